Context: an optimization exercise on an open-source flow, tuned for small area. The choices shown serve that exercise and are no tape-out recipe.
Only simulation tests tie the RTL to the original design; equivalence was not proved.
The runs stand in the order in which they began. Some may have run side by side, so a run need not build on the results above it, and the first need not be the original design.
The series may have gaps, and a smaller design here may also do less where the tests do not look.
The flow treats the clock pin as an ideal source, which a real chip does not have.
Power is estimated from default activity; no workload was simulated.

==> design.v <==
module register
#(
  parameter int WORD_WIDTH = 1,
  parameter logic [WORD_WIDTH-1:0] RESET_VALUE = 0
)
(
  input  logic                  clk,
  input  logic                  rstn,
  input  logic                  ce,    
  input  logic [WORD_WIDTH-1:0] in,
  output logic [WORD_WIDTH-1:0] out
);
  always_ff @(posedge clk) begin
    if (~rstn)
      out <= RESET_VALUE;
    else if (ce)
      out <= in;
  end
endmodule
module counter #(
    parameter int WORD_WIDTH = 32,
    parameter logic [WORD_WIDTH-1:0] RESET_VALUE = 0
)(
    input  logic clk,
    input  logic rstn,
    input  logic ce,
    output logic [WORD_WIDTH-1:0] count
);
    logic [WORD_WIDTH-1:0] plus_one;
    register #(
        .WORD_WIDTH (WORD_WIDTH),
        .RESET_VALUE(RESET_VALUE)
    ) rvfi_order_reg (
        .clk (clk),
        .rstn(rstn),
        .ce  (ce),
        .in  (plus_one),
        .out (count)
    );
    assign plus_one = count + 1'b1;
endmodule
module shift_register
#(
  parameter int WORD_WIDTH = 1,
  parameter logic [WORD_WIDTH-1:0] RESET_VALUE = 0
)
(
  input  logic                  clk,
  input  logic                  rstn,
  input  logic                  ce,
  input  logic                  in,
  output logic [WORD_WIDTH-1:0] out
);
  register #(.WORD_WIDTH(WORD_WIDTH), .RESET_VALUE(RESET_VALUE))
  shift_register_inst(
    .clk  (clk),
    .rstn (rstn),
    .ce   (ce),
    .in   ({out[WORD_WIDTH-2:0], in}),
    .out  (out)
  );
endmodule
module obi_spi #(
  parameter int unsigned BASE_ADDR                = 0,
  parameter int unsigned ADDR_WIDTH               = 32,
  parameter int unsigned DATA_WIDTH               = 32,
  parameter int unsigned NUM_SLAVES               = 4,
  parameter int unsigned SCLK_COUNTER_RESET_VALUE = 0,
  parameter int unsigned SPI_DATA_LENGTH          = 8,
  parameter int unsigned SPI_DIV_WIDTH            = 16
) (
  input logic clk_i,
  input logic rstn_i,
  input   logic                     obi_areq_i,
  output  logic                     obi_agnt_o,
  input   logic [ADDR_WIDTH-1:0]    obi_aaddr_i,
  input   logic [DATA_WIDTH-1:0]    obi_awdata_i,
  input   logic                     obi_awe_i,
  input   logic [DATA_WIDTH/8-1:0]  obi_abe_i,
  output  logic                     obi_rvalid_o,
  input   logic                     obi_rready_i,
  output  logic [DATA_WIDTH-1:0]    obi_rdata_o,
  output  logic                     obi_rerr_o,    
  output  logic [NUM_SLAVES-1 : 0]  spi_ss_o,
  output  logic                     spi_sclk_o,
  output  logic                     spi_mosi_o,
  input   logic                     spi_miso_i,
  output  logic                     complete_o
);
  localparam int TxDataRegAddrOffset        = BASE_ADDR + 0;
  localparam int RxDataRegAddrOffset        = BASE_ADDR + 4;
  localparam int SpiDivClkRegAddrOffset     = BASE_ADDR + 8;
  localparam int SsRegAddrOffset            = BASE_ADDR + 12;
  localparam int CtrlRegAddrOffset          = BASE_ADDR + 16;
  localparam int CtrlStartWritingBit         = 0;
  localparam int CtrlStartReadingBit         = 1;
  localparam int CtrlBusyBit                 = 2;
  localparam int CtrlTxBufferEmptyBit        = 3;
  localparam int CtrlRxBufferNonEmptyBit     = 4;
  localparam int CtrlCompleteBit             = 5;
  localparam int CtrlStartWritingBitMask     = 1 << CtrlStartWritingBit;
  localparam int CtrlStartReadingBitMask     = 1 << CtrlStartReadingBit;
  localparam int CtrlBusyBitMask             = 1 << CtrlBusyBit;
  localparam int CtrlTxBufferEmptyBitMask    = 1 << CtrlTxBufferEmptyBit;
  localparam int CtrlRxBufferNonEmptyBitMask = 1 << CtrlRxBufferNonEmptyBit;
  localparam int CtrlCompleteBitMask         = 1 << CtrlCompleteBit;
  localparam int SclkMaxValue = SCLK_COUNTER_RESET_VALUE << 1;
  typedef enum reg [1:0] {
    eSPI_IDLE,       
    eSPI_WRITING,    
    eSPI_READING,    
    eSPI_DONE        
    } spi_state_t;
  typedef enum reg [1:0] {
    eOBI_IDLE,        
    eOBI_READING,     
    eOBI_WRITING      
  } obi_state_t;
  logic [SPI_DATA_LENGTH-1:0] tx_data_reg;
  logic [SPI_DATA_LENGTH-1:0] rx_data_reg;
  logic [SPI_DIV_WIDTH-1 : 0] spi_div_clk_reg;
  logic [NUM_SLAVES-1 : 0] ss_reg;
  logic ctrl_start_writing_bit;
  logic ctrl_start_reading_bit; 
  logic ctrl_busy_bit;
  logic ctrl_tx_buffer_empty_bit;
  logic ctrl_rx_buffer_non_empty_bit;
  logic ctrl_complete_bit;
  logic ctrl_complete_bit_next, ctrl_complete_bit_write;
  logic [5:0] ctrl_reg_value;
  logic obi_a_fire;
  logic obi_a_write, obi_a_read;
  logic obi_a_write_valid;
  logic obi_started_reading, obi_started_writing, obi_done;
  obi_state_t obi_state, obi_state_next;
  logic [DATA_WIDTH-1 : 0] obi_read_value;
  logic [3:0] spi_data_index;
  logic [SPI_DIV_WIDTH-1:0] spi_sclk_counter;
  logic spi_sclk_prev;
  logic spi_sclk_counter_en;
  logic spi_started_writing, spi_stopped_writing, spi_started_reading, spi_stopped_reading, spi_completed;
  spi_state_t spi_state, spi_state_next;
  register ctrl_complete_bit_inst (.clk(clk_i), .rstn(rstn_i), .ce(ctrl_complete_bit_write), .in(ctrl_complete_bit_next), .out(ctrl_complete_bit));
  assign ctrl_complete_bit_write = (obi_a_write && obi_aaddr_i == CtrlRegAddrOffset && obi_abe_i[0]) || spi_state == eSPI_DONE;
  always_comb begin
    ctrl_complete_bit_next = ctrl_complete_bit;
    if(obi_a_write && obi_aaddr_i == CtrlRegAddrOffset && obi_abe_i[0])
      ctrl_complete_bit_next = obi_awdata_i[CtrlCompleteBit];
    else if(spi_state == eSPI_DONE)
      ctrl_complete_bit_next = '1;
  end
  register ctrl_start_reading_bit_inst (.clk (clk_i), .rstn (rstn_i && ~spi_completed), .ce(spi_started_reading), .in(1'b1), .out(ctrl_start_reading_bit));
  register ctrl_start_writing_bit_inst (.clk (clk_i), .rstn (rstn_i && ~spi_completed), .ce(spi_started_writing), .in(1'b1), .out(ctrl_start_writing_bit));
  assign ctrl_reg_value = (
      ({5'b0, ctrl_start_writing_bit} << CtrlStartWritingBit)
    | ({5'b0, ctrl_start_reading_bit} << CtrlStartReadingBit)
    | ({5'b0, ctrl_busy_bit} << CtrlBusyBit)
    | ({5'b0, ctrl_tx_buffer_empty_bit} << CtrlTxBufferEmptyBit)
    | ({5'b0, ctrl_rx_buffer_non_empty_bit} << CtrlRxBufferNonEmptyBit)
    | ({5'b0, ctrl_complete_bit} << CtrlCompleteBit)
    | 6'b0
  );
  shift_register #(
    .WORD_WIDTH(SPI_DATA_LENGTH)
  ) rx_data_reg_inst (
    .clk  (clk_i),
    .rstn (rstn_i),
    .ce   (~spi_sclk_prev && spi_sclk_o && ctrl_start_reading_bit),
    .in   (spi_miso_i),
    .out  (rx_data_reg)
  );
  counter #(
    .WORD_WIDTH(4)
  ) spi_data_index_inst (
      .clk (clk_i),
      .rstn(rstn_i && ~({28'b0, spi_data_index} == SPI_DATA_LENGTH)),
      .ce  (spi_sclk_counter == 0 && ~spi_sclk_o && spi_sclk_prev),
      .count (spi_data_index)
  );
  counter #(
    .WORD_WIDTH(SPI_DIV_WIDTH)
  ) spi_sclk_counter_inst (
      .clk (clk_i),
      .rstn(rstn_i && ~(spi_sclk_counter == spi_div_clk_reg) && spi_sclk_counter_en),
      .ce  ((spi_sclk_counter < spi_div_clk_reg) && spi_sclk_counter_en),
      .count (spi_sclk_counter)
  );
  register spi_sclk_prev_inst (.clk(clk_i), .rstn(rstn_i), .ce(1'b1), .in(spi_sclk_o), .out(spi_sclk_prev));
  register spi_sclk_o_inst (.clk(clk_i), .rstn(rstn_i && spi_ss_o < '1), .ce(spi_sclk_counter == spi_div_clk_reg), .in(~spi_sclk_o), .out(spi_sclk_o));
  assign spi_sclk_counter_en = (spi_state == eSPI_WRITING || spi_state == eSPI_READING);
  assign spi_ss_o = ~(ss_reg);
  assign spi_mosi_o = (spi_state == eSPI_IDLE || spi_data_index == SPI_DATA_LENGTH || spi_state == eSPI_DONE || spi_state == eSPI_READING) ? 1'b0 : tx_data_reg[SPI_DATA_LENGTH - 1 - {28'b0, spi_data_index}];
  assign complete_o = ctrl_complete_bit;
  assign spi_started_reading = obi_a_write_valid && obi_aaddr_i == CtrlRegAddrOffset && obi_abe_i[0] && ((obi_awdata_i & CtrlStartReadingBitMask) > '0);
  assign spi_started_writing = obi_a_write_valid && obi_aaddr_i == CtrlRegAddrOffset && obi_abe_i[0] && ((obi_awdata_i & CtrlStartWritingBitMask) > '0);
  assign ctrl_busy_bit = (spi_state == eSPI_READING || spi_state == eSPI_WRITING);
  assign ctrl_tx_buffer_empty_bit     = 1'b0;
  assign ctrl_rx_buffer_non_empty_bit = 1'b0;
  always_comb begin
    spi_stopped_writing =   spi_state == eSPI_WRITING  && {28'b0, spi_data_index} == SPI_DATA_LENGTH;
    spi_stopped_reading = spi_state == eSPI_READING && {28'b0, spi_data_index} == SPI_DATA_LENGTH;
    spi_completed = spi_state == eSPI_DONE && ~ctrl_complete_bit;
  end
  always_comb begin
    spi_state_next = spi_started_writing                          ? eSPI_WRITING : spi_state;
    spi_state_next = spi_started_reading                          ? eSPI_READING : spi_state_next;
    spi_state_next = (spi_stopped_writing || spi_stopped_reading) ? eSPI_DONE :    spi_state_next;
    spi_state_next = spi_completed                                ? eSPI_IDLE :    spi_state_next;
  end
  register #(.WORD_WIDTH(2), .RESET_VALUE(eSPI_IDLE)) spi_state_inst (.clk(clk_i), .rstn(rstn_i), .ce(1'b1), .in(spi_state_next), .out(spi_state));
  assign obi_rerr_o = 1'b0;
  assign obi_a_fire = obi_areq_i && obi_agnt_o;
  assign obi_a_write = obi_a_fire && obi_awe_i;
  assign obi_a_read = obi_a_fire && ~obi_awe_i;
  assign obi_a_write_valid = obi_a_write && spi_state == eSPI_IDLE && obi_state == eOBI_IDLE;
  register #(
    .WORD_WIDTH(SPI_DATA_LENGTH)
  ) tx_data_reg_inst (
    .clk  (clk_i),
    .rstn (rstn_i),
    .ce   (obi_a_write_valid && obi_aaddr_i == TxDataRegAddrOffset && obi_abe_i[0]),
    .in   (obi_awdata_i[SPI_DATA_LENGTH - 1:0]),
    .out  (tx_data_reg)
  );
  register #(
    .WORD_WIDTH(SPI_DIV_WIDTH),
    .RESET_VALUE(SCLK_COUNTER_RESET_VALUE)
  ) spi_div_clk_reg_inst (
    .clk  (clk_i),
    .rstn (rstn_i),
    .ce   (obi_a_write_valid && obi_aaddr_i == SpiDivClkRegAddrOffset && obi_abe_i[0]),
    .in   (obi_awdata_i[SPI_DIV_WIDTH-1:0]),
    .out  (spi_div_clk_reg)
  );
  register #(
    .WORD_WIDTH(NUM_SLAVES)
  ) ss_reg_inst (
    .clk  (clk_i),
    .rstn (rstn_i),
    .ce   (obi_a_write_valid && obi_aaddr_i == SsRegAddrOffset && obi_abe_i[0]),
    .in   (obi_awdata_i[NUM_SLAVES-1:0]),
    .out  (ss_reg)
  );
  register #(.WORD_WIDTH(DATA_WIDTH)) obi_rdata_o_inst (.clk(clk_i), .rstn(rstn_i && (obi_a_read || ~obi_done)), .ce(obi_a_read), .in(obi_read_value), .out(obi_rdata_o));
  always_comb begin
    unique case (obi_aaddr_i)
      TxDataRegAddrOffset: obi_read_value = {24'b0, tx_data_reg};
      RxDataRegAddrOffset: obi_read_value = {24'b0, rx_data_reg};
      SpiDivClkRegAddrOffset: obi_read_value = {{(DATA_WIDTH-SPI_DIV_WIDTH){1'b0}}, spi_div_clk_reg};
      SsRegAddrOffset: obi_read_value = {28'b0, ss_reg};
      CtrlRegAddrOffset: obi_read_value = {26'b0, ctrl_reg_value};
      default: obi_read_value = '0;
    endcase
  end
  assign obi_agnt_o = (obi_state == eOBI_IDLE);
  assign obi_rvalid_o = (obi_state == eOBI_READING || obi_state == eOBI_WRITING);
  always_comb begin
    obi_started_reading = obi_state == eOBI_IDLE && obi_a_read;
    obi_started_writing = obi_state == eOBI_IDLE && obi_a_write;
    obi_done            = obi_rvalid_o && obi_rready_i;
  end
  always_comb begin
    obi_state_next = obi_started_reading  ? eOBI_READING : obi_state;
    obi_state_next = obi_started_writing  ? eOBI_WRITING : obi_state_next;
    obi_state_next = obi_done             ? eOBI_IDLE    : obi_state_next;
  end
  register #(.WORD_WIDTH(2), .RESET_VALUE(eOBI_IDLE)) obi_state_inst (.clk(clk_i), .rstn(rstn_i), .ce(1'b1), .in(obi_state_next), .out(obi_state));
endmodule
==> run.sh <==
#!/bin/bash
# synth_recipe.tcl (not shown) runs the flow's synth.tcl, then flattens the netlist and writes it again
# the make line also repeats each setting of config.mk as NAME=value (left out here)
make -C /OpenROAD-flow-scripts/flow DESIGN_CONFIG=/design/flow/config.mk WORK_HOME=/design/flow/orfs CLKGATE_MAP_FILE= SYNTH_SCRIPT=/design/flow/synth_recipe.tcl finish
==> config.mk <==
export PLATFORM = sky130hd
export DESIGN_NAME = obi_spi
export DESIGN_NICKNAME = obi_spi
export VERILOG_FILES = /design/flow/design.v
export SDC_FILE = /design/flow/constraint.sdc
export NUM_CORES = 4
export LEC_CHECK = 0
export CAP_MARGIN = 20
export CORE_MARGIN = 2
export CORE_UTILIZATION = 40
export SLEW_MARGIN = 20
==> constraint.sdc <==
create_clock -name core_clock -period 10.0 [get_ports {clk_i}]
set_input_delay 2.0000 -clock core_clock [delete_from_list [all_inputs] [get_ports {clk_i}]]
set_output_delay 2.0000 -clock core_clock [all_outputs]
set_load 0.01 [all_outputs]
==> results of run 1 <==
[cell usage in the layout, fill, tap and decap left out, types with 2 or more instances in the layout]
master	Yosys	final
inv_8	0	2
a32o_1	2	2
nor3_2	2	2
a21boi_1	16	16
xor2_1	2	2
mux2_2	2	2
a222oi_1	3	3
nand4_1	14	14
a31oi_1	4	4
nor4b_1	3	3
nand3b_1	2	2
inv_6	0	2
nor3b_1	2	2
nor4_1	11	11
nand2_1	72	72
o21ai_0	8	8
and4_1	2	2
mux4_2	3	3
nor3_1	4	4
conb_1	1	17
inv_1	34	34
clkbuf_8	0	9
and2_1	6	6
or3_1	6	6
buf_4	19	2
xnor2_1	10	10
nor2b_1	24	24
ha_1	25	25
nor4_2	2	2
nor2_1	27	27
clkdlybuf4s50_1	0	79
or4_1	2	2
o21a_1	2	2
dfxtp_1	81	81
nand3_1	6	6
and3_1	4	4
mux2i_1	29	29
a21oi_1	36	36
[tightest hold or removal path, cell delays in order, from the launching register on]
cell and delay (ns):
dfxtp_1 0.32, inv_1 0.05, a21oi_1 0.05
[layer usage]
metal / up-vias / track usage [%]
met1: 1750 / 25.9
li1: 1869 / -
met2: 106 / 33.6
met4: 0 / 7.60
met3: 30 / 3.95
met5: - / 0
[power breakdown]
group / total, W / switching (W) / internal, W
Sequential: 0.000329 / 0.00000229 / 0.000327
Clock: 0.000243 / 0.000145 / 0.0000981
Combinational: 0.0000645 / 0.0000286 / 0.0000359
Total: 0.000637 / 0.000176 / 0.000461
[path summary, 6_finish.rpt]
path | slack (ns) | to | cells past startpoint | startpoint
worst max-delay path | 5.48 | spi_div_clk_reg_inst.out[2] | 6 | obi_aaddr_i[3]
worst min-delay path | 0.45 | ctrl_start_writing_bit_inst.out | 2 | ctrl_start_writing_bit_inst.out
worst max register to register | 7.52 | spi_sclk_counter_inst.rvfi_order_reg.out[9] | 8 | spi_div_clk_reg_inst.out[15]
worst min register to register | 0.45 | ctrl_start_writing_bit_inst.out | 2 | ctrl_start_writing_bit_inst.out
[sequential cells by signal, indices dropped and copies added (netlist names)]
signal                                    flops
ctrl_complete_bit_inst.out                    1
ctrl_start_reading_bit_inst.out               1
ctrl_start_writing_bit_inst.out               1
obi_rdata_o_inst.out                         16
obi_state_inst.out                            2
rx_data_reg_inst.shift_register_inst.out      8
spi_data_index_inst.rvfi_order_reg.out        4
spi_div_clk_reg_inst.out                     16
spi_sclk_counter_inst.rvfi_order_reg.out     16
spi_sclk_o_inst.out                           1
spi_sclk_prev_inst.out                        1
spi_state_inst.out                            2
ss_reg_inst.out                               4
tx_data_reg_inst.out                          8
[final cells by class]
cell class	count	area share (%)
inverters	34	2.36
clock inverters	7	1.34
repair buffers	81	14.9
clock buffers	9	2.29
well taps	140	3.24
flip-flops and latches	81	30.0
multi-input cells	368	45.8
[through the flow]
stage	hold slack (ns)	instances	cell area, um2	setup slack (ns)	total power [W]
2_1_floorplan	0.422	521	4440	6.50	0.000367
3_3_place_gp	0.433	704	5200	5.10	0.000400
3_5_place_dp	0.438	704	5200	5.12	0.000401
4_1_cts	0.452	720	5400	5.49	0.000643
5_1_grt	0.486	720	5400	5.15	0.000662
6_report	0.450	720	5400	5.48	0.000637
[cell families after synthesis]
logic type	count (synthesis)	share of synthesized area, %
fa+ha+maj	25	7.14
buf+inv	72	7.89
other cells	1	0.0856
flops	81	37.0
simple gates	198	24.2
compound gates	82	12.5
mux	34	8.69
xor+xnor	12	2.40
==> run_results.csv, run 1 <==
group,metric,value,unit
power_and_ir_drop,p_leak,1.96,nW
detailed_routing,routedWlPerCell,15.5,um
placed_design,gp_congestion,0.837,
yosys,synth_top_area_share,37.0,%
flow_run,drv_cap,0,
critical_path,crit_path_end_kind,"flop",
status,status,"finished clean",
grt,grt_usage,20.2,%
sta,tightest_slew,0.789,ns
sta,rsz0062_at_grt,"false",
detailed_routing,routed.top_layer,"met4",
die,die_w,109,um
worst_hold_path,hp-class,"flop to flop",
clocking,htree_levels,3,
yosys,synth-seq-cells,81,
yosys,synth_top_area_cell,"dfxtp_1",
clocking,cts.sinks,81,
critical_path,critPathKind,"primary input to flop",
clocking,hold_buffers,0,
die,rows,38,
die,pin_count,116,
detailed_routing,firstDrtPassIters,4,
layout,final-seq-area,1620,um2
power_and_ir_drop,powerDensity,118,nW/um2
die,dieArea,11800,um2
sta,setup_viol,0,
critical_path,crit_fanout,16,
power_and_ir_drop,peakVddDrop,0.0587,mV
critical_path,worstPathCellList,"clkdlybuf4s50_1 -> nor3b_1 -> nor3b_2 -> and2_1 -> nand2_1 -> a21boi_1",
clocking,clk_latency,0.37,ns
grt,antenna_found_initial,0,
detailed_routing,antenna_left,0,
grt,grt_pass1_wl,18.5,mm
clocking,numCtsBuffers,9,
sta,period_share,45.2,%
layout,antenna_cells,0,
layout,multi_input_area,2470,um2
grt,grt_max_degree,47,
sta,skew,0.0180,ns
layout,final_util,50.2,%
detailed_routing,num_vias,3755,
yosys,synth-edff-count,0,
sta,fin_setup_tns,0,ns
clocking,clk_pin_slew,0.09,ns
detailed_routing,wl_met1,5.08,mm
grt,grt_pass1_vias,3712,
sta,slew_viol_final,0,
sta,fin_crit,4.52,ns
yosys,seq_area_frac_synth,37.0,%
yosys,synth-async-reset-ratio,0,%
critical_path,cpLargestDelayFamily,"simple AND/OR/NAND/NOR gates",
yosys,ys_warn_count,10,
die,die-height,109,um
yosys,yosys-top-cells-count,"dfxtp_1, nand2_1, a21oi_1",
placed_design,portBuffers,79,
detailed_routing,drt_iter0_drc,155,
critical_path,cp_slowest_stage_delay,0.84,ns
clocking,post_cts_buffers,0,
detailed_routing,routed_wl,11.2,mm
detailed_routing,vias_per_cell,5.22,
critical_path,startpoint_type,"primary input",
grt,grt.overflow.total,0,
clocking,clk_path_buf_depth,2,
yosys,synth_top_flop_cell,"dfxtp_1",
yosys,synth_area_leaders,"dfxtp_1, ha_1, mux2i_1",
layout,num-fill-cells,1078,
sta,hold_violations,0,
detailed_routing,routed-wl-met2,5.24,mm
detailed_routing,met3_length,541,um
detailed_routing,drc_errors,0,
sta,max_freq,221,MHz
layout,syn_to_final_growth,23.3,%
sta,relSlewSlack,47.2,%
critical_path,critPathBufInv,1,
critical_path,slowest_stage,"clkdlybuf4s50_1",
clocking,clockRootBuffer,"clkbuf_8",
critical_path,critical_path_required,10.29,ns
yosys,yosysUniqueCellTypes,56,
clocking,tritoncts,"built",
critical_path,cp.arrival,4.81,ns
yosys,yosys.cell_count.top_type,"dfxtp_1",
yosys,synth_area,4380,um2
layout,drive_gt1_share,6.72,%
clocking,cts.repair.resized,0,
yosys,synthCells,505,
die,start_util,40.8,%
placed_design,post-dp-hpwl,8.51,mm
yosys,postSynthAreaPerCell,8.67,um2
layout,nets,674,
die,core_area,10700,um2
==> inputs of run 2 (changes only) <==
==> design.v (replaced) <==
module register
#(
  parameter int WORD_WIDTH = 1,
  parameter logic [WORD_WIDTH-1:0] RESET_VALUE = 0
)
(
  input  logic                  clk,
  input  logic                  rstn,
  input  logic                  ce,    
  input  logic [WORD_WIDTH-1:0] in,
  output logic [WORD_WIDTH-1:0] out
);
  always_ff @(posedge clk) begin
    if (~rstn)
      out <= RESET_VALUE;
    else if (ce)
      out <= in;
  end
endmodule
module counter #(
    parameter int WORD_WIDTH = 32,
    parameter logic [WORD_WIDTH-1:0] RESET_VALUE = 0
)(
    input  logic clk,
    input  logic rstn,
    input  logic ce,
    output logic [WORD_WIDTH-1:0] count
);
    logic [WORD_WIDTH-1:0] plus_one;
    register #(
        .WORD_WIDTH (WORD_WIDTH),
        .RESET_VALUE(RESET_VALUE)
    ) rvfi_order_reg (
        .clk (clk),
        .rstn(rstn),
        .ce  (ce),
        .in  (plus_one),
        .out (count)
    );
    assign plus_one = count + 1'b1;
endmodule
module shift_register
#(
  parameter int WORD_WIDTH = 1,
  parameter logic [WORD_WIDTH-1:0] RESET_VALUE = 0
)
(
  input  logic                  clk,
  input  logic                  rstn,
  input  logic                  ce,
  input  logic                  in,
  output logic [WORD_WIDTH-1:0] out
);
  register #(.WORD_WIDTH(WORD_WIDTH), .RESET_VALUE(RESET_VALUE))
  shift_register_inst(
    .clk  (clk),
    .rstn (rstn),
    .ce   (ce),
    .in   ({out[WORD_WIDTH-2:0], in}),
    .out  (out)
  );
endmodule
module obi_spi #(
  parameter int unsigned ADDR_WIDTH = 32,
  parameter int unsigned DATA_WIDTH = 32,
  parameter int unsigned NUM_SLAVES = 4
) (
  input logic clk_i,
  input logic rstn_i,
  input   logic                     obi_areq_i,
  output  logic                     obi_agnt_o,
  input   logic [ADDR_WIDTH-1:0]    obi_aaddr_i,
  input   logic [DATA_WIDTH-1:0]    obi_awdata_i,
  input   logic                     obi_awe_i,
  input   logic [DATA_WIDTH/8-1:0]  obi_abe_i,
  output  logic                     obi_rvalid_o,
  input   logic                     obi_rready_i,
  output  logic [DATA_WIDTH-1:0]    obi_rdata_o,
  output  logic                     obi_rerr_o,
  output  logic [NUM_SLAVES-1 : 0]  spi_ss_o,
  output  logic                     spi_sclk_o,
  output  logic                     spi_mosi_o,
  input   logic                     spi_miso_i,
  output  logic                     complete_o
);
  logic [7:0]  tx_q, rx_q;
  logic [15:0] div_q;
  logic [3:0]  ss_q;
  logic        complete_q;
  logic        w_q, r_q, done_q;
  logic [2:0]  idx_q;         
  logic        idx8_q;        
  logic [15:0] cnt_q;         
  logic        sclk_q, sclk_prev_q;
  logic        rvalid_q;
  logic [7:0]  rdata_lo_q;
  logic        rdata_div_q;
  logic addr_ok, a_tx, a_rx, a_div, a_ss, a_ctrl;
  assign addr_ok = ~|obi_aaddr_i[31:5] & ~|obi_aaddr_i[1:0];
  assign a_tx   = addr_ok & (obi_aaddr_i[4:2] == 3'd0);
  assign a_rx   = addr_ok & (obi_aaddr_i[4:2] == 3'd1);
  assign a_div  = addr_ok & (obi_aaddr_i[4:2] == 3'd2);
  assign a_ss   = addr_ok & (obi_aaddr_i[4:2] == 3'd3);
  assign a_ctrl = addr_ok & (obi_aaddr_i[4:2] == 3'd4);
  logic spi_idle, busy, wr, wr_idle;
  assign spi_idle = ~w_q & ~r_q;
  assign busy     = (w_q | r_q) & ~done_q;
  assign wr       = obi_areq_i & ~rvalid_q & obi_awe_i & obi_abe_i[0];
  assign wr_idle  = wr & spi_idle;
  assign obi_agnt_o   = ~rvalid_q;
  assign obi_rvalid_o = rvalid_q;
  assign obi_rerr_o   = 1'b0;
  always_ff @(posedge clk_i) begin
    if (~rstn_i) rvalid_q <= 1'b0;
    else rvalid_q <= rvalid_q ? ~obi_rready_i : obi_areq_i;
  end
  logic [15:0] div_d;
  assign div_d = (wr_idle & a_div) ? obi_awdata_i[15:0] : div_q;
  always_ff @(posedge clk_i) begin
    if (~rstn_i) begin
      tx_q  <= '0;
      div_q <= '0;
      ss_q  <= '0;
    end else begin
      if (wr_idle & a_tx) tx_q <= obi_awdata_i[7:0];
      div_q <= div_d;
      if (wr_idle & a_ss) ss_q <= obi_awdata_i[3:0];
    end
  end
  always_ff @(posedge clk_i) begin
    if (~rstn_i) complete_q <= 1'b0;
    else if (wr & a_ctrl) complete_q <= obi_awdata_i[5];
    else if (done_q) complete_q <= 1'b1;
  end
  logic completed, start;
  assign completed = done_q & ~complete_q;
  assign start     = wr_idle & a_ctrl;
  always_ff @(posedge clk_i) begin
    if (~rstn_i | completed) begin
      w_q <= 1'b0;
      r_q <= 1'b0;
    end else begin
      if (start & obi_awdata_i[0]) w_q <= 1'b1;
      if (start & obi_awdata_i[1]) r_q <= 1'b1;
    end
  end
  always_ff @(posedge clk_i) begin
    if (~rstn_i) done_q <= 1'b0;
    else done_q <= (busy & idx8_q) | (done_q & complete_q);
  end
  logic cnt_zero, sclk_fall, sclk_rise;
  assign cnt_zero  = ~|cnt_q;
  assign sclk_fall = sclk_prev_q & ~sclk_q;
  assign sclk_rise = ~sclk_prev_q & sclk_q;
  always_ff @(posedge clk_i) begin
    if (~busy | cnt_zero) cnt_q <= div_d;
    else cnt_q <= cnt_q - 16'd1;
  end
  always_ff @(posedge clk_i) begin
    if (~rstn_i | ~|ss_q) sclk_q <= 1'b0;
    else if (cnt_zero) sclk_q <= ~sclk_q;
  end
  always_ff @(posedge clk_i) begin
    if (~rstn_i) sclk_prev_q <= 1'b0;
    else sclk_prev_q <= sclk_q;
  end
  always_ff @(posedge clk_i) begin
    if (~rstn_i) begin
      idx_q  <= '0;
      idx8_q <= 1'b0;
    end else begin
      idx8_q <= sclk_fall & (&idx_q);
      if (sclk_fall) idx_q <= idx_q + 3'd1;
    end
  end
  always_ff @(posedge clk_i) begin
    if (~rstn_i) rx_q <= '0;
    else if (sclk_rise & r_q) rx_q <= {rx_q[6:0], spi_miso_i};
  end
  assign spi_ss_o   = ~ss_q;
  assign spi_sclk_o = sclk_q;
  assign spi_mosi_o = w_q & ~r_q & ~done_q & ~idx8_q & tx_q[~idx_q];
  assign complete_o = complete_q;
  logic [7:0] rd_lo;
  assign rd_lo = ({8{a_tx}}  & tx_q)
               | ({8{a_rx}}  & rx_q)
               | ({8{a_div}} & div_q[7:0])
               | ({8{a_ss}}  & {4'b0, ss_q})
               | ({8{a_ctrl}} & {2'b0, complete_q, 2'b0, busy, r_q, w_q});
  always_ff @(posedge clk_i) begin
    if (~rvalid_q) begin
      rdata_lo_q  <= rd_lo;
      rdata_div_q <= a_div;
    end
  end
  assign obi_rdata_o = {16'b0, {8{rdata_div_q}} & div_q[15:8], rdata_lo_q};
endmodule
==> run_results.csv, run 2 <==
group,metric,value,unit
detailed_routing,num_vias,2913,
grt,grt_usage,18.3,%
power_and_ir_drop,powerDensity,126,nW/um2
die,pin_count,116,
yosys,synth-edff-count,9,
critical_path,reg2reg_depth,5,
yosys,synth_area,3570,um2
clocking,cts.sinks,72,
grt,grt_max_degree,58,
power_and_ir_drop,p_leak,1.73,nW
layout,final_cell_area,4550,um2
critical_path,critPathKind,"primary input to flop",
yosys,synth-seq-cells,72,
yosys,ys_warn_count,1,
power_and_ir_drop,p_clk_share,40.1,%
placed_design,dpl-instance-area,4360,um2
placed_design,placedCellCount,550,
die,die-height,98.5,um
die,start_util,41.1,%
critical_path,crit_path_end_kind,"flop",
sta,fin_crit,5.04,ns
detailed_routing,vias_per_cell,5.15,
power_and_ir_drop,pwr-share-seq,51.8,%
status,status,"finished clean",
yosys,synth_top_area_share,35.3,%
layout,layout_commonest_cell,"clkdlybuf4s50_1",
die,dieArea,9690,um2
critical_path,cpLargestDelayFamily,"simple AND/OR/NAND/NOR gates",
placed_design,portBuffers,79,
detailed_routing,drt_iter0_drc,154,
placed_design,gp_congestion,0.848,
critical_path,critical_path_required,10.19,ns
critical_path,cp_slowest_stage_delay,0.94,ns
layout,syn_to_final_growth,27.6,%
clocking,clockRootBuffer,"clkbuf_8",
critical_path,startpoint_type,"primary input",
power_and_ir_drop,netSwitchingPower,0.000128,W
critical_path,cp.arrival,5.22,ns
yosys,yosys-top-cells-count,"dfxtp_1, mux2i_1, nand2_1",
sta,fin_setup_tns,0,ns
detailed_routing,drc_errors,0,
clocking,cts.repair.resized,0,
clocking,hold_buffers,0,
clocking,clk_pin_slew,0.07,ns
power_and_ir_drop,power.total,0.000572,W
die,die_w,98.5,um
detailed_routing,firstDrtPassIters,5,
yosys,seq_area_frac_synth,42.9,%
yosys,synthCells,382,
layout,nets,531,
sta,tightest_slew,1.01,ns
sta,rsz0062_at_grt,"false",
power_and_ir_drop,pwr-share-comb,8.1,%
detailed_routing,routed_wl,8.50,mm
worst_hold_path,hp-class,"flop to flop",
clocking,post_cts_buffers,0,
critical_path,slowest_stage,"clkdlybuf4s50_1",
sta,max_freq,199,MHz
clocking,numCtsBuffers,9,
clocking,htree_levels,3,
yosys,synth_top_flop_cell,"dfxtp_1",
critical_path,worstPathCellList,"clkdlybuf4s50_1 -> nor2b_1 -> nand4b_1 -> nor3_4 -> mux2i_1 -> a21oi_1",
yosys,yosysUniqueCellTypes,48,
worst_hold_path,hold_path_depth,2,
critical_path,worst-path-stages,6,
critical_path,crit_fanout,16,
power_and_ir_drop,internal-power,0.000444,W
grt,grt_pass1_vias,2799,
critical_path,r2r_slack,7.18,ns
yosys,synth-async-reset-ratio,0,%
critical_path,critPathBufInv,1,
sta,setup_viol,0,
layout,antenna_cells,0,
grt,grt_pass1_wl,14.0,mm
clocking,clk_path_buf_depth,2,
sta,hold_violations,0,
yosys,yosys.cell_count.top_type,"dfxtp_1",
layout,reg_top3,"cnt_q x16, div_q x16",
detailed_routing,antenna_left,0,
die,core_area,8680,um2
yosys,synth_area_leaders,"dfxtp_1, mux2i_1, edfxtp_1",
clocking,tritoncts,"built",
placed_design,post-dp-hpwl,6.23,mm
detailed_routing,routedWlPerCell,15.0,um
layout,drive_gt1_share,5.24,%
sta,whs,0.481,ns
layout,fin_cells,566,
grt,grt.overflow.total,0,
sta,period_share,50.4,%
power_and_ir_drop,peakVddDrop,0.0699,mV
sta,slew_viol_final,0,
die,rows,34,
layout,layout_common_cells,"clkdlybuf4s50_1, dfxtp_1, mux2i_1, nand2_1, nor2_1",
flow_run,drv_cap,0,
clocking,clk_latency,0.35,ns
sta,skew,0.0117,ns
power_and_ir_drop,switching_share,22.4,%
yosys,synth_top_area_cell,"dfxtp_1",
sta,relSlewSlack,32.7,%
yosys,postSynthAreaPerCell,9.34,um2
grt,antenna_found_initial,0,
[run 2: cell types whose count changed after synthesis, moves of 6 or more]
cell,before,now
a21boi_1,16,10
a21oi_1,36,9
a31oi_1,4,10
dfxtp_1,81,63
edfxtp_1,0,9
ha_1,25,4
inv_1,34,9
nand2_1,72,33
nand3_1,6,13
nand4_1,14,3
o21ai_1,0,12
[run 2: final timing paths]
kind             startpoint         to
max          obi_aaddr_i[3]  cnt_q[13]
min                 tx_q[5]    tx_q[5]
max reg2reg        rvalid_q  cnt_q[13]
min reg2reg         tx_q[5]    tx_q[5]
[run 2: kinds of logic after synthesis]
kind of cell | count (synthesis) | synth area share [%]
other cells | 1 | 0.105
fa+ha+maj | 4 | 1.40
flops | 72 | 42.9
xor+xnor | 14 | 3.44
mux | 37 | 11.8
buf+inv | 45 | 6.94
simple gates | 149 | 22.8
compound gates | 60 | 10.6
[run 2: final cells by class]
| cell class | count | area, um2 |
|---|---|---|
| fill | 830 | 4120 |
| multi-input combinational | 281 | 1860 |
| sequential | 72 | 1530 |
| timing repair buffer | 80 | 798 |
| clock buffer | 11 | 141 |
| tap | 108 | 135 |
| clock inverter | 5 | 56.3 |
| inverter | 9 | 33.8 |
[run 2: routing by layer]
layer	share of wire, %	track usage [%]	vias to the layer above
li1	-	-	1457
met1	46	24.4	1370
met2	46	29.1	73
met3	5.5	4.18	13
met4	1.7	6.53	0
met5	0	0	-
[run 2: worst reg2reg max path, stage by stage (launching register included)]
cell and delay, ns:
dfxtp_1 0.36, and4b_1 0.37, nand4b_1 0.58, nor3_4 0.93, mux2i_1 0.33, a21oi_1 0.10
[run 2: through the flow]
stage | worst slack (ns) | utilization (%)
after floorplan | 6.47 | -
after global placement | 4.66 | 50.1
after detailed placement | 4.62 | 50.2
after CTS | 4.98 | 52.5
after global routing | 4.68 | 52.5
final | 4.96 | 52.5
[run 2: power by group through the flow]
stage               Sequential [W]  Clock [W]  Combinational [W]
finish                    0.000296   0.000229          0.0000466
global route              0.000297   0.000245          0.0000500
CTS                       0.000296   0.000236          0.0000469
detailed placement        0.000303          0          0.0000466
global placement          0.000303          0          0.0000462
floorplan                 0.000304          0          0.0000195
==> inputs of run 3 (changes only) <==
--- a/config.mk
+++ b/config.mk
@@ -6,4 +6,5 @@
 export NUM_CORES = 4
 export LEC_CHECK = 0
+export ABC_AREA = 1
 export CAP_MARGIN = 20
 export CORE_MARGIN = 2
==> run_results.csv, run 3 <==
group,metric,value,unit
power_and_ir_drop,powerDensity,119,nW/um2
yosys,yosys.cell_count.top_type,"nand2_1",
sta,rsz0062_at_grt,"false",
yosys,yosysUniqueCellTypes,34,
grt,grt_usage,19.8,%
clocking,htree_levels,3,
layout,antenna_cells,0,
critical_path,crit_path_end_kind,"primary output",
layout,nets,714,
critical_path,reg2reg_depth,7,
clocking,clk_latency,0.34,ns
clocking,clockRootBuffer,"clkbuf_8",
detailed_routing,firstDrtPassIters,4,
grt,antenna_found_initial,0,
critical_path,crit_end,"spi_mosi_o",
yosys,yosys-top-cells-count,"nand2_1, nor2_1, inv_1",
sta,hold_violations,0,
die,rows,35,
yosys,synth_area_leaders,"dfxtp_1, nand2_1, nor2_1",
layout,syn_to_final_growth,26.0,%
flow_run,drv_cap,0,
layout,multi_input_area,1850,um2
placed_design,post-dp-hpwl,7.36,mm
clocking,post_cts_buffers,0,
die,die-height,102,um
worst_hold_path,hp-class,"flop to flop",
clocking,numCtsBuffers,9,
sta,tightest_slew,0.871,ns
critical_path,crit_start,"idx_q[0]",
die,dieArea,10400,um2
yosys,synth_area,3850,um2
layout,num-fill-cells,957,
sta,relSlewSlack,41.5,%
layout,layout_common_cells,"nand2_1, nor2_1, clkdlybuf4s50_1",
die,start_util,41.5,%
critical_path,startpoint_type,"flop",
grt,grt_pass1_vias,3487,
critical_path,cp.arrival,2.05,ns
sta,skew,0.00741,ns
critical_path,reg2reg_to,"tx_q[5]",
yosys,postSynthAreaPerCell,6.83,um2
die,die_w,102,um
sta,fin_crit,4.05,ns
detailed_routing,drt_iter0_drc,188,
power_and_ir_drop,peakVddDrop,0.0565,mV
layout,final-seq-area,1530,um2
clocking,cts.repair.resized,0,
sta,period_share,40.5,%
yosys,ys_warn_count,1,
sta,whs,0.472,ns
sta,max_freq,247,MHz
critical_path,r2r_start,"rvalid_q",
detailed_routing,num_vias,3658,
yosys,synth_top_area_cell,"dfxtp_1",
sta,slew_viol_final,0,
layout,reg_top3,"cnt_q x16, div_q x16",
yosys,synth-edff-count,9,
clocking,cts.sinks,72,
critical_path,critical_path_required,8.00,ns
detailed_routing,antenna_left,0,
critical_path,crit_fanout,7,
detailed_routing,vias_per_cell,4.75,
power_and_ir_drop,p_leak,2.25,nW
yosys,synth-async-reset-ratio,0,%
critical_path,critPathKind,"flop to primary output",
layout,drive_gt1_share,4.68,%
sta,setup_viol,0,
detailed_routing,routed_wl,9.70,mm
yosys,synth_top_area_share,32.7,%
clocking,hold_buffers,0,
yosys,seq_area_frac_synth,39.8,%
status,status,"finished clean",
clocking,clk_pin_slew,0.07,ns
clocking,tritoncts,"built",
grt,grt_pass1_wl,16.2,mm
layout,layout_commonest_cell,"nand2_1",
die,core_area,9280,um2
grt,grt.overflow.total,0,
placed_design,gp_congestion,0.853,
die,pin_count,116,
critical_path,r2r_slack,7.86,ns
clocking,clk_path_buf_depth,2,
yosys,synth_top_flop_cell,"dfxtp_1",
detailed_routing,routedWlPerCell,12.6,um
grt,grt_max_degree,54,
placed_design,portBuffers,79,
detailed_routing,drc_errors,0,
sta,fin_setup_tns,0,ns
yosys,synth-seq-cells,72,
yosys,synthCells,564,
-- run 3: changes by cell type after synthesis, sizes merged, moves of 11 or more --
| cell | change |
|---|---|
| nor2b | -20 |
| a21boi | -11 |
| mux2i | -33 |
| nand3 | +21 |
| nand4 | +38 |
| nor2 | +63 |
| inv | +71 |
| and2 | -11 |
| nor4 | -12 |
| nand2 | +103 |
-- run 3: power breakdown --
group,internal (W),switching [W]
sequential,0.000295,0.00000121
clock,0.000128,0.000105
combinational,0.0000255,0.0000222
-- run 3: critical path, cell delays in order (launching register included) --
cell and delay [ns]:
dfxtp_1 0.42, inv_1 0.14, a21oi_1 0.16, o21ai_0 0.10, o211ai_1 0.09, nand2_1 0.07, a21oi_1 0.17, clkdlybuf4s50_1 0.56
-- run 3: final cells by class --
| cell class | instances | share of cell area [%] |
|---|---|---|
| Inverter | 80 | 6.19 |
| Clock inverter | 3 | 0.825 |
| Timing Repair Buffer | 82 | 16.8 |
| Sequential cell | 72 | 31.6 |
| Clock buffer | 13 | 3.28 |
| Multi-Input combinational cell | 391 | 38.0 |
| Tap cell | 129 | 3.33 |
-- run 3: through the flow --
stage	instance area, um2	util (%)	total power [W]	setup slack, ns	cells
6_report	4850	52.3	0.000577	5.95	770
5_1_grt	4850	52.3	0.000601	5.80	770
4_1_cts	4850	52.3	0.000584	5.92	770
3_5_place_dp	4650	50.1	0.000350	5.79	754
3_3_place_gp	4650	50.1	0.000350	5.81	754
2_1_floorplan	3910	-	0.000323	6.84	580
-- run 3: layer usage --
metal | vias up | track usage, % | routed length, um
li1 | 1900 | - | -
met1 | 1634 | 25.9 | 4550
met2 | 108 | 32.3 | 4410
met3 | 16 | 4.79 | 543
met4 | 0 | 6.36 | 194
met5 | - | 0 | 0
-- run 3: worst min-delay path by stage --
| stage | start | cells past startpoint | slack [ns] | end |
|---|---|---|---|---|
| floorplan | idx8_q | 2 | 0.44 | done_q |
| global placement | idx8_q | 2 | 0.46 | done_q |
| global route | sclk_q | 2 | 0.50 | sclk_prev_q |
| CTS | idx8_q | 2 | 0.48 | done_q |
| finish | idx8_q | 2 | 0.47 | done_q |
| detailed placement | idx8_q | 2 | 0.47 | done_q |
-- run 3: logic make-up after synthesis --
group,count (synthesis),synth area share (%)
compound gates,43,5.98
fa+ha+maj,4,1.30
flops,72,39.8
xor+xnor,10,2.27
buf+inv,117,13.9
simple gates,317,36.7
other cells,1,0.0974
==> inputs of run 4 (changes only) <==
==> flow/run.sh (new file) <==
#!/bin/bash
# Standard ORFS layout, with single-drive-strength port buffers, no CTS dummy loads and a
# shared tie cell for the constant outputs. Each step's full log stays in orfs/logs/.
set -euo pipefail
export BUFFER_PORTS_ARGS="-buffer_cell sky130_fd_sc_hd__buf_1"
export SKIP_REPAIR_TIE_FANOUT=1
export CTS_ARGS="-sink_clustering_enable -repair_clock_nets -dont_use_dummy_load"
bash standard.sh > standard.log 2>&1
==> standard.sh (new file) <==
#!/bin/bash
# synth_recipe.tcl (not shown) runs the flow's synth.tcl, then flattens the netlist and writes it again
# the make line also repeats each setting of config.mk as NAME=value (left out here)
make -C /OpenROAD-flow-scripts/flow DESIGN_CONFIG=/design/flow/config.mk WORK_HOME=/design/flow/orfs CLKGATE_MAP_FILE= SYNTH_SCRIPT=/design/flow/synth_recipe.tcl "${@:-finish}"
removed: run.sh
==> run_results.csv, run 4 <==
group,metric,value,unit
critical_path,cp_slowest_stage_delay,0.42,ns
critical_path,worstPathCellList,"inv_1 -> a21oi_1 -> o21ai_0 -> o211ai_1 -> nand2_1 -> a21oi_1 -> buf_1",
power_and_ir_drop,powerDensity,119,nW/um2
grt,grt_pass1_vias,3239,
power_and_ir_drop,internal-power,0.000384,W
yosys,synth-edff-count,9,
yosys,synth_top_area_share,32.7,%
placed_design,place_ws,6.08,ns
die,pin_count,116,
yosys,yosys-top-cells-count,"nand2_1, nor2_1, inv_1",
critical_path,cp.arrival,1.62,ns
yosys,synthCells,564,
clocking,post_cts_buffers,0,
layout,final-seq-area,1530,um2
layout,drive_gt1_share,4.05,%
die,core_area,9280,um2
layout,syn_to_final_growth,9.62,%
detailed_routing,vias_per_cell,4.85,
critical_path,critPathKind,"flop to primary output",
flow_run,drv_cap,0,
critical_path,cpLargestDelayFamily,"compound AO/OA/AOI/OAI gates",
grt,grt.overflow.total,0,
yosys,synth_top_flop_cell,"dfxtp_1",
critical_path,slowest_stage,"dfxtp_1",
placed_design,portBuffers,79,
grt,antenna_found_initial,0,
clocking,hold_buffers,0,
sta,tightest_slew,0.849,ns
clocking,tritoncts,"built",
power_and_ir_drop,p_clk_share,35.0,%
layout,layout_common_cells,"nand2_1, nor2_1, buf_1",
sta,finalWorstSetupSlack,6.38,ns
clocking,htree_levels,3,
die,dieArea,10400,um2
yosys,synth-seq-cells,72,
yosys,synth_area_leaders,"dfxtp_1, nand2_1, nor2_1",
clocking,clockRootBuffer,"clkbuf_8",
critical_path,crit_path_end_kind,"primary output",
power_and_ir_drop,switching_share,23.8,%
sta,relSlewSlack,43.3,%
clocking,cts.sinks,72,
detailed_routing,drc_errors,0,
sta,setup_viol,0,
placed_design,post-dp-hpwl,6.91,mm
yosys,yosys.cell_count.top_type,"nand2_1",
layout,antenna_cells,0,
sta,period_share,36.2,%
sta,slew_viol_final,0,
sta,skew,0.0276,ns
critical_path,critical_path_required,8.00,ns
sta,fin_setup_tns,0,ns
yosys,synth_top_area_cell,"dfxtp_1",
yosys,ys_warn_count,1,
die,die-height,102,um
clocking,cts.repair.resized,0,
layout,num-fill-cells,1018,
yosys,seq_area_frac_synth,39.8,%
clocking,numCtsBuffers,9,
sta,max_freq,277,MHz
sta,rsz0062_at_grt,"false",
placed_design,gp_congestion,0.829,
detailed_routing,routedWlPerCell,12.9,um
clocking,clk_path_buf_depth,2,
layout,multi_input_area,1790,um2
clocking,clk_latency,0.35,ns
sta,hold_violations,0,
clocking,clk_pin_slew,0.08,ns
layout,reg_top3,"cnt_q x16, div_q x16",
power_and_ir_drop,pwr-share-comb,6.3,%
power_and_ir_drop,p_leak,1.95,nW
power_and_ir_drop,pwr-share-seq,58.7,%
grt,grt_max_degree,54,
yosys,synth-async-reset-ratio,0,%
critical_path,path_common_cell,"a21oi_1",
detailed_routing,drt_iter0_drc,226,
critical_path,crit_fanout,7,
layout,layout_commonest_cell,"nand2_1",
detailed_routing,num_vias,3626,
power_and_ir_drop,peakVddDrop,0.0606,mV
yosys,postSynthAreaPerCell,6.83,um2
layout,nets,698,
detailed_routing,antenna_left,0,
worst_hold_path,hp-class,"flop to flop",
yosys,yosysUniqueCellTypes,34,
detailed_routing,routed_wl,9.61,mm
yosys,synth_area,3850,um2
sta,fin_crit,3.62,ns
critical_path,critPathBufInv,2,
die,start_util,41.5,%
power_and_ir_drop,netSwitchingPower,0.000120,W
die,die_w,102,um
critical_path,startpoint_type,"flop",
status,status,"finished clean",
die,rows,35,
detailed_routing,firstDrtPassIters,4,
grt,grt_pass1_wl,15.8,mm
grt,grt_usage,19.4,%
## run 4: worst reg2reg max path, delay by kind of cell (launching register included)
family,cells,cell delay (ns)
buffers and inverters,2,0.68
flip-flops,1,0.31
AND/OR/NAND/NOR,6,1.09
## run 4: worst paths after layout
kind / startpoint / endpoint / slack [ns] / depth (start not counted)
hold / removal: sclk_q / sclk_prev_q / 0.48 / 2
setup reg to reg: rvalid_q / cnt_q[7] / 7.85 / 8
hold reg to reg: sclk_q / sclk_prev_q / 0.48 / 2
setup / recovery: idx_q[0] / spi_mosi_o / 6.38 / 7
## run 4: metrics by stage
step	utilization, %	total power, W	cells	cell area [um2]	hold WS, ns
3_3_place_gp	44.1	0.000334	738	4100	0.466
5_1_grt	45.5	0.000521	747	4220	0.499
6_report	45.5	0.000504	747	4220	0.480
4_1_cts	45.5	0.000509	747	4220	0.476
2_1_floorplan	-	0.000323	564	3850	0.439
3_5_place_dp	44.1	0.000334	738	4100	0.472
## run 4: logic make-up after synthesis
group                    synth area share (%)
AO/OA/AOI/OAI                            5.98
XOR/XNOR                                 2.27
adder cells (fa/ha/maj)                  1.30
buffers and inverters                    13.9
flip-flops                               39.8
other                                  0.0974
AND/OR/NAND/NOR                          36.7
## run 4: metal layers
layer / wire length (um) / global-route usage, % / part of all wire [%] / vias to the layer above
li1: - / - / - / 1888
met1: 4670 / 27.2 / 49 / 1610
met2: 4160 / 30.5 / 43 / 121
met3: 694 / 2.74 / 7.2 / 7
met4: 87 / 6.77 / 0.91 / 0
met5: 0 / 0 / 0 / -
## run 4: final cells by class
class / count / share of cell area, %
clock buffers: 9 / 2.93
inverters: 80 / 7.11
multi-input cells: 375 / 42.3
flip-flops and latches: 72 / 36.3
well taps: 129 / 3.82
repair buffers: 82 / 7.56
## run 4: power groups by stage
stage,registers (W),logic [W],clock network (W)
5_1_grt,0.000296,0.0000354,0.000190
2_1_floorplan,0.000303,0.0000202,0
4_1_cts,0.000296,0.0000316,0.000182
3_5_place_dp,0.000303,0.0000315,0
3_3_place_gp,0.000302,0.0000311,0
6_report,0.000296,0.0000316,0.000176
==> inputs of run 5 (changes only) <==
==> flow/run.sh (replaced) <==
#!/bin/bash
# Standard ORFS layout, with single-drive-strength port buffers, small clock buffers and no CTS
# dummy loads, and a shared tie cell for the constant outputs. Each step's full log stays in
# orfs/logs/; make's own output goes to standard.log.
set -euo pipefail
export BUFFER_PORTS_ARGS="-buffer_cell sky130_fd_sc_hd__buf_1"
export SKIP_REPAIR_TIE_FANOUT=1
export CTS_ARGS="-sink_clustering_enable -repair_clock_nets -dont_use_dummy_load -buf_list sky130_fd_sc_hd__clkbuf_4"
bash standard.sh > standard.log 2>&1
--- a/config.mk
+++ b/config.mk
@@ -6,7 +6,7 @@
 export NUM_CORES = 4
 export LEC_CHECK = 0
-export ABC_AREA = 1
 export CAP_MARGIN = 20
 export CORE_MARGIN = 2
-export CORE_UTILIZATION = 40
+export CORE_UTILIZATION = 65
+export PLACE_DENSITY = 0.85
 export SLEW_MARGIN = 20
==> run_results.csv, run 5 <==
group,metric,value,unit
layout,reg_top3,"cnt_q x16, div_q x16",
clocking,clk_path_buf_depth,2,
clocking,cts.sinks,72,
sta,relSlewSlack,33.7,%
die,core_area,5200,um2
power_and_ir_drop,p_leak,1.41,nW
yosys,synth-seq-cells,72,
critical_path,r2r_start,"w_q",
yosys,synth-edff-count,9,
power_and_ir_drop,powerDensity,118,nW/um2
yosys,synth_top_area_cell,"dfxtp_1",
critical_path,crit_path_end_kind,"flop",
sta,tightest_slew,0.992,ns
status,status,"finished clean",
grt,grt_pass1_vias,2779,
worst_hold_path,hold_start,"tx_q[6]",
critical_path,slowest_stage,"nor3_4",
die,die-height,78.1,um
sta,fin_setup_tns,0,ns
critical_path,cp_slowest_stage_delay,0.86,ns
yosys,synthCells,382,
clocking,htree_levels,3,
yosys,yosys.area_share.adder,1.40,%
clocking,numCtsBuffers,9,
clocking,cts.repair.resized,0,
grt,grt.overflow.total,0,
critical_path,critPathBufInv,1,
detailed_routing,routedWlPerCell,15.3,um
sta,hold_violations,0,
yosys,synth-async-reset-ratio,0,%
detailed_routing,num_vias,2930,
grt,grt_pass1_wl,12.8,mm
sta,setup_viol,0,
die,pin_count,116,
detailed_routing,vias_per_cell,5.81,
detailed_routing,routed_wl,7.69,mm
clocking,post_cts_buffers,0,
detailed_routing,firstDrtPassIters,5,
yosys,synth_area_leaders,"dfxtp_1, mux2i_1, edfxtp_1",
critical_path,startpoint_type,"primary input",
layout,layout_commonest_cell,"buf_1",
yosys,synth_area,3570,um2
yosys,postSynthAreaPerCell,9.34,um2
placed_design,post-dp-hpwl,5.58,mm
flow_run,drv_cap,0,
die,dieArea,6100,um2
sta,skew,0.0310,ns
critical_path,cpLargestDelayFamily,"simple AND/OR/NAND/NOR gates",
placed_design,portBuffers,79,
detailed_routing,drt_iter0_drc,215,
critical_path,critical_path_required,10.24,ns
clocking,tritoncts,"built",
layout,layout_common_cells,"buf_1, dfxtp_1, mux2i_1, nand2_1, nor2_1",
yosys,yosys-top-cells-count,"dfxtp_1, mux2i_1, nand2_1",
worst_hold_path,hp-class,"flop to flop",
clocking,hold_buffers,0,
critical_path,crit_start,"obi_aaddr_i[3]",
die,rows,26,
yosys,synth-xor-area-share,3.44,%
yosys,synth_mux_area_share,11.8,%
clocking,clk_pin_slew,0.10,ns
grt,antenna_found_initial,0,
critical_path,crit_fanout,16,
layout,drive_gt1_share,4.15,%
critical_path,critPathKind,"primary input to flop",
detailed_routing,antenna_left,0,
yosys,synth_top_family_by_area,"simple AND/OR/NAND/NOR gates",
clocking,clockRootBuffer,"clkbuf_4",
yosys,yosys.area_share.simple,22.8,%
yosys,yosysUniqueCellTypes,48,
die,die_w,78.1,um
yosys,synth-compound-area-share,10.6,%
die,start_util,68.6,%
critical_path,cp.arrival,4.75,ns
layout,antenna_cells,0,
sta,max_freq,222,MHz
critical_path,worstPathCellList,"buf_1 -> nor2b_1 -> nand4b_1 -> nor3_4 -> mux2i_1 -> a21oi_1",
sta,period_share,45.1,%
yosys,yosys.cell_count.top_type,"dfxtp_1",
layout,num-fill-cells,417,
detailed_routing,drc_errors,0,
sta,fin_crit,4.51,ns
sta,slew_viol_final,0,
layout,nets,514,
yosys,synth_top_flop_cell,"dfxtp_1",
yosys,synth_top_area_share,35.3,%
grt,grt_max_degree,58,
placed_design,gp_congestion,0.844,
layout,final_util,73.3,%
layout,syn_to_final_growth,6.94,%
yosys,ys_warn_count,1,
sta,rsz0062_at_grt,"false",
grt,grt_usage,26.6,%
clocking,clk_latency,0.40,ns
power_and_ir_drop,peakVddDrop,0.0889,mV
yosys,seq_area_frac_synth,42.9,%
## run 5: worst paths after layout
kind / end / slack (ns) / cells past startpoint
worst min register to register: tx_q[6] / 0.49 / 2
worst max register to register: cnt_q[0] / 7.36 / 5
worst max-delay path: cnt_q[0] / 5.49 / 6
worst min-delay path: tx_q[6] / 0.49 / 2
## run 5: metal layers
layer,share of wire (%),track usage (%),vias to the layer above
met4,1.6,12.1,0
met2,48,42.6,115
met5,0,0,-
met1,46,34.9,1369
met3,5.2,5.52,12
li1,-,-,1434
## run 5: cell type report
type | count | area (um2) | share of cell area, %
Multi-Input combinational cell | 265 | 1800 | 47.1
Inverter | 9 | 33.8 | 0.885
Sequential cell | 72 | 1530 | 40.1
Clock buffer | 9 | 67.6 | 1.77
Timing Repair Buffer | 79 | 298 | 7.80
Tap cell | 70 | 87.6 | 2.30
## run 5: worst min-delay path: stages, from the launching register on
cell and delay, ns:
dfxtp_1 0.34, nand2_1 0.06, o21ai_1 0.05
## run 5: logic make-up after synthesis
kind of cell             Yosys count
buffers and inverters             45
other                              1
AO/OA/AOI/OAI                     60
AND/OR/NAND/NOR                  149
XOR/XNOR                          14
adder cells (fa/ha/maj)            4
flip-flops                        72
multiplexers                      37
## run 5: where the power goes
part	internal, W	switching [W]
Combinational	0.0000103	0.0000183
Sequential	0.000295	0.00000149
Clock	0.0000419	0.0000850
## run 5: stage by stage
| stage | hold WS (ns) | instances | instance area [um2] | worst slack (ns) | total power (W) |
|---|---|---|---|---|---|
| 3_3_place_gp | 0.462 | 495 | 3740 | 5.07 | 0.000331 |
| 2_1_floorplan | 0.438 | 382 | 3570 | 6.47 | 0.000323 |
| 4_1_cts | 0.488 | 504 | 3810 | 5.50 | 0.000454 |
| 5_1_grt | 0.503 | 504 | 3820 | 5.31 | 0.000469 |
| 6_report | 0.490 | 504 | 3820 | 5.49 | 0.000452 |
| 3_5_place_dp | 0.476 | 495 | 3740 | 5.10 | 0.000331 |
==> inputs of run 6 (changes only) <==
--- a/flow/run.sh
+++ b/flow/run.sh
@@ -6,4 +6,4 @@
 export BUFFER_PORTS_ARGS="-buffer_cell sky130_fd_sc_hd__buf_1"
 export SKIP_REPAIR_TIE_FANOUT=1
-export CTS_ARGS="-sink_clustering_enable -repair_clock_nets -dont_use_dummy_load -buf_list sky130_fd_sc_hd__clkbuf_4"
+export CTS_ARGS="-sink_clustering_enable -repair_clock_nets -dont_use_dummy_load -buf_list sky130_fd_sc_hd__clkbuf_4 -sink_clustering_size 24 -sink_clustering_max_diameter 60"
 bash standard.sh > standard.log 2>&1
==> run_results.csv, run 6 <==
group,metric,value,unit
critical_path,r2r_start,"w_q",
sta,rsz0062_at_grt,"false",
clocking,numCtsBuffers,9,
critical_path,startpoint_type,"primary input",
grt,grt_max_degree,58,
yosys,synth_area,3570,um2
power_and_ir_drop,power.total,0.000452,W
clocking,clk_pin_slew,0.10,ns
status,status,"finished clean",
yosys,synth-async-reset-ratio,0,%
clocking,hold_buffers,0,
grt,grt_pass1_vias,2779,
layout,nets,514,
layout,layout_commonest_cell,"buf_1",
power_and_ir_drop,pwr-share-seq,65.6,%
die,core_area,5200,um2
sta,max_freq,222,MHz
die,die_w,78.1,um
layout,reg_top3,"cnt_q x16, div_q x16",
die,die-height,78.1,um
power_and_ir_drop,internal-power,0.000347,W
grt,grt.overflow.total,0,
clocking,post_cts_buffers,0,
yosys,synth_top_area_share,35.3,%
clocking,clk_latency,0.40,ns
power_and_ir_drop,peakVddDrop,0.0889,mV
sta,setup_viol,0,
sta,fin_setup_tns,0,ns
die,start_util,68.6,%
sta,period_share,45.1,%
yosys,yosys-top-cells-count,"dfxtp_1, mux2i_1, nand2_1",
yosys,synth_top_flop_cell,"dfxtp_1",
power_and_ir_drop,p_leak,1.41,nW
power_and_ir_drop,powerDensity,118,nW/um2
power_and_ir_drop,netSwitchingPower,0.000105,W
placed_design,gp_congestion,0.844,
yosys,ys_warn_count,1,
die,pin_count,116,
detailed_routing,routed_wl,7.69,mm
sta,fin_crit,4.51,ns
worst_hold_path,hold_start,"tx_q[6]",
sta,skew,0.0310,ns
detailed_routing,antenna_left,0,
yosys,yosysUniqueCellTypes,48,
power_and_ir_drop,p_clk_share,28.1,%
clocking,clk_path_buf_depth,2,
placed_design,post-dp-hpwl,5.58,mm
yosys,postSynthAreaPerCell,9.34,um2
grt,grt_usage,26.6,%
sta,tightest_slew,0.992,ns
die,dieArea,6100,um2
yosys,yosys.cell_count.top_type,"dfxtp_1",
layout,drive_gt1_share,4.15,%
clocking,htree_levels,3,
yosys,synth-edff-count,9,
layout,fin_cells,504,
clocking,cts.sinks,72,
critical_path,critPathKind,"primary input to flop",
worst_hold_path,hp-class,"flop to flop",
critical_path,crit_fanout,16,
critical_path,cp.arrival,4.75,ns
layout,antenna_cells,0,
detailed_routing,vias_per_cell,5.81,
detailed_routing,num_vias,2930,
yosys,synth_area_leaders,"dfxtp_1, mux2i_1, edfxtp_1",
power_and_ir_drop,switching_share,23.2,%
critical_path,critical_path_required,10.24,ns
power_and_ir_drop,pwr-share-comb,6.3,%
clocking,cts.repair.resized,0,
detailed_routing,routedWlPerCell,15.3,um
yosys,synth-seq-cells,72,
sta,relSlewSlack,33.7,%
flow_run,drv_cap,0,
detailed_routing,drc_errors,0,
clocking,tritoncts,"built",
critical_path,crit_start,"obi_aaddr_i[3]",
yosys,seq_area_frac_synth,42.9,%
sta,slew_viol_final,0,
die,rows,26,
yosys,synthCells,382,
yosys,synth_top_area_cell,"dfxtp_1",
placed_design,portBuffers,79,
clocking,clockRootBuffer,"clkbuf_4",
sta,hold_violations,0,
detailed_routing,drt_iter0_drc,215,
grt,grt_pass1_wl,12.8,mm
critical_path,crit_path_end_kind,"flop",
grt,antenna_found_initial,0,
layout,syn_to_final_growth,6.94,%
layout,layout_common_cells,"buf_1, dfxtp_1, mux2i_1, nand2_1, nor2_1",
layout,num-fill-cells,417,
placed_design,placedCellCount,495,
detailed_routing,firstDrtPassIters,5,
-- run 6: per-stage QoR --
step / util [%] / hold WS (ns) / worst slack (ns) / instance area (um2)
6_report: 73.3 / 0.490 / 5.49 / 3820
5_1_grt: 73.3 / 0.503 / 5.31 / 3820
3_5_place_dp: 71.9 / 0.476 / 5.10 / 3740
2_1_floorplan: - / 0.438 / 6.47 / 3570
4_1_cts: 73.1 / 0.488 / 5.50 / 3810
3_3_place_gp: 71.9 / 0.462 / 5.07 / 3740
-- run 6: layout make-up --
type                            instances  area (um2)  area share [%]
Multi-Input combinational cell        265        1800            47.1
Sequential cell                        72        1530            40.1
Timing Repair Buffer                   79         298            7.80
Tap cell                               70        87.6            2.30
Clock buffer                            9        67.6            1.77
Inverter                                9        33.8           0.885
-- run 6: cell families after synthesis --
logic type | after synthesis | share of synthesized area, %
muxes | 37 | 11.8
xor gates and xnor gates | 14 | 3.44
buffers and inverters | 45 | 6.94
AOI/OAI and AO/OA | 60 | 10.6
other | 1 | 0.105
and+or+nand+nor | 149 | 22.8
adders and majority gates | 4 | 1.40
DFF | 72 | 42.9
-- run 6: layer usage --
layer	vias to the layer above	wire length, um	global-route usage (%)
li1	1434	-	-
met1	1369	3500	34.9
met2	115	3660	42.6
met3	12	403	5.52
met4	0	126	12.1
met5	-	0	0
-- run 6: final timing paths --
path | to | slack (ns) | cells after the start
max | cnt_q[0] | 5.49 | 6
min | tx_q[6] | 0.49 | 2
max reg2reg | cnt_q[0] | 7.36 | 5
min reg2reg | tx_q[6] | 0.49 | 2
-- run 6: critical path: stages --
cell and delay (ns):
buf_1 0.62, nor2b_1 0.29, nand4b_1 0.53, nor3_4 0.86, mux2i_1 0.34, a21oi_1 0.09
-- run 6: power groups by stage --
stage                     sequential (W)  clock (W)  combinational [W]
after floorplan                 0.000304          0          0.0000195
after global placement          0.000303          0          0.0000277
after CTS                       0.000296   0.000129          0.0000282
after detailed placement        0.000303          0          0.0000281
final                           0.000296   0.000127          0.0000286
after global routing            0.000297   0.000141          0.0000314
==> inputs of run 7 (changes only) <==
--- a/flow/run.sh
+++ b/flow/run.sh
@@ -6,4 +6,4 @@
 export BUFFER_PORTS_ARGS="-buffer_cell sky130_fd_sc_hd__buf_1"
 export SKIP_REPAIR_TIE_FANOUT=1
-export CTS_ARGS="-sink_clustering_enable -repair_clock_nets -dont_use_dummy_load -buf_list sky130_fd_sc_hd__clkbuf_4 -sink_clustering_size 24 -sink_clustering_max_diameter 60"
+export CTS_ARGS="-sink_clustering_enable -repair_clock_nets -dont_use_dummy_load -buf_list sky130_fd_sc_hd__clkbuf_4"
 bash standard.sh > standard.log 2>&1
--- a/config.mk
+++ b/config.mk
@@ -8,5 +8,4 @@
 export CAP_MARGIN = 20
 export CORE_MARGIN = 2
-export CORE_UTILIZATION = 65
-export PLACE_DENSITY = 0.85
+export CORE_UTILIZATION = 40
 export SLEW_MARGIN = 20
==> run_results.csv, run 7 <==
group,metric,value,unit
critical_path,critPathKind,"primary input to flop",
power_and_ir_drop,internal-power,0.000347,W
yosys,postSynthAreaPerCell,9.34,um2
grt,grt_usage,17.4,%
layout,reg_top3,"cnt_q x16, div_q x16",
placed_design,gp_congestion,0.802,
layout,num-fill-cells,910,
yosys,synthCells,382,
yosys,synth-async-reset-ratio,0,%
yosys,yosys.cell_count.top_type,"dfxtp_1",
grt,grt_max_degree,58,
detailed_routing,num_vias,2817,
clocking,cts.sinks,72,
placed_design,dpl-instance-area,3790,um2
critical_path,startpoint_type,"primary input",
clocking,clk_latency,0.40,ns
power_and_ir_drop,p_leak,1.41,nW
die,start_util,41.1,%
sta,slew_viol_final,0,
worst_hold_path,hp-class,"flop to flop",
power_and_ir_drop,peakVddDrop,0.0367,mV
yosys,synth_area_leaders,"dfxtp_1, mux2i_1, edfxtp_1",
sta,fin_crit,4.54,ns
clocking,hold_buffers,0,
sta,hold_violations,0,
detailed_routing,drt_iter0_drc,131,
placed_design,post-dp-hpwl,6.00,mm
layout,syn_to_final_growth,8.28,%
detailed_routing,routedWlPerCell,15.1,um
grt,grt.overflow.total,0,
die,pin_count,116,
sta,skew,0.0265,ns
detailed_routing,vias_per_cell,5.20,
layout,final_util,44.5,%
yosys,synth_top_area_share,35.3,%
power_and_ir_drop,powerDensity,118,nW/um2
layout,antenna_cells,0,
critical_path,crit_path_end_kind,"flop",
clocking,post_cts_buffers,0,
grt,grt_pass1_wl,13.5,mm
clocking,clockRootBuffer,"clkbuf_4",
detailed_routing,routed_wl,8.16,mm
clocking,htree_levels,3,
flow_run,drv_cap,0,
sta,fin_setup_tns,0,ns
layout,drive_gt1_share,4.15,%
die,core_area,8680,um2
yosys,synth-seq-cells,72,
yosys,yosysUniqueCellTypes,48,
critical_path,cp.arrival,4.79,ns
layout,layout_common_cells,"buf_1, dfxtp_1, mux2i_1, nand2_1, nor2_1",
layout,layout_commonest_cell,"buf_1",
detailed_routing,drc_errors,0,
status,status,"finished clean",
grt,grt_pass1_vias,2746,
power_and_ir_drop,netSwitchingPower,0.000108,W
critical_path,crit_fanout,16,
yosys,synth_area,3570,um2
yosys,synth-edff-count,9,
clocking,clk_pin_slew,0.11,ns
detailed_routing,antenna_left,0,
die,rows,34,
clocking,clk_path_buf_depth,2,
yosys,synth_top_flop_cell,"dfxtp_1",
power_and_ir_drop,switching_share,23.8,%
yosys,synth_top_area_cell,"dfxtp_1",
die,dieArea,9690,um2
yosys,seq_area_frac_synth,42.9,%
sta,max_freq,220,MHz
critical_path,critical_path_required,10.25,ns
layout,nets,514,
sta,setup_viol,0,
layout,final_cell_area,3860,um2
sta,whs,0.478,ns
sta,rsz0062_at_grt,"false",
clocking,numCtsBuffers,9,
sta,period_share,45.4,%
power_and_ir_drop,pwr-share-comb,6.5,%
detailed_routing,firstDrtPassIters,4,
clocking,cts.repair.resized,0,
power_and_ir_drop,pwr-share-seq,65.1,%
yosys,ys_warn_count,1,
die,die-height,98.5,um
placed_design,portBuffers,79,
yosys,yosys-top-cells-count,"dfxtp_1, mux2i_1, nand2_1",
grt,antenna_found_initial,0,
sta,tightest_slew,1.03,ns
die,die_w,98.5,um
sta,relSlewSlack,31.3,%
power_and_ir_drop,p_clk_share,28.5,%
clocking,tritoncts,"built",
## run 7: cell counts after synthesis
Identical to the previous run, type by type.
## run 7: metal layers
metal	routed length [um]	share of wire (%)	GRT usage [%]	up-vias
li1	-	-	-	1430
met4	116	1.4	6.32	0
met2	3760	46	27.0	72
met5	0	0	0	-
met3	427	5.2	3.19	15
met1	3860	47	24.3	1300
## run 7: power groups by stage
stage          Sequential, W  Clock (W)  Combinational (W)
6_report            0.000296   0.000130          0.0000294
5_1_grt             0.000297   0.000146          0.0000324
4_1_cts             0.000296   0.000134          0.0000295
3_5_place_dp        0.000303          0          0.0000293
3_3_place_gp        0.000303          0          0.0000291
2_1_floorplan       0.000304          0          0.0000195
## run 7: worst max-delay path, stage by stage
cell and delay (ns):
buf_1 0.65, nor2b_1 0.31, nand4b_1 0.53, nor3_4 0.88
mux2i_1 0.31, mux2i_1 0.10
## run 7: area by class of cell
cell class                      count  area, um2  area share (%)
Timing Repair Buffer               79        298            7.71
Clock buffer                        9       67.6            1.75
Multi-Input combinational cell    265       1800            46.5
Sequential cell                    72       1530            39.6
Inverter                            9       33.8           0.874
Tap cell                          108        135            3.50
## run 7: logic make-up (layout without fill, tap and decap cells)
| family | count (synthesis) | after routing | share of synthesized area, % |
|---|---|---|---|
| AO/OA/AOI/OAI | 60 | 60 | 10.6 |
| flip-flops | 72 | 72 | 42.9 |
| multiplexers | 37 | 37 | 11.8 |
| buffers and inverters | 45 | 97 | 6.94 |
| adder cells (fa/ha/maj) | 4 | 4 | 1.40 |
| AND/OR/NAND/NOR | 149 | 149 | 22.8 |
| XOR/XNOR | 14 | 14 | 3.44 |
| other | 1 | 1 | 0.105 |
## run 7: path summary, 6_finish.rpt
kind                        from   endpoint  slack (ns)  depth (start not counted)
setup / recovery  obi_aaddr_i[3]  cnt_q[15]        5.46                          6
hold / removal           tx_q[6]    tx_q[6]        0.48                          2
hold reg to reg          tx_q[6]    tx_q[6]        0.48                          2
setup reg to reg        rvalid_q  cnt_q[15]        7.32                          5
## run 7: metrics by stage
step	instances	power (W)	worst slack (ns)
after global routing	542	0.000475	5.22
final	542	0.000455	5.46
after CTS	542	0.000460	5.43
after detailed placement	533	0.000332	5.02
after global placement	533	0.000332	5.03
after floorplan	382	0.000323	6.47
==> inputs of run 8 (changes only) <==
==> flow/run.sh (replaced) <==
#!/bin/bash
# Standard ORFS layout (standard.sh), with these changes:
#  - port buffers are buf_1 instead of the default clkdlybuf4s50_1,
#  - one tie cell drives all constant outputs,
#  - CTS uses clkbuf_4 only and inserts no dummy loads,
#  - before repair_design, combinational cells go to their smallest drive strength.
# Each ORFS step's full log stays in orfs/logs/; make's own output goes to standard.log.
set -euo pipefail
export BUFFER_PORTS_ARGS="-buffer_cell sky130_fd_sc_hd__buf_1"
export SKIP_REPAIR_TIE_FANOUT=1
export CTS_ARGS="-sink_clustering_enable -repair_clock_nets -dont_use_dummy_load -buf_list sky130_fd_sc_hd__clkbuf_4"
export PRE_RESIZE_TCL="$PWD/flow/downsize.tcl"
bash standard.sh > standard.log 2>&1
==> flow/downsize.tcl (new file) <==
# Before repair_design: put every combinational cell at the smallest drive strength of its
# family (synthesis sizes for a far tighter clock than the design has); repair_design then
# upsizes wherever slew, capacitance or fanout need it.
set db [ord::get_db]
set block [[$db getChip] getBlock]
set smallest [dict create]
foreach lib [$db getLibs] {
  foreach m [$lib getMasters] {
    set n [$m getName]
    if {[regexp {^(sky130_fd_sc_hd__[a-z0-9]+)_([0-9]+)$} $n -> fam drv]} {
      set a [expr {[$m getWidth] * [$m getHeight]}]
      if {![dict exists $smallest $fam] || $a < [lindex [dict get $smallest $fam] 1]} {
        dict set smallest $fam [list $m $a]
      }
    }
  }
}
set n_swapped 0
foreach inst [$block getInsts] {
  set m [$inst getMaster]
  set n [$m getName]
  if {![regexp {^(sky130_fd_sc_hd__[a-z0-9]+)_([0-9]+)$} $n -> fam drv]} { continue }
  if {[regexp {__(df|edf|sdf|dl|clk|conb|tap|fill|decap|diode)} $n]} { continue }
  if {![dict exists $smallest $fam]} { continue }
  set best [lindex [dict get $smallest $fam] 0]
  if {[$best getName] ne $n} {
    $inst swapMaster $best
    incr n_swapped
  }
}
puts "downsize: swapped $n_swapped instances to their family's smallest cell"
--- a/config.mk
+++ b/config.mk
@@ -8,4 +8,5 @@
 export CAP_MARGIN = 20
 export CORE_MARGIN = 2
-export CORE_UTILIZATION = 40
+export CORE_UTILIZATION = 65
+export PLACE_DENSITY = 0.85
 export SLEW_MARGIN = 20
==> run_results.csv, run 8 <==
group,metric,value,unit
sta,fin_setup_tns,0,ns
grt,grt_pass1_wl,12.7,mm
worst_hold_path,hold_path_depth,2,
layout,final_util,73.0,%
sta,tightest_slew,0.982,ns
sta,setup_viol,0,
clocking,clk_path_buf_depth,2,
detailed_routing,routed_wl,7.65,mm
yosys,synth_area,3570,um2
yosys,yosys-top-cells-count,"dfxtp_1, mux2i_1, nand2_1",
die,rows,26,
sta,skew,0.0280,ns
die,core_area,5200,um2
critical_path,crit_path_end_kind,"flop",
flow_run,drv_cap,0,
clocking,numCtsBuffers,9,
sta,fin_crit,4.53,ns
critical_path,reg2reg_depth,5,
sta,rsz0062_at_grt,"false",
critical_path,critical_path_required,10.28,ns
clocking,cts.sinks,72,
layout,nets,517,
detailed_routing,vias_per_cell,5.74,
critical_path,r2r_start,"cnt_q[6]",
critical_path,reg2reg_to,"cnt_q[4]",
sta,hold_violations,0,
sta,relSlewSlack,34.0,%
clocking,htree_levels,3,
critical_path,crit_fanout,15,
clocking,cts.repair.resized,0,
die,die_w,78.1,um
grt,grt.overflow.total,0,
detailed_routing,drt_iter0_drc,148,
detailed_routing,num_vias,2908,
die,start_util,68.6,%
layout,layout_common_cells,"buf_1, dfxtp_1, mux2i_1, nand2_1, nor2_1",
layout,drive_gt1_share,4.35,%
yosys,synth-edff-count,9,
clocking,clk_latency,0.42,ns
worst_hold_path,min_to,"tx_q[4]",
layout,layout_commonest_cell,"buf_1",
grt,antenna_found_initial,0,
worst_hold_path,hp-class,"flop to flop",
layout,reg_top3,"cnt_q x16, div_q x16",
yosys,postSynthAreaPerCell,9.34,um2
sta,period_share,45.3,%
grt,grt_usage,26.6,%
yosys,synth_top_flop_cell,"dfxtp_1",
placed_design,gp_congestion,0.844,
power_and_ir_drop,powerDensity,119,nW/um2
grt,grt_pass1_vias,2783,
placed_design,post-dp-hpwl,5.66,mm
placed_design,portBuffers,79,
layout,num-fill-cells,430,
yosys,yosysUniqueCellTypes,48,
yosys,synthCells,382,
clocking,hold_buffers,0,
detailed_routing,routedWlPerCell,15.1,um
critical_path,startpoint_type,"primary input",
clocking,clk_pin_slew,0.12,ns
yosys,yosys.cell_count.top_type,"dfxtp_1",
yosys,seq_area_frac_synth,42.9,%
clocking,clockRootBuffer,"clkbuf_4",
yosys,synth_top_area_cell,"dfxtp_1",
die,pin_count,116,
yosys,synth_area_leaders,"dfxtp_1, mux2i_1, edfxtp_1",
layout,syn_to_final_growth,6.52,%
critical_path,cp.arrival,4.81,ns
detailed_routing,firstDrtPassIters,4,
critical_path,critPathKind,"primary input to flop",
yosys,synth-seq-cells,72,
worst_hold_path,hold_start,"tx_q[4]",
power_and_ir_drop,p_leak,1.37,nW
clocking,post_cts_buffers,0,
detailed_routing,antenna_left,0,
sta,whs,0.491,ns
detailed_routing,drc_errors,0,
clocking,tritoncts,"built",
layout,antenna_cells,0,
yosys,synth-async-reset-ratio,0,%
die,dieArea,6100,um2
sta,max_freq,221,MHz
critical_path,r2r_slack,7.22,ns
yosys,ys_warn_count,1,
power_and_ir_drop,peakVddDrop,0.0762,mV
grt,grt_max_degree,58,
die,die-height,78.1,um
sta,slew_viol_final,0,
yosys,synth_top_area_share,35.3,%
status,status,"finished clean",
run 8: worst max path at each step:
stage / start / to / depth (start not counted)
3_5_place_dp: obi_aaddr_i[3] / cnt_q[9] / 7
6_report: obi_aaddr_i[3] / cnt_q[9] / 7
5_1_grt: obi_aaddr_i[3] / cnt_q[9] / 7
3_3_place_gp: obi_aaddr_i[3] / cnt_q[9] / 6
2_1_floorplan: obi_aaddr_i[12] / ss_q[0] / 6
4_1_cts: obi_aaddr_i[3] / cnt_q[9] / 7
run 8: cells by family after synthesis:
kind of cell | Yosys count | synth area share [%]
AND/OR/NAND/NOR | 149 | 22.8
flip-flops | 72 | 42.9
AO/OA/AOI/OAI | 60 | 10.6
buffers and inverters | 45 | 6.94
multiplexers | 37 | 11.8
XOR/XNOR | 14 | 3.44
adder cells (fa/ha/maj) | 4 | 1.40
other | 1 | 0.105
run 8: layout make-up:
class	count	area (um2)	share of cell area, %
sequential	72	1530	40.3
timing repair buffer	82	319	8.39
tap	70	87.6	2.30
clock buffer	9	67.6	1.78
inverter	9	33.8	0.889
multi-input combinational	265	1760	46.3
run 8: power breakdown:
part           leakage, nW  internal [W]  switching (W)
clock               0.0414     0.0000419      0.0000879
sequential           0.607      0.000295     0.00000148
combinational        0.724     0.0000102      0.0000177
run 8: worst max-delay path, stage by stage:
cell and delay [ns]:
buf_1 0.62, nor2b_1 0.31, nand4b_1 0.47, nor3_2 0.77, buf_6 0.24, mux2i_1 0.27, mux2i_1 0.11
run 8: through the flow:
stage          power (W)  cell area (um2)  setup slack [ns]  instances
2_1_floorplan   0.000323             3570              6.47        382
3_3_place_gp    0.000331             3740              5.07        495
3_5_place_dp    0.000331             3730              5.07        497
4_1_cts         0.000455             3800              5.53        506
5_1_grt         0.000467             3800              5.18        507
6_report        0.000454             3800              5.47        507
run 8: routing by layer:
metal | part of all wire [%] | GRT usage, %
met5 | 0 | 0
met4 | 2.0 | 11.9
met3 | 4.5 | 4.25
met2 | 48 | 43.7
met1 | 46 | 34.7
==> inputs of run 9 (changes only) <==
--- a/flow/run.sh
+++ b/flow/run.sh
@@ -9,5 +9,5 @@
 export BUFFER_PORTS_ARGS="-buffer_cell sky130_fd_sc_hd__buf_1"
 export SKIP_REPAIR_TIE_FANOUT=1
-export CTS_ARGS="-sink_clustering_enable -repair_clock_nets -dont_use_dummy_load -buf_list sky130_fd_sc_hd__clkbuf_4"
+export CTS_ARGS="-sink_clustering_enable -repair_clock_nets -dont_use_dummy_load -buf_list sky130_fd_sc_hd__clkbuf_4 -root_buf sky130_fd_sc_hd__clkbuf_8"
 export PRE_RESIZE_TCL="$PWD/flow/downsize.tcl"
 bash standard.sh > standard.log 2>&1
==> run_results.csv, run 9 <==
group,metric,value,unit
status,status,"finished clean",
clocking,hold_buffers,0,
placed_design,post-dp-hpwl,5.66,mm
critical_path,critical_path_required,10.19,ns
layout,layout_common_cells,"buf_1, dfxtp_1, mux2i_1, nand2_1, nor2_1",
yosys,synth-seq-cells,72,
yosys,synth_top_area_share,35.3,%
clocking,cts.repair.resized,0,
clocking,htree_levels,3,
placed_design,portBuffers,79,
layout,nets,516,
clocking,clk_pin_slew,0.08,ns
sta,slew_viol_final,0,
clocking,tritoncts,"built",
worst_hold_path,hold_start,"tx_q[4]",
clocking,cts.sinks,72,
sta,whs,0.482,ns
yosys,seq_area_frac_synth,42.9,%
detailed_routing,drc_errors,0,
die,rows,26,
die,core_area,5200,um2
detailed_routing,routed_wl,7.82,mm
critical_path,worstPathCellList,"buf_1 -> nor2b_1 -> nand4b_1 -> nor3_2 -> buf_6 -> mux2i_1 -> mux2i_1",
grt,grt_max_degree,58,
yosys,postSynthAreaPerCell,9.34,um2
critical_path,crit_fanout,15,
critical_path,reg2reg_to,"cnt_q[12]",
yosys,synth_area_leaders,"dfxtp_1, mux2i_1, edfxtp_1",
clocking,post_cts_buffers,0,
worst_hold_path,hold_path_depth,2,
detailed_routing,routedWlPerCell,15.4,um
sta,hold_violations,0,
die,pin_count,116,
yosys,yosysUniqueCellTypes,48,
placed_design,gp_congestion,0.844,
layout,final_cell_area,3860,um2
yosys,synth_top_area_cell,"dfxtp_1",
grt,grt_pass1_vias,2854,
power_and_ir_drop,peakVddDrop,0.109,mV
power_and_ir_drop,powerDensity,129,nW/um2
die,die_w,78.1,um
grt,grt_usage,26.7,%
sta,period_share,46.4,%
worst_hold_path,min_to,"tx_q[4]",
layout,syn_to_final_growth,8.13,%
worst_hold_path,hp-class,"flop to flop",
sta,fin_setup_tns,0,ns
critical_path,startpoint_type,"primary input",
yosys,yosys-top-cells-count,"dfxtp_1, mux2i_1, nand2_1",
clocking,clk_latency,0.34,ns
detailed_routing,firstDrtPassIters,5,
critical_path,cp.arrival,4.83,ns
detailed_routing,vias_per_cell,5.81,
sta,tightest_slew,0.979,ns
sta,rsz0062_at_grt,"false",
critical_path,r2r_slack,7.23,ns
critical_path,cpLargestDelayFamily,"simple AND/OR/NAND/NOR gates",
flow_run,drv_cap,0,
critical_path,critPathKind,"primary input to flop",
layout,drive_gt1_share,4.36,%
clocking,clk_path_buf_depth,2,
critical_path,reg2reg_depth,5,
layout,antenna_cells,0,
yosys,synth-edff-count,9,
die,start_util,68.6,%
power_and_ir_drop,p_leak,1.39,nW
yosys,synth-async-reset-ratio,0,%
sta,max_freq,216,MHz
yosys,synth_top_flop_cell,"dfxtp_1",
grt,grt_pass1_wl,12.8,mm
yosys,synth_area,3570,um2
sta,setup_viol,0,
critical_path,path_common_cell,"mux2i_1",
layout,layout_commonest_cell,"buf_1",
sta,fin_crit,4.64,ns
layout,reg_top3,"cnt_q x16, div_q x16",
clocking,numCtsBuffers,9,
critical_path,cp_slowest_stage_delay,0.77,ns
critical_path,crit_path_end_kind,"flop",
critical_path,r2r_start,"cnt_q[6]",
detailed_routing,drt_iter0_drc,177,
sta,relSlewSlack,34.1,%
yosys,ys_warn_count,1,
yosys,synthCells,382,
detailed_routing,num_vias,2941,
grt,antenna_found_initial,0,
critical_path,critPathBufInv,2,
sta,skew,0.0164,ns
critical_path,worst-path-stages,7,
clocking,clockRootBuffer,"clkbuf_8",
grt,grt.overflow.total,0,
detailed_routing,antenna_left,0,
critical_path,slowest_stage,"nor3_2",
placed_design,dpl-instance-area,3730,um2
die,die-height,78.1,um
yosys,yosys.cell_count.top_type,"dfxtp_1",
die,dieArea,6100,um2
run 9: worst max path at each step:
stage	from	slack [ns]	end
global placement	obi_aaddr_i[3]	5.07	cnt_q[9]
finish	obi_aaddr_i[3]	5.36	cnt_q[14]
floorplan	obi_aaddr_i[12]	6.47	ss_q[0]
detailed placement	obi_aaddr_i[3]	5.07	cnt_q[9]
CTS	obi_aaddr_i[3]	5.41	cnt_q[14]
global route	obi_aaddr_i[3]	5.09	cnt_q[9]
run 9: layout make-up:
| class | count | area (um2) |
|---|---|---|
| well taps | 70 | 87.6 |
| inverters | 9 | 33.8 |
| flip-flops and latches | 72 | 1530 |
| multi-input cells | 265 | 1770 |
| clock buffers | 9 | 124 |
| fillers | 410 | 1350 |
| repair buffers | 81 | 314 |
run 9: kinds of logic (layout without fill, tap and decap cells):
| kind of cell | count (synthesis) | after routing | synth area share [%] |
|---|---|---|---|
| AOI/OAI and AO/OA | 60 | 60 | 10.6 |
| xor gates and xnor gates | 14 | 14 | 3.44 |
| adders and majority gates | 4 | 4 | 1.40 |
| buffers and inverters | 45 | 99 | 6.94 |
| DFF | 72 | 72 | 42.9 |
| muxes | 37 | 37 | 11.8 |
| other | 1 | 1 | 0.105 |
| and+or+nand+nor | 149 | 149 | 22.8 |
run 9: where the power goes:
part | total [W] | leakage (nW) | internal (W) | switching [W]
sequential | 0.000297 | 0.607 | 0.000295 | 0.00000151
combinational | 0.0000281 | 0.719 | 0.0000103 | 0.0000178
clock | 0.000172 | 0.0647 | 0.0000802 | 0.0000914
total | 0.000496 | 1.39 | 0.000386 | 0.000111
run 9: worst reg2reg max path, cell delays in order, from the launching register on:
cell	delay, ns
dfxtp_1	0.33
nor4_1	0.85
nand4_1	0.35
nand2_1	0.84
nor2_1	0.15
a31oi_1	0.19
run 9: per-layer routing:
| layer | up-vias | part of all wire (%) | track usage, % |
|---|---|---|---|
| li1 | 1431 | - | - |
| met2 | 99 | 48 | 44.5 |
| met5 | - | 0 | 0 |
| met1 | 1393 | 45 | 34.2 |
| met3 | 18 | 5.1 | 4.48 |
| met4 | 0 | 2.2 | 11.9 |
run 9: metrics by stage:
stage | worst slack [ns] | cells | power [W] | util, %
2_1_floorplan | 6.47 | 382 | 0.000323 | -
3_3_place_gp | 5.07 | 495 | 0.000331 | 71.9
3_5_place_dp | 5.07 | 497 | 0.000331 | 71.6
4_1_cts | 5.41 | 506 | 0.000498 | 74.0
5_1_grt | 5.09 | 506 | 0.000511 | 74.1
6_report | 5.36 | 506 | 0.000496 | 74.1
==> inputs of run 10 (changes only) <==
--- a/flow/run.sh
+++ b/flow/run.sh
@@ -9,5 +9,5 @@
 export BUFFER_PORTS_ARGS="-buffer_cell sky130_fd_sc_hd__buf_1"
 export SKIP_REPAIR_TIE_FANOUT=1
-export CTS_ARGS="-sink_clustering_enable -repair_clock_nets -dont_use_dummy_load -buf_list sky130_fd_sc_hd__clkbuf_4 -root_buf sky130_fd_sc_hd__clkbuf_8"
+export CTS_ARGS="-sink_clustering_enable -repair_clock_nets -dont_use_dummy_load -buf_list sky130_fd_sc_hd__clkbuf_4"
 export PRE_RESIZE_TCL="$PWD/flow/downsize.tcl"
 bash standard.sh > standard.log 2>&1
--- a/config.mk
+++ b/config.mk
@@ -8,5 +8,5 @@
 export CAP_MARGIN = 20
 export CORE_MARGIN = 2
-export CORE_UTILIZATION = 65
-export PLACE_DENSITY = 0.85
+export CORE_UTILIZATION = 75
+export PLACE_DENSITY = 0.9
 export SLEW_MARGIN = 20
==> run_results.csv, run 10 <==
group,metric,value,unit
sta,rsz0062_at_grt,"false",
critical_path,path_common_cell,"mux2i_1",
die,core_area,4660,um2
clocking,clockRootBuffer,"clkbuf_4",
yosys,synth_mux_area_share,11.8,%
clocking,clk_pin_slew,0.10,ns
detailed_routing,num_vias,3013,
yosys,yosys.area_share.adder,1.40,%
yosys,synth-compound-area-share,10.6,%
sta,whs,0.486,ns
critical_path,cpLargestDelayFamily,"simple AND/OR/NAND/NOR gates",
die,die_w,73.0,um
detailed_routing,routed_wl,8.13,mm
clocking,tritoncts,"built",
detailed_routing,routedWlPerCell,16.6,um
critical_path,worstPathCellList,"buf_1 -> nor2b_1 -> nand4b_1 -> nor3_2 -> buf_6 -> mux2i_1 -> mux2i_1",
die,rows,25,
sta,fin_crit,4.46,ns
layout,num-fill-cells,315,
yosys,synth_top_family_by_area,"simple AND/OR/NAND/NOR gates",
status,status,"finished clean",
detailed_routing,drc_errors,0,
sta,tightest_slew,1.07,ns
critical_path,critPathBufInv,2,
flow_run,drv_cap,0,
placed_design,placedCellCount,481,
sta,skew,0.0287,ns
sta,slew_viol_final,0,
yosys,synth-seq-cells,72,
placed_design,portBuffers,79,
layout,nets,516,
critical_path,slowest_stage,"nor3_2",
yosys,synth_top_area_cell,"dfxtp_1",
grt,grt.overflow.total,0,
critical_path,critical_path_required,10.24,ns
critical_path,critPathKind,"primary input to flop",
sta,max_freq,224,MHz
yosys,ys_warn_count,1,
layout,layout_common_cells,"buf_1, dfxtp_1, mux2i_1, nand2_1, nor2_1",
detailed_routing,vias_per_cell,6.15,
layout,layout_commonest_cell,"buf_1",
yosys,synth_area,3570,um2
layout,drive_gt1_share,4.13,%
sta,setup_viol,0,
detailed_routing,antenna_left,0,
sta,hold_violations,0,
clocking,cts.sinks,72,
power_and_ir_drop,peakVddDrop,0.0894,mV
grt,grt_max_degree,58,
grt,grt_pass1_wl,13.2,mm
yosys,synth_top_flop_cell,"dfxtp_1",
grt,grt_usage,32.5,%
placed_design,gp_congestion,0.856,
power_and_ir_drop,powerDensity,119,nW/um2
grt,antenna_found_initial,0,
yosys,yosys.area_share.simple,22.8,%
yosys,yosysUniqueCellTypes,48,
yosys,synth-edff-count,9,
layout,antenna_cells,0,
yosys,yosys-top-cells-count,"dfxtp_1, mux2i_1, nand2_1",
yosys,synth_top_area_share,35.3,%
detailed_routing,drt_iter0_drc,227,
sta,relSlewSlack,28.1,%
clocking,cts.repair.resized,0,
die,die-height,73.0,um
clocking,htree_levels,3,
die,pin_count,116,
clocking,post_cts_buffers,0,
yosys,synth-xor-area-share,3.44,%
yosys,seq_area_frac_synth,42.9,%
clocking,numCtsBuffers,9,
power_and_ir_drop,p_leak,1.37,nW
yosys,synth-async-reset-ratio,0,%
layout,reg_top3,"cnt_q x16, div_q x16",
yosys,postSynthAreaPerCell,9.34,um2
sta,fin_setup_tns,0,ns
detailed_routing,firstDrtPassIters,5,
layout,syn_to_final_growth,5.82,%
critical_path,crit_path_end_kind,"flop",
worst_hold_path,hp-class,"flop to flop",
clocking,clk_path_buf_depth,2,
sta,period_share,44.6,%
clocking,clk_latency,0.41,ns
placed_design,post-dp-hpwl,5.94,mm
critical_path,startpoint_type,"primary input",
die,start_util,76.6,%
yosys,synth_area_leaders,"dfxtp_1, mux2i_1, edfxtp_1",
critical_path,crit_fanout,15,
clocking,hold_buffers,0,
critical_path,cp.arrival,4.71,ns
yosys,yosys.cell_count.top_type,"dfxtp_1",
critical_path,cp_slowest_stage_delay,0.69,ns
layout,fin_cells,490,
grt,grt_pass1_vias,2875,
die,dieArea,5330,um2
yosys,synthCells,382,
run 10: metrics by stage:
step	setup slack, ns	area, um2	util, %	power, W
floorplan	6.47	3570	-	0.000323
global placement	5.09	3720	79.8	0.000330
detailed placement	5.16	3710	79.6	0.000331
CTS	5.57	3780	81.0	0.000452
global route	5.30	3780	81.0	0.000466
finish	5.54	3780	81.0	0.000451
run 10: cells by family after synthesis:
| logic type | Yosys count |
|---|---|
| muxes | 37 |
| DFF | 72 |
| AOI/OAI and AO/OA | 60 |
| adders and majority gates | 4 |
| xor gates and xnor gates | 14 |
| and+or+nand+nor | 149 |
| buffers and inverters | 45 |
| other | 1 |
run 10: path summary, 6_finish.rpt:
kind | startpoint | to | slack [ns] | depth (start not counted)
setup / recovery | obi_aaddr_i[3] | cnt_q[14] | 5.54 | 7
hold / removal | tx_q[0] | tx_q[0] | 0.49 | 2
setup reg to reg | cnt_q[6] | cnt_q[2] | 7.22 | 5
hold reg to reg | tx_q[0] | tx_q[0] | 0.49 | 2
run 10: power by group:
part	total, W	internal [W]	leakage [nW]	switching [W]
registers	0.000296	0.000295	0.607	0.00000141
logic	0.0000286	0.0000103	0.719	0.0000183
clock network	0.000126	0.0000419	0.0414	0.0000840
run 10: layer usage:
layer / vias to the layer above / GRT usage [%] / part of all wire, %
li1: 1437 / - / -
met1: 1395 / 42.8 / 43
met2: 154 / 51.5 / 48
met3: 27 / 5.66 / 6.1
met4: 0 / 16.5 / 3.0
met5: - / 0 / 0
run 10: final cells by class:
| cell class | instances | area [um2] | area share, % |
|---|---|---|---|
| multi-input combinational | 265 | 1760 | 46.7 |
| sequential | 72 | 1530 | 40.6 |
| timing repair buffer | 81 | 314 | 8.32 |
| clock buffer | 9 | 67.6 | 1.79 |
| tap | 54 | 67.6 | 1.79 |
| inverter | 9 | 33.8 | 0.895 |
run 10: worst register-to-register path, delay by kind of cell, from the launching register on:
family          cells  cell delay, ns
compound gates      1            0.21
flops               1            0.36
simple gates        4            2.10
==> inputs of run 11 (changes only) <==
--- a/design.v
+++ b/design.v
@@ -182,15 +182,18 @@
   assign spi_mosi_o = w_q & ~r_q & ~done_q & ~idx8_q & tx_q[~idx_q];
   assign complete_o = complete_q;
-  logic [7:0] rd_lo;
-  assign rd_lo = ({8{a_tx}}  & tx_q)
-               | ({8{a_rx}}  & rx_q)
-               | ({8{a_div}} & div_q[7:0])
-               | ({8{a_ss}}  & {4'b0, ss_q})
-               | ({8{a_ctrl}} & {2'b0, complete_q, 2'b0, busy, r_q, w_q});
-  always_ff @(posedge clk_i) begin
-    if (~rvalid_q) begin
-      rdata_lo_q  <= rd_lo;
-      rdata_div_q <= a_div;
-    end
+  logic s_tx, s_rx, s_div, s_ss, s_ctrl;
+  assign s_tx   = a_tx   & ~rvalid_q;
+  assign s_rx   = a_rx   & ~rvalid_q;
+  assign s_div  = a_div  & ~rvalid_q;
+  assign s_ss   = a_ss   & ~rvalid_q;
+  assign s_ctrl = a_ctrl & ~rvalid_q;
+  always_ff @(posedge clk_i) begin
+    rdata_lo_q <= ({8{rvalid_q}} & rdata_lo_q)
+                | ({8{s_tx}}  & tx_q)
+                | ({8{s_rx}}  & rx_q)
+                | ({8{s_div}} & div_q[7:0])
+                | ({8{s_ss}}  & {4'b0, ss_q})
+                | ({8{s_ctrl}} & {2'b0, complete_q, 2'b0, busy, r_q, w_q});
+    rdata_div_q <= (rvalid_q & rdata_div_q) | s_div;
   end
   assign obi_rdata_o = {16'b0, {8{rdata_div_q}} & div_q[15:8], rdata_lo_q};
==> run_results.csv, run 11 <==
group,metric,value,unit
status,status,"finished clean",
detailed_routing,num_vias,2863,
layout,num-fill-cells,337,
sta,hold_violations,0,
critical_path,critPathKind,"flop to primary output",
sta,rsz0062_at_grt,"false",
critical_path,cp_slowest_stage_delay,0.54,ns
layout,nets,510,
yosys,synth_area_leaders,"dfxtp_1, mux2i_1, nor2b_1",
yosys,synth-seq-cells,72,
sta,fin_crit,3.78,ns
placed_design,gp_congestion,0.896,
clocking,htree_levels,3,
clocking,clk_pin_slew,0.12,ns
critical_path,worstPathCellList,"mux4_2 -> mux2i_1 -> nor4b_1 -> buf_1",
layout,layout_common_cells,"buf_1, dfxtp_1, mux2i_1",
critical_path,cpLargestDelayFamily,"multiplexers",
critical_path,critical_path_required,8.00,ns
die,core_area,4660,um2
sta,fin_setup_tns,0,ns
detailed_routing,firstDrtPassIters,5,
grt,grt_pass1_wl,11.9,mm
clocking,cts.sinks,72,
critical_path,slowest_stage,"mux4_2",
sta,finalWorstSetupSlack,6.22,ns
layout,antenna_cells,0,
sta,tightest_slew,0.891,ns
layout,reg_top3,"cnt_q x16, div_q x16",
yosys,synth_top_flop_cell,"dfxtp_1",
sta,slew_viol_final,0,
critical_path,cp.arrival,1.78,ns
detailed_routing,antenna_left,0,
grt,grt_usage,29.6,%
die,dieArea,5310,um2
sta,skew,0.0362,ns
power_and_ir_drop,p_leak,1.51,nW
clocking,clk_latency,0.43,ns
clocking,clockRootBuffer,"clkbuf_4",
yosys,yosysUniqueCellTypes,46,
sta,relSlewSlack,40.6,%
yosys,ys_warn_count,1,
layout,syn_to_final_growth,5.53,%
worst_hold_path,hold_path_depth,2,
grt,grt.overflow.total,0,
critical_path,crit_path_end_kind,"primary output",
detailed_routing,drc_errors,0,
critical_path,crit_fanout,4,
layout,drive_gt1_share,4.19,%
yosys,synth_top_area_share,40.0,%
critical_path,worst-path-stages,4,
die,start_util,76.3,%
layout,layout_commonest_cell,"buf_1",
yosys,synth_top_area_cell,"dfxtp_1",
die,pin_count,116,
yosys,synthCells,372,
clocking,cts.repair.resized,0,
yosys,yosys.cell_count.top_type,"dfxtp_1",
yosys,synth-edff-count,1,
grt,antenna_found_initial,0,
die,die-height,72.8,um
yosys,yosys-top-cells-count,"dfxtp_1, mux2i_1, nand2_1",
power_and_ir_drop,powerDensity,118,nW/um2
sta,max_freq,265,MHz
critical_path,reg2reg_depth,6,
placed_design,place_ws,5.96,ns
power_and_ir_drop,peakVddDrop,0.0919,mV
yosys,synth_area,3550,um2
detailed_routing,routed_wl,7.53,mm
detailed_routing,drt_iter0_drc,158,
die,rows,25,
yosys,seq_area_frac_synth,40.8,%
sta,period_share,37.8,%
flow_run,drv_cap,0,
placed_design,portBuffers,79,
placed_design,post-dp-hpwl,5.63,mm
grt,grt_pass1_vias,2622,
critical_path,critPathBufInv,1,
yosys,postSynthAreaPerCell,9.56,um2
clocking,numCtsBuffers,9,
detailed_routing,routedWlPerCell,15.6,um
clocking,tritoncts,"built",
critical_path,startpoint_type,"flop",
clocking,hold_buffers,0,
die,die_w,72.8,um
yosys,synth-async-reset-ratio,0,%
worst_hold_path,hp-class,"flop to flop",
clocking,clk_path_buf_depth,2,
grt,grt_max_degree,54,
clocking,post_cts_buffers,0,
sta,setup_viol,0,
detailed_routing,vias_per_cell,5.92,
==> run 11: changes by cell type after synthesis, moves of 6 or more <==
cell / before / now
a21oi_2: 0 / 6
dfxtp_1: 63 / 71
mux2i_1: 33 / 52
nand3_1: 13 / 3
o21ai_1: 12 / 0
nor2b_1: 20 / 29
o21ai_0: 7 / 14
a31oi_1: 10 / 3
nor2_1: 31 / 19
a21boi_1: 10 / 0
edfxtp_1: 9 / 1
==> run 11: worst paths after layout <==
check                     start            end  slack [ns]
hold reg to reg   rdata_lo_q[2]  rdata_lo_q[2]        0.47
setup reg to reg      cnt_q[11]       cnt_q[2]        7.16
setup / recovery       idx_q[0]     spi_mosi_o        6.22
hold / removal    rdata_lo_q[2]  rdata_lo_q[2]        0.47
==> run 11: cell families (layout without fill, tap and decap cells) <==
| logic type | count (synthesis) | count (layout) | share of synthesized area [%] |
|---|---|---|---|
| compound gates | 38 | 38 | 7.81 |
| xor+xnor | 15 | 15 | 3.70 |
| fa+ha+maj | 4 | 4 | 1.41 |
| buf+inv | 45 | 103 | 7.04 |
| flops | 72 | 72 | 40.8 |
| mux | 57 | 57 | 17.8 |
| other cells | 1 | 1 | 0.105 |
| simple gates | 140 | 140 | 21.3 |
==> run 11: per-stage QoR <==
stage / util [%] / cell area, um2 / std cells / total power [W] / hold slack (ns)
5_1_grt: 80.5 / 3750 / 484 / 0.000458 / 0.501
6_report: 80.5 / 3750 / 484 / 0.000442 / 0.472
2_1_floorplan: - / 3550 / 372 / 0.000314 / 0.445
3_3_place_gp: 80.2 / 3740 / 474 / 0.000320 / 0.442
3_5_place_dp: 79.0 / 3680 / 475 / 0.000320 / 0.452
4_1_cts: 80.5 / 3750 / 484 / 0.000442 / 0.473
==> run 11: layout make-up <==
cell class,count,area (um2),area share [%]
inverter,12,45.0,1.20
clock buffer,9,67.6,1.80
timing repair buffer,82,312,8.31
sequential,72,1450,38.7
multi-input combinational,255,1810,48.2
tap,54,67.6,1.80
==> run 11: where the power goes <==
| group | switching (W) | leakage, nW | internal (W) |
|---|---|---|---|
| clock network | 0.0000862 | 0.0414 | 0.0000418 |
| registers | 0.00000159 | 0.583 | 0.000288 |
| logic | 0.0000154 | 0.889 | 0.00000950 |
| total | 0.000103 | 1.51 | 0.000339 |
==> run 11: worst min-delay path, delay by kind of cell (launching register included) <==
family	cells	cell delay [ns]
AOI/OAI and AO/OA	1	0.05
DFF	1	0.34
and+or+nand+nor	1	0.05
==> run 11: routing by layer <==
| metal | up-vias | part of all wire (%) | GRT usage [%] |
|---|---|---|---|
| li1 | 1390 | - | - |
| met1 | 1329 | 43 | 37.9 |
| met2 | 124 | 48 | 47.7 |
| met3 | 20 | 6.1 | 6.77 |
| met4 | 0 | 3.1 | 13.8 |
| met5 | - | 0 | 0 |
==> inputs of run 12 (changes only) <==
--- a/flow/run.sh
+++ b/flow/run.sh
@@ -4,5 +4,6 @@
 #  - one tie cell drives all constant outputs,
 #  - CTS uses clkbuf_4 only and inserts no dummy loads,
-#  - before repair_design, combinational cells go to their smallest drive strength.
+#  - before repair_design, combinational cells go to their smallest drive strength,
+#  - after CTS, the root clock buffer is a clkbuf_8.
 # Each ORFS step's full log stays in orfs/logs/; make's own output goes to standard.log.
 set -euo pipefail
@@ -11,3 +12,4 @@
 export CTS_ARGS="-sink_clustering_enable -repair_clock_nets -dont_use_dummy_load -buf_list sky130_fd_sc_hd__clkbuf_4"
 export PRE_RESIZE_TCL="$PWD/flow/downsize.tcl"
+export POST_CTS_TCL="$PWD/flow/root_clkbuf.tcl"
 bash standard.sh > standard.log 2>&1
==> flow/root_clkbuf.tcl (new file) <==
# After CTS: the clock port drives one clkbuf_4 that in turn drives every leaf clock buffer.
# Give that root buffer more drive (clkbuf_8) for a sharper clock edge at the leaves, then
# legalize the placement again.
set db [ord::get_db]
set block [[$db getChip] getBlock]
set big [$db findMaster sky130_fd_sc_hd__clkbuf_8]
set clk_net [$block findNet clk_i]
foreach iterm [$clk_net getITerms] {
  set inst [$iterm getInst]
  if {[string match "sky130_fd_sc_hd__clkbuf_*" [[$inst getMaster] getName]]} {
    puts "root_clkbuf: [$inst getName] [[$inst getMaster] getName] -> sky130_fd_sc_hd__clkbuf_8"
    $inst swapMaster $big
  }
}
detailed_placement
check_placement -verbose
estimate_parasitics -placement
==> run_results.csv, run 12 <==
group,metric,value,unit
layout,layout_common_cells,"buf_1, dfxtp_1, mux2i_1",
clocking,clk_pin_slew,0.12,ns
yosys,yosysUniqueCellTypes,46,
detailed_routing,num_vias,2868,
sta,rsz0062_at_grt,"false",
critical_path,worstPathCellList,"mux4_2 -> mux2i_1 -> nor4b_1 -> buf_1",
yosys,postSynthAreaPerCell,9.56,um2
die,die_w,72.8,um
die,pin_count,116,
layout,final_util,80.6,%
grt,grt_pass1_wl,11.9,mm
clocking,tritoncts,"built",
sta,fin_setup_tns,0,ns
sta,period_share,37.1,%
critical_path,critPathKind,"flop to primary output",
yosys,seq_area_frac_synth,40.8,%
critical_path,slowest_stage,"mux4_2",
die,die-height,72.8,um
critical_path,critical_path_required,8.00,ns
power_and_ir_drop,power.total,0.000447,W
yosys,synth-seq-cells,72,
detailed_routing,antenna_left,0,
yosys,synthCells,372,
clocking,cts.sinks,72,
critical_path,startpoint_type,"flop",
yosys,synth_top_area_cell,"dfxtp_1",
critical_path,cp_slowest_stage_delay,0.54,ns
yosys,synth_area,3550,um2
die,core_area,4660,um2
worst_hold_path,hp-class,"flop to flop",
grt,antenna_found_initial,0,
yosys,synth-async-reset-ratio,0,%
layout,nets,510,
detailed_routing,drt_iter0_drc,157,
layout,reg_top3,"cnt_q x16, div_q x16",
detailed_routing,routedWlPerCell,15.5,um
yosys,yosys-top-cells-count,"dfxtp_1, mux2i_1, nand2_1",
placed_design,gp_congestion,0.896,
die,dieArea,5310,um2
layout,layout_commonest_cell,"buf_1",
sta,setup_viol,0,
worst_hold_path,hold_path_depth,2,
layout,drive_gt1_share,4.19,%
critical_path,reg2reg_depth,6,
grt,grt_usage,29.6,%
die,start_util,76.3,%
layout,antenna_cells,0,
flow_run,drv_cap,0,
power_and_ir_drop,p_leak,1.52,nW
sta,relSlewSlack,40.8,%
grt,grt_pass1_vias,2622,
critical_path,r2r_slack,7.16,ns
placed_design,post-dp-hpwl,5.63,mm
yosys,yosys.cell_count.top_type,"dfxtp_1",
power_and_ir_drop,peakVddDrop,0.0921,mV
yosys,synth_top_area_share,40.0,%
status,status,"finished clean",
sta,tightest_slew,0.888,ns
clocking,clk_latency,0.36,ns
critical_path,crit_fanout,4,
sta,hold_violations,0,
yosys,ys_warn_count,1,
sta,fin_crit,3.71,ns
detailed_routing,firstDrtPassIters,5,
detailed_routing,vias_per_cell,5.93,
yosys,synth-edff-count,1,
critical_path,cp.arrival,1.71,ns
placed_design,portBuffers,79,
sta,max_freq,269,MHz
die,rows,25,
power_and_ir_drop,powerDensity,119,nW/um2
sta,skew,0.0362,ns
critical_path,crit_path_end_kind,"primary output",
yosys,synth_area_leaders,"dfxtp_1, mux2i_1, nor2b_1",
detailed_routing,routed_wl,7.52,mm
grt,grt.overflow.total,0,
layout,syn_to_final_growth,5.70,%
grt,grt_max_degree,54,
yosys,synth_top_flop_cell,"dfxtp_1",
sta,slew_viol_final,0,
detailed_routing,drc_errors,0,
-- run 12: cell counts after synthesis --
No cell type changed its count.
-- run 12: cells by family after synthesis --
group	synth area share [%]
other	0.105
buffers and inverters	7.04
multiplexers	17.8
AO/OA/AOI/OAI	7.81
XOR/XNOR	3.70
AND/OR/NAND/NOR	21.3
flip-flops	40.8
adder cells (fa/ha/maj)	1.41
-- run 12: worst max-delay path: cells and delay by family (launching register included) --
kind / cells / cell delay, ns
buffers and inverters: 1 / 0.13
flip-flops: 1 / 0.46
multiplexers: 2 / 0.69
AND/OR/NAND/NOR: 1 / 0.08
-- run 12: final timing paths --
kind / from / end
worst min-delay path: rdata_lo_q[2] / rdata_lo_q[2]
worst min register to register: rdata_lo_q[2] / rdata_lo_q[2]
worst max-delay path: idx_q[0] / spi_mosi_o
worst max register to register: cnt_q[11] / cnt_q[2]
-- run 12: where the power goes --
part,switching (W),internal [W]
logic,0.0000154,0.00000950
clock network,0.0000860,0.0000466
registers,0.00000159,0.000288
total,0.000103,0.000344
-- run 12: area by class of cell --
cell class	count	area, um2
Clock buffer	9	73.8
Fill cell	335	903
Inverter	12	45.0
Multi-Input combinational cell	255	1810
Sequential cell	72	1450
Tap cell	54	67.6
Timing Repair Buffer	82	312
-- run 12: through the flow --
step / instances / instance area [um2] / setup WS, ns / hold slack (ns)
after floorplan: 372 / 3550 / 6.24 / 0.445
after global placement: 474 / 3740 / 6.06 / 0.442
after detailed placement: 475 / 3680 / 5.96 / 0.452
after global routing: 484 / 3760 / 6.03 / 0.501
final: 484 / 3760 / 6.29 / 0.472
-- run 12: routing by layer --
metal / GRT usage [%] / vias up / routed length [um]
li1: - / 1390 / -
met1: 37.9 / 1333 / 3230
met2: 47.7 / 125 / 3600
met3: 6.77 / 20 / 467
met4: 13.8 / 0 / 233
met5: 0 / - / 0
==> inputs of run 13 (changes only) <==
--- a/flow/run.sh
+++ b/flow/run.sh
@@ -5,5 +5,5 @@
 #  - CTS uses clkbuf_4 only and inserts no dummy loads,
 #  - before repair_design, combinational cells go to their smallest drive strength,
-#  - after CTS, the root clock buffer is a clkbuf_8.
+#  - after CTS, clock buffers with an output slew over 100 ps become clkbuf_8.
 # Each ORFS step's full log stays in orfs/logs/; make's own output goes to standard.log.
 set -euo pipefail
@@ -12,4 +12,4 @@
 export CTS_ARGS="-sink_clustering_enable -repair_clock_nets -dont_use_dummy_load -buf_list sky130_fd_sc_hd__clkbuf_4"
 export PRE_RESIZE_TCL="$PWD/flow/downsize.tcl"
-export POST_CTS_TCL="$PWD/flow/root_clkbuf.tcl"
+export POST_CTS_TCL="$PWD/flow/clkbuf_upsize.tcl"
 bash standard.sh > standard.log 2>&1
==> flow/clkbuf_upsize.tcl (new file) <==
set db [ord::get_db]
set block [[$db getChip] getBlock]
set big [$db findMaster sky130_fd_sc_hd__clkbuf_8]
estimate_parasitics -placement
set swapped 0
foreach inst [$block getInsts] {
  set name [[$inst getMaster] getName]
  if {![string match "sky130_fd_sc_hd__clkbuf_*" $name] || $name eq "sky130_fd_sc_hd__clkbuf_8"} { continue }
  set pin [get_pins -of_objects [get_cells [$inst getName]] -filter "direction==output"]
  set slew [get_property $pin slew_max]
  if {$slew > 0.100} {
    puts "clkbuf_upsize: [$inst getName] $name slew $slew -> sky130_fd_sc_hd__clkbuf_8"
    $inst swapMaster $big
    incr swapped
  }
}
if {$swapped > 0} {
  detailed_placement
  check_placement -verbose
  estimate_parasitics -placement
}
removed: flow/root_clkbuf.tcl
==> run_results.csv, run 13 <==
group,metric,value,unit
clocking,tritoncts,"built",
flow_run,drv_cap,0,
sta,fin_setup_tns,0,ns
yosys,synth-seq-cells,72,
critical_path,cp_slowest_stage_delay,0.51,ns
die,die_w,72.8,um
layout,layout_common_cells,"buf_1, dfxtp_1, mux2i_1",
yosys,ys_warn_count,1,
grt,antenna_found_initial,0,
detailed_routing,drt_iter0_drc,190,
die,start_util,76.3,%
layout,layout_commonest_cell,"buf_1",
clocking,clk_latency,0.34,ns
critical_path,slowest_stage,"buf_2",
yosys,synth_area_leaders,"dfxtp_1, mux2i_1, nor2b_1",
sta,max_freq,271,MHz
yosys,synth_top_area_cell,"dfxtp_1",
critical_path,cp.arrival,3.89,ns
detailed_routing,routedWlPerCell,15.6,um
yosys,yosys-top-cells-count,"dfxtp_1, mux2i_1, nand2_1",
detailed_routing,wl_met1,3.28,mm
critical_path,path_common_cell,"nor4_1",
worst_hold_path,hp-class,"flop to flop",
yosys,yosys.cell_count.top_type,"dfxtp_1",
yosys,postSynthAreaPerCell,9.56,um2
yosys,synth_top_flop_cell,"dfxtp_1",
clocking,clk_pin_slew,0.09,ns
sta,fin_crit,3.69,ns
detailed_routing,num_vias,2886,
detailed_routing,antenna_left,0,
detailed_routing,vias_per_cell,5.96,
grt,grt.overflow.total,0,
layout,syn_to_final_growth,6.12,%
placed_design,portBuffers,79,
critical_path,critPathKind,"primary input to flop",
critical_path,crit_path_end_kind,"flop",
yosys,synth_top_area_share,40.0,%
die,dieArea,5310,um2
critical_path,critical_path_required,10.20,ns
detailed_routing,met3_length,414,um
layout,drive_gt1_share,4.19,%
yosys,yosysUniqueCellTypes,46,
power_and_ir_drop,power.total,0.000450,W
grt,grt_pass1_wl,11.9,mm
sta,period_share,36.9,%
yosys,synth_area,3550,um2
detailed_routing,drc_errors,0,
grt,grt_pass1_vias,2630,
sta,whs,0.474,ns
sta,slew_viol_final,0,
grt,grt_max_degree,54,
detailed_routing,firstDrtPassIters,4,
power_and_ir_drop,powerDensity,119,nW/um2
power_and_ir_drop,peakVddDrop,0.100,mV
placed_design,placedCellCount,475,
status,status,"finished clean",
detailed_routing,routed.top_layer,"met4",
sta,tightest_slew,0.735,ns
sta,relSlewSlack,51.0,%
layout,nets,510,
critical_path,worstPathCellList,"buf_1 -> nor4_1 -> nand4_1 -> nor4_1 -> buf_2 -> mux2i_1 -> a21oi_1",
die,pin_count,116,
sta,finalWorstSetupSlack,6.31,ns
die,rows,25,
sta,skew,0.0196,ns
placed_design,post-dp-hpwl,5.63,mm
yosys,synthCells,372,
clocking,cts.sinks,72,
sta,hold_violations,0,
layout,num-fill-cells,331,
detailed_routing,routed-wl-met2,3.59,mm
sta,rsz0062_at_grt,"false",
placed_design,gp_congestion,0.896,
yosys,synth-edff-count,1,
power_and_ir_drop,p_leak,1.52,nW
sta,setup_viol,0,
critical_path,crit_fanout,17,
layout,antenna_cells,0,
detailed_routing,routed_wl,7.54,mm
yosys,seq_area_frac_synth,40.8,%
yosys,synth-async-reset-ratio,0,%
layout,reg_top3,"cnt_q x16, div_q x16",
layout,fin_cells,484,
critical_path,startpoint_type,"primary input",
grt,grt_usage,29.7,%
die,core_area,4660,um2
die,die-height,72.8,um
placed_design,place_ws,5.96,ns
[run 13: final cells by class]
class / count / area (um2) / share of cell area, %
Inverter: 12 / 45.0 / 1.19
Multi-Input combinational cell: 255 / 1810 / 47.9
Timing Repair Buffer: 82 / 320 / 8.49
Tap cell: 54 / 67.6 / 1.79
Clock buffer: 9 / 80.1 / 2.12
Sequential cell: 72 / 1450 / 38.5
[run 13: cells by family (layout without fill, tap and decap cells)]
kind of cell,after synthesis,in the layout,synth area share [%]
and+or+nand+nor,140,140,21.3
adders and majority gates,4,4,1.41
DFF,72,72,40.8
AOI/OAI and AO/OA,38,38,7.81
other,1,1,0.105
muxes,57,57,17.8
xor gates and xnor gates,15,15,3.70
buffers and inverters,45,103,7.04
[run 13: final timing paths]
kind              depth (start not counted)       endpoint       startpoint  slack [ns]
hold reg to reg                           2  rdata_lo_q[2]    rdata_lo_q[2]        0.47
setup / recovery                          7       cnt_q[5]  obi_aaddr_i[21]        6.31
setup reg to reg                          6       cnt_q[2]        cnt_q[11]        7.15
hold / removal                            2  rdata_lo_q[2]    rdata_lo_q[2]        0.47
[run 13: worst max-delay path, delay by kind of cell]
family / cells / cell delay (ns)
compound gates: 1 / 0.11
mux: 1 / 0.35
simple gates: 3 / 0.84
buf+inv: 2 / 0.58
[run 13: stage by stage]
step	cell area (um2)	utilization [%]
global route	3770	80.9
detailed placement	3680	79.0
global placement	3740	80.2
finish	3770	80.9
floorplan	3550	-
[run 13: power by group]
part,internal (W),switching [W],leakage (nW)
clock network,0.0000508,0.0000848,0.0466
logic,0.00000974,0.0000153,0.892
registers,0.000288,0.00000160,0.583
total,0.000348,0.000102,1.52
[run 13: routing by layer]
metal	up-vias	GRT usage, %
li1	1391	-
met1	1344	37.7
met2	127	48.3
met3	24	6.49
met4	0	13.8
met5	-	0
==> inputs of run 14 (changes only) <==
--- a/flow/clkbuf_upsize.tcl
+++ b/flow/clkbuf_upsize.tcl
@@ -7,4 +7,9 @@
   set name [[$inst getMaster] getName]
   if {![string match "sky130_fd_sc_hd__clkbuf_*" $name] || $name eq "sky130_fd_sc_hd__clkbuf_8"} { continue }
+  set out_net ""
+  foreach iterm [$inst getITerms] {
+    if {[$iterm isOutputSignal]} { set out_net [$iterm getNet] }
+  }
+  if {$out_net eq "" || [$out_net getSigType] ne "CLOCK"} { continue }
   set pin [get_pins -of_objects [get_cells [$inst getName]] -filter "direction==output"]
   set slew [get_property $pin slew_max]
==> run_results.csv, run 14 <==
group,metric,value,unit
power_and_ir_drop,p_leak,1.52,nW
clocking,tritoncts,"built",
placed_design,gp_congestion,0.896,
layout,syn_to_final_growth,5.88,%
yosys,ys_warn_count,1,
grt,grt_max_degree,54,
layout,multi_input_area,1810,um2
die,dieArea,5310,um2
sta,max_freq,270,MHz
die,rows,25,
yosys,synthCells,372,
critical_path,worstPathCellList,"buf_1 -> nor4_1 -> nand4_1 -> nor4_1 -> buf_2 -> mux2i_1 -> a21oi_1",
layout,nets,510,
yosys,yosysUniqueCellTypes,46,
power_and_ir_drop,peakVddDrop,0.0977,mV
power_and_ir_drop,pwr-share-comb,5.5,%
grt,antenna_found_initial,0,
critical_path,cpLargestDelayFamily,"simple AND/OR/NAND/NOR gates",
layout,drive_gt1_share,4.19,%
status,status,"finished clean",
clocking,clk_latency,0.34,ns
layout,final-seq-area,1450,um2
yosys,yosys-top-cells-count,"dfxtp_1, mux2i_1, nand2_1",
placed_design,post-dp-hpwl,5.63,mm
critical_path,critical_path_required,10.20,ns
critical_path,cp_slowest_stage_delay,0.52,ns
yosys,synth_area_leaders,"dfxtp_1, mux2i_1, nor2b_1",
die,die_w,72.8,um
yosys,synth-async-reset-ratio,0,%
critical_path,startpoint_type,"primary input",
layout,antenna_cells,0,
yosys,yosys.cell_count.top_type,"dfxtp_1",
grt,grt_pass1_vias,2637,
yosys,postSynthAreaPerCell,9.56,um2
sta,setup_viol,0,
critical_path,path_common_cell,"nor4_1",
sta,skew,0.0216,ns
layout,layout_commonest_cell,"buf_1",
grt,grt_usage,29.6,%
sta,slew_viol_final,0,
power_and_ir_drop,netSwitchingPower,0.000102,W
layout,reg_top3,"cnt_q x16, div_q x16",
sta,tightest_slew,0.900,ns
power_and_ir_drop,power.total,0.000450,W
sta,period_share,37.0,%
die,pin_count,116,
critical_path,slowest_stage,"buf_2",
detailed_routing,num_vias,2897,
power_and_ir_drop,p_clk_share,30.3,%
critical_path,crit_fanout,17,
yosys,synth_area,3550,um2
critical_path,critPathBufInv,2,
detailed_routing,routedWlPerCell,15.6,um
critical_path,critPathKind,"primary input to flop",
detailed_routing,firstDrtPassIters,6,
worst_hold_path,hp-class,"flop to flop",
sta,finalWorstSetupSlack,6.30,ns
die,start_util,76.3,%
detailed_routing,drc_errors,0,
clocking,clk_pin_slew,0.09,ns
yosys,synth_top_area_share,40.0,%
detailed_routing,routed_wl,7.54,mm
power_and_ir_drop,switching_share,22.7,%
placed_design,portBuffers,79,
die,die-height,72.8,um
critical_path,cp.arrival,3.90,ns
power_and_ir_drop,pwr-share-seq,64.2,%
detailed_routing,vias_per_cell,5.99,
power_and_ir_drop,internal-power,0.000348,W
sta,fin_setup_tns,0,ns
yosys,synth_top_flop_cell,"dfxtp_1",
die,core_area,4660,um2
yosys,seq_area_frac_synth,40.8,%
yosys,synth-edff-count,1,
critical_path,crit_start,"obi_aaddr_i[21]",
yosys,synth-seq-cells,72,
power_and_ir_drop,powerDensity,120,nW/um2
grt,grt.overflow.total,0,
placed_design,place_ws,5.96,ns
detailed_routing,antenna_left,0,
sta,hold_violations,0,
flow_run,drv_cap,0,
critical_path,r2r_start,"cnt_q[11]",
clocking,cts.sinks,72,
detailed_routing,drt_iter0_drc,217,
yosys,synth_top_area_cell,"dfxtp_1",
critical_path,crit_path_end_kind,"flop",
layout,num-fill-cells,336,
sta,rsz0062_at_grt,"false",
sta,relSlewSlack,40.0,%
worst_hold_path,hold_start,"rdata_lo_q[2]",
grt,grt_pass1_wl,11.9,mm
sta,fin_crit,3.70,ns
layout,layout_common_cells,"buf_1, dfxtp_1, mux2i_1",
[run 14: power groups by stage]
stage               Sequential (W)  Combinational, W  Clock [W]
floorplan                 0.000295         0.0000191          0
global placement          0.000296         0.0000238          0
detailed placement        0.000296         0.0000244          0
global route              0.000290         0.0000276   0.000150
finish                    0.000289         0.0000249   0.000136
[run 14: cell families (layout without fill, tap and decap cells)]
kind of cell,count (synthesis),count (layout),synth area share (%)
multiplexers,57,57,17.8
XOR/XNOR,15,15,3.70
AO/OA/AOI/OAI,38,38,7.81
adder cells (fa/ha/maj),4,4,1.41
buffers and inverters,45,103,7.04
flip-flops,72,72,40.8
other,1,1,0.105
AND/OR/NAND/NOR,140,140,21.3
[run 14: routing by layer]
metal	GRT usage, %	part of all wire [%]
met3	6.63	6.0
met2	48.1	48
met1	37.6	43
met5	0	0
met4	13.6	3.1
[run 14: final timing paths]
kind | cells after the start | slack [ns] | to
setup reg to reg | 6 | 7.15 | cnt_q[2]
hold / removal | 2 | 0.47 | rdata_lo_q[2]
setup / recovery | 7 | 6.30 | cnt_q[5]
hold reg to reg | 2 | 0.47 | rdata_lo_q[2]
[run 14: worst min-delay path: stages, from the launching register on]
cell and delay (ns):
dfxtp_1 0.34, nand2_1 0.05, o21ai_0 0.05
[run 14: layout make-up]
type | instances | share of cell area [%]
inverter | 12 | 1.20
sequential | 72 | 38.6
clock buffer | 9 | 2.13
multi-input combinational | 255 | 48.0
timing repair buffer | 82 | 8.28
tap | 54 | 1.80
[run 14: per-stage QoR]
step / instances / hold slack (ns) / cell area, um2 / utilization (%)
floorplan: 372 / 0.445 / 3550 / -
global placement: 474 / 0.442 / 3740 / 80.2
detailed placement: 475 / 0.452 / 3680 / 79.0
global route: 484 / 0.500 / 3760 / 80.8
finish: 484 / 0.471 / 3760 / 80.8
==> inputs of run 15 (changes only) <==
--- a/flow/run.sh
+++ b/flow/run.sh
@@ -3,4 +3,5 @@
 #  - port buffers are buf_1 instead of the default clkdlybuf4s50_1,
 #  - one tie cell drives all constant outputs,
+#  - after floorplan, the combinational logic is re-mapped for area (OpenROAD restructure),
 #  - CTS uses clkbuf_4 only and inserts no dummy loads,
 #  - before repair_design, combinational cells go to their smallest drive strength,
@@ -11,4 +12,5 @@
 export SKIP_REPAIR_TIE_FANOUT=1
 export CTS_ARGS="-sink_clustering_enable -repair_clock_nets -dont_use_dummy_load -buf_list sky130_fd_sc_hd__clkbuf_4"
+export POST_FLOORPLAN_TCL="$PWD/flow/restructure.tcl"
 export PRE_RESIZE_TCL="$PWD/flow/downsize.tcl"
 export POST_CTS_TCL="$PWD/flow/clkbuf_upsize.tcl"
==> flow/restructure.tcl (new file) <==
# After floorplan: re-map the combinational logic for area with OpenROAD's restructure (ABC);
# the standard synthesis maps it for speed, and the 10 ns clock leaves ample slack.
# Registers are not touched. Afterwards one tie cell per constant value drives every constant
# load again.
set_dont_use $::env(DONT_USE_CELLS)
set rmp_dir $::env(OBJECTS_DIR)/restructure
file mkdir $rmp_dir
set lo [join $::env(TIELO_CELL_AND_PORT) /]
set hi [join $::env(TIEHI_CELL_AND_PORT) /]
# restructure's ABC reads the liberty file as it is, so give it a copy without the don't-use cells
set dont_use [dict create]
foreach c $::env(DONT_USE_CELLS) { dict set dont_use $c 1 }
set fin [open [lindex $::env(LIB_FILES) 0] r]
set fout [open $rmp_dir/lib_no_dont_use.lib w]
set skip 0
set depth 0
while {[gets $fin line] >= 0} {
  if {!$skip && [regexp {^\s*cell\s*\(\s*"?([A-Za-z0-9_]+)"?\s*\)} $line -> cname] && [dict exists $dont_use $cname]} {
    set skip 1
    set depth 0
  }
  if {$skip} {
    incr depth [expr {[string length $line] - [string length [string map {"\{" ""} $line]]}]
    incr depth [expr {[string length [string map {"\}" ""} $line]] - [string length $line]}]
    if {$depth <= 0 && [string first "\}" $line] >= 0} { set skip 0 }
    continue
  }
  puts $fout $line
}
close $fin
close $fout

report_design_area
restructure -target area -liberty_file $rmp_dir/lib_no_dont_use.lib \
  -tielo_port $lo -tiehi_port $hi -work_dir $rmp_dir -abc_logfile $rmp_dir/abc.log
report_design_area

# merge tie cells: keep the first tie cell of each kind, move every load of the others to it
set block [ord::get_db_block]
set keep [dict create]
foreach inst [$block getInsts] {
  set master [$inst getMaster]
  if {[$master getName] ne [lindex $::env(TIELO_CELL_AND_PORT) 0]} { continue }
  foreach iterm [$inst getITerms] {
    if {![$iterm isOutputSignal]} { continue }
    set net [$iterm getNet]
    if {$net eq "NULL" || $net eq ""} { continue }
    set port [[$iterm getMTerm] getName]
    if {![dict exists $keep $port]} {
      dict set keep $port $net
      continue
    }
    set knet [dict get $keep $port]
    foreach load [$net getITerms] {
      if {[$load isOutputSignal]} { continue }
      $load disconnect
      $load connect $knet
    }
    foreach bt [$net getBTerms] {
      # a constant output port: the kept net takes it over
      $bt disconnect
      $bt connect $knet
    }
  }
}
set removed 0
foreach inst [$block getInsts] {
  if {[[$inst getMaster] getName] ne [lindex $::env(TIELO_CELL_AND_PORT) 0]} { continue }
  set used 0
  foreach iterm [$inst getITerms] {
    if {[$iterm isOutputSignal] && [$iterm getNet] ne "NULL" && [$iterm getNet] ne ""} {
      set n [$iterm getNet]
      if {[llength [$n getITerms]] > 1 || [llength [$n getBTerms]] > 0} { set used 1 }
    }
  }
  if {!$used} {
    foreach iterm [$inst getITerms] {
      set n [$iterm getNet]
      if {$n ne "NULL" && $n ne ""} {
        $iterm disconnect
        if {[llength [$n getITerms]] == 0 && [llength [$n getBTerms]] == 0} { odb::dbNet_destroy $n }
      }
    }
    odb::dbInst_destroy $inst
    incr removed
  }
}
puts "restructure: removed $removed extra tie cells"
report_design_area
--- a/config.mk
+++ b/config.mk
@@ -8,5 +8,5 @@
 export CAP_MARGIN = 20
 export CORE_MARGIN = 2
-export CORE_UTILIZATION = 75
-export PLACE_DENSITY = 0.9
+export CORE_UTILIZATION = 55
+export PLACE_DENSITY = 0.7
 export SLEW_MARGIN = 20
==> run_results.csv, run 15 <==
group,metric,value,unit
sta,whs,0.458,ns
yosys,synth_area,3550,um2
power_and_ir_drop,p_leak,1.14,nW
die,start_util,56.3,%
placed_design,placedCellCount,484,
clocking,clk_pin_slew,0.09,ns
layout,reg_top3,"cnt_q x16, div_q x16",
die,rows,29,
status,status,"finished clean",
placed_design,post-dp-hpwl,5.25,mm
worst_hold_path,hp-class,"flop to flop",
critical_path,critical_path_required,10.16,ns
grt,antenna_found_initial,0,
sta,relSlewSlack,28.0,%
die,pin_count,116,
grt,grt_pass1_vias,2522,
sta,skew,0.0240,ns
placed_design,place_ws,3.85,ns
sta,finalWorstSetupSlack,4.23,ns
clocking,clk_latency,0.35,ns
sta,period_share,57.7,%
power_and_ir_drop,switching_share,23.2,%
yosys,postSynthAreaPerCell,9.56,um2
critical_path,crit_path_end_kind,"flop",
critical_path,cp.arrival,5.94,ns
detailed_routing,drc_errors,0,
detailed_routing,routed_wl,7.24,mm
detailed_routing,drt_iter0_drc,143,
grt,grt_pass1_wl,11.9,mm
clocking,tritoncts,"built",
yosys,synth_top_area_share,40.0,%
critical_path,worstPathCellList,"buf_1 -> or4_1 -> or3_1 -> or4_1 -> or3_1 -> nor4_1 -> buf_1 -> clkinv_1 -> a22oi_1 -> a22oi_1",
detailed_routing,firstDrtPassIters,4,
yosys,synthCells,372,
layout,layout_commonest_cell,"buf_1",
critical_path,crit_fanout,17,
grt,grt_max_degree,26,
sta,setup_viol,0,
layout,nets,492,
sta,hold_violations,0,
sta,fin_setup_tns,0,ns
layout,drive_gt1_share,2.16,%
power_and_ir_drop,peakVddDrop,0.0677,mV
critical_path,critPathKind,"primary input to flop",
layout,layout_common_cells,"buf_1, dfxtp_1, nor2_1",
layout,fin_cells,493,
detailed_routing,num_vias,2779,
power_and_ir_drop,powerDensity,136,nW/um2
sta,rsz0062_at_grt,"false",
critical_path,crit_start,"obi_aaddr_i[29]",
yosys,yosys-top-cells-count,"dfxtp_1, mux2i_1, nand2_1",
power_and_ir_drop,pwr-share-seq,61.5,%
yosys,synth_top_area_cell,"dfxtp_1",
critical_path,critPathBufInv,3,
yosys,seq_area_frac_synth,40.8,%
critical_path,slowest_stage,"clkinv_1",
die,core_area,6310,um2
detailed_routing,vias_per_cell,5.64,
critical_path,cp_slowest_stage_delay,0.71,ns
placed_design,portBuffers,79,
die,die_w,84.4,um
die,die-height,84.4,um
detailed_routing,antenna_left,0,
sta,fin_crit,5.77,ns
layout,antenna_cells,0,
layout,syn_to_final_growth,-3.34,%
yosys,yosys.cell_count.top_type,"dfxtp_1",
worst_hold_path,hold_start,"rdata_lo_q[6]",
sta,slew_viol_final,0,
yosys,ys_warn_count,1,
power_and_ir_drop,pwr-share-comb,5.7,%
placed_design,gp_congestion,0.800,
flow_run,drv_cap,0,
critical_path,cpLargestDelayFamily,"simple AND/OR/NAND/NOR gates",
critical_path,startpoint_type,"primary input",
power_and_ir_drop,internal-power,0.000360,W
yosys,yosysUniqueCellTypes,46,
clocking,cts.sinks,72,
yosys,synth_top_flop_cell,"dfxtp_1",
critical_path,r2r_slack,6.58,ns
sta,max_freq,173,MHz
sta,tightest_slew,1.07,ns
yosys,synth-edff-count,1,
yosys,synth-seq-cells,72,
critical_path,r2r_start,"rvalid_q",
power_and_ir_drop,netSwitchingPower,0.000109,W
power_and_ir_drop,p_clk_share,32.8,%
detailed_routing,routedWlPerCell,14.7,um
grt,grt_usage,21.1,%
grt,grt.overflow.total,0,
yosys,synth_area_leaders,"dfxtp_1, mux2i_1, nor2b_1",
yosys,synth-async-reset-ratio,0,%
die,dieArea,7120,um2
[run 15: power by group through the flow]
stage | clock network [W] | registers, W | logic [W]
2_1_floorplan | 0 | 0.000295 | 0.0000191
3_3_place_gp | 0 | 0.000295 | 0.0000267
3_5_place_dp | 0 | 0.000295 | 0.0000268
5_1_grt | 0.000170 | 0.000289 | 0.0000302
6_report | 0.000154 | 0.000289 | 0.0000267
[run 15: worst paths after layout]
kind              endpoint  depth (start not counted)
max               cnt_q[8]                         10
min          rdata_lo_q[6]                          2
max reg2reg       cnt_q[8]                          8
min reg2reg  rdata_lo_q[6]                          2
[run 15: cells by family (layout without fill, tap and decap cells)]
logic type | after synthesis | after routing | synth area share (%)
flops | 72 | 72 | 40.8
buf+inv | 45 | 118 | 7.04
fa+ha+maj | 4 | 0 | 1.41
xor+xnor | 15 | 0 | 3.70
mux | 57 | 0 | 17.8
other cells | 1 | 1 | 0.105
compound gates | 38 | 121 | 7.81
simple gates | 140 | 104 | 21.3
[run 15: area by class of cell]
class	count	area, um2
timing repair buffer	82	308
fill	625	2880
inverter	27	101
multi-input combinational	226	1380
sequential	72	1450
tap	77	96.3
clock buffer	9	98.8
[run 15: worst min-delay path, stage by stage (launching register included)]
cell and delay, ns:
dfxtp_1 0.33, nand2_1 0.04, o21ai_0 0.05
[run 15: metrics by stage]
stage / utilization [%] / total power [W] / instance area [um2]
after floorplan: - / 0.000314 / 3550
after global placement: 53.1 / 0.000322 / 3350
after detailed placement: 52.9 / 0.000322 / 3340
after global routing: 54.4 / 0.000489 / 3440
final: 54.4 / 0.000469 / 3440
[run 15: per-layer routing]
| layer | wire (um) | track usage [%] | vias to the layer above |
|---|---|---|---|
| met5 | 0 | 0 | - |
| li1 | - | - | 1410 |
| met2 | 3290 | 33.3 | 79 |
| met4 | 89 | 6.93 | 0 |
| met1 | 3390 | 28.5 | 1281 |
| met3 | 466 | 5.31 | 9 |
==> inputs of run 16 (changes only) <==
--- a/config.mk
+++ b/config.mk
@@ -8,5 +8,4 @@
 export CAP_MARGIN = 20
 export CORE_MARGIN = 2
-export CORE_UTILIZATION = 55
-export PLACE_DENSITY = 0.7
+export CORE_UTILIZATION = 40
 export SLEW_MARGIN = 20
==> run_results.csv, run 16 <==
group,metric,value,unit
yosys,ys_warn_count,1,
sta,slew_viol_final,0,
die,rows,34,
grt,grt_pass1_wl,12.7,mm
yosys,synth_area,3550,um2
yosys,synth-edff-count,1,
clocking,tritoncts,"built",
worst_hold_path,hold_start,"rdata_lo_q[0]",
critical_path,cp_slowest_stage_delay,0.73,ns
grt,grt_pass1_vias,2676,
sta,tightest_slew,1.03,ns
critical_path,cp.arrival,5.95,ns
grt,grt.overflow.total,0,
grt,grt_usage,16.3,%
layout,drive_gt1_share,2.16,%
critical_path,r2r_start,"rvalid_q",
critical_path,slowest_stage,"clkinv_1",
grt,grt_max_degree,26,
yosys,synthCells,372,
detailed_routing,routed_wl,7.76,mm
clocking,clk_latency,0.34,ns
die,pin_count,116,
worst_hold_path,hp-class,"flop to flop",
placed_design,post-dp-hpwl,5.83,mm
yosys,yosys.area_share.simple,21.3,%
layout,layout_common_cells,"buf_1, dfxtp_1, nor2_1",
yosys,synth_mux_area_share,17.8,%
yosys,synth_top_flop_cell,"dfxtp_1",
placed_design,gp_congestion,0.803,
placed_design,dpl-instance-area,3380,um2
power_and_ir_drop,p_leak,1.14,nW
sta,hold_violations,0,
power_and_ir_drop,peakVddDrop,0.0512,mV
critical_path,reg2reg_to,"cnt_q[8]",
detailed_routing,drt_iter0_drc,141,
critical_path,worstPathCellList,"buf_1 -> or4_1 -> or3_1 -> or4_1 -> or3_1 -> nor4_1 -> buf_1 -> clkinv_1 -> a22oi_1 -> a22oi_1",
yosys,seq_area_frac_synth,40.8,%
yosys,synth-compound-area-share,7.81,%
die,core_area,8680,um2
critical_path,r2r_slack,6.54,ns
yosys,synth_top_area_share,40.0,%
critical_path,crit_fanout,17,
die,start_util,41.0,%
yosys,synth-async-reset-ratio,0,%
yosys,synth_top_family_by_area,"simple AND/OR/NAND/NOR gates",
detailed_routing,antenna_left,0,
sta,fin_setup_tns,0,ns
layout,antenna_cells,0,
sta,skew,0.0221,ns
yosys,postSynthAreaPerCell,9.56,um2
power_and_ir_drop,powerDensity,133,nW/um2
layout,syn_to_final_growth,-2.43,%
critical_path,critical_path_required,10.18,ns
sta,whs,0.459,ns
critical_path,startpoint_type,"primary input",
die,die-height,98.3,um
status,status,"finished clean",
yosys,yosys.cell_count.top_type,"dfxtp_1",
critical_path,cpLargestDelayFamily,"simple AND/OR/NAND/NOR gates",
layout,layout_commonest_cell,"buf_1",
die,dieArea,9660,um2
sta,fin_crit,5.77,ns
critical_path,crit_end,"cnt_q[8]",
critical_path,worst-path-stages,10,
grt,antenna_found_initial,0,
sta,finalWorstSetupSlack,4.23,ns
yosys,synth_top_area_cell,"dfxtp_1",
die,die_w,98.3,um
detailed_routing,firstDrtPassIters,4,
layout,nets,492,
detailed_routing,routedWlPerCell,14.8,um
critical_path,crit_start,"obi_aaddr_i[29]",
yosys,synth_area_leaders,"dfxtp_1, mux2i_1, nor2b_1",
detailed_routing,num_vias,2794,
sta,relSlewSlack,30.9,%
layout,reg_top3,"cnt_q x16, div_q x16",
sta,rsz0062_at_grt,"false",
sta,period_share,57.7,%
yosys,synth-xor-area-share,3.70,%
layout,final_cell_area,3470,um2
yosys,yosys.area_share.adder,1.41,%
sta,max_freq,173,MHz
critical_path,critPathBufInv,3,
yosys,yosysUniqueCellTypes,46,
yosys,synth-seq-cells,72,
critical_path,crit_path_end_kind,"flop",
critical_path,reg2reg_depth,8,
clocking,clk_pin_slew,0.08,ns
detailed_routing,vias_per_cell,5.33,
power_and_ir_drop,power.total,0.000461,W
critical_path,critPathKind,"primary input to flop",
placed_design,portBuffers,79,
yosys,yosys-top-cells-count,"dfxtp_1, mux2i_1, nand2_1",
clocking,cts.sinks,72,
flow_run,drv_cap,0,
detailed_routing,drc_errors,0,
sta,setup_viol,0,
placed_design,place_ws,3.91,ns
-- run 16: cell counts after synthesis --
Identical to the previous run, type by type.
-- run 16: kinds of logic (layout without fill, tap and decap cells) --
group	after synthesis	in the layout
fa+ha+maj	4	0
flops	72	72
xor+xnor	15	0
compound gates	38	121
mux	57	0
buf+inv	45	118
other cells	1	1
simple gates	140	104
-- run 16: routing by layer --
metal / up-vias / routed length (um) / track usage [%]
met5: - / 0 / 0
met4: 0 / 29 / 3.16
met3: 4 / 531 / 5.58
met2: 88 / 3650 / 28.4
met1: 1293 / 3550 / 19.7
li1: 1409 / - / -
-- run 16: through the flow --
step / util, % / std cells
5_1_grt: 40.0 / 524
2_1_floorplan: - / 372
3_5_place_dp: 38.9 / 515
3_3_place_gp: 39.1 / 515
6_report: 40.0 / 524
-- run 16: worst min path at each step --
stage	endpoint	slack, ns	depth (start not counted)
2_1_floorplan	tx_q[0]	0.45	2
3_3_place_gp	rdata_lo_q[6]	0.43	2
3_5_place_dp	rdata_lo_q[0]	0.45	2
5_1_grt	rdata_lo_q[0]	0.48	2
6_report	rdata_lo_q[0]	0.46	2
-- run 16: where the power goes --
part	internal, W	switching (W)
Sequential	0.000288	0.00000100
Combinational	0.00000912	0.0000182
Clock	0.0000593	0.0000859
Total	0.000356	0.000105
-- run 16: layout make-up --
cell class	count	area, um2
Fill cell	922	5210
Sequential cell	72	1450
Multi-Input combinational cell	226	1380
Timing Repair Buffer	82	308
Tap cell	108	135
Inverter	27	101
Clock buffer	9	92.6
-- run 16: worst reg2reg max path: stages, from the launching register on --
cell	delay [ns]
dfxtp_1	0.42
clkinv_1	0.15
nand4_1	0.14
or3_1	0.35
nor4_1	0.25
buf_1	0.68
clkinv_1	0.73
a22oi_1	0.45
a22oi_1	0.13
==> inputs of run 17 (changes only) <==
--- a/design.v
+++ b/design.v
@@ -86,5 +86,5 @@
   logic [7:0]  tx_q, rx_q;
   logic [15:0] div_q;
-  logic [3:0]  ss_q;
+  logic [3:0]  ssn_q;         
   logic        complete_q;
   logic        w_q, r_q, done_q;
@@ -121,9 +121,9 @@
       tx_q  <= '0;
       div_q <= '0;
-      ss_q  <= '0;
+      ssn_q <= '1;
     end else begin
       if (wr_idle & a_tx) tx_q <= obi_awdata_i[7:0];
       div_q <= div_d;
-      if (wr_idle & a_ss) ss_q <= obi_awdata_i[3:0];
+      if (wr_idle & a_ss) ssn_q <= ~obi_awdata_i[3:0];
     end
   end
@@ -158,5 +158,5 @@
   end
   always_ff @(posedge clk_i) begin
-    if (~rstn_i | ~|ss_q) sclk_q <= 1'b0;
+    if (~rstn_i | &ssn_q) sclk_q <= 1'b0;
     else if (cnt_zero) sclk_q <= ~sclk_q;
   end
@@ -178,5 +178,5 @@
     else if (sclk_rise & r_q) rx_q <= {rx_q[6:0], spi_miso_i};
   end
-  assign spi_ss_o   = ~ss_q;
+  assign spi_ss_o   = ssn_q;
   assign spi_sclk_o = sclk_q;
   assign spi_mosi_o = w_q & ~r_q & ~done_q & ~idx8_q & tx_q[~idx_q];
@@ -193,5 +193,5 @@
                 | ({8{s_rx}}  & rx_q)
                 | ({8{s_div}} & div_q[7:0])
-                | ({8{s_ss}}  & {4'b0, ss_q})
+                | ({8{s_ss}}  & {4'b0, ~ssn_q})
                 | ({8{s_ctrl}} & {2'b0, complete_q, 2'b0, busy, r_q, w_q});
     rdata_div_q <= (rvalid_q & rdata_div_q) | s_div;
==> run_results.csv, run 17 <==
group,metric,value,unit
status,status,"finished clean",
yosys,synth_area_leaders,"dfxtp_1, mux2i_1, nor2b_1",
grt,grt.overflow.total,0,
sta,setup_viol,0,
yosys,seq_area_frac_synth,40.4,%
die,core_area,8720,um2
sta,whs,0.456,ns
layout,layout_common_cells,"buf_1, dfxtp_1, nor2_1",
clocking,clk_pin_slew,0.08,ns
layout,syn_to_final_growth,-4.01,%
critical_path,critical_path_required,10.17,ns
die,pin_count,116,
power_and_ir_drop,pwr-share-seq,61.8,%
detailed_routing,antenna_left,0,
layout,layout_commonest_cell,"buf_1",
power_and_ir_drop,powerDensity,136,nW/um2
power_and_ir_drop,peakVddDrop,0.0590,mV
yosys,yosys.cell_count.top_type,"dfxtp_1",
worst_hold_path,hp-class,"flop to flop",
power_and_ir_drop,p_clk_share,32.3,%
yosys,synth-edff-count,1,
power_and_ir_drop,internal-power,0.000360,W
yosys,synth_top_area_cell,"dfxtp_1",
detailed_routing,num_vias,2761,
critical_path,path_common_cell,"or4_1",
layout,antenna_cells,0,
placed_design,portBuffers,79,
detailed_routing,firstDrtPassIters,5,
critical_path,critPathBufInv,3,
yosys,postSynthAreaPerCell,9.75,um2
clocking,clk_latency,0.35,ns
power_and_ir_drop,p_leak,1.12,nW
clocking,tritoncts,"built",
placed_design,placedCellCount,497,
grt,antenna_found_initial,0,
worst_hold_path,hold_start,"rdata_lo_q[6]",
detailed_routing,routedWlPerCell,15.3,um
sta,slew_viol_final,0,
critical_path,cp.arrival,6.08,ns
sta,period_share,59.1,%
layout,fin_cells,506,
flow_run,drv_cap,0,
yosys,yosysUniqueCellTypes,49,
power_and_ir_drop,pwr-share-comb,5.9,%
sta,fin_setup_tns,0,ns
yosys,synth_area,3590,um2
layout,reg_top3,"cnt_q x16, div_q x16",
yosys,synth_top_area_share,39.6,%
grt,grt_max_degree,25,
die,dieArea,9740,um2
critical_path,crit_path_end_kind,"flop",
sta,hold_violations,0,
critical_path,critPathKind,"primary input to flop",
grt,grt_pass1_wl,12.7,mm
die,die_w,98.7,um
critical_path,cp_slowest_stage_delay,0.74,ns
critical_path,slowest_stage,"clkinv_1",
sta,rsz0062_at_grt,"false",
sta,relSlewSlack,27.3,%
placed_design,gp_congestion,0.803,
critical_path,cpLargestDelayFamily,"simple AND/OR/NAND/NOR gates",
clocking,cts.sinks,72,
detailed_routing,routed_wl,7.77,mm
detailed_routing,vias_per_cell,5.46,
die,die-height,98.7,um
yosys,synth-async-reset-ratio,0,%
yosys,synth-seq-cells,72,
placed_design,post-dp-hpwl,5.71,mm
yosys,ys_warn_count,1,
grt,grt_pass1_vias,2564,
grt,grt_usage,16.4,%
power_and_ir_drop,netSwitchingPower,0.000107,W
critical_path,crit_start,"obi_aaddr_i[22]",
yosys,yosys-top-cells-count,"dfxtp_1, mux2i_1, nand2_1",
die,start_util,41.1,%
layout,nets,474,
layout,final_util,39.5,%
sta,tightest_slew,1.09,ns
yosys,synthCells,368,
sta,max_freq,169,MHz
power_and_ir_drop,switching_share,22.9,%
sta,fin_crit,5.91,ns
detailed_routing,drt_iter0_drc,200,
critical_path,worstPathCellList,"buf_1 -> or4_1 -> or4_1 -> or4_1 -> nor4_1 -> nor2b_1 -> buf_1 -> clkinv_1 -> a22oi_1 -> o22ai_1",
critical_path,crit_fanout,17,
layout,drive_gt1_share,2.26,%
power_and_ir_drop,power.total,0.000468,W
critical_path,startpoint_type,"primary input",
detailed_routing,drc_errors,0,
sta,skew,0.0311,ns
die,rows,34,
yosys,synth_top_flop_cell,"dfxtp_1",
critical_path,r2r_start,"cnt_q[0]",
[run 17: metrics by stage]
stage	setup slack, ns	cell area [um2]
6_report	4.09	3440
3_5_place_dp	3.80	3350
3_3_place_gp	4.58	3370
2_1_floorplan	6.33	3590
5_1_grt	3.64	3440
[run 17: power by group through the flow]
stage	Clock, W	Sequential (W)	Combinational, W
2_1_floorplan	0	0.000295	0.0000208
3_3_place_gp	0	0.000295	0.0000273
3_5_place_dp	0	0.000295	0.0000272
5_1_grt	0.000169	0.000289	0.0000305
6_report	0.000151	0.000289	0.0000276
[run 17: path summary, 6_finish.rpt]
check / end / slack [ns] / cells after the start
worst max-delay path: cnt_q[7] / 4.09 / 10
worst min-delay path: rdata_lo_q[6] / 0.46 / 2
worst max register to register: cnt_q[7] / 5.59 / 14
worst min register to register: rdata_lo_q[6] / 0.46 / 2
[run 17: tightest hold or removal path: stages, from the launching register on]
cell,delay [ns]
dfxtp_1,0.33
nand2_1,0.04
o21ai_0,0.05
[run 17: metal layers]
layer  global-route usage, %  up-vias  share of wire (%)
met2                    25.3       76                 47
met3                    4.26        6                5.9
met1                    22.3     1303                 46
met5                       0        -                  0
met4                    5.80        0                1.1
li1                        -     1376                  -
[run 17: cell type report]
cell class                 instances  area (um2)
clock buffer                       9        98.8
sequential                        72        1450
inverter                          25        93.8
fill                             881        5280
timing repair buffer              85         319
tap                              108         135
multi-input combinational        207        1350
[run 17: cell families (layout without fill, tap and decap cells)]
family | after synthesis | in the layout | synth area share [%]
and+or+nand+nor | 140 | 89 | 23.3
DFF | 72 | 72 | 40.4
muxes | 66 | 0 | 19.6
buffers and inverters | 40 | 119 | 6.38
AOI/OAI and AO/OA | 30 | 117 | 5.13
xor gates and xnor gates | 15 | 0 | 3.66
adders and majority gates | 4 | 0 | 1.39
other | 1 | 1 | 0.105
==> inputs of run 18 (changes only) <==
--- a/flow/run.sh
+++ b/flow/run.sh
@@ -6,5 +6,5 @@
 #  - CTS uses clkbuf_4 only and inserts no dummy loads,
 #  - before repair_design, combinational cells go to their smallest drive strength,
-#  - after CTS, clock buffers with an output slew over 100 ps become clkbuf_8.
+#  - after CTS, clock buffers with an output slew over 110 ps become clkbuf_8.
 # Each ORFS step's full log stays in orfs/logs/; make's own output goes to standard.log.
 set -euo pipefail
--- a/flow/clkbuf_upsize.tcl
+++ b/flow/clkbuf_upsize.tcl
@@ -14,5 +14,5 @@
   set pin [get_pins -of_objects [get_cells [$inst getName]] -filter "direction==output"]
   set slew [get_property $pin slew_max]
-  if {$slew > 0.100} {
+  if {$slew > 0.110} {
     puts "clkbuf_upsize: [$inst getName] $name slew $slew -> sky130_fd_sc_hd__clkbuf_8"
     $inst swapMaster $big
--- a/config.mk
+++ b/config.mk
@@ -6,6 +6,6 @@
 export NUM_CORES = 4
 export LEC_CHECK = 0
-export CAP_MARGIN = 20
+export CAP_MARGIN = 10
 export CORE_MARGIN = 2
 export CORE_UTILIZATION = 40
-export SLEW_MARGIN = 20
+export SLEW_MARGIN = 10
==> run_results.csv, run 18 <==
group,metric,value,unit
critical_path,cpLargestDelayFamily,"simple AND/OR/NAND/NOR gates",
sta,hold_violations,0,
critical_path,crit_path_end_kind,"flop",
detailed_routing,drt_iter0_drc,196,
die,start_util,41.1,%
yosys,synth_top_flop_cell,"dfxtp_1",
critical_path,cp.arrival,6.10,ns
critical_path,critical_path_required,10.17,ns
yosys,synth_top_area_cell,"dfxtp_1",
yosys,synthCells,368,
sta,tightest_slew,1.04,ns
die,rows,34,
power_and_ir_drop,peakVddDrop,0.0588,mV
yosys,synth_area,3590,um2
yosys,synth_area_leaders,"dfxtp_1, mux2i_1, nor2b_1",
critical_path,critPathBufInv,3,
critical_path,cp_slowest_stage_delay,0.76,ns
layout,reg_top3,"cnt_q x16, div_q x16",
yosys,synth_top_area_share,39.6,%
layout,num-fill-cells,884,
yosys,synth-seq-cells,72,
die,core_area,8720,um2
clocking,tritoncts,"built",
detailed_routing,routed_wl,7.73,mm
sta,fin_setup_tns,0,ns
layout,layout_common_cells,"buf_1, dfxtp_1, nor2_1",
yosys,synth-async-reset-ratio,0,%
power_and_ir_drop,powerDensity,134,nW/um2
worst_hold_path,hp-class,"flop to flop",
layout,syn_to_final_growth,-4.36,%
layout,final_cell_area,3430,um2
placed_design,post-dp-hpwl,5.71,mm
critical_path,path_common_cell,"or4_1",
yosys,yosys-top-cells-count,"dfxtp_1, mux2i_1, nand2_1",
sta,relSlewSlack,30.6,%
critical_path,critPathKind,"primary input to flop",
placed_design,gp_congestion,0.803,
die,pin_count,116,
clocking,clk_latency,0.35,ns
power_and_ir_drop,power.total,0.000459,W
critical_path,slowest_stage,"clkinv_1",
clocking,clk_pin_slew,0.08,ns
detailed_routing,antenna_left,0,
placed_design,portBuffers,79,
detailed_routing,num_vias,2728,
detailed_routing,vias_per_cell,5.39,
die,dieArea,9740,um2
yosys,yosys.cell_count.top_type,"dfxtp_1",
grt,antenna_found_initial,0,
critical_path,crit_fanout,17,
critical_path,startpoint_type,"primary input",
sta,max_freq,169,MHz
yosys,seq_area_frac_synth,40.4,%
layout,layout_commonest_cell,"buf_1",
yosys,synth-edff-count,1,
layout,drive_gt1_share,2.26,%
yosys,yosysUniqueCellTypes,49,
grt,grt_max_degree,25,
critical_path,worstPathCellList,"buf_1 -> or4_1 -> or4_1 -> or4_1 -> nor4_1 -> nor2b_1 -> buf_1 -> clkinv_1 -> a22oi_1 -> o22ai_1",
placed_design,dpl-instance-area,3350,um2
die,die-height,98.7,um
sta,slew_viol_final,0,
layout,antenna_cells,0,
power_and_ir_drop,p_leak,1.11,nW
sta,skew,0.0294,ns
yosys,postSynthAreaPerCell,9.75,um2
die,die_w,98.7,um
grt,grt.overflow.total,0,
detailed_routing,routedWlPerCell,15.3,um
detailed_routing,firstDrtPassIters,4,
grt,grt_usage,16.5,%
sta,rsz0062_at_grt,"false",
grt,grt_pass1_wl,12.8,mm
status,status,"finished clean",
clocking,cts.sinks,72,
sta,period_share,59.3,%
detailed_routing,drc_errors,0,
layout,nets,474,
sta,fin_crit,5.93,ns
sta,setup_viol,0,
grt,grt_pass1_vias,2559,
yosys,ys_warn_count,1,
flow_run,drv_cap,0,
==> run 18: path summary, 6_finish.rpt <==
check / start / cells past startpoint / to / slack [ns]
min reg2reg: rdata_lo_q[6] / 2 / rdata_lo_q[6] / 0.46
max: obi_aaddr_i[22] / 10 / cnt_q[7] / 4.07
max reg2reg: cnt_q[0] / 14 / cnt_q[7] / 5.54
min: rdata_lo_q[6] / 2 / rdata_lo_q[6] / 0.46
==> run 18: per-stage QoR <==
step / utilization (%) / hold WS (ns) / setup WS (ns) / instances
5_1_grt: 39.4 / 0.480 / 3.65 / 506
2_1_floorplan: - / 0.440 / 6.33 / 368
3_3_place_gp: 38.6 / 0.436 / 4.58 / 497
3_5_place_dp: 38.4 / 0.441 / 3.80 / 497
6_report: 39.4 / 0.456 / 4.07 / 506
==> run 18: where the power goes <==
part           switching (W)   total, W  internal, W
registers         0.00000109   0.000289     0.000288
clock network      0.0000877   0.000143    0.0000551
logic              0.0000182  0.0000273   0.00000911
==> run 18: cell families after synthesis <==
family	after synthesis	share of synthesized area, %
compound gates	30	5.13
xor+xnor	15	3.66
fa+ha+maj	4	1.39
buf+inv	40	6.38
flops	72	40.4
mux	66	19.6
other cells	1	0.105
simple gates	140	23.3
==> run 18: worst min-delay path, delay by kind of cell (launching register included) <==
family           cells  cell delay [ns]
AO/OA/AOI/OAI        1             0.05
AND/OR/NAND/NOR      1             0.04
flip-flops           1             0.33
==> run 18: final cells by class <==
type                    count  area (um2)  area share, %
inverters                  25        93.8           2.73
well taps                 108         135           3.94
repair buffers             85         319           9.30
multi-input cells         207        1350           39.2
clock buffers               9        86.3           2.52
flip-flops and latches     72        1450           42.3
==> run 18: per-layer routing <==
metal  up-vias  global-route usage [%]  wire length (um)
li1       1374                       -                 -
met1      1287                    22.3              3540
met2        56                    25.2              3630
met3        11                    4.89               428
met4         0                    5.80               130
met5         -                       0                 0
==> inputs of run 19 (changes only) <==
--- a/config.mk
+++ b/config.mk
@@ -6,6 +6,6 @@
 export NUM_CORES = 4
 export LEC_CHECK = 0
-export CAP_MARGIN = 10
+export CAP_MARGIN = 0
 export CORE_MARGIN = 2
 export CORE_UTILIZATION = 40
-export SLEW_MARGIN = 10
+export SLEW_MARGIN = 0
==> run_results.csv, run 19 <==
group,metric,value,unit
status,status,"finished clean",
yosys,synth_area,3590,um2
layout,reg_top3,"cnt_q x16, div_q x16",
detailed_routing,routed-wl-met2,3.63,mm
placed_design,post-dp-hpwl,5.71,mm
detailed_routing,num_vias,2728,
detailed_routing,routed_wl,7.73,mm
critical_path,cpLargestDelayFamily,"simple AND/OR/NAND/NOR gates",
layout,nets,474,
detailed_routing,firstDrtPassIters,4,
die,die_w,98.7,um
critical_path,worstPathCellList,"buf_1 -> or4_1 -> or4_1 -> or4_1 -> nor4_1 -> nor2b_1 -> buf_1 -> clkinv_1 -> a22oi_1 -> o22ai_1",
yosys,yosys.cell_count.top_type,"dfxtp_1",
critical_path,critical_path_required,10.17,ns
critical_path,critPathKind,"primary input to flop",
die,dieArea,9740,um2
sta,slew_viol_final,0,
power_and_ir_drop,powerDensity,134,nW/um2
critical_path,r2r_slack,5.54,ns
layout,syn_to_final_growth,-4.36,%
sta,tightest_slew,1.04,ns
critical_path,crit_end,"cnt_q[7]",
sta,max_freq,169,MHz
yosys,ys_warn_count,1,
yosys,yosysUniqueCellTypes,49,
layout,layout_common_cells,"buf_1, dfxtp_1, nor2_1",
clocking,tritoncts,"built",
sta,rsz0062_at_grt,"false",
grt,grt_pass1_wl,12.8,mm
detailed_routing,antenna_left,0,
grt,grt_max_degree,25,
grt,antenna_found_initial,0,
critical_path,crit_start,"obi_aaddr_i[22]",
critical_path,slowest_stage,"clkinv_1",
sta,fin_setup_tns,0,ns
detailed_routing,met3_length,428,um
sta,relSlewSlack,30.6,%
critical_path,startpoint_type,"primary input",
layout,drive_gt1_share,2.26,%
yosys,synth_area_leaders,"dfxtp_1, mux2i_1, nor2b_1",
critical_path,crit_fanout,17,
detailed_routing,wl_met1,3.54,mm
critical_path,reg2reg_to,"cnt_q[7]",
die,start_util,41.1,%
placed_design,portBuffers,79,
critical_path,reg2reg_depth,14,
die,rows,34,
sta,hold_violations,0,
grt,grt.overflow.total,0,
grt,grt_pass1_vias,2559,
sta,setup_viol,0,
yosys,synth_top_area_share,39.6,%
sta,period_share,59.3,%
critical_path,path_common_cell,"or4_1",
power_and_ir_drop,peakVddDrop,0.0588,mV
critical_path,critPathBufInv,3,
die,die-height,98.7,um
clocking,clk_latency,0.35,ns
detailed_routing,drc_errors,0,
critical_path,cp_slowest_stage_delay,0.76,ns
detailed_routing,routed.top_layer,"met4",
critical_path,worst-path-stages,10,
grt,grt_usage,16.5,%
critical_path,r2r_start,"cnt_q[0]",
die,pin_count,116,
yosys,synth-seq-cells,72,
clocking,cts.sinks,72,
sta,skew,0.0294,ns
yosys,seq_area_frac_synth,40.4,%
sta,whs,0.456,ns
layout,layout_commonest_cell,"buf_1",
yosys,synthCells,368,
layout,antenna_cells,0,
detailed_routing,vias_per_cell,5.39,
yosys,synth-async-reset-ratio,0,%
detailed_routing,drt_iter0_drc,196,
detailed_routing,routedWlPerCell,15.3,um
critical_path,cp.arrival,6.10,ns
sta,fin_crit,5.93,ns
worst_hold_path,hp-class,"flop to flop",
power_and_ir_drop,p_leak,1.11,nW
critical_path,crit_path_end_kind,"flop",
yosys,postSynthAreaPerCell,9.75,um2
die,core_area,8720,um2
clocking,clk_pin_slew,0.08,ns
yosys,synth-edff-count,1,
flow_run,drv_cap,0,
yosys,synth_top_flop_cell,"dfxtp_1",
yosys,synth_top_area_cell,"dfxtp_1",
placed_design,gp_congestion,0.803,
yosys,yosys-top-cells-count,"dfxtp_1, mux2i_1, nand2_1",
[run 19: cell families after synthesis]
logic type	share of synthesized area, %
compound gates	5.13
xor+xnor	3.66
fa+ha+maj	1.39
buf+inv	6.38
flops	40.4
mux	19.6
other cells	0.105
simple gates	23.3
[run 19: tightest hold or removal path, delay by kind of cell, from the launching register on]
kind	cells	cell delay (ns)
AO/OA/AOI/OAI	1	0.05
flip-flops	1	0.33
AND/OR/NAND/NOR	1	0.04
[run 19: per-layer routing]
layer	vias to the layer above	global-route usage, %
li1	1374	-
met1	1287	22.3
met2	56	25.2
met3	11	4.89
met4	0	5.80
met5	-	0
[run 19: cell type report]
class	count	area, um2
clock buffer	9	86.3
fill	884	5290
timing repair buffer	85	319
sequential	72	1450
multi-input combinational	207	1350
tap	108	135
inverter	25	93.8
[run 19: through the flow]
| step | instance area (um2) | cells | utilization, % | power (W) | setup WS (ns) |
|---|---|---|---|---|---|
| floorplan | 3590 | 368 | - | 0.000316 | 6.33 |
| global placement | 3370 | 497 | 38.6 | 0.000323 | 4.58 |
| detailed placement | 3350 | 497 | 38.4 | 0.000323 | 3.80 |
| global route | 3430 | 506 | 39.4 | 0.000480 | 3.65 |
| finish | 3430 | 506 | 39.4 | 0.000459 | 4.07 |
[run 19: worst min-delay path by stage]
stage / from / end / slack (ns) / depth (start not counted)
floorplan: tx_q[3] / tx_q[3] / 0.44 / 2
global placement: rdata_lo_q[7] / rdata_lo_q[7] / 0.44 / 2
global route: rdata_lo_q[3] / rdata_lo_q[3] / 0.48 / 2
detailed placement: rdata_lo_q[6] / rdata_lo_q[6] / 0.44 / 2
finish: rdata_lo_q[6] / rdata_lo_q[6] / 0.46 / 2
[run 19: power breakdown]
group	total [W]	switching (W)	internal, W
clock	0.000143	0.0000877	0.0000551
sequential	0.000289	0.00000109	0.000288
combinational	0.0000273	0.0000182	0.00000911
total	0.000459	0.000107	0.000352
==> inputs of run 20 (changes only) <==
--- a/config.mk
+++ b/config.mk
@@ -6,6 +6,7 @@
 export NUM_CORES = 4
 export LEC_CHECK = 0
-export CAP_MARGIN = 0
+export CAP_MARGIN = 20
 export CORE_MARGIN = 2
 export CORE_UTILIZATION = 40
-export SLEW_MARGIN = 0
+export GPL_TIMING_DRIVEN = 0
+export SLEW_MARGIN = 20
==> run_results.csv, run 20 <==
group,metric,value,unit
layout,reg_top3,"cnt_q x16, div_q x16",
die,die_w,98.7,um
grt,grt.overflow.total,0,
critical_path,critical_path_required,10.21,ns
yosys,seq_area_frac_synth,40.4,%
die,core_area,8720,um2
yosys,yosys-top-cells-count,"dfxtp_1, mux2i_1, nand2_1",
sta,setup_viol,0,
layout,antenna_cells,0,
detailed_routing,vias_per_cell,5.38,
sta,slew_viol_final,0,
detailed_routing,drc_errors,0,
sta,whs,0.454,ns
clocking,tritoncts,"built",
yosys,synth_top_flop_cell,"dfxtp_1",
worst_hold_path,hp-class,"flop to flop",
clocking,cts.sinks,72,
detailed_routing,num_vias,2694,
sta,rsz0062_at_grt,"false",
clocking,clk_pin_slew,0.08,ns
die,start_util,41.1,%
grt,use_met1,21.2,%
placed_design,dpl-instance-area,3330,um2
sta,period_share,55.5,%
detailed_routing,firstDrtPassIters,4,
die,dieArea,9740,um2
detailed_routing,routed_wl,7.52,mm
detailed_routing,routedWlPerCell,15.0,um
sta,fin_setup_tns,0,ns
power_and_ir_drop,powerDensity,134,nW/um2
yosys,synth_area_leaders,"dfxtp_1, mux2i_1, nor2b_1",
yosys,synth-seq-cells,72,
yosys,synth_top_area_cell,"dfxtp_1",
placed_design,placedCellCount,491,
sta,max_freq,180,MHz
grt,antenna_found_initial,0,
sta,fin_crit,5.55,ns
flow_run,drv_cap,0,
layout,nets,469,
grt,grt_max_degree,25,
yosys,synth-edff-count,1,
layout,syn_to_final_growth,-4.67,%
placed_design,place_ws,4.05,ns
placed_design,post-dp-hpwl,5.59,mm
yosys,synth_top_area_share,39.6,%
placed_design,portBuffers,79,
grt,grt.busiest_layer,"met2",
sta,tightest_slew,1.13,ns
yosys,yosys.cell_count.top_type,"dfxtp_1",
yosys,synth-async-reset-ratio,0,%
layout,final_cell_area,3420,um2
worst_hold_path,hold_start,"rdata_lo_q[4]",
critical_path,startpoint_type,"primary input",
sta,finalWorstSetupSlack,4.45,ns
sta,relSlewSlack,24.2,%
grt,grtUsageMet2,25.2,%
yosys,yosysUniqueCellTypes,49,
layout,layout_common_cells,"buf_1, dfxtp_1, nor2_1",
critical_path,crit_path_end_kind,"flop",
yosys,ys_warn_count,1,
sta,skew,0.0262,ns
layout,multi_input_area,1350,um2
critical_path,critPathKind,"primary input to flop",
critical_path,r2r_start,"cnt_q[0]",
grt,grt_pass1_wl,12.4,mm
layout,fin_cells,501,
grt,grt_usage,15.9,%
layout,drive_gt1_share,3.05,%
sta,hold_violations,0,
power_and_ir_drop,p_leak,1.11,nW
layout,final-seq-area,1450,um2
yosys,postSynthAreaPerCell,9.75,um2
status,status,"finished clean",
critical_path,crit_start,"obi_aaddr_i[26]",
yosys,synthCells,368,
grt,grt_pass1_vias,2582,
critical_path,cp.arrival,5.76,ns
die,rows,34,
clocking,clk_latency,0.34,ns
layout,layout_commonest_cell,"buf_1",
detailed_routing,antenna_left,0,
placed_design,gp_congestion,0.855,
detailed_routing,drt_iter0_drc,177,
power_and_ir_drop,peakVddDrop,0.0656,mV
grt,gr-usage-met3,4.33,%
yosys,synth_area,3590,um2
die,pin_count,116,
critical_path,crit_fanout,17,
die,die-height,98.7,um
layout,num-fill-cells,868,
## run 20: cell count changes in the layout (fill, tap and decap cells not counted), sizes merged
cell,before,now
buf,85,79
clkbuf,9,10
## run 20: stage by stage
stage / power (W) / util, %
global route: 0.000480 / 39.2
floorplan: 0.000316 / -
finish: 0.000459 / 39.2
global placement: 0.000322 / 38.1
detailed placement: 0.000323 / 38.1
## run 20: kinds of logic after synthesis
kind of cell,after synthesis,synth area share [%]
AO/OA/AOI/OAI,30,5.13
XOR/XNOR,15,3.66
adder cells (fa/ha/maj),4,1.39
buffers and inverters,40,6.38
flip-flops,72,40.4
multiplexers,66,19.6
other,1,0.105
AND/OR/NAND/NOR,140,23.3
## run 20: critical path, cell delays in order
cell and delay, ns:
buf_1 0.07, or4_1 0.49, or4_1 0.53, or4_1 0.49, nor4_1 0.23, nor2b_2 0.71, clkinv_1 0.68, a22oi_1 0.44
a32oi_1 0.10
## run 20: cell type report
cell class	instances	area share, %
clock buffer	9	2.52
inverter	25	2.74
multi-input combinational	207	39.4
sequential	72	42.4
tap	108	3.95
timing repair buffer	80	8.92
## run 20: power by group
group | switching [W] | internal [W] | leakage, nW
Combinational | 0.0000183 | 0.00000899 | 0.480
Clock | 0.0000882 | 0.0000551 | 0.0492
Sequential | 0.00000105 | 0.000288 | 0.583
Total | 0.000108 | 0.000352 | 1.11
## run 20: path summary, 6_finish.rpt
check,end,slack (ns),cells past startpoint
worst min register to register,rdata_lo_q[4],0.45,2
worst min-delay path,rdata_lo_q[4],0.45,2
worst max register to register,cnt_q[2],5.89,14
worst max-delay path,cnt_q[5],4.45,9
## run 20: metal layers
layer	wire [um]	part of all wire [%]
met5	0	0
met1	3530	47
met3	388	5.2
met4	138	1.8
met2	3470	46

port drivers added, routing unchanged:
How much do the figures lean on ideal ports? The routed layouts below were timed once more, with nothing changed but the port constraints. Step 1 (the two cells are an assumption about what drives the block):
set clk [get_ports {clk_i}]
set_driving_cell -lib_cell sky130_fd_sc_hd__clkbuf_16 $clk
set_driving_cell -lib_cell sky130_fd_sc_hd__buf_2 [delete_from_list [all_inputs] $clk]
Step 2 moves the port delays by t, midway between the first and last clock arrival at a register: inputs arrive t later, outputs are due t later. That takes back most of the time a late clock gives input paths. Three values: ideal, step 1, step 2; two values: the first two.
| run | shift t [ns] | slack for setup (ns) | worst setup path after step 2 | pins driven straight from the clock port |
|---|---|---|---|---|
| run 1 | 0.391 | 5.477 / 5.475 / 5.084 | input to register | 1 |
| run 2 | 0.377 | 4.964 / 4.968 / 4.591 | input to register | 1 |
| run 3 | 0.372 | 5.946 / 5.915 / 5.783 | input to register | 1 |
| run 4 | 0.365 | 6.384 / 6.354 / 6.061 | input to register | 1 |
| run 5 | 0.415 | 5.492 / 5.493 / 5.078 | input to register | 1 |
| run 6 | 0.415 | 5.492 / 5.493 / 5.078 | input to register | 1 |
| run 7 | 0.414 | 5.464 / 5.461 / 5.047 | input to register | 1 |
| run 8 | 0.432 | 5.472 / 5.475 / 5.043 | input to register | 1 |
| run 9 | 0.367 | 5.364 / 5.369 / 5.002 | input to register | 1 |
| run 10 | 0.419 | 5.537 / 5.532 / 5.113 | input to register | 1 |
| run 11 | 0.436 | 6.223 / 6.194 / 5.939 | input to register | 1 |
| run 12 | 0.373 | 6.289 / 6.258 / 5.940 | input to register | 1 |
| run 13 | 0.364 | 6.308 / 6.300 / 5.936 | input to register | 1 |
| run 14 | 0.366 | 6.302 / 6.298 / 5.932 | input to register | 1 |
| run 15 | 0.367 | 4.228 / 4.231 / 3.863 | input to register | 1 |
| run 16 | 0.353 | 4.227 / 4.231 / 3.879 | input to register | 1 |
| run 17 | 0.360 | 4.090 / 4.097 / 3.736 | input to register | 1 |
| run 18 | 0.362 | 4.072 / 4.079 / 3.717 | input to register | 1 |
| run 19 | 0.362 | 4.072 / 4.079 / 3.717 | input to register | 1 |
| run 20 | 0.361 | 4.449 / 4.459 / 4.098 | input to register | 1 |
After both steps setup and hold are still met in every run listed. The setup slack of run 8, which loses most, moves by +0.003 ns with the drivers and by -0.429 ns with both steps.
